This design comes from an exercise in tuning for small area on the open sky130 flow, not from production work. At most, simulation tests tie the RTL to the original design; equivalence was not proved. Order is by start time. A run may have started before the one above it ended, and the first run may already hold edits. Not every run is shown, and edits may drop behaviour that the tests do not exercise. No functional check of the RTL was part of runs 2, 13 and 22.

[run.sh]
#!/bin/bash
# synth_recipe.tcl (not shown) runs the flow's synth.tcl, then flattens the netlist and writes it again
# the make line also repeats each setting of config.mk as NAME=value (left out here)
make -C /OpenROAD-flow-scripts/flow DESIGN_CONFIG=/design/flow/config.mk WORK_HOME=/design/flow/orfs CLKGATE_MAP_FILE= SYNTH_SCRIPT=/design/flow/synth_recipe.tcl finish
[config.mk]
export PLATFORM = sky130hd
export DESIGN_NAME = smv16b
export DESIGN_NICKNAME = smv16b
export VERILOG_FILES = /design/flow/design.v
export SDC_FILE = /design/flow/constraint.sdc
export NUM_CORES = 4
export LEC_CHECK = 0
export CAP_MARGIN = 20
export CORE_MARGIN = 2
export CORE_UTILIZATION = 40
export SLEW_MARGIN = 20
[constraint.sdc]
create_clock -name core_clock -period 10.0 [get_ports {clk}]
set_input_delay 2.0000 -clock core_clock [delete_from_list [all_inputs] [get_ports {clk}]]
set_output_delay 2.0000 -clock core_clock [all_outputs]
set_load 0.01 [all_outputs]
[design.v]
module full_adder(
	output	s,
	output	co,  
	input	a,
	input	b,
	input	ci	 
);
	wire x;
	wire y;
	wire z;
	assign x = a ^ b;
	assign s = x ^ ci;
	assign y = x & ci;
	assign z = a & b;
	assign co = y | z;
endmodule
module adder32b(
	output	[31:0]	s,
	output	co,  
	input	[31:0]	a,
	input	[31:0]	b,
	input	ci	 
);
	wire [31:0] carry;
	assign co = carry[31];
		full_adder g0(
			.a(a[0]),
			.b(b[0]),
			.s(s[0]),
			.ci(ci),
			.co(carry[0])
		);
		full_adder g1(
			.a(a[1]),
			.b(b[1]),
			.s(s[1]),
			.ci(carry[0]),
			.co(carry[1])
		);
		full_adder g2(
			.a(a[2]),
			.b(b[2]),
			.s(s[2]),
			.ci(carry[1]),
			.co(carry[2])
		);
		full_adder g3(
			.a(a[3]),
			.b(b[3]),
			.s(s[3]),
			.ci(carry[2]),
			.co(carry[3])
		);
		full_adder g4(
			.a(a[4]),
			.b(b[4]),
			.s(s[4]),
			.ci(carry[3]),
			.co(carry[4])
		);
		full_adder g5(
			.a(a[5]),
			.b(b[5]),
			.s(s[5]),
			.ci(carry[4]),
			.co(carry[5])
		);
		full_adder g6(
			.a(a[6]),
			.b(b[6]),
			.s(s[6]),
			.ci(carry[5]),
			.co(carry[6])
		);
		full_adder g7(
			.a(a[7]),
			.b(b[7]),
			.s(s[7]),
			.ci(carry[6]),
			.co(carry[7])
		);
		full_adder g8(
			.a(a[8]),
			.b(b[8]),
			.s(s[8]),
			.ci(carry[7]),
			.co(carry[8])
		);
		full_adder g9(
			.a(a[9]),
			.b(b[9]),
			.s(s[9]),
			.ci(carry[8]),
			.co(carry[9])
		);
		full_adder g10(
			.a(a[10]),
			.b(b[10]),
			.s(s[10]),
			.ci(carry[9]),
			.co(carry[10])
		);
		full_adder g11(
			.a(a[11]),
			.b(b[11]),
			.s(s[11]),
			.ci(carry[10]),
			.co(carry[11])
		);
		full_adder g12(
			.a(a[12]),
			.b(b[12]),
			.s(s[12]),
			.ci(carry[11]),
			.co(carry[12])
		);
		full_adder g13(
			.a(a[13]),
			.b(b[13]),
			.s(s[13]),
			.ci(carry[12]),
			.co(carry[13])
		);
		full_adder g14(
			.a(a[14]),
			.b(b[14]),
			.s(s[14]),
			.ci(carry[13]),
			.co(carry[14])
		);
		full_adder g15(
			.a(a[15]),
			.b(b[15]),
			.s(s[15]),
			.ci(carry[14]),
			.co(carry[15])
		);
		full_adder g16(
			.a(a[16]),
			.b(b[16]),
			.s(s[16]),
			.ci(carry[15]),
			.co(carry[16])
		);
		full_adder g17(
			.a(a[17]),
			.b(b[17]),
			.s(s[17]),
			.ci(carry[16]),
			.co(carry[17])
		);
		full_adder g18(
			.a(a[18]),
			.b(b[18]),
			.s(s[18]),
			.ci(carry[17]),
			.co(carry[18])
		);
		full_adder g19(
			.a(a[19]),
			.b(b[19]),
			.s(s[19]),
			.ci(carry[18]),
			.co(carry[19])
		);
		full_adder g20(
			.a(a[20]),
			.b(b[20]),
			.s(s[20]),
			.ci(carry[19]),
			.co(carry[20])
		);
		full_adder g21(
			.a(a[21]),
			.b(b[21]),
			.s(s[21]),
			.ci(carry[20]),
			.co(carry[21])
		);
		full_adder g22(
			.a(a[22]),
			.b(b[22]),
			.s(s[22]),
			.ci(carry[21]),
			.co(carry[22])
		);
		full_adder g23(
			.a(a[23]),
			.b(b[23]),
			.s(s[23]),
			.ci(carry[22]),
			.co(carry[23])
		);
		full_adder g24(
			.a(a[24]),
			.b(b[24]),
			.s(s[24]),
			.ci(carry[23]),
			.co(carry[24])
		);
		full_adder g25(
			.a(a[25]),
			.b(b[25]),
			.s(s[25]),
			.ci(carry[24]),
			.co(carry[25])
		);
		full_adder g26(
			.a(a[26]),
			.b(b[26]),
			.s(s[26]),
			.ci(carry[25]),
			.co(carry[26])
		);
		full_adder g27(
			.a(a[27]),
			.b(b[27]),
			.s(s[27]),
			.ci(carry[26]),
			.co(carry[27])
		);
		full_adder g28(
			.a(a[28]),
			.b(b[28]),
			.s(s[28]),
			.ci(carry[27]),
			.co(carry[28])
		);
		full_adder g29(
			.a(a[29]),
			.b(b[29]),
			.s(s[29]),
			.ci(carry[28]),
			.co(carry[29])
		);
		full_adder g30(
			.a(a[30]),
			.b(b[30]),
			.s(s[30]),
			.ci(carry[29]),
			.co(carry[30])
		);
		full_adder g31(
			.a(a[31]),
			.b(b[31]),
			.s(s[31]),
			.ci(carry[30]),
			.co(carry[31])
		);
endmodule
module smv16b(
	output	[15:0]	dout_inst,
	output	reg [15:0]	dout_avg,
	input 	[15:0]	din,
	input 	run,
	input	sysrst,		
	input	clk	
);
	reg[2:0] state;
	parameter s0	=3'b000;
	parameter s1	=3'b001;
	parameter s2	=3'b010;
	parameter s3	=3'b011;
	parameter s4	=3'b100;
	parameter s5	=3'b101;	
	reg [15:0] p,p0,p1,p2,p3,p4,p5,p6,p7,p8,p9,p10,p11,p12,p13,p14,p15;
	reg [3:0] cnt;
	reg [4:0] delay;
	reg  [31:0] r_sum_i, r_sum_r, r_sum_o;	
	wire [31:0] sum_i,sum_r, sum_o;
	wire [2:0] co;
	always@(posedge clk) begin
		if(~sysrst) begin
			state <=s0;
			cnt <=0;
			delay<=0;
		end else begin
			case (state) 
				s0 :	 
						begin
							cnt <=0;
							delay<=0;
							if(~sysrst) begin
								state <=s0;
							end else begin
								state <=s1;
							end
						end
				s1:		 
						begin
							if(run) begin
								state <=s2;  
							end else begin
								state <=s0;
							end						
						end
				s2:		 
						begin
							cnt <=0;
							state <= s3;
						end
				s3:		 
						begin
								state <= s4;
						end
				s4:		 
						begin
							if(cnt < 4'd15) begin
								cnt <= cnt +1;
								delay <=0;
								state <= s3;
							end else begin
								state <= s5;	
							end
						end
				s5:		 
						begin
								state <= s1;
						end
				default :	begin
							end
			endcase
		end
	end
	assign  dout_inst = p15;
	always@(posedge clk) begin
		if(~sysrst) begin
				p15	<=0;
				p14 <=0;
				p13 <=0;
				p12 <=0;
				p11 <=0;
				p10 <=0;
				p9 	<=0;
				p8 	<=0;
				p7 	<=0;
				p6 	<=0;
				p5  <=0;
				p4  <=0;
				p3  <=0;
				p2  <=0;
				p1  <=0;
				p0  <=0;	
				r_sum_i	<=0;	
				r_sum_r	<=0;	
				r_sum_o	<=0;				
		end else begin
			case (state) 
				s0:	begin
					end
				s1: begin
					end
				s2:	begin
						p0	<= din;
						p1	<=p0;
						p2	<=p1;			
						p3	<=p2;
						p4	<=p3;		
						p5	<=p4;
						p6	<=p5;		
						p7	<=p6;
						p8	<=p7;		
						p9	<=p8;
						p10	<=p9;		
						p11	<=p10;
						p12	<=p11;		
						p13	<=p12;
						p14	<=p13;		
						p15	<=p14;					
					end
				s3:	begin				
					end
				s4:	begin
						r_sum_i <= sum_i;
						r_sum_r <= sum_r;				
					end
				s5: begin
						r_sum_i <= 0;
						r_sum_r <= 0;
						dout_avg <= sum_o[15:0];
					end
				default:	begin
							end
			endcase
		end
	end
	always@(*) begin
		case (cnt)
			4'd0:	p =p0;
			4'd1:	p =p1;
			4'd2:	p =p2;
			4'd3:	p =p3;
			4'd4:	p =p4;
			4'd5:	p =p5;						
			4'd6:	p =p6;
			4'd7:	p =p7;
			4'd8:	p =p8;
			4'd9:	p =p9;
			4'd10:	p =p10;
			4'd11:	p =p11;
			4'd12:	p =p12;
			4'd13:	p =p13;
			4'd14:	p =p14;
			4'd15:	p =p15;		
		endcase
	end
	adder32b ADDER_I(
		.s(sum_i),
		.co(co[0]),
		.a( {20'b0000_0000_0000_0000_0000,p[15:4]} ),
		.b(r_sum_i),
		.ci(1'b0)
	);
	adder32b ADDER_R(
		.s(sum_r),
		.co(co[1]),
		.a( {28'b0000_0000_0000_0000_0000_0000_0000, p[3:0]} ),
		.b(r_sum_r),
		.ci(1'b0)						
	);	
	adder32b ADDER_O(
		.s(sum_o),
		.co(co[2]),
		.a(r_sum_i),
		.b( {4'b000,r_sum_r[31:4]} ),
		.ci(1'b0)						
	);		
endmodule
==> results of run 1 <==
-- synth_stat cells (3+ instances only) --
master	number
sky130_fd_sc_hd__nand2_1	544
sky130_fd_sc_hd__dfxtp_1	299
sky130_fd_sc_hd__a21boi_0	256
sky130_fd_sc_hd__clkbuf_1	70
sky130_fd_sc_hd__buf_2	60
sky130_fd_sc_hd__a21oi_1	57
sky130_fd_sc_hd__nor2b_1	39
sky130_fd_sc_hd__nor2_1	36
sky130_fd_sc_hd__nor3b_1	36
sky130_fd_sc_hd__a22oi_1	34
sky130_fd_sc_hd__fa_1	28
sky130_fd_sc_hd__ha_1	25
sky130_fd_sc_hd__nand3_1	25
sky130_fd_sc_hd__a222oi_1	23
sky130_fd_sc_hd__edfxtp_1	16
sky130_fd_sc_hd__a221oi_1	15
sky130_fd_sc_hd__a31oi_1	12
sky130_fd_sc_hd__o21ai_0	12
sky130_fd_sc_hd__a22o_1	9
sky130_fd_sc_hd__buf_1	9
sky130_fd_sc_hd__inv_1	8
sky130_fd_sc_hd__a221o_1	6
sky130_fd_sc_hd__o22ai_1	6
sky130_fd_sc_hd__a2111oi_0	5
sky130_fd_sc_hd__o211ai_1	5
sky130_fd_sc_hd__and2_1	4
sky130_fd_sc_hd__buf_4	4
sky130_fd_sc_hd__mux2i_1	4
sky130_fd_sc_hd__nand2b_1	4
sky130_fd_sc_hd__xnor2_1	4
sky130_fd_sc_hd__a211o_1	3
sky130_fd_sc_hd__a211oi_1	3
sky130_fd_sc_hd__a32oi_1	3
sky130_fd_sc_hd__buf_6	3
sky130_fd_sc_hd__nor3_1	3
-- kinds of logic (layout without fill, tap and decap cells) --
logic type / Yosys count / in the layout / share of synthesized area, %
AOI/OAI and AO/OA: 462 / 462 / 23.5
xor gates and xnor gates: 4 / 4 / 0.242
adders and majority gates: 53 / 53 / 6.03
buffers and inverters: 155 / 137 / 4.79
DFF: 315 / 315 / 44.6
muxes: 6 / 6 / 0.587
and+or+nand+nor: 697 / 697 / 20.2
-- metal layers --
layer,wire (um),track usage [%],vias to the layer above
met5,0,0,-
met4,840,5.30,0
met3,1710,2.65,48
met2,16600,30.8,257
met1,17300,26.9,5438
li1,-,-,5710
-- per-stage QoR --
step	util (%)	hold WS (ns)
after detailed placement	42.3	0.465
final	45.4	0.474
after floorplan	-	0.440
after global placement	42.3	0.462
after CTS	45.4	0.474
after global routing	45.4	0.498
-- tightest hold or removal path, cell delays in order, from the launching register on --
cell and delay [ns]:
sky130_fd_sc_hd__dfxtp_1 0.32, sky130_fd_sc_hd__nand2_1 0.06, sky130_fd_sc_hd__a21boi_1 0.05
-- worst max-delay path by stage --
| stage | startpoint | to | slack, ns |
|---|---|---|---|
| after global placement | cnt[0]$_SDFFE_PN0P_ | r_sum_i[14]$_SDFFE_PN0P_ | 2.09 |
| after detailed placement | cnt[0]$_SDFFE_PN0P_ | r_sum_i[14]$_SDFFE_PN0P_ | 2.06 |
| after global routing | cnt[0]$_SDFFE_PN0P_ | r_sum_i[14]$_SDFFE_PN0P_ | 1.60 |
| after CTS | cnt[0]$_SDFFE_PN0P_ | r_sum_i[14]$_SDFFE_PN0P_ | 2.03 |
| final | cnt[0]$_SDFFE_PN0P_ | r_sum_i[14]$_SDFFE_PN0P_ | 2.09 |
| after floorplan | cnt[0]$_SDFFE_PN0P_ | r_sum_i[14]$_SDFFE_PN0P_ | 2.61 |
-- cell type report --
cell class	count	area, um^2
clock buffer	53	1050
clock inverter	7	85.1
fill	3411	19500
inverter	9	33.8
multi-input combinational	1222	7350
sequential	315	6470
tap	461	577
timing repair buffer	68	637
==> metrics.md, run 1 <==
| Metric | Value |
|---|---|
| Result of the run | timing/DRC/antenna clean |
| Number of nets with antenna violations after routing | 0 |
| Vias in the first global route | 10,700 |
| Final setup fails | 0 |
| Max-cap violations | 0 |
| Level count of the clock H-tree | 2 |
| Library cell occupying the most area in the post-synthesis netlist | sky130_fd_sc_hd__dfxtp_1 |
| Worst slack at placement | 2.06 ns |
| Post-Synthesis Net Count | 1,764 |
| Count of non-filler cells in the finished layout | 2,135 |
| CTS buffer count | 35 |
| Arrival time worst endpoint | 8.31 ns |
| Final Cell Area | 16,200 um^2 |
| Core Region | 35,700 um^2 |
| Largest net degree at the start of global routing | 173 |
| Clock latency (worst-skew pair) | 0.51 ns |
| Number of flip-flops in the largest register | 20 |
| End point of the worst hold path | p13[15]$_SDFFE_PN0P_ |
| Distinct cell type count after synthesis | 50 |
| Number of synthesized flops with an enable pin | 16 |
| Worst max-slew margin expressed relative to the limit | 28.4% |
| Fin nets | 1,723 |
| Register with the highest flop count | r_sum_r |
| Top FF cell, synth | sky130_fd_sc_hd__dfxtp_1 |
| Number of buffers inserted by port buffering | 50 |
| Global-route wire length before repair | 59,100 um |
| Setup repair after global routing missed its margin | no |
| Commonest non-fill, non-tap cells in the layout | 543 x sky130_fd_sc_hd__nand2_1, 297 x sky130_fd_sc_hd__dfxtp_1, 256 x sky130_fd_sc_hd__a21boi_0 |
| Reg2reg end | r_sum_i[14]$_SDFFE_PN0P_ |
| Placed standard-cell area | 15,100 um^2 |
| Post-synth ARST share | 0% |
| Average detailed-routed wire length per instance | 17.1 um |
| Largest driver fanout on the critical path | 26 |
| Worst r2r src | cnt[0]$_SDFFE_PN0P_ |
| Slowest cell delay on critical path | 0.58 ns |
| Vias per cell | 5.36 |
| Max-slew violation count | 0 |
| Launching element type of the critical path | flop |
| Initial Utilization | 40.6% |
| Instance count on the critical path | 24 |
| Row Count | 69 |
| Average size of a mapped cell | 8.57 um^2 |
| Category of cells accounting for the largest share of critical-path delay | adder cells |
| Number of detailed-route iterations in the first pass | 23 |
| Type of the worst setup path | flop to flop |
| Post-detailed-route DRC marker count | 0 |
| Share of post-route cells with drive strength above 1 | 4.84% |
| CTS tree | built |
| Buffers inserted by post-CTS timing repair | 0 |
| Synthesized netlist cell count | 1,692 |
| Number of DRC markers in iteration 0 | 1,132 |
| Horizontal die dimension | 194 um |
| Post-synthesis sequential area ratio | 44.6% |
| Yosys warns | 1 |
| Area fraction of the dominant cell type after synthesis | 41.3% |
| Post-synthesis cell area | 14,500 um^2 |
| Maximum frequency from static timing analysis | 126 MHz |
| Period utilization | 79.1% |
| Worst reg2reg setup slack | 2.09 ns |
| Routability Congestion | 0.808 |
| Total of flip-flops plus latches after synthesis | 315 |
| Die Area | 37,800 um^2 |
| Beginning of the worst hold path | p13[15]$_SDFFE_PN0P_ |
| Most used cell along the critical path | sky130_fd_sc_hd__fa_1 |
| CTS clock-pin slew for the worst setup and hold paths | 0.06 ns |
| Diodes inserted | 0 |
| Antenna violations before repair | 1 |
| Overall Global Routing Usage | 19.1% |
| Cell chain of the critical path | inv_1 -> ha_2 -> nor3_1 -> and2_1 -> nor3_1 -> a31oi_1 -> ha_1 -> fa_1 -> fa_1 -> fa_1 -> fa_1 -> fa_1 -> fa_1 -> fa_1 -> fa_1 -> fa_1 -> fa_1 -> fa_1 -> ha_1 -> ha_1 -> ha_1 -> nor3b_1 -> a21oi_1 -> nor2b_1 |
| Cells taking the most area after synthesis | sky130_fd_sc_hd__dfxtp_1 41%, sky130_fd_sc_hd__nand2_1 14%, sky130_fd_sc_hd__a21boi_0 13%, sky130_fd_sc_hd__fa_1 3.9%, sky130_fd_sc_hd__edfxtp_1 3.3% |
| Final count of hold timing violations | 0 |
| # IOs | 51 |
| Most common cell after layout, fill and taps aside | sky130_fd_sc_hd__nand2_1 |
| Sum Neg Setup Slack | 0 ns |
| Cell at the slowest stage of the critical path | sky130_fd_sc_hd__ha_2 |
| Critical path capture point type | flop |
| CTS root buffer | sky130_fd_sc_hd__clkbuf_16 |
| Signed area change from the synthesized netlist to the final layout | 11.8% |
| Vertical extent of the die | 194 um |
| Post-detail-place hpwl | 23,000 um |
| Overflow left after global routing | 0 |
| Buf/Inv on CP | 1 |
| Worst Reg2Reg Path Length in Cells | 24 |
| Worst Setup Slack, final | 2.09 ns |
| Vias after detailed routing | 11,500 |
| Clock period minus worst slack | 7.91 ns |
| Hold Path Class | flop to flop |
| Maximum buffer depth of the clock tree | 3 |
| Worst-case clock skew | 0.00705 ns |
| Slew at the pin closest to its max-slew limit | 1.07 ns |
| DRT Wirelength | 36,500 um |
| Count of hold buffers inserted by post-cts repair | 0 |
| Required time reported for the critical path endpoint | 10.40 ns |
| CTS Sinks | 315 |
| Quantity of gates resized following cts | 0 |
| Instance count after placement with tap cells included | 2,075 |
| Number of cells traversed by the worst hold path | 2 |
Power of run 1 is not shown: the default activity estimate is doubtful for this run.
==> run 2, diff against run 1 <==
--- a/design.v
+++ b/design.v
@@ -253,176 +253,65 @@
 	output	reg [15:0]	dout_avg,
 	input 	[15:0]	din,
 	input 	run,
-	input	sysrst,		
-	input	clk	
+	input	sysrst,
+	input	clk
 );
-	reg[2:0] state;
-	parameter s0	=3'b000;
-	parameter s1	=3'b001;
-	parameter s2	=3'b010;
-	parameter s3	=3'b011;
-	parameter s4	=3'b100;
-	parameter s5	=3'b101;	
-	reg [15:0] p,p0,p1,p2,p3,p4,p5,p6,p7,p8,p9,p10,p11,p12,p13,p14,p15;
-	reg [3:0] cnt;
-	reg [4:0] delay;
-	reg  [31:0] r_sum_i, r_sum_r, r_sum_o;	
-	wire [31:0] sum_i,sum_r, sum_o;
-	wire [2:0] co;
-	always@(posedge clk) begin
-		if(~sysrst) begin
-			state <=s0;
-			cnt <=0;
-			delay<=0;
-		end else begin
-			case (state) 
-				s0 :	 
-						begin
-							cnt <=0;
-							delay<=0;
-							if(~sysrst) begin
-								state <=s0;
-							end else begin
-								state <=s1;
-							end
-						end
-				s1:		 
-						begin
-							if(run) begin
-								state <=s2;  
-							end else begin
-								state <=s0;
-							end						
-						end
-				s2:		 
-						begin
-							cnt <=0;
-							state <= s3;
-						end
-				s3:		 
-						begin
-								state <= s4;
-						end
-				s4:		 
-						begin
-							if(cnt < 4'd15) begin
-								cnt <= cnt +1;
-								delay <=0;
-								state <= s3;
-							end else begin
-								state <= s5;	
-							end
-						end
-				s5:		 
-						begin
-								state <= s1;
-						end
-				default :	begin
-							end
-			endcase
-		end
+	reg [5:0]  t;       
+	reg [3:0]  c;       
+	reg        clr;     
+	reg        pend;    
+	reg [15:0] ring [0:13];
+	reg [15:0] n, d;
+	reg [19:0] acc;
+	wire rst   = ~sysrst;
+	wire load  = (t == 6'd2);
+	wire swap  = pend & (c == 4'd0);
+	wire [15:0] tap = ring[13];
+	wire [19:0] sum = acc + {4'b0, tap};
+	assign dout_inst = d;
+	integer i;
+	always @(posedge clk) begin
+		for (i = 13; i > 0; i = i - 1)
+			ring[i] <= ring[i-1];
+		ring[0] <= swap ? n : (clr ? 16'd0 : tap);
 	end
-	assign  dout_inst = p15;
-	always@(posedge clk) begin
-		if(~sysrst) begin
-				p15	<=0;
-				p14 <=0;
-				p13 <=0;
-				p12 <=0;
-				p11 <=0;
-				p10 <=0;
-				p9 	<=0;
-				p8 	<=0;
-				p7 	<=0;
-				p6 	<=0;
-				p5  <=0;
-				p4  <=0;
-				p3  <=0;
-				p2  <=0;
-				p1  <=0;
-				p0  <=0;	
-				r_sum_i	<=0;	
-				r_sum_r	<=0;	
-				r_sum_o	<=0;				
+	always @(posedge clk) begin
+		if (rst) begin
+			t    <= 6'd0;
+			c    <= 4'd0;
+			clr  <= 1'b1;
+			pend <= 1'b0;
+			n    <= 16'd0;
+			d    <= 16'd0;
 		end else begin
-			case (state) 
-				s0:	begin
-					end
-				s1: begin
-					end
-				s2:	begin
-						p0	<= din;
-						p1	<=p0;
-						p2	<=p1;			
-						p3	<=p2;
-						p4	<=p3;		
-						p5	<=p4;
-						p6	<=p5;		
-						p7	<=p6;
-						p8	<=p7;		
-						p9	<=p8;
-						p10	<=p9;		
-						p11	<=p10;
-						p12	<=p11;		
-						p13	<=p12;
-						p14	<=p13;		
-						p15	<=p14;					
-					end
-				s3:	begin				
-					end
-				s4:	begin
-						r_sum_i <= sum_i;
-						r_sum_r <= sum_r;				
-					end
-				s5: begin
-						r_sum_i <= 0;
-						r_sum_r <= 0;
-						dout_avg <= sum_o[15:0];
-					end
-				default:	begin
-							end
-			endcase
+			if (t == 6'd35)
+				t <= 6'd1;
+			else if (t == 6'd1 && !run)
+				t <= 6'd0;
+			else
+				t <= t + 6'd1;
+			if (c == 4'd13 || swap)
+				c <= 4'd0;
+			else
+				c <= c + 4'd1;
+			if (c == 4'd13)
+				clr <= 1'b0;
+			if (load) begin
+				pend <= 1'b1;
+				n    <= din;
+				d    <= n;
+			end else if (swap) begin
+				pend <= 1'b0;
+				n    <= tap;
+			end
 		end
 	end
-	always@(*) begin
-		case (cnt)
-			4'd0:	p =p0;
-			4'd1:	p =p1;
-			4'd2:	p =p2;
-			4'd3:	p =p3;
-			4'd4:	p =p4;
-			4'd5:	p =p5;						
-			4'd6:	p =p6;
-			4'd7:	p =p7;
-			4'd8:	p =p8;
-			4'd9:	p =p9;
-			4'd10:	p =p10;
-			4'd11:	p =p11;
-			4'd12:	p =p12;
-			4'd13:	p =p13;
-			4'd14:	p =p14;
-			4'd15:	p =p15;		
-		endcase
+	always @(posedge clk) begin
+		if (t == 6'd21)
+			acc <= {4'b0, d} + {4'b0, n};
+		else
+			acc <= sum;
+		if (t == 6'd35 && sysrst)
+			dout_avg <= sum[19:4];
 	end
-	adder32b ADDER_I(
-		.s(sum_i),
-		.co(co[0]),
-		.a( {20'b0000_0000_0000_0000_0000,p[15:4]} ),
-		.b(r_sum_i),
-		.ci(1'b0)
-	);
-	adder32b ADDER_R(
-		.s(sum_r),
-		.co(co[1]),
-		.a( {28'b0000_0000_0000_0000_0000_0000_0000, p[3:0]} ),
-		.b(r_sum_r),
-		.ci(1'b0)						
-	);	
-	adder32b ADDER_O(
-		.s(sum_o),
-		.co(co[2]),
-		.a(r_sum_i),
-		.b( {4'b000,r_sum_r[31:4]} ),
-		.ci(1'b0)						
-	);		
 endmodule
==> metrics.md, run 2 <==
| Metric | Value |
|---|---|
| Antenna violations before repair | 0 (-1) |
| Slowest cell delay on critical path | 0.58 ns (about the same) |
| Vertical extent of the die | 157 um (-19%) |
| Vias in the first global route | 5,162 (-52%) |
| Core Region | 23,300 um^2 (-35%) |
| Fin nets | 904 (-48%) |
| Fill cell instance count of the final layout | 2,120 (-38%) |
| Critical path capture point type | output port |
| Result of the run | timing/DRC/antenna clean |
| Row Count | 56 (-19%) |
| Worst-case clock skew | 0.0328 ns (+0.0258 ns) |
| Number of nets with antenna violations after routing | 0 (unchanged) |
| Top FF cell, synth | sky130_fd_sc_hd__dfxtp_1 |
| Worst r2r src | d[0]$_SDFFE_PN0P_ |
| Maximum frequency from static timing analysis | 281 MHz (+120%) |
| Worst max-slew margin expressed relative to the limit | 43.9% (+16 points) |
| Synth cell count leaders | 288 x sky130_fd_sc_hd__dfxtp_1, 103 x sky130_fd_sc_hd__nand2_1, 38 x sky130_fd_sc_hd__ha_1 |
| Overflow left after global routing | 0 (unchanged) |
| Number of DRC markers in iteration 0 | 220 (-81%) |
| Final count of hold timing violations | 0 (unchanged) |
| Clock latency (worst-skew pair) | 0.56 ns (+0.05 ns) |
| Setup repair after global routing missed its margin | no |
| Sequential Area | 6250 um^2 (-3.4%) |
| Buf/Inv on CP | 1 (unchanged) |
| CTS tree | built |
| Routability Congestion | 0.791 (-2.1%) |
| Diodes inserted | 0 (unchanged) |
| Share of post-route cells with drive strength above 1 | 8.29% (+3.5 points) |
| Hold Path Class | flop to flop |
| Buffers inserted by post-CTS timing repair | 0 (unchanged) |
| Launching element type of the critical path | flop |
| Required time reported for the critical path endpoint | 8.00 ns (-2.40 ns) |
| Instance count on the critical path | 1 (-96%) |
| Overall Global Routing Usage | 13.2% (-5.9 points) |
| Maximum buffer depth of the clock tree | 3 (unchanged) |
| Worst setup path start | d[8]$_SDFFE_PN0P_ |
| Post-detailed-route DRC marker count | 0 (unchanged) |
| Type of the worst setup path | flop to output port |
| Synthesized netlist cell count | 789 (-53%) |
| Post-detail-place hpwl | 11,000 um (-52%) |
| Horizontal die dimension | 157 um (-19%) |
| Category of cells accounting for the largest share of critical-path delay | buffers and inverters |
| Final setup fails | 0 (unchanged) |
| Arrival time worst endpoint | 1.56 ns (-6.75 ns) |
| Post-Synthesis Net Count | 848 (-52%) |
| Number of detailed-route iterations in the first pass | 4 (-83%) |
| Quantity of gates resized following cts | 0 (unchanged) |
| Sum Neg Setup Slack | 0 ns (unchanged) |
| Signed area change from the synthesized netlist to the final layout | 19.9% |
| Total of flip-flops plus latches after synthesis | 304 (-3.5%) |
| Most common cell after layout, fill and taps aside | sky130_fd_sc_hd__dfxtp_1 |
| Register with the highest flop count | ring |
| Library cell occupying the most area in the post-synthesis netlist | sky130_fd_sc_hd__dfxtp_1 |
| Number of buffers inserted by port buffering | 50 (unchanged) |
| Post-synthesis cell area | 9410 um^2 (-35%) |
| Area fraction of the dominant cell type after synthesis | 61.2% (+20 points) |
| Number of synthesized flops with an enable pin | 16 (unchanged) |
| Largest driver fanout on the critical path | 3 (-88%) |
| Vias after detailed routing | 5,468 (-52%) |
| Cell chain of the critical path | clkdlybuf4s50_1 |
| Global-route wire length before repair | 25,900 um (-56%) |
| CTS Sinks | 304 (-3.5%) |
| Multi-input combinational cell area | 3040 um^2 (-59%) |
| DRT Wirelength | 16,000 um (-56%) |
| End of the critical path | dout_inst[8] |
| Worst Reg2Reg Path Length in Cells | 8 (-67%) |
| Number of flip-flops in the largest register | 224 (+1000%) |
| Period utilization | 35.6% (-43 points) |
| Vias per cell | 4.61 (-14%) |
| Die Area | 24,800 um^2 (-34%) |
| Count of hold buffers inserted by post-cts repair | 0 (unchanged) |
| Cells taking the most area after synthesis | sky130_fd_sc_hd__dfxtp_1 61%, sky130_fd_sc_hd__edfxtp_1 5.1%, sky130_fd_sc_hd__ha_1 5.1%, sky130_fd_sc_hd__nand2_1 4.1%, sky130_fd_sc_hd__mux2i_1 2.0% |
| Clock period minus worst slack | 3.56 ns (-4.35 ns) |
| # IOs | 51 (unchanged) |
| Reg2reg end | acc[16]$_DFF_P_ |
| CTS buffer count | 30 (-14%) |
| Slew at the pin closest to its max-slew limit | 0.821 ns (-0.254 ns) |
| Distinct cell type count after synthesis | 55 (+10%) |
| Dominant cell by count in the synthesized netlist | sky130_fd_sc_hd__dfxtp_1 |
| Largest net degree at the start of global routing | 51 (-71%) |
| Cell at the slowest stage of the critical path | sky130_fd_sc_hd__clkdlybuf4s50_1 |
| Average detailed-routed wire length per instance | 13.5 um (-21%) |
| Max-cap violations | 0 (unchanged) |
| Average size of a mapped cell | 11.9 um^2 (+39%) |
| Commonest non-fill, non-tap cells in the layout | 288 x sky130_fd_sc_hd__dfxtp_1, 103 x sky130_fd_sc_hd__nand2_1, 50 x sky130_fd_sc_hd__clkdlybuf4s50_1 |
| CTS clock-pin slew for the worst setup and hold paths | 0.06 ns (about the same) |
| Registers with the highest flip-flop counts | ring (224), acc (20) |
| Worst reg2reg setup slack | 7.04 ns (+4.95 ns) |
| Post-synth ARST share | 0% (unchanged) |
| Level count of the clock H-tree | 1 (-1) |
| Yosys warns | 2 (+1) |
| Max-slew violation count | 0 (unchanged) |
| Post-synthesis sequential area ratio | 66.3% (+22 points) |
| Initial Utilization | 40.5% (-0.18 points) |
| CTS root buffer | sky130_fd_sc_hd__clkbuf_16 |
[run 2: cell types whose count changed in the layout (fill, tap and decap cells not counted), moves of 23 or more]
cell,delta
sky130_fd_sc_hd__nor3b_1,-36
sky130_fd_sc_hd__a21boi_0,-239
sky130_fd_sc_hd__a22oi_1,-34
sky130_fd_sc_hd__a222oi_1,-23
sky130_fd_sc_hd__nor2b_1,-37
sky130_fd_sc_hd__a21oi_1,-25
sky130_fd_sc_hd__fa_1,-26
sky130_fd_sc_hd__nand2_1,-440
[run 2: worst min-delay path by stage]
stage / from / end / slack [ns] / cells past startpoint
floorplan: ring[9][0]$_DFF_P_ / ring[10][0]$_DFF_P_ / 0.31 / 0
global placement: ring[1][4]$_DFF_P_ / ring[2][4]$_DFF_P_ / 0.31 / 0
CTS: ring[5][2]$_DFF_P_ / ring[6][2]$_DFF_P_ / 0.32 / 0
finish: ring[5][2]$_DFF_P_ / ring[6][2]$_DFF_P_ / 0.32 / 0
detailed placement: ring[12][15]$_DFF_P_ / ring[13][15]$_DFF_P_ / 0.31 / 0
global route: ring[5][2]$_DFF_P_ / ring[6][2]$_DFF_P_ / 0.32 / 0
[run 2: kinds of logic after synthesis]
kind of cell / Yosys count / synth area share (%)
simple gates: 196 / 9.37
buf+inv: 39 / 1.58
xor+xnor: 32 / 2.98
flops: 304 / 66.3
compound gates: 152 / 11.4
mux: 26 / 2.86
fa+ha+maj: 40 / 5.48
[run 2: through the flow]
stage / utilization (%) / cells / hold slack (ns) / worst slack (ns) / instance area (um^2)
after floorplan: - / 789 / 0.310 / 7.10 / 9410
after global placement: 44.0 / 1132 / 0.310 / 6.08 / 10200
after CTS: 48.5 / 1187 / 0.321 / 6.41 / 11300
final: 48.5 / 1187 / 0.323 / 6.44 / 11300
after detailed placement: 44.0 / 1132 / 0.312 / 6.07 / 10200
after global routing: 48.5 / 1187 / 0.323 / 6.39 / 11300
[run 2: routing by layer]
layer	part of all wire [%]	GRT usage [%]	vias to the layer above
met1	52	19.2	2526
met4	2.7	4.24	0
met3	4.2	2.67	30
li1	-	-	2818
met5	0	0	-
met2	41	19.7	94
[run 2: final cells by class]
class | count | share of cell area, %
clock buffers | 43 | 7.98
flip-flops and latches | 304 | 55.3
repair buffers | 53 | 4.63
multi-input cells | 446 | 26.9
well taps | 319 | 3.54
inverters | 10 | 0.332
clock inverters | 12 | 1.32
[run 2: worst register-to-register path, cell delays in order (launching register included)]
cell and delay (ns):
sky130_fd_sc_hd__dfxtp_1 0.34, sky130_fd_sc_hd__ha_1 0.26, sky130_fd_sc_hd__fa_1 0.44, sky130_fd_sc_hd__a211oi_1 0.35
sky130_fd_sc_hd__o211ai_1 0.23, sky130_fd_sc_hd__nand2_1 0.17, sky130_fd_sc_hd__o31ai_1 0.13, sky130_fd_sc_hd__a2111oi_0 0.75
sky130_fd_sc_hd__nor3_1 0.13
Power of run 2 is not shown: the default activity estimate is doubtful for this run.
==> run 3, diff against run 2 <==
--- a/design.v
+++ b/design.v
@@ -267,7 +267,20 @@
 	wire load  = (t == 6'd2);
 	wire swap  = pend & (c == 4'd0);
 	wire [15:0] tap = ring[13];
-	wire [19:0] sum = acc + {4'b0, tap};
+	wire        init = (t == 6'd21);
+	wire [19:0] opa  = init ? {4'b0, d} : acc;
+	wire [15:0] opb  = init ? n : tap;
+	wire [19:0] sum;
+	wire [20:0] cy;
+	assign cy[0] = 1'b0;
+	genvar k;
+	generate
+		for (k = 0; k < 20; k = k + 1) begin : g_add
+			wire b = (k < 16) ? opb[k] : 1'b0;
+			assign sum[k]  = opa[k] ^ b ^ cy[k];
+			assign cy[k+1] = (opa[k] & b) | (opa[k] & cy[k]) | (b & cy[k]);
+		end
+	endgenerate
 	assign dout_inst = d;
 	integer i;
 	always @(posedge clk) begin
@@ -307,10 +320,7 @@
 		end
 	end
 	always @(posedge clk) begin
-		if (t == 6'd21)
-			acc <= {4'b0, d} + {4'b0, n};
-		else
-			acc <= sum;
+		acc <= sum;
 		if (t == 6'd35 && sysrst)
 			dout_avg <= sum[19:4];
 	end
--- a/config.mk
+++ b/config.mk
@@ -8,4 +8,7 @@
 export CAP_MARGIN = 20
 export CORE_MARGIN = 2
 export CORE_UTILIZATION = 40
+export CTS_BUF_LIST = sky130_fd_sc_hd__clkbuf_16
+export CTS_CLUSTER_DIAMETER = 100
+export CTS_CLUSTER_SIZE = 24
 export SLEW_MARGIN = 20
==> metrics.md, run 3 <==
| Metric | Value |
|---|---|
| Register with the highest flop count | ring |
| Cells taking the most area after synthesis | sky130_fd_sc_hd__dfxtp_1 68%, sky130_fd_sc_hd__edfxtp_1 5.7%, sky130_fd_sc_hd__fa_1 3.5%, sky130_fd_sc_hd__nand2_1 3.1%, sky130_fd_sc_hd__mux2_1 2.7% |
| Worst-case clock skew | 0.0165 ns (-0.0164 ns) |
| CTS root buffer | sky130_fd_sc_hd__clkbuf_16 |
| Average detailed-routed wire length per instance | 15.7 um (+16%) |
| Slew at the pin closest to its max-slew limit | 1.05 ns (+0.230 ns) |
| Max-cap violations | 0 (unchanged) |
| Clock period minus worst slack | 8.31 ns (+4.75 ns) |
| Post-synth ARST share | 0% (unchanged) |
| Synth cell count leaders | 288 x sky130_fd_sc_hd__dfxtp_1, 69 x sky130_fd_sc_hd__nand2_1, 22 x sky130_fd_sc_hd__nand3_1 |
| Critical path capture point type | flop |
| Max-slew violation count | 0 (unchanged) |
| Worst slack at placement | 1.73 ns (-4.34 ns) |
| Quantity of gates resized following cts | 0 (unchanged) |
| Post-synthesis cell area | 8460 um^2 (-10%) |
| Global-route wire length before repair | 23,600 um (-9.0%) |
| Post-Synthesis Net Count | 649 (-23%) |
| Result of the run | timing/DRC/antenna clean |
| Dominant cell by count in the synthesized netlist | sky130_fd_sc_hd__dfxtp_1 |
| Share of post-route cells with drive strength above 1 | 8.64% (+0.34 points) |
| Post-layout utilization of the core | 46.2% (-2.3 points) |
| Worst max-slew margin expressed relative to the limit | 29.9% (-14 points) |
| Type of the worst setup path | flop to flop |
| Core Region | 20,900 um^2 (-10%) |
| Number of DRC markers in iteration 0 | 274 (+25%) |
| Commonest non-fill, non-tap cells in the layout | 288 x sky130_fd_sc_hd__dfxtp_1, 69 x sky130_fd_sc_hd__nand2_1, 50 x sky130_fd_sc_hd__clkdlybuf4s50_1 |
| Period utilization | 83.1% (+47 points) |
| Routability Congestion | 0.796 (+0.72%) |
| Average size of a mapped cell | 14.0 um^2 (+17%) |
| Synthesized netlist cell count | 605 (-23%) |
| Sum Neg Setup Slack | 0 ns (unchanged) |
| Worst Setup Slack, final | 1.69 ns (-4.75 ns) |
| Fin nets | 696 (-23%) |
| Most common cell after layout, fill and taps aside | sky130_fd_sc_hd__dfxtp_1 |
| CTS tree | built |
| Post-detailed-route DRC marker count | 0 (unchanged) |
| Overflow left after global routing | 0 (unchanged) |
| Count of non-filler cells in the finished layout | 935 (-21%) |
| Post-synthesis sequential area ratio | 73.8% (+7.4 points) |
| Setup repair after global routing missed its margin | no |
| Largest net degree at the start of global routing | 41 (-20%) |
| Row Count | 53 (-5.4%) |
| Post-detail-place hpwl | 9190 um (-16%) |
| Number of nets with antenna violations after routing | 0 (unchanged) |
| Top FF cell, synth | sky130_fd_sc_hd__dfxtp_1 |
| Registers with the highest flip-flop counts | ring (224), acc (20) |
| Largest driver fanout on the critical path | 7 (+4) |
| Maximum frequency from static timing analysis | 120 MHz (-57%) |
| Final count of hold timing violations | 0 (unchanged) |
| Count of hold buffers inserted by post-cts repair | 0 (unchanged) |
| Yosys warns | 2 (unchanged) |
| Hold Path Class | flop to flop |
| Library cell occupying the most area in the post-synthesis netlist | sky130_fd_sc_hd__dfxtp_1 |
| Initial Utilization | 40.5% (+0.052 points) |
| Clock latency (worst-skew pair) | 0.49 ns (-0.07 ns) |
| Horizontal die dimension | 149 um (-5.0%) |
| Vias per cell | 4.62 (+0.25%) |
| Number of synthesized flops with an enable pin | 16 (unchanged) |
| CTS Sinks | 304 (unchanged) |
| Vias after detailed routing | 4,318 (-21%) |
| Area fraction of the dominant cell type after synthesis | 68.1% (+6.9 points) |
| Vias in the first global route | 4,390 (-15%) |
| Total of flip-flops plus latches after synthesis | 304 (unchanged) |
| Signed area change from the synthesized netlist to the final layout | 14.1% |
| Buffers inserted by post-CTS timing repair | 0 (unchanged) |
| Final setup fails | 0 (unchanged) |
| Number of buffers inserted by port buffering | 50 (unchanged) |
| CTS buffer count | 16 (-47%) |
| Maximum buffer depth of the clock tree | 3 (unchanged) |
| Required time reported for the critical path endpoint | 10.23 ns (+2.23 ns) |
| Diodes inserted | 0 (unchanged) |
| Launching element type of the critical path | flop |
| Number of detailed-route iterations in the first pass | 4 (unchanged) |
| Number of flip-flops in the largest register | 224 (unchanged) |
| DRT Wirelength | 14,700 um (-8.4%) |
| Antenna violations before repair | 0 (unchanged) |
| # IOs | 51 (unchanged) |
| Level count of the clock H-tree | 1 (unchanged) |
| Distinct cell type count after synthesis | 37 (-33%) |
| Arrival time worst endpoint | 8.54 ns (+6.98 ns) |
| Instance count after placement with tap cells included | 909 (-20%) |
| CTS clock-pin slew for the worst setup and hold paths | 0.10 ns (+0.04 ns) |
| Vertical extent of the die | 149 um (-5.0%) |
| Overall Global Routing Usage | 13.5% (+0.30 points) |
| Die Area | 22,300 um^2 (-9.8%) |
==> run 3: changes by cell type after synthesis, moves of 19 or more <==
cell,previous run,this run
sky130_fd_sc_hd__nand2b_1,20,1
sky130_fd_sc_hd__ha_1,38,10
sky130_fd_sc_hd__clkbuf_1,27,8
sky130_fd_sc_hd__mux2_1,0,20
sky130_fd_sc_hd__nor2_1,31,5
sky130_fd_sc_hd__o21ai_0,27,2
sky130_fd_sc_hd__nand2_1,103,69
==> run 3: worst paths after layout <==
check,start,to,slack (ns),cells after the start
worst min-delay path,ring[8][8]$_DFF_P_,ring[9][8]$_DFF_P_,0.31,0
worst max-delay path,t[0]$_SDFF_PN0_,dout_avg[15]$_DFFE_PP_,1.69,26
worst min register to register,ring[8][8]$_DFF_P_,ring[9][8]$_DFF_P_,0.31,0
worst max register to register,t[0]$_SDFF_PN0_,dout_avg[15]$_DFFE_PP_,1.69,26
==> run 3: layer usage <==
layer	up-vias	share of wire, %	GRT usage [%]	wire length (um)
li1	2110	-	-	-
met5	-	0	0	0
met4	0	1.8	3.71	264
met3	19	5.2	2.84	760
met1	2111	47	18.7	6840
met2	78	46	21.6	6830
==> run 3: critical path: stages, from the launching register on <==
cell                       delay, ns
sky130_fd_sc_hd__dfxtp_1        0.39
sky130_fd_sc_hd__ha_1           0.24
sky130_fd_sc_hd__nand4b_4       0.16
sky130_fd_sc_hd__nor2_8         0.18
sky130_fd_sc_hd__mux2_1         0.34
sky130_fd_sc_hd__ha_1           0.21
sky130_fd_sc_hd__fa_1           0.35
sky130_fd_sc_hd__inv_1          0.08
sky130_fd_sc_hd__fa_1           0.15
sky130_fd_sc_hd__inv_1          0.05
sky130_fd_sc_hd__fa_1           0.37
sky130_fd_sc_hd__fa_1           0.39
sky130_fd_sc_hd__fa_1           0.41
sky130_fd_sc_hd__fa_1           0.41
sky130_fd_sc_hd__fa_1           0.40
sky130_fd_sc_hd__fa_1           0.40
sky130_fd_sc_hd__fa_1           0.41
sky130_fd_sc_hd__fa_1           0.40
sky130_fd_sc_hd__fa_1           0.42
sky130_fd_sc_hd__fa_1           0.40
sky130_fd_sc_hd__fa_1           0.40
sky130_fd_sc_hd__fa_1           0.40
sky130_fd_sc_hd__fa_1           0.38
sky130_fd_sc_hd__ha_1           0.19
sky130_fd_sc_hd__ha_1           0.18
sky130_fd_sc_hd__ha_1           0.19
sky130_fd_sc_hd__xnor2_1        0.14
==> run 3: stage by stage <==
stage	area (um^2)	hold WS, ns
floorplan	8460	0.310
global placement	9200	0.310
detailed placement	9200	0.312
CTS	9660	0.316
global route	9660	0.323
finish	9660	0.312
==> run 3: area by class of cell <==
cell class | count | area, um^2
timing repair buffer | 57 | 553
inverter | 9 | 33.8
tap | 275 | 344
multi-input combinational | 264 | 2020
clock inverter | 9 | 38.8
fill | 1796 | 11200
clock buffer | 17 | 425
sequential | 304 | 6250
==> run 3: cells by family (layout without fill, tap and decap cells) <==
logic type	Yosys count	after routing	synth area share, %
compound gates	55	55	4.09
xor+xnor	6	6	0.621
fa+ha+maj	25	25	5.03
buf+inv	37	92	2.57
flops	304	304	73.8
mux	32	32	4.23
simple gates	146	146	9.67
Power of run 3 is not shown: the default activity estimate is doubtful for this run.
==> run 4, diff against run 3 <==
--- a/config.mk
+++ b/config.mk
@@ -8,7 +8,7 @@
 export CAP_MARGIN = 20
 export CORE_MARGIN = 2
 export CORE_UTILIZATION = 40
-export CTS_BUF_LIST = sky130_fd_sc_hd__clkbuf_16
-export CTS_CLUSTER_DIAMETER = 100
-export CTS_CLUSTER_SIZE = 24
+export CTS_BUF_LIST = sky130_fd_sc_hd__clkbuf_8
+export CTS_CLUSTER_DIAMETER = 60
+export CTS_CLUSTER_SIZE = 14
 export SLEW_MARGIN = 20
==> metrics.md, run 4 <==
| Metric | Value |
|---|---|
| Result of the run | timing/DRC/antenna clean |
| CTS buffer count | 25 (+9) |
| Initial Utilization | 40.5% (unchanged) |
| Met3 global-route usage | 2.90% (+0.061 points) |
| Vertical extent of the die | 149 um (unchanged) |
| Main combinational cell family by area after synthesis | simple AND/OR/NAND/NOR gates |
| Number of flip-flops in the largest register | 224 (unchanged) |
| Top FF cell, synth | sky130_fd_sc_hd__dfxtp_1 |
| Synthesized netlist cell count | 605 (unchanged) |
| Number of synthesized flops with an enable pin | 16 (unchanged) |
| Vias per cell | 4.57 (-0.94%) |
| Overall Global Routing Usage | 13.8% (+0.27 points) |
| # IOs | 51 (unchanged) |
| Number of DRC markers in iteration 0 | 275 (+0.36%) |
| Number of detailed-route iterations in the first pass | 4 (unchanged) |
| Commonest non-fill, non-tap cells in the layout | 288 x sky130_fd_sc_hd__dfxtp_1, 69 x sky130_fd_sc_hd__nand2_1, 50 x sky130_fd_sc_hd__clkdlybuf4s50_1 |
| Clock latency (worst-skew pair) | 0.55 ns (+0.06 ns) |
| Arrival time worst endpoint | 8.61 ns (+0.07 ns) |
| Largest driver fanout on the critical path | 7 (unchanged) |
| Registers with the highest flip-flop counts | ring (224), acc (20) |
| Antenna violations before repair | 0 (unchanged) |
| Diodes inserted | 0 (unchanged) |
| Register with the highest flop count | ring |
| Largest net degree at the start of global routing | 41 (unchanged) |
| Cells taking the most area after synthesis | sky130_fd_sc_hd__dfxtp_1 68%, sky130_fd_sc_hd__edfxtp_1 5.7%, sky130_fd_sc_hd__fa_1 3.5%, sky130_fd_sc_hd__nand2_1 3.1%, sky130_fd_sc_hd__mux2_1 2.7% |
| Setup repair after global routing missed its margin | no |
| Yosys warns | 2 (unchanged) |
| CTS tree | built |
| Library cell occupying the most area in the post-synthesis netlist | sky130_fd_sc_hd__dfxtp_1 |
| Post-Synth Adder-Cell Area | 5.03% (unchanged) |
| Post-synth ARST share | 0% (unchanged) |
| Area share of and/or/nand/nor cells after synthesis | 9.67% (unchanged) |
| Routing usage on met1 | 18.7% (+0.037 points) |
| Count of hold buffers inserted by post-cts repair | 0 (unchanged) |
| Share of post-route cells with drive strength above 1 | 9.85% (+1.2 points) |
| Period utilization | 83.1% (about the same) |
| Overflow left after global routing | 0 (unchanged) |
| Distinct cell type count after synthesis | 37 (unchanged) |
| Signed area change from the synthesized netlist to the final layout | 13.2% |
| Global-route wire length before repair | 24,000 um (+1.8%) |
| Hold Path Class | flop to flop |
| Max-slew violation count | 0 (unchanged) |
| Most common cell after layout, fill and taps aside | sky130_fd_sc_hd__dfxtp_1 |
| Global routing usage on met2 | 22.0% (+0.41 points) |
| DRT Wirelength | 14,800 um (+0.95%) |
| Post-synthesis sequential area ratio | 73.8% (unchanged) |
| CTS clock-pin slew for the worst setup and hold paths | 0.10 ns (about the same) |
| Synth cell count leaders | 288 x sky130_fd_sc_hd__dfxtp_1, 69 x sky130_fd_sc_hd__nand2_1, 22 x sky130_fd_sc_hd__nand3_1 |
| Vias after detailed routing | 4,323 (+0.12%) |
| Vias in the first global route | 4,473 (+1.9%) |
| Xor and xnor fraction of the mapped netlist area | 0.621% (unchanged) |
| Post-detail-place hpwl | 9190 um (unchanged) |
| CTS root buffer | sky130_fd_sc_hd__clkbuf_8 |
| Max-cap violations | 0 (unchanged) |
| Final count of hold timing violations | 0 (unchanged) |
| Fraction of synthesized area in multiplexers | 4.23% (unchanged) |
| Highest-utilization routing layer at the global route stage | met2 |
| Routability Congestion | 0.796 (unchanged) |
| Row Count | 53 (unchanged) |
| Sum Neg Setup Slack | 0 ns (unchanged) |
| Average detailed-routed wire length per instance | 15.7 um (-0.12%) |
| Average size of a mapped cell | 14.0 um^2 (unchanged) |
| Number of buffers inserted by port buffering | 50 (unchanged) |
| Dominant cell by count in the synthesized netlist | sky130_fd_sc_hd__dfxtp_1 |
| Die Area | 22,300 um^2 (unchanged) |
| Area fraction of the dominant cell type after synthesis | 68.1% (unchanged) |
| Horizontal die dimension | 149 um (unchanged) |
| Maximum frequency from static timing analysis | 120 MHz (about the same) |
| Worst Hold Slack | 0.319 ns (+0.00623 ns) |
| Worst max-slew margin expressed relative to the limit | 31.1% (+1.2 points) |
| Level count of the clock H-tree | 1 (unchanged) |
| Core Region | 20,900 um^2 (unchanged) |
| Fin nets | 705 (+1.3%) |
| Buffers inserted by post-CTS timing repair | 0 (unchanged) |
| Launching element type of the critical path | flop |
| Type of the worst setup path | flop to flop |
| Number of nets with antenna violations after routing | 0 (unchanged) |
| Clock period minus worst slack | 8.31 ns (+0.00256 ns) |
| Critical path capture point type | flop |
| CTS Sinks | 304 (unchanged) |
| Worst-case clock skew | 0.0183 ns (+0.00179 ns) |
| Area fraction in compound gates after synthesis | 4.09% (unchanged) |
| Post-Synthesis Net Count | 649 (unchanged) |
| Final setup fails | 0 (unchanged) |
| Slew at the pin closest to its max-slew limit | 1.03 ns (-0.0177 ns) |
| Post-synthesis cell area | 8460 um^2 (unchanged) |
| Post-detailed-route DRC marker count | 0 (unchanged) |
| Fill cell instance count of the final layout | 1,811 (+0.84%) |
| Maximum buffer depth of the clock tree | 3 (unchanged) |
| Quantity of gates resized following cts | 0 (unchanged) |
| Total of flip-flops plus latches after synthesis | 304 (unchanged) |
| Required time reported for the critical path endpoint | 10.29 ns (+0.06 ns) |
==> run 4: cell count changes in the layout (fill, tap and decap cells not counted), sizes merged <==
cell and change:
clkbuf +8, clkinv +1, clkinvlp +1
==> run 4: logic make-up (layout without fill, tap and decap cells) <==
logic type      Yosys count  in the layout
flops                   304            304
simple gates            146            146
compound gates           55             55
buf+inv                  37            102
mux                      32             32
fa+ha+maj                25             25
xor+xnor                  6              6
==> run 4: final timing paths <==
path / from / end / slack [ns] / depth (start not counted)
max: t[1]$_SDFF_PP0_ / dout_avg[15]$_DFFE_PP_ / 1.69 / 27
min: ring[10][5]$_DFF_P_ / ring[11][5]$_DFF_P_ / 0.32 / 0
max reg2reg: t[1]$_SDFF_PP0_ / dout_avg[15]$_DFFE_PP_ / 1.69 / 27
min reg2reg: ring[10][5]$_DFF_P_ / ring[11][5]$_DFF_P_ / 0.32 / 0
==> run 4: through the flow <==
| step | setup WS, ns | instances | utilization, % | area (um^2) |
|---|---|---|---|---|
| finish | 1.69 | 945 | 45.9 | 9590 |
| detailed placement | 1.73 | 909 | 44.0 | 9200 |
| CTS | 1.64 | 945 | 45.9 | 9590 |
| global route | 1.32 | 945 | 45.9 | 9590 |
| global placement | 1.79 | 909 | 44.0 | 9200 |
| floorplan | 2.03 | 605 | - | 8460 |
==> run 4: metal layers <==
| layer | vias up | routed length (um) | part of all wire (%) |
|---|---|---|---|
| li1 | 2122 | - | - |
| met1 | 2091 | 6870 | 46 |
| met2 | 87 | 6840 | 46 |
| met3 | 23 | 821 | 5.5 |
| met4 | 0 | 296 | 2.0 |
| met5 | - | 0 | 0 |
==> run 4: cell type report <==
class | count | area, um^2 | area share, %
flip-flops and latches | 304 | 6250 | 65.2
multi-input cells | 264 | 2020 | 21.1
repair buffers | 57 | 553 | 5.77
clock buffers | 25 | 344 | 3.59
well taps | 275 | 344 | 3.59
clock inverters | 11 | 46.3 | 0.483
inverters | 9 | 33.8 | 0.352
==> run 4: critical path: stages, from the launching register on <==
cell                       delay, ns
sky130_fd_sc_hd__dfxtp_1        0.36
sky130_fd_sc_hd__inv_1          0.07
sky130_fd_sc_hd__ha_1           0.21
sky130_fd_sc_hd__nand4b_4       0.16
sky130_fd_sc_hd__nor2_8         0.18
sky130_fd_sc_hd__mux2_1         0.34
sky130_fd_sc_hd__ha_1           0.21
sky130_fd_sc_hd__fa_1           0.35
sky130_fd_sc_hd__inv_1          0.08
sky130_fd_sc_hd__fa_1           0.15
sky130_fd_sc_hd__inv_1          0.05
sky130_fd_sc_hd__fa_1           0.37
sky130_fd_sc_hd__fa_1           0.39
sky130_fd_sc_hd__fa_1           0.41
sky130_fd_sc_hd__fa_1           0.41
sky130_fd_sc_hd__fa_1           0.39
sky130_fd_sc_hd__fa_1           0.39
sky130_fd_sc_hd__fa_1           0.41
sky130_fd_sc_hd__fa_1           0.40
sky130_fd_sc_hd__fa_1           0.42
sky130_fd_sc_hd__fa_1           0.40
sky130_fd_sc_hd__fa_1           0.40
sky130_fd_sc_hd__fa_1           0.40
sky130_fd_sc_hd__fa_1           0.38
sky130_fd_sc_hd__ha_1           0.19
sky130_fd_sc_hd__ha_1           0.18
sky130_fd_sc_hd__ha_1           0.19
sky130_fd_sc_hd__xnor2_1        0.14
Power of run 4 is not shown: the default activity estimate is doubtful for this run.
==> run 5, diff against run 4 <==
==> flow/run.sh (new file) <==
#!/bin/bash
# Standard ORFS layout (standard.sh), with the port buffers inserted
# by buffer_ports made from the smallest buffer cell instead of the default.
set -euo pipefail
export BUFFER_PORTS_ARGS="-buffer_cell sky130_fd_sc_hd__buf_1"
bash standard.sh > flow_orfs.log 2>&1
==> standard.sh (new file) <==
#!/bin/bash
# synth_recipe.tcl (not shown) runs the flow's synth.tcl, then flattens the netlist and writes it again
# the make line also repeats each setting of config.mk as NAME=value (left out here)
make -C /OpenROAD-flow-scripts/flow DESIGN_CONFIG=/design/flow/config.mk WORK_HOME=/design/flow/orfs CLKGATE_MAP_FILE= SYNTH_SCRIPT=/design/flow/synth_recipe.tcl "${@:-finish}"
removed: run.sh
==> metrics.md, run 5 <==
| Metric | Value |
|---|---|
| Result of the run | timing/DRC/antenna clean |
| Initial Utilization | 40.5% (unchanged) |
| Required time reported for the critical path endpoint | 10.29 ns (about the same) |
| DRT Wirelength | 15,000 um (+1.1%) |
| Horizontal die dimension | 149 um (unchanged) |
| # IOs | 51 (unchanged) |
| Number of detailed-route iterations in the first pass | 4 (unchanged) |
| Hold Path Class | flop to flop |
| Vias in the first global route | 4,568 (+2.1%) |
| Antenna violations before repair | 0 (unchanged) |
| Number of flip-flops in the largest register | 224 (unchanged) |
| Post-synthesis cell area | 8460 um^2 (unchanged) |
| Launching element type of the critical path | flop |
| CTS root buffer | sky130_fd_sc_hd__clkbuf_8 |
| Commonest non-fill, non-tap cells in the layout | 288 x sky130_fd_sc_hd__dfxtp_1, 69 x sky130_fd_sc_hd__nand2_1, 50 x sky130_fd_sc_hd__buf_1 |
| Registers with the highest flip-flop counts | ring (224), acc (20) |
| Diodes inserted | 0 (unchanged) |
| Yosys warns | 2 (unchanged) |
| Setup repair after global routing missed its margin | no |
| Share of post-route cells with drive strength above 1 | 9.76% (-0.091 points) |
| Row Count | 53 (unchanged) |
| Average detailed-routed wire length per instance | 15.9 um (+1.6%) |
| Dominant cell by count in the synthesized netlist | sky130_fd_sc_hd__dfxtp_1 |
| Quantity of gates resized following cts | 0 (unchanged) |
| Sum Neg Setup Slack | 0 ns (unchanged) |
| Core Region | 20,900 um^2 (unchanged) |
| Area fraction of the dominant cell type after synthesis | 68.1% (unchanged) |
| Arrival time worst endpoint | 8.57 ns (-0.04 ns) |
| Worst reg2reg setup slack | 1.72 ns (+0.03 ns) |
| Synthesized netlist cell count | 605 (unchanged) |
| CTS tree | built |
| Number of synthesized flops with an enable pin | 16 (unchanged) |
| Clock latency (worst-skew pair) | 0.54 ns (about the same) |
| Top FF cell, synth | sky130_fd_sc_hd__dfxtp_1 |
| Register with the highest flop count | ring |
| Number of buffers inserted by port buffering | 50 (unchanged) |
| Synth cell count leaders | 288 x sky130_fd_sc_hd__dfxtp_1, 69 x sky130_fd_sc_hd__nand2_1, 22 x sky130_fd_sc_hd__nand3_1 |
| Global-route wire length before repair | 24,000 um (about the same) |
| Post-detail-place hpwl | 9310 um (+1.4%) |
| Max-slew violation count | 0 (unchanged) |
| Largest net degree at the start of global routing | 41 (unchanged) |
| Type of the worst setup path | flop to flop |
| Die Area | 22,300 um^2 (unchanged) |
| Overall Global Routing Usage | 13.7% (-0.096 points) |
| Distinct cell type count after synthesis | 37 (unchanged) |
| Critical path capture point type | flop |
| Number of DRC markers in iteration 0 | 352 (+28%) |
| Post-detailed-route DRC marker count | 0 (unchanged) |
| Period utilization | 82.8% (-0.29 points) |
| Signed area change from the synthesized netlist to the final layout | 9.31% |
| Total of flip-flops plus latches after synthesis | 304 (unchanged) |
| CTS buffer count | 25 (unchanged) |
| Buffers inserted by post-CTS timing repair | 0 (unchanged) |
| Most common cell after layout, fill and taps aside | sky130_fd_sc_hd__dfxtp_1 |
| Average size of a mapped cell | 14.0 um^2 (unchanged) |
| Overflow left after global routing | 0 (unchanged) |
| Vias per cell | 4.62 (+0.91%) |
| CTS Sinks | 304 (unchanged) |
| Maximum frequency from static timing analysis | 121 MHz (+0.35%) |
| Largest driver fanout on the critical path | 5 (-2) |
| Final setup fails | 0 (unchanged) |
| Post-synth ARST share | 0% (unchanged) |
| Clock period minus worst slack | 8.28 ns (-0.0287 ns) |
| Routability Congestion | 0.739 (-7.2%) |
| Slew at the pin closest to its max-slew limit | 1.03 ns (-0.00143 ns) |
| Post-synthesis sequential area ratio | 73.8% (unchanged) |
| Vertical extent of the die | 149 um (unchanged) |
| Maximum buffer depth of the clock tree | 3 (unchanged) |
| Final count of hold timing violations | 0 (unchanged) |
| Number of nets with antenna violations after routing | 0 (unchanged) |
| Cells taking the most area after synthesis | sky130_fd_sc_hd__dfxtp_1 68%, sky130_fd_sc_hd__edfxtp_1 5.7%, sky130_fd_sc_hd__fa_1 3.5%, sky130_fd_sc_hd__nand2_1 3.1%, sky130_fd_sc_hd__mux2_1 2.7% |
| CTS clock-pin slew for the worst setup and hold paths | 0.10 ns (about the same) |
| Count of hold buffers inserted by post-cts repair | 0 (unchanged) |
| Worst max-slew margin expressed relative to the limit | 31.2% (+0.096 points) |
| Fin nets | 704 (-0.14%) |
| Vias after detailed routing | 4,344 (+0.49%) |
| Level count of the clock H-tree | 1 (unchanged) |
| Post-Synthesis Net Count | 649 (unchanged) |
| Worst-case clock skew | 0.0185 ns (+0.000232 ns) |
| Library cell occupying the most area in the post-synthesis netlist | sky130_fd_sc_hd__dfxtp_1 |
| Max-cap violations | 0 (unchanged) |
-- run 5: cell counts after synthesis --
Identical to the previous run, type by type.
-- run 5: layer usage --
| layer | global-route usage [%] | routed length (um) | share of wire, % |
|---|---|---|---|
| met1 | 17.3 | 6750 | 45 |
| met4 | 6.29 | 467 | 3.1 |
| met2 | 22.5 | 6980 | 47 |
| met5 | 0 | 0 | 0 |
| met3 | 2.96 | 801 | 5.3 |
-- run 5: kinds of logic (layout without fill, tap and decap cells) --
kind of cell	count (synthesis)	after routing	share of synthesized area (%)
flip-flops	304	304	73.8
adder cells (fa/ha/maj)	25	25	5.03
XOR/XNOR	6	6	0.621
AND/OR/NAND/NOR	146	146	9.67
multiplexers	32	32	4.23
AO/OA/AOI/OAI	55	55	4.09
buffers and inverters	37	98	2.57
-- run 5: critical path: stages, from the launching register on --
cell	delay, ns
sky130_fd_sc_hd__dfxtp_1	0.40
sky130_fd_sc_hd__ha_1	0.23
sky130_fd_sc_hd__nand4b_4	0.15
sky130_fd_sc_hd__nor2_8	0.15
sky130_fd_sc_hd__mux2_1	0.34
sky130_fd_sc_hd__ha_1	0.21
sky130_fd_sc_hd__fa_1	0.35
sky130_fd_sc_hd__inv_1	0.07
sky130_fd_sc_hd__fa_1	0.16
sky130_fd_sc_hd__inv_1	0.05
sky130_fd_sc_hd__fa_1	0.37
sky130_fd_sc_hd__fa_1	0.39
sky130_fd_sc_hd__fa_1	0.40
sky130_fd_sc_hd__fa_1	0.40
sky130_fd_sc_hd__fa_1	0.42
sky130_fd_sc_hd__fa_1	0.41
sky130_fd_sc_hd__fa_1	0.40
sky130_fd_sc_hd__fa_1	0.42
sky130_fd_sc_hd__fa_1	0.43
sky130_fd_sc_hd__fa_1	0.40
sky130_fd_sc_hd__fa_1	0.41
sky130_fd_sc_hd__fa_1	0.39
sky130_fd_sc_hd__fa_1	0.37
sky130_fd_sc_hd__ha_1	0.20
sky130_fd_sc_hd__ha_1	0.18
sky130_fd_sc_hd__ha_1	0.18
sky130_fd_sc_hd__xnor2_1	0.14
-- run 5: final timing paths --
kind / startpoint / to / depth (start not counted)
setup reg to reg: t[0]$_SDFF_PN0_ / dout_avg[15]$_DFFE_PP_ / 26
hold / removal: ring[7][10]$_DFF_P_ / ring[8][10]$_DFF_P_ / 0
setup / recovery: t[0]$_SDFF_PN0_ / dout_avg[15]$_DFFE_PP_ / 26
hold reg to reg: ring[7][10]$_DFF_P_ / ring[8][10]$_DFF_P_ / 0
-- run 5: through the flow --
| stage | area (um^2) | hold slack (ns) | setup slack [ns] | instances | util, % |
|---|---|---|---|---|---|
| after floorplan | 8460 | 0.310 | 2.03 | 605 | - |
| after global placement | 8880 | 0.310 | 1.78 | 908 | 42.5 |
| after detailed placement | 8880 | 0.312 | 1.73 | 908 | 42.5 |
| after CTS | 9250 | 0.320 | 1.68 | 941 | 44.3 |
| after global routing | 9250 | 0.326 | 1.36 | 941 | 44.3 |
| final | 9250 | 0.321 | 1.72 | 941 | 44.3 |
-- run 5: area by class of cell --
type | count | area [um^2]
fillers | 1883 | 11600
flip-flops and latches | 304 | 6250
multi-input cells | 264 | 2020
clock buffers | 25 | 344
well taps | 275 | 344
repair buffers | 56 | 233
inverters | 9 | 33.8
clock inverters | 8 | 31.3
Power of run 5 is not shown: the default activity estimate is doubtful for this run.
==> run 6, diff against run 5 <==
--- a/design.v
+++ b/design.v
@@ -256,29 +256,44 @@
 	input	sysrst,
 	input	clk
 );
-	reg [5:0]  t;       
-	reg [3:0]  c;       
+	localparam [5:0] S_IDLE = 6'd0;
+	localparam [5:0] S_POLL = 6'd1;
+	localparam [5:0] S_F1   = 6'd3;    
+	localparam [5:0] S_F20  = 6'd22;   
+	localparam [5:0] S_F34  = 6'd6;    
+	localparam [3:0] C_0    = 4'd0;
+	localparam [3:0] C_13   = 4'd4;
+	reg [5:0]  t;
+	reg [3:0]  c;
 	reg        clr;     
 	reg        pend;    
 	reg [15:0] ring [0:13];
 	reg [15:0] n, d;
 	reg [19:0] acc;
 	wire rst   = ~sysrst;
-	wire load  = (t == 6'd2);
-	wire swap  = pend & (c == 4'd0);
+	wire load  = (t == S_F1);
+	wire swap  = pend & (c == C_0);
+	wire cwrap = (c == C_13);
 	wire [15:0] tap = ring[13];
-	wire        init = (t == 6'd21);
-	wire [19:0] opa  = init ? {4'b0, d} : acc;
-	wire [15:0] opb  = init ? n : tap;
+	wire keep  = ~swap & ~clr;
+	wire n_din = sysrst & load;
+	wire n_tap = sysrst & swap;
+	wire n_hld = sysrst & ~load & ~swap;
+	wire d_new = sysrst & load;
+	wire d_hld = sysrst & ~load;
+	wire [5:0] t_lfsr = {t[4:0], ~(t[5] ^ t[4])};
+	wire [3:0] c_lfsr = {c[2:0], ~(c[3] ^ c[2])};
+	wire        init = (t == S_F20);
+	wire [19:0] opa  = ({20{init}} & {4'b0, d}) | ({20{~init}} & acc);
+	wire [19:0] opb  = {4'b0, ({16{init}} & n) | ({16{~init}} & tap)};
 	wire [19:0] sum;
 	wire [20:0] cy;
 	assign cy[0] = 1'b0;
 	genvar k;
 	generate
 		for (k = 0; k < 20; k = k + 1) begin : g_add
-			wire b = (k < 16) ? opb[k] : 1'b0;
-			assign sum[k]  = opa[k] ^ b ^ cy[k];
-			assign cy[k+1] = (opa[k] & b) | (opa[k] & cy[k]) | (b & cy[k]);
+			assign sum[k]  = opa[k] ^ opb[k] ^ cy[k];
+			assign cy[k+1] = (opa[k] & opb[k]) | (opa[k] & cy[k]) | (opb[k] & cy[k]);
 		end
 	endgenerate
 	assign dout_inst = d;
@@ -286,42 +301,40 @@
 	always @(posedge clk) begin
 		for (i = 13; i > 0; i = i - 1)
 			ring[i] <= ring[i-1];
-		ring[0] <= swap ? n : (clr ? 16'd0 : tap);
+		ring[0] <= ({16{swap}} & n) | ({16{keep}} & tap);
 	end
 	always @(posedge clk) begin
 		if (rst) begin
-			t    <= 6'd0;
-			c    <= 4'd0;
+			t    <= S_IDLE;
+			c    <= C_0;
 			clr  <= 1'b1;
 			pend <= 1'b0;
-			n    <= 16'd0;
-			d    <= 16'd0;
 		end else begin
-			if (t == 6'd35)
-				t <= 6'd1;
-			else if (t == 6'd1 && !run)
-				t <= 6'd0;
+			if (t == S_F34)
+				t <= S_POLL;
+			else if (t == S_POLL && !run)
+				t <= S_IDLE;
 			else
-				t <= t + 6'd1;
-			if (c == 4'd13 || swap)
-				c <= 4'd0;
+				t <= t_lfsr;
+			if (cwrap || swap)
+				c <= C_0;
 			else
-				c <= c + 4'd1;
-			if (c == 4'd13)
+				c <= c_lfsr;
+			if (cwrap)
 				clr <= 1'b0;
-			if (load) begin
+			if (load)
 				pend <= 1'b1;
-				n    <= din;
-				d    <= n;
-			end else if (swap) begin
+			else if (swap)
 				pend <= 1'b0;
-				n    <= tap;
-			end
 		end
 	end
 	always @(posedge clk) begin
+		n <= ({16{n_din}} & din) | ({16{n_tap}} & tap) | ({16{n_hld}} & n);
+		d <= ({16{d_new}} & n) | ({16{d_hld}} & d);
+	end
+	always @(posedge clk) begin
 		acc <= sum;
-		if (t == 6'd35 && sysrst)
+		if (t == S_F34 && sysrst)
 			dout_avg <= sum[19:4];
 	end
 endmodule
--- a/config.mk
+++ b/config.mk
@@ -7,8 +7,9 @@
 export LEC_CHECK = 0
 export CAP_MARGIN = 20
 export CORE_MARGIN = 2
-export CORE_UTILIZATION = 40
+export CORE_UTILIZATION = 70
 export CTS_BUF_LIST = sky130_fd_sc_hd__clkbuf_8
 export CTS_CLUSTER_DIAMETER = 60
-export CTS_CLUSTER_SIZE = 14
+export CTS_CLUSTER_SIZE = 16
+export PLACE_DENSITY = 0.8
 export SLEW_MARGIN = 20
==> metrics.md, run 6 <==
| Metric | Value |
|---|---|
| Result of the run | timing/DRC/antenna clean |
| CTS root buffer | sky130_fd_sc_hd__clkbuf_8 |
| Vias after detailed routing | 3,935 (-9.4%) |
| Vias in the first global route | 4,016 (-12%) |
| Antenna violations before repair | 0 (unchanged) |
| Arrival time worst endpoint | 9.59 ns (+1.02 ns) |
| Post-Synthesis Net Count | 578 (-11%) |
| Maximum frequency from static timing analysis | 107 MHz (-11%) |
| Largest net degree at the start of global routing | 34 (-17%) |
| Post-synth ARST share | 0% (unchanged) |
| Setup repair after global routing missed its margin | no |
| Worst-case clock skew | 0.0167 ns (-0.00176 ns) |
| Required time reported for the critical path endpoint | 10.26 ns (-0.03 ns) |
| Horizontal die dimension | 112 um (-25%) |
| Clock latency (worst-skew pair) | 0.52 ns (-0.02 ns) |
| Die Area | 12,500 um^2 (-44%) |
| Number of cells traversed by the worst hold path | 0 (unchanged) |
| Slowest cell delay on critical path | 0.49 ns (+0.06 ns) |
| Vias per cell | 5.27 (+14%) |
| CTS clock-pin slew for the worst setup and hold paths | 0.10 ns (about the same) |
| Clock period minus worst slack | 9.33 ns (+1.04 ns) |
| Launching element type of the critical path | flop |
| Overall Global Routing Usage | 21.3% (+7.6 points) |
| Global-route wire length before repair | 21,100 um (-12%) |
| Average size of a mapped cell | 15.1 um^2 (+8.3%) |
| Number of nets with antenna violations after routing | 0 (unchanged) |
| Core Region | 11,400 um^2 (-46%) |
| Vertical extent of the die | 112 um (-25%) |
| Top FF cell, synth | sky130_fd_sc_hd__dfxtp_1 |
| Level count of the clock H-tree | 1 (unchanged) |
| Count of non-filler cells in the finished layout | 747 (-21%) |
| Signed area change from the synthesized netlist to the final layout | 7.89% |
| Average detailed-routed wire length per instance | 17.2 um (+8.0%) |
| Share of post-route cells with drive strength above 1 | 7.62% (-2.1 points) |
| Post-detailed-route DRC marker count | 0 (unchanged) |
| Cell chain of the critical path | or3b_4 -> nor2_8 -> buf_4 -> mux2_4 -> fa_1 -> inv_1 -> fa_1 -> inv_1 -> fa_1 -> fa_1 -> fa_1 -> fa_1 -> fa_1 -> fa_1 -> fa_1 -> fa_1 -> fa_1 -> fa_1 -> fa_1 -> fa_1 -> fa_1 -> ha_1 -> ha_1 -> ha_1 |
| Hold Path Class | flop to flop |
| Buffers inserted by post-CTS timing repair | 0 (unchanged) |
| Registers with the highest flip-flop counts | ring (224), acc (20) |
| Most used cell along the critical path | sky130_fd_sc_hd__fa_1 |
| Total of flip-flops plus latches after synthesis | 304 (unchanged) |
| Number of DRC markers in iteration 0 | 253 (-28%) |
| Final setup fails | 0 (unchanged) |
| Library cell occupying the most area in the post-synthesis netlist | sky130_fd_sc_hd__dfxtp_1 |
| Sum Neg Setup Slack | 0 ns (unchanged) |
| CTS buffer count | 22 (-12%) |
| Worst Hold Slack | 0.321 ns (+0.000515 ns) |
| Cell at the slowest stage of the critical path | sky130_fd_sc_hd__fa_1 |
| Critical path capture point type | flop |
| Number of flip-flops in the largest register | 224 (unchanged) |
| # IOs | 51 (unchanged) |
| Worst slack at placement | 0.636 ns (-1.09 ns) |
| Post-synthesis sequential area ratio | 76.9% (+3.1 points) |
| Count of hold buffers inserted by post-cts repair | 0 (unchanged) |
| Instance count after placement with tap cells included | 714 (-21%) |
| Area fraction of the dominant cell type after synthesis | 71.0% (+2.9 points) |
| Number of detailed-route iterations in the first pass | 4 (unchanged) |
| Period utilization | 93.3% (+10 points) |
| Type of the worst setup path | flop to flop |
| DRT Wirelength | 12,900 um (-14%) |
| Diodes inserted | 0 (unchanged) |
| CTS tree | built |
| Post-synthesis cell area | 8120 um^2 (-4.1%) |
| Post-detail-place hpwl | 8060 um (-13%) |
| Initial Utilization | 71.4% (+31 points) |
| Number of synthesized flops with an enable pin | 16 (unchanged) |
| Most common cell after layout, fill and taps aside | sky130_fd_sc_hd__dfxtp_1 |
| Worst max-slew margin expressed relative to the limit | 36.0% (+4.8 points) |
| Dominant cell by count in the synthesized netlist | sky130_fd_sc_hd__dfxtp_1 |
| Worst Setup Slack, final | 0.673 ns (-1.04 ns) |
| Commonest non-fill, non-tap cells in the layout | 288 x sky130_fd_sc_hd__dfxtp_1, 50 x sky130_fd_sc_hd__buf_1, 23 x sky130_fd_sc_hd__clkbuf_8 |
| Sequential Area | 6250 um^2 (unchanged) |
| Yosys warns | 2 (unchanged) |
| Register with the highest flop count | ring |
| Worst Reg2Reg Path Length in Cells | 24 (-7.7%) |
| Routability Congestion | 0.785 (+6.2%) |
| Max-cap violations | 0 (unchanged) |
| Fin nets | 637 (-9.5%) |
| Cells taking the most area after synthesis | sky130_fd_sc_hd__dfxtp_1 71%, sky130_fd_sc_hd__edfxtp_1 5.9%, sky130_fd_sc_hd__fa_1 3.7%, sky130_fd_sc_hd__mux2_1 2.8%, sky130_fd_sc_hd__a221o_1 2.0% |
| Slew at the pin closest to its max-slew limit | 0.957 ns (-0.0740 ns) |
| Row Count | 39 (-26%) |
| Final count of hold timing violations | 0 (unchanged) |
| Number of buffers inserted by port buffering | 50 (unchanged) |
| CTS Sinks | 304 (unchanged) |
| Fill cell instance count of the final layout | 682 (-64%) |
| Overflow left after global routing | 0 (unchanged) |
| Max-slew violation count | 0 (unchanged) |
| Maximum buffer depth of the clock tree | 3 (unchanged) |
| Synthesized netlist cell count | 536 (-11%) |
| Quantity of gates resized following cts | 0 (unchanged) |
| Synth cell count leaders | 288 x sky130_fd_sc_hd__dfxtp_1, 22 x sky130_fd_sc_hd__nor2_1, 20 x sky130_fd_sc_hd__mux2_1 |
| Largest driver fanout on the critical path | 16 (+11) |
| Distinct cell type count after synthesis | 37 (unchanged) |
| Multi-input combinational cell area | 1720 um^2 (-15%) |
run 6: worst paths after layout:
path                                          endpoint               start  slack, ns
worst max-delay path            dout_avg[14]$_DFFE_PP_     t[2]$_SDFF_PP0_       0.67
worst min-delay path                ring[9][2]$_DFF_P_  ring[8][2]$_DFF_P_       0.32
worst max register to register  dout_avg[14]$_DFFE_PP_     t[2]$_SDFF_PP0_       0.67
worst min register to register      ring[9][2]$_DFF_P_  ring[8][2]$_DFF_P_       0.32
run 6: worst max-delay path, delay by kind of cell (launching register included):
| kind | cells | cell delay [ns] |
|---|---|---|
| buffers and inverters | 3 | 0.42 |
| AND/OR/NAND/NOR | 2 | 0.58 |
| flip-flops | 1 | 0.40 |
| adder cells (fa/ha/maj) | 18 | 7.34 |
| multiplexers | 1 | 0.33 |
run 6: kinds of logic after synthesis:
family                   share of synthesized area (%)
AO/OA/AOI/OAI                                     5.52
AND/OR/NAND/NOR                                   5.99
adder cells (fa/ha/maj)                           4.93
XOR/XNOR                                         0.108
flip-flops                                        76.9
multiplexers                                      4.64
buffers and inverters                             1.90
run 6: final cells by class:
| class | count | share of cell area [%] |
|---|---|---|
| sequential | 304 | 71.3 |
| multi-input combinational | 203 | 19.7 |
| clock buffer | 23 | 3.61 |
| timing repair buffer | 55 | 2.57 |
| tap | 143 | 2.04 |
| clock inverter | 10 | 0.428 |
| inverter | 9 | 0.386 |
run 6: per-stage QoR:
step	instance area, um^2	utilization (%)
floorplan	8120	-
global placement	8410	73.9
detailed placement	8410	73.9
CTS	8760	77.1
global route	8760	77.1
finish	8760	77.1
run 6: metal layers:
layer / up-vias / GRT usage [%] / routed length (um)
li1: 1910 / - / -
met1: 1920 / 30.4 / 5860
met2: 84 / 33.3 / 6170
met3: 21 / 4.74 / 623
met4: 0 / 6.17 / 204
met5: - / 0 / 0
Power of run 6 is not shown: the default activity estimate is doubtful for this run.
==> run 7, diff against run 6 <==
--- a/config.mk
+++ b/config.mk
@@ -7,9 +7,8 @@
 export LEC_CHECK = 0
 export CAP_MARGIN = 20
 export CORE_MARGIN = 2
-export CORE_UTILIZATION = 70
+export CORE_UTILIZATION = 40
 export CTS_BUF_LIST = sky130_fd_sc_hd__clkbuf_8
 export CTS_CLUSTER_DIAMETER = 60
-export CTS_CLUSTER_SIZE = 16
-export PLACE_DENSITY = 0.8
+export CTS_CLUSTER_SIZE = 14
 export SLEW_MARGIN = 20
==> metrics.md, run 7 <==
| Metric | Value |
|---|---|
| Worst setup path start | t[2]$_SDFF_PP0_ |
| Die Area | 21,500 um^2 (+72%) |
| Met1 Wirelength | 6450 um (+10%) |
| Category of cells accounting for the largest share of critical-path delay | adder cells |
| # IOs | 51 (unchanged) |
| Slowest cell delay on critical path | 0.50 ns (about the same) |
| Distinct cell type count after synthesis | 37 (unchanged) |
| Number of detailed-route iterations in the first pass | 4 (unchanged) |
| Worst max-slew margin expressed relative to the limit | 34.0% (-2.0 points) |
| Number of cells traversed by the worst hold path | 0 (unchanged) |
| End of the critical path | dout_avg[15]$_DFFE_PP_ |
| CTS tree | built |
| Cell at the slowest stage of the critical path | sky130_fd_sc_hd__fa_1 |
| Number of DRC markers in iteration 0 | 263 (+4.0%) |
| Global-route wire length before repair | 22,000 um (+4.4%) |
| Reg2reg end | dout_avg[15]$_DFFE_PP_ |
| Overflow left after global routing | 0 (unchanged) |
| Level count of the clock H-tree | 1 (unchanged) |
| Yosys warns | 2 (unchanged) |
| Fin nets | 639 (+0.31%) |
| CTS buffer count | 25 (+14%) |
| Post-detailed-route DRC marker count | 0 (unchanged) |
| DRT Wirelength | 13,500 um (+4.9%) |
| Setup repair after global routing missed its margin | no |
| Core Region | 20,100 um^2 (+77%) |
| Highest metal layer used by the detailed router | met4 |
| Register with the highest flop count | ring |
| Quantity of gates resized following cts | 0 (unchanged) |
| Total of flip-flops plus latches after synthesis | 304 (unchanged) |
| Post-Synthesis Net Count | 578 (unchanged) |
| Maximum frequency from static timing analysis | 107 MHz (-0.66%) |
| Required time reported for the critical path endpoint | 10.28 ns (+0.02 ns) |
| Vias per cell | 4.53 (-14%) |
| Largest net degree at the start of global routing | 34 (unchanged) |
| Max-slew violation count | 0 (unchanged) |
| Launching element type of the critical path | flop |
| Post-synthesis cell area | 8120 um^2 (unchanged) |
| Maximum buffer depth of the clock tree | 3 (unchanged) |
| Number of flip-flops in the largest register | 224 (unchanged) |
| Placed standard-cell area | 8560 um^2 (+1.8%) |
| Row Count | 52 (+33%) |
| Signed area change from the synthesized netlist to the final layout | 10.4% |
| Hold Path Class | flop to flop |
| Area fraction of the dominant cell type after synthesis | 71.0% (unchanged) |
| Type of the worst setup path | flop to flop |
| CTS root buffer | sky130_fd_sc_hd__clkbuf_8 |
| Top FF cell, synth | sky130_fd_sc_hd__dfxtp_1 |
| Number of nets with antenna violations after routing | 0 (unchanged) |
| Largest driver fanout on the critical path | 7 (-9) |
| Wire length on met2 | 5990 um (-2.9%) |
| Library cell occupying the most area in the post-synthesis netlist | sky130_fd_sc_hd__dfxtp_1 |
| Final count of hold timing violations | 0 (unchanged) |
| Worst r2r src | t[2]$_SDFF_PP0_ |
| CTS Sinks | 304 (unchanged) |
| Post-detail-place hpwl | 8400 um (+4.2%) |
| Slew at the pin closest to its max-slew limit | 0.986 ns (+0.0294 ns) |
| Diodes inserted | 0 (unchanged) |
| Clock period minus worst slack | 9.39 ns (+0.0615 ns) |
| Final Cell Area | 8960 um^2 (+2.3%) |
| Final setup fails | 0 (unchanged) |
| Result of the run | timing/DRC/antenna clean |
| Average detailed-routed wire length per instance | 15.4 um (-10%) |
| Synthesized netlist cell count | 536 (unchanged) |
| Count of hold buffers inserted by post-cts repair | 0 (unchanged) |
| Dominant cell by count in the synthesized netlist | sky130_fd_sc_hd__dfxtp_1 |
| Vertical extent of the die | 146 um (+31%) |
| Arrival time worst endpoint | 9.67 ns (+0.08 ns) |
| Critical path capture point type | flop |
| CTS clock-pin slew for the worst setup and hold paths | 0.10 ns (about the same) |
| Number of buffers inserted by port buffering | 50 (unchanged) |
| Average size of a mapped cell | 15.1 um^2 (unchanged) |
| Routability Congestion | 0.734 (-6.4%) |
| Met3 wire length | 536 um (-14%) |
| Registers with the highest flip-flop counts | ring (224), acc (20) |
| Most common cell after layout, fill and taps aside | sky130_fd_sc_hd__dfxtp_1 |
| Most used cell along the critical path | sky130_fd_sc_hd__fa_1 |
| Share of post-route cells with drive strength above 1 | 8.10% (+0.48 points) |
| Cells taking the most area after synthesis | sky130_fd_sc_hd__dfxtp_1 71%, sky130_fd_sc_hd__edfxtp_1 5.9%, sky130_fd_sc_hd__fa_1 3.7%, sky130_fd_sc_hd__mux2_1 2.8%, sky130_fd_sc_hd__a221o_1 2.0% |
| Max-cap violations | 0 (unchanged) |
| Synth cell count leaders | 288 x sky130_fd_sc_hd__dfxtp_1, 22 x sky130_fd_sc_hd__nor2_1, 20 x sky130_fd_sc_hd__mux2_1 |
| Initial Utilization | 40.4% (-31 points) |
| Worst Reg2Reg Path Length in Cells | 25 (+4.2%) |
| Instance count on the critical path | 25 (+4.2%) |
| Fill cell instance count of the final layout | 1,785 (+160%) |
| Buf/Inv on CP | 2 (-1) |
| Post-synthesis sequential area ratio | 76.9% (unchanged) |
| Period utilization | 93.9% (+0.62 points) |
| Clock latency (worst-skew pair) | 0.54 ns (+0.02 ns) |
| Antenna violations before repair | 0 (unchanged) |
| Sum Neg Setup Slack | 0 ns (unchanged) |
| Horizontal die dimension | 146 um (+31%) |
| Worst-case clock skew | 0.0246 ns (+0.00790 ns) |
| Buffers inserted by post-CTS timing repair | 0 (unchanged) |
| Number of synthesized flops with an enable pin | 16 (unchanged) |
| Overall Global Routing Usage | 12.9% (-8.3 points) |
| Post-synth ARST share | 0% (unchanged) |
| Vias in the first global route | 4,161 (+3.6%) |
| Worst reg2reg setup slack | 0.61 ns (-0.06 ns) |
| Vias after detailed routing | 3,960 (+0.64%) |
| Commonest non-fill, non-tap cells in the layout | 288 x sky130_fd_sc_hd__dfxtp_1, 50 x sky130_fd_sc_hd__buf_1, 27 x sky130_fd_sc_hd__clkbuf_8 |
run 7: cell counts after synthesis:
Identical to the previous run, type by type.
run 7: logic make-up after synthesis:
| group | synth area share (%) |
|---|---|
| flops | 76.9 |
| simple gates | 5.99 |
| compound gates | 5.52 |
| mux | 4.64 |
| buf+inv | 1.90 |
| fa+ha+maj | 4.93 |
| xor+xnor | 0.108 |
run 7: worst min-delay path by stage:
stage | endpoint | slack [ns] | from
after floorplan | ring[10][0]$_DFF_P_ | 0.31 | ring[9][0]$_DFF_P_
after global placement | ring[13][10]$_DFF_P_ | 0.31 | ring[12][10]$_DFF_P_
after CTS | ring[13][12]$_DFF_P_ | 0.32 | ring[12][12]$_DFF_P_
final | ring[13][9]$_DFF_P_ | 0.31 | ring[12][9]$_DFF_P_
after detailed placement | ring[1][10]$_DFF_P_ | 0.31 | ring[0][10]$_DFF_P_
after global routing | ring[13][12]$_DFF_P_ | 0.32 | ring[12][12]$_DFF_P_
run 7: worst register-to-register path: cells and delay by family, from the launching register on:
| family | cells | cell delay, ns |
|---|---|---|
| xor gates and xnor gates | 1 | 0.14 |
| adders and majority gates | 19 | 7.50 |
| buffers and inverters | 2 | 0.15 |
| DFF | 1 | 0.39 |
| muxes | 1 | 0.34 |
| and+or+nand+nor | 2 | 0.63 |
run 7: layer usage:
layer	up-vias	track usage [%]
met5	-	0
met2	79	20.2
met4	0	6.55
met3	49	2.50
li1	1908	-
met1	1924	17.3
run 7: per-stage QoR:
stage	hold slack [ns]	std cells	utilization (%)	worst slack, ns
after floorplan	0.310	536	-	0.852
after global placement	0.310	840	42.6	0.623
after detailed placement	0.312	840	42.6	0.589
after CTS	0.321	875	44.6	0.549
after global routing	0.324	875	44.6	0.277
final	0.308	875	44.6	0.611
run 7: area by class of cell:
type                       instances  area (um^2)  share of cell area (%)
multi-input combinational        203         1730                    19.3
tap                              270          338                    3.77
inverter                           9         33.8                   0.377
sequential                       304         6250                    69.7
clock buffer                      27          372                    4.15
timing repair buffer              54          218                    2.43
clock inverter                     8         30.0                   0.335
Power of run 7 is not shown: the default activity estimate is doubtful for this run.
==> run 8, diff against run 7 <==
--- a/config.mk
+++ b/config.mk
@@ -8,7 +8,7 @@
 export CAP_MARGIN = 20
 export CORE_MARGIN = 2
 export CORE_UTILIZATION = 40
-export CTS_BUF_LIST = sky130_fd_sc_hd__clkbuf_8
-export CTS_CLUSTER_DIAMETER = 60
-export CTS_CLUSTER_SIZE = 14
+export CTS_BUF_LIST = sky130_fd_sc_hd__clkbuf_4
+export CTS_CLUSTER_DIAMETER = 40
+export CTS_CLUSTER_SIZE = 8
 export SLEW_MARGIN = 20
==> metrics.md, run 8 <==
| Metric | Value |
|---|---|
| Overall Global Routing Usage | 13.4% (+0.44 points) |
| Arrival time worst endpoint | 9.75 ns (+0.08 ns) |
| Multi-input combinational cell area | 1730 um^2 (unchanged) |
| Synthesized netlist cell count | 536 (unchanged) |
| Placed standard-cell area | 8560 um^2 (unchanged) |
| Worst Setup Slack, final | 0.621 ns (+0.00908 ns) |
| Final count of hold timing violations | 0 (unchanged) |
| Vias after detailed routing | 4,043 (+2.1%) |
| Top FF cell, synth | sky130_fd_sc_hd__dfxtp_1 |
| Number of synthesized flops with an enable pin | 16 (unchanged) |
| Sum Neg Setup Slack | 0 ns (unchanged) |
| Launching element type of the critical path | flop |
| Dominant cell by count in the synthesized netlist | sky130_fd_sc_hd__dfxtp_1 |
| CTS root buffer | sky130_fd_sc_hd__clkbuf_4 |
| Vias per cell | 4.46 (-1.5%) |
| Worst max-slew margin expressed relative to the limit | 37.2% (+3.2 points) |
| Period utilization | 93.8% (about the same) |
| Slew at the pin closest to its max-slew limit | 0.938 ns (-0.0480 ns) |
| CTS tree | built |
| Post-synth ARST share | 0% (unchanged) |
| Vias in the first global route | 4,321 (+3.8%) |
| Max-slew violation count | 0 (unchanged) |
| Area fraction of the dominant cell type after synthesis | 71.0% (unchanged) |
| Row Count | 52 (unchanged) |
| Result of the run | timing/DRC/antenna clean |
| Commonest non-fill, non-tap cells in the layout | 288 x sky130_fd_sc_hd__dfxtp_1, 60 x sky130_fd_sc_hd__clkbuf_4, 50 x sky130_fd_sc_hd__buf_1 |
| Type of the worst setup path | flop to flop |
| Buf/Inv on CP | 2 (unchanged) |
| Setup repair after global routing missed its margin | no |
| Signed area change from the synthesized netlist to the final layout | 11.7% |
| Number of nets with antenna violations after routing | 0 (unchanged) |
| Global-route wire length before repair | 22,400 um (+2.0%) |
| Most common cell after layout, fill and taps aside | sky130_fd_sc_hd__dfxtp_1 |
| Clock latency (worst-skew pair) | 0.63 ns (+0.09 ns) |
| Slowest cell delay on critical path | 0.50 ns (about the same) |
| Worst slack at placement | 0.589 ns (unchanged) |
| Die Area | 21,500 um^2 (unchanged) |
| Number of DRC markers in iteration 0 | 213 (-19%) |
| Final Cell Area | 9070 um^2 (+1.2%) |
| Final setup fails | 0 (unchanged) |
| Average size of a mapped cell | 15.1 um^2 (unchanged) |
| CTS buffer count | 45 (+80%) |
| Critical path capture point type | flop |
| DRT Wirelength | 13,600 um (+0.87%) |
| Post-synthesis sequential area ratio | 76.9% (unchanged) |
| Post-synthesis cell area | 8120 um^2 (unchanged) |
| Most used cell along the critical path | sky130_fd_sc_hd__fa_1 |
| Registers with the highest flip-flop counts | ring (224), acc (20) |
| Cells taking the most area after synthesis | sky130_fd_sc_hd__dfxtp_1 71%, sky130_fd_sc_hd__edfxtp_1 5.9%, sky130_fd_sc_hd__fa_1 3.7%, sky130_fd_sc_hd__mux2_1 2.8%, sky130_fd_sc_hd__a221o_1 2.0% |
| Vertical extent of the die | 146 um (unchanged) |
| Antenna violations before repair | 1 (+1) |
| Routability Congestion | 0.734 (unchanged) |
| Average detailed-routed wire length per instance | 15.0 um (-2.7%) |
| Worst-case clock skew | 0.0334 ns (+0.00877 ns) |
| Largest net degree at the start of global routing | 34 (unchanged) |
| Library cell occupying the most area in the post-synthesis netlist | sky130_fd_sc_hd__dfxtp_1 |
| Fin nets | 659 (+3.1%) |
| Clock period minus worst slack | 9.38 ns (-0.00908 ns) |
| Sequential Area | 6250 um^2 (unchanged) |
| Max-cap violations | 0 (unchanged) |
| Number of buffers inserted by port buffering | 50 (unchanged) |
| Horizontal die dimension | 146 um (unchanged) |
| Required time reported for the critical path endpoint | 10.37 ns (+0.09 ns) |
| Synth cell count leaders | 288 x sky130_fd_sc_hd__dfxtp_1, 22 x sky130_fd_sc_hd__nor2_1, 20 x sky130_fd_sc_hd__mux2_1 |
| Yosys warns | 2 (unchanged) |
| Number of detailed-route iterations in the first pass | 4 (unchanged) |
| CTS Sinks | 304 (unchanged) |
| Instance count after placement with tap cells included | 840 (unchanged) |
| Maximum frequency from static timing analysis | 107 MHz (about the same) |
| Post-Synthesis Net Count | 578 (unchanged) |
| Hold Path Class | flop to flop |
| Total of flip-flops plus latches after synthesis | 304 (unchanged) |
| Buffers inserted by post-CTS timing repair | 0 (unchanged) |
| CTS clock-pin slew for the worst setup and hold paths | 0.10 ns (about the same) |
| Count of non-filler cells in the finished layout | 907 (+3.7%) |
| Post-detail-place hpwl | 8400 um (unchanged) |
| Count of hold buffers inserted by post-cts repair | 0 (unchanged) |
| # IOs | 51 (unchanged) |
| Category of cells accounting for the largest share of critical-path delay | adder cells |
| Number of flip-flops in the largest register | 224 (unchanged) |
| Core Region | 20,100 um^2 (unchanged) |
| Overflow left after global routing | 0 (unchanged) |
| Cell at the slowest stage of the critical path | sky130_fd_sc_hd__fa_1 |
| Post-detailed-route DRC marker count | 0 (unchanged) |
| Quantity of gates resized following cts | 0 (unchanged) |
| Distinct cell type count after synthesis | 37 (unchanged) |
| Register with the highest flop count | ring |
| Largest driver fanout on the critical path | 7 (unchanged) |
| Level count of the clock H-tree | 2 (+1) |
| Fill cell instance count of the final layout | 1,796 (+0.62%) |
| Initial Utilization | 40.4% (unchanged) |
| Share of post-route cells with drive strength above 1 | 13.7% (+5.6 points) |
| Maximum buffer depth of the clock tree | 3 (unchanged) |
## run 8: cell counts after synthesis
Identical to the previous run, type by type.
## run 8: layout make-up
type | count | area share (%)
antenna | 1 | 0.0276
clock buffer | 60 | 4.96
clock inverter | 6 | 0.621
inverter | 9 | 0.372
multi-input combinational | 203 | 19.0
sequential | 304 | 68.8
tap | 270 | 3.72
timing repair buffer | 54 | 2.40
## run 8: cell families after synthesis
group	count (synthesis)	synth area share [%]
flip-flops	304	76.9
multiplexers	32	4.64
adder cells (fa/ha/maj)	23	4.93
buffers and inverters	29	1.90
AO/OA/AOI/OAI	56	5.52
AND/OR/NAND/NOR	91	5.99
XOR/XNOR	1	0.108
## run 8: worst reg2reg max path, stage by stage (launching register included)
cell                      delay [ns]
sky130_fd_sc_hd__dfxtp_1        0.39
sky130_fd_sc_hd__or3b_4         0.44
sky130_fd_sc_hd__nor2_8         0.19
sky130_fd_sc_hd__mux2_1         0.34
sky130_fd_sc_hd__ha_1           0.22
sky130_fd_sc_hd__fa_1           0.43
sky130_fd_sc_hd__inv_1          0.09
sky130_fd_sc_hd__fa_1           0.17
sky130_fd_sc_hd__inv_1          0.06
sky130_fd_sc_hd__fa_1           0.46
sky130_fd_sc_hd__fa_1           0.46
sky130_fd_sc_hd__fa_1           0.46
sky130_fd_sc_hd__fa_1           0.46
sky130_fd_sc_hd__fa_1           0.46
sky130_fd_sc_hd__fa_1           0.48
sky130_fd_sc_hd__fa_1           0.50
sky130_fd_sc_hd__fa_1           0.48
sky130_fd_sc_hd__fa_1           0.47
sky130_fd_sc_hd__fa_1           0.47
sky130_fd_sc_hd__fa_1           0.46
sky130_fd_sc_hd__fa_1           0.46
sky130_fd_sc_hd__fa_1           0.43
sky130_fd_sc_hd__ha_1           0.22
sky130_fd_sc_hd__ha_1           0.21
sky130_fd_sc_hd__ha_1           0.21
sky130_fd_sc_hd__xnor2_1        0.14
## run 8: path summary, 6_finish.rpt
kind	startpoint	endpoint	slack, ns	cells after the start
setup reg to reg	t[2]$_SDFF_PP0_	dout_avg[15]$_DFFE_PP_	0.62	25
hold / removal	ring[9][0]$_DFF_P_	ring[10][0]$_DFF_P_	0.31	0
setup / recovery	t[2]$_SDFF_PP0_	dout_avg[15]$_DFFE_PP_	0.62	25
hold reg to reg	ring[9][0]$_DFF_P_	ring[10][0]$_DFF_P_	0.31	0
## run 8: per-layer routing
metal / vias to the layer above / wire length, um / global-route usage [%]
met4: 0 / 364 / 7.33
li1: 1976 / - / -
met2: 91 / 6170 / 20.2
met3: 30 / 659 / 3.69
met5: - / 0 / 0
met1: 1946 / 6410 / 17.5
## run 8: metrics by stage
| stage | util [%] | hold slack [ns] |
|---|---|---|
| 4_1_cts | 45.1 | 0.315 |
| 5_1_grt | 45.1 | 0.318 |
| 3_3_place_gp | 42.6 | 0.310 |
| 2_1_floorplan | - | 0.310 |
| 3_5_place_dp | 42.6 | 0.312 |
| 6_report | 45.1 | 0.310 |
Power of run 8 is not shown: the default activity estimate is doubtful for this run.
==> run 9, diff against run 8 <==
--- a/flow/run.sh
+++ b/flow/run.sh
@@ -3,4 +3,5 @@
 # by buffer_ports made from the smallest buffer cell instead of the default.
 set -euo pipefail
 export BUFFER_PORTS_ARGS="-buffer_cell sky130_fd_sc_hd__buf_1"
+export RECOVER_POWER=100
 bash standard.sh > flow_orfs.log 2>&1
==> config.mk (replaced) <==
export PLATFORM = sky130hd
export DESIGN_NAME = smv16b
export DESIGN_NICKNAME = smv16b
export VERILOG_FILES = /design/flow/design.v
export SDC_FILE = /design/flow/constraint.sdc
export NUM_CORES = 4
export LEC_CHECK = 0
export CAP_MARGIN = 20
export CORE_MARGIN = 2
export CORE_UTILIZATION = 70
export CTS_BUF_LIST = sky130_fd_sc_hd__clkbuf_8
export CTS_CLUSTER_DIAMETER = 60
export CTS_CLUSTER_SIZE = 16
export PLACE_DENSITY = 0.8
export SLEW_MARGIN = 20
==> metrics.md, run 9 <==
| Metric | Value |
|---|---|
| Result of the run | complete, but fails checks |
| Layout check failures | capacitance limit, slew limit |
| Highest-utilization routing layer at the global route stage | met2 |
| Clock latency (worst-skew pair) | 0.52 ns (-0.11 ns) |
| Routing usage on met1 | 30.4% (+13 points) |
| Diodes inserted | 0 (-1) |
| Post-detail-place hpwl | 8060 um (-4.1%) |
| Commonest non-fill, non-tap cells in the layout | 288 x sky130_fd_sc_hd__dfxtp_1, 50 x sky130_fd_sc_hd__buf_1, 23 x sky130_fd_sc_hd__clkbuf_8 |
| CTS root buffer | sky130_fd_sc_hd__clkbuf_8 |
| Average size of a mapped cell | 15.1 um^2 (unchanged) |
| # IOs | 51 (unchanged) |
| Cells taking the most area after synthesis | sky130_fd_sc_hd__dfxtp_1 71%, sky130_fd_sc_hd__edfxtp_1 5.9%, sky130_fd_sc_hd__fa_1 3.7%, sky130_fd_sc_hd__mux2_1 2.8%, sky130_fd_sc_hd__a221o_1 2.0% |
| Worst max-slew margin expressed relative to the limit | -79.3% (-120 points) |
| Register with the highest flop count | ring |
| Vias per cell | 5.23 (+17%) |
| Category of cells accounting for the largest share of critical-path delay | adder cells |
| Number of detailed-route iterations in the first pass | 4 (unchanged) |
| Area fraction of the dominant cell type after synthesis | 71.0% (unchanged) |
| Most common cell after layout, fill and taps aside | sky130_fd_sc_hd__dfxtp_1 |
| Launching element type of the critical path | flop |
| Slowest cell delay on critical path | 0.49 ns (about the same) |
| Cell at the slowest stage of the critical path | sky130_fd_sc_hd__fa_1 |
| Required time reported for the critical path endpoint | 10.26 ns (-0.11 ns) |
| Fin nets | 637 (-3.3%) |
| CTS tree | built |
| Arrival time worst endpoint | 9.67 ns (-0.08 ns) |
| Final setup fails | 0 (unchanged) |
| Number of buffers inserted by port buffering | 50 (unchanged) |
| Core Region | 11,400 um^2 (-43%) |
| Level count of the clock H-tree | 1 (-1) |
| Area fraction in compound gates after synthesis | 5.52% (unchanged) |
| Type of the worst setup path | flop to flop |
| Worst-case clock skew | 0.0188 ns (-0.0146 ns) |
| Dominant cell by count in the synthesized netlist | sky130_fd_sc_hd__dfxtp_1 |
| Max-slew violation count | 34 (+34) |
| Max-cap violations | 2 (+2) |
| Overall Global Routing Usage | 21.3% (+7.9 points) |
| Number of synthesized flops with an enable pin | 16 (unchanged) |
| Placed standard-cell area | 8410 um^2 (-1.8%) |
| Area share of and/or/nand/nor cells after synthesis | 5.99% (unchanged) |
| Registers with the highest flip-flop counts | ring (224), acc (20) |
| CTS buffer count | 22 (-51%) |
| Xor and xnor fraction of the mapped netlist area | 0.108% (unchanged) |
| Vertical extent of the die | 112 um (-24%) |
| CTS Sinks | 304 (unchanged) |
| Vias after detailed routing | 3,906 (-3.4%) |
| Post-Synthesis Net Count | 578 (unchanged) |
| Fraction of synthesized area in multiplexers | 4.64% (unchanged) |
| Vias in the first global route | 4,016 (-7.1%) |
| Total of flip-flops plus latches after synthesis | 304 (unchanged) |
| Count of non-filler cells in the finished layout | 747 (-18%) |
| Synthesized netlist cell count | 536 (unchanged) |
| Number of flip-flops in the largest register | 224 (unchanged) |
| Post-synth ARST share | 0% (unchanged) |
| Die Area | 12,500 um^2 (-42%) |
| Share of post-route cells with drive strength above 1 | 6.29% (-7.4 points) |
| Number of nets with antenna violations after routing | 0 (unchanged) |
| Synth cell count leaders | 288 x sky130_fd_sc_hd__dfxtp_1, 22 x sky130_fd_sc_hd__nor2_1, 20 x sky130_fd_sc_hd__mux2_1 |
| Average detailed-routed wire length per instance | 17.2 um (+15%) |
| Buffers inserted by post-CTS timing repair | 0 (unchanged) |
| Instance count after placement with tap cells included | 714 (-15%) |
| Row Count | 39 (-25%) |
| Global routing usage on met2 | 33.3% (+13 points) |
| Count of hold buffers inserted by post-cts repair | 0 (unchanged) |
| Most used cell along the critical path | sky130_fd_sc_hd__fa_1 |
| Final Cell Area | 8720 um^2 (-3.8%) |
| Largest driver fanout on the critical path | 16 (+9) |
| Signed area change from the synthesized netlist to the final layout | 7.44% |
| Main combinational cell family by area after synthesis | simple AND/OR/NAND/NOR gates |
| Setup repair after global routing missed its margin | no |
| Period utilization | 94.1% (+0.28 points) |
| Final count of hold timing violations | 0 (unchanged) |
| Initial Utilization | 71.4% (+31 points) |
| Horizontal die dimension | 112 um (-24%) |
| Library cell occupying the most area in the post-synthesis netlist | sky130_fd_sc_hd__dfxtp_1 |
| Post-layout utilization of the core | 76.7% (+32 points) |
| Antenna violations before repair | 0 (-1) |
| Met3 global-route usage | 4.74% (+1.0 points) |
| Routability Congestion | 0.785 (+6.9%) |
| Number of DRC markers in iteration 0 | 253 (+19%) |
| Post-synthesis sequential area ratio | 76.9% (unchanged) |
| Global-route wire length before repair | 21,100 um (-6.1%) |
| CTS clock-pin slew for the worst setup and hold paths | 0.10 ns (about the same) |
| Maximum buffer depth of the clock tree | 3 (unchanged) |
| Post-Synth Adder-Cell Area | 4.93% (unchanged) |
| Quantity of gates resized following cts | 0 (unchanged) |
| Critical path capture point type | flop |
| Slew at the pin closest to its max-slew limit | 2.67 ns (+1.73 ns) |
| DRT Wirelength | 12,800 um (-5.7%) |
| Largest net degree at the start of global routing | 34 (unchanged) |
| Yosys warns | 2 (unchanged) |
| Distinct cell type count after synthesis | 37 (unchanged) |
| Buf/Inv on CP | 3 (+1) |
| Post-detailed-route DRC marker count | 0 (unchanged) |
| Post-synthesis cell area | 8120 um^2 (unchanged) |
| Hold Path Class | flop to flop |
| Cell chain of the critical path | or3b_1 -> nor2_8 -> buf_4 -> mux2_1 -> fa_1 -> inv_1 -> fa_1 -> inv_1 -> fa_1 -> fa_1 -> fa_1 -> fa_1 -> fa_1 -> fa_1 -> fa_1 -> fa_1 -> fa_1 -> fa_1 -> fa_1 -> fa_1 -> fa_1 -> ha_1 -> ha_1 -> ha_1 |
| Clock period minus worst slack | 9.41 ns (+0.0282 ns) |
| Maximum frequency from static timing analysis | 106 MHz (-0.30%) |
| Sum Neg Setup Slack | 0 ns (unchanged) |
| Overflow left after global routing | 0 (unchanged) |
| Top FF cell, synth | sky130_fd_sc_hd__dfxtp_1 |
## run 9: cell counts after synthesis
Identical to the previous run, type by type.
## run 9: final cells by class
class / instances / area, um^2
tap: 143 / 179
timing repair buffer: 55 / 214
clock buffer: 23 / 317
clock inverter: 10 / 37.5
fill: 693 / 2650
inverter: 9 / 33.8
sequential: 304 / 6250
multi-input combinational: 203 / 1700
## run 9: path summary, 6_finish.rpt
path / slack, ns / to / cells after the start / startpoint
max: 0.59 / dout_avg[14]$_DFFE_PP_ / 24 / t[2]$_SDFF_PP0_
min: 0.32 / ring[3][2]$_DFF_P_ / 0 / ring[2][2]$_DFF_P_
max reg2reg: 0.59 / dout_avg[14]$_DFFE_PP_ / 24 / t[2]$_SDFF_PP0_
min reg2reg: 0.32 / ring[3][2]$_DFF_P_ / 0 / ring[2][2]$_DFF_P_
## run 9: cells by family (layout without fill, tap and decap cells)
family / count (synthesis) / count (layout)
muxes: 32 / 32
buffers and inverters: 29 / 97
xor gates and xnor gates: 1 / 1
DFF: 304 / 304
and+or+nand+nor: 91 / 91
AOI/OAI and AO/OA: 56 / 56
adders and majority gates: 23 / 23
## run 9: through the flow
stage	hold WS, ns	setup slack, ns
finish	0.322	0.592
global route	0.330	0.229
CTS	0.327	0.611
detailed placement	0.312	0.636
global placement	0.309	0.772
floorplan	0.310	0.852
## run 9: per-layer routing
| metal | up-vias | part of all wire, % | wire (um) |
|---|---|---|---|
| met3 | 26 | 5.0 | 642 |
| met2 | 82 | 47 | 5990 |
| met4 | 0 | 2.0 | 252 |
| met1 | 1887 | 46 | 5940 |
| met5 | - | 0 | 0 |
| li1 | 1911 | - | - |
## run 9: worst reg2reg max path: stages, from the launching register on
cell and delay, ns:
sky130_fd_sc_hd__dfxtp_1 0.39, sky130_fd_sc_hd__or3b_1 0.47, sky130_fd_sc_hd__nor2_8 0.17, sky130_fd_sc_hd__buf_4 0.27, sky130_fd_sc_hd__mux2_1 0.38, sky130_fd_sc_hd__fa_1 0.39
sky130_fd_sc_hd__inv_1 0.09, sky130_fd_sc_hd__fa_1 0.17, sky130_fd_sc_hd__inv_1 0.06, sky130_fd_sc_hd__fa_1 0.45, sky130_fd_sc_hd__fa_1 0.46, sky130_fd_sc_hd__fa_1 0.46
sky130_fd_sc_hd__fa_1 0.46, sky130_fd_sc_hd__fa_1 0.46, sky130_fd_sc_hd__fa_1 0.48, sky130_fd_sc_hd__fa_1 0.48, sky130_fd_sc_hd__fa_1 0.47, sky130_fd_sc_hd__fa_1 0.47
sky130_fd_sc_hd__fa_1 0.49, sky130_fd_sc_hd__fa_1 0.48, sky130_fd_sc_hd__fa_1 0.46, sky130_fd_sc_hd__fa_1 0.43, sky130_fd_sc_hd__ha_1 0.21, sky130_fd_sc_hd__ha_1 0.19
sky130_fd_sc_hd__ha_1 0.34
Power of run 9 is not shown: the default activity estimate is doubtful for this run.
==> run 10, diff against run 9 <==
==> flow/run.sh (replaced) <==
#!/bin/bash
# The standard ORFS layout (standard.sh) with two changes:
#  - synthesis maps the combinational logic with an area-oriented ABC script
#    (flow/abc_area.script) instead of ORFS's speed script; everything else
#    in synthesis (incl. -nofsm -noshare, flatten, rename) is unchanged, so the
#    registers are the standard synthesis's;
#  - the port buffers inserted by buffer_ports use the smallest buffer cell.
# Each tool's output goes to a log file in this folder.
set -euo pipefail
W=$(pwd)
# synthesis script: synth_recipe.tcl, sourcing a copy of ORFS's synth.tcl whose
# abc call uses our ABC script
sed 's#^  log_cmd abc {\*}\$abc_args#  set abc_args [lreplace $abc_args 1 1 '"$W"'/flow/abc_area.script]\n  log_cmd abc {*}$abc_args#' \
  "$FLOW_HOME/scripts/synth.tcl" > "$W/synth_area.tcl"
grep -q "flow/abc_area.script" "$W/synth_area.tcl"
sed "s#source \$::env(SCRIPTS_DIR)/synth.tcl#source $W/synth_area.tcl#" synth_recipe.tcl > "$W/synth_recipe_area.tcl"
grep -q "synth_area.tcl" "$W/synth_recipe_area.tcl"
sed "s#SYNTH_SCRIPT=[^ ]*#SYNTH_SCRIPT=$W/synth_recipe_area.tcl#" standard.sh > "$W/standard_area.sh"
grep -q "synth_recipe_area.tcl" "$W/standard_area.sh"
export BUFFER_PORTS_ARGS="-buffer_cell sky130_fd_sc_hd__buf_1"
bash "$W/standard_area.sh" > "$W/flow_orfs.log" 2>&1
==> flow/abc_area.script (new file) <==
strash
dch -f
amap
topo
dnsize
==> metrics.md, run 10 <==
| Metric | Value |
|---|---|
| Result of the run | timing/DRC/antenna clean |
| Antenna violations before repair | 0 (unchanged) |
| Distinct cell type count after synthesis | 19 (-49%) |
| Buffers inserted by post-CTS timing repair | 0 (unchanged) |
| Final setup fails | 0 (unchanged) |
| Final count of hold timing violations | 0 (unchanged) |
| Area fraction of the dominant cell type after synthesis | 74.6% (+3.6 points) |
| Cells taking the most area after synthesis | sky130_fd_sc_hd__dfxtp_1 75%, sky130_fd_sc_hd__edfxtp_1 6.2%, sky130_fd_sc_hd__clkinv_1 4.0%, sky130_fd_sc_hd__o22ai_1 4.0%, sky130_fd_sc_hd__fa_1 3.9% |
| Vias after detailed routing | 3,927 (+0.54%) |
| Horizontal die dimension | 109 um (-2.4%) |
| Signed area change from the synthesized netlist to the final layout | 9.81% |
| Arrival time worst endpoint | 9.55 ns (-0.12 ns) |
| Critical path capture point type | flop |
| Overflow left after global routing | 0 (unchanged) |
| Number of synthesized flops with an enable pin | 16 (unchanged) |
| Core Region | 10,800 um^2 (-5.1%) |
| Worst r2r src | t[1]$_SDFF_PP0_ |
| Worst Setup Slack, final | 0.707 ns (+0.114 ns) |
| Fin nets | 661 (+3.8%) |
| Post-synth ARST share | 0% (unchanged) |
| Row Count | 38 (-2.6%) |
| Synth cell count leaders | 288 x sky130_fd_sc_hd__dfxtp_1, 83 x sky130_fd_sc_hd__clkinv_1, 49 x sky130_fd_sc_hd__o22ai_1 |
| CTS Sinks | 304 (unchanged) |
| Yosys warns | 2 (unchanged) |
| Total of flip-flops plus latches after synthesis | 304 (unchanged) |
| Share of post-route cells with drive strength above 1 | 4.63% (-1.7 points) |
| Maximum frequency from static timing analysis | 108 MHz (+1.2%) |
| Average detailed-routed wire length per instance | 16.5 um (-3.9%) |
| Top FF cell, synth | sky130_fd_sc_hd__dfxtp_1 |
| Most common cell after layout, fill and taps aside | sky130_fd_sc_hd__dfxtp_1 |
| Post-layout utilization of the core | 78.6% (+1.9 points) |
| Largest net degree at the start of global routing | 49 (+44%) |
| Hold Path Class | flop to flop |
| Post-detail-place hpwl | 8190 um (+1.6%) |
| Clock latency (worst-skew pair) | 0.52 ns (about the same) |
| Register with the highest flop count | ring |
| Highest metal layer used by the detailed router | met4 |
| Required time reported for the critical path endpoint | 10.26 ns (about the same) |
| Met3 wire length | 763 um (+19%) |
| Commonest non-fill, non-tap cells in the layout | 288 x sky130_fd_sc_hd__dfxtp_1, 83 x sky130_fd_sc_hd__clkinv_1, 50 x sky130_fd_sc_hd__buf_1 |
| CTS tree | built |
| Type of the worst setup path | flop to flop |
| Routability Congestion | 0.827 (+5.4%) |
| Average size of a mapped cell | 14.3 um^2 (-5.5%) |
| Clock period minus worst slack | 9.29 ns (-0.114 ns) |
| Post-Synthesis Net Count | 582 (+0.69%) |
| Vias in the first global route | 4,133 (+2.9%) |
| Worst slack at placement | 0.716 ns (+0.0794 ns) |
| Slew at the pin closest to its max-slew limit | 1.04 ns (-1.64 ns) |
| Quantity of gates resized following cts | 0 (unchanged) |
| Worst Hold Slack | 0.319 ns (-0.00292 ns) |
| Count of hold buffers inserted by post-cts repair | 0 (unchanged) |
| Synthesized netlist cell count | 540 (+0.75%) |
| Launching element type of the critical path | flop |
| Die Area | 11,900 um^2 (-4.7%) |
| Global-route wire length before repair | 19,800 um (-6.0%) |
| Largest driver fanout on the critical path | 48 (+32) |
| Worst-case clock skew | 0.0230 ns (+0.00420 ns) |
| Vias per cell | 5.12 (-2.1%) |
| Number of nets with antenna violations after routing | 0 (unchanged) |
| CTS buffer count | 22 (unchanged) |
| Worst setup path start | t[1]$_SDFF_PP0_ |
| Beginning of the worst hold path | ring[4][7]$_DFF_P_ |
| Number of detailed-route iterations in the first pass | 5 (+1) |
| Worst Reg2Reg Path Length in Cells | 27 (+13%) |
| Maximum buffer depth of the clock tree | 3 (unchanged) |
| Overall Global Routing Usage | 21.9% (+0.61 points) |
| Registers with the highest flip-flop counts | ring (224), acc (20) |
| Dominant cell by count in the synthesized netlist | sky130_fd_sc_hd__dfxtp_1 |
| Diodes inserted | 0 (unchanged) |
| Initial Utilization | 71.6% (+0.19 points) |
| Worst max-slew margin expressed relative to the limit | 30.8% (+110 points) |
| Post-synthesis cell area | 7730 um^2 (-4.8%) |
| Period utilization | 92.9% (-1.1 points) |
| Number of buffers inserted by port buffering | 50 (unchanged) |
| CTS root buffer | sky130_fd_sc_hd__clkbuf_8 |
| Library cell occupying the most area in the post-synthesis netlist | sky130_fd_sc_hd__dfxtp_1 |
| Number of flip-flops in the largest register | 224 (unchanged) |
| CTS clock-pin slew for the worst setup and hold paths | 0.10 ns (about the same) |
| DRT Wirelength | 12,700 um (-1.3%) |
| Post-synthesis sequential area ratio | 80.8% (+3.9 points) |
| Number of cells traversed by the worst hold path | 0 (unchanged) |
| Wire length on met2 | 6080 um (+1.4%) |
| Sum Neg Setup Slack | 0 ns (unchanged) |
| Level count of the clock H-tree | 1 (unchanged) |
| # IOs | 51 (unchanged) |
| Met1 Wirelength | 5500 um (-7.5%) |
| Post-detailed-route DRC marker count | 0 (unchanged) |
| Setup repair after global routing missed its margin | no |
| Vertical extent of the die | 109 um (-2.4%) |
| Max-cap violations | 0 (-2) |
| Max-slew violation count | 0 (-100%) |
| Number of DRC markers in iteration 0 | 297 (+17%) |
[run 10: cell count changes after synthesis, moves of 10 or more]
cell	change
sky130_fd_sc_hd__nand2_1	-12
sky130_fd_sc_hd__a21oi_1	+14
sky130_fd_sc_hd__clkinv_1	+83
sky130_fd_sc_hd__o21ai_0	-10
sky130_fd_sc_hd__nand2b_1	-16
sky130_fd_sc_hd__a222oi_1	+16
sky130_fd_sc_hd__a221o_1	-16
sky130_fd_sc_hd__mux2_1	-20
sky130_fd_sc_hd__a22o_1	-16
sky130_fd_sc_hd__nand3_1	-17
sky130_fd_sc_hd__o22ai_1	+49
[run 10: final timing paths]
kind	end	slack [ns]
worst min-delay path	ring[5][7]$_DFF_P_	0.32
worst max-delay path	dout_avg[15]$_DFFE_PP_	0.71
worst max register to register	dout_avg[15]$_DFFE_PP_	0.71
worst min register to register	ring[5][7]$_DFF_P_	0.32
[run 10: layout make-up]
class / count / area (um^2)
Timing Repair Buffer: 55 / 225
Sequential cell: 304 / 6250
Clock inverter: 9 / 33.8
Fill cell: 625 / 2310
Tap cell: 140 / 175
Inverter: 83 / 312
Multi-Input combinational cell: 153 / 1180
Clock buffer: 23 / 317
[run 10: per-stage QoR]
stage,instance area (um^2),cells
6_report,8490,767
5_1_grt,8490,767
4_1_cts,8490,767
3_5_place_dp,8140,735
3_3_place_gp,8140,735
2_1_floorplan,7740,540
[run 10: cell families after synthesis]
family	synth area share, %
AO/OA/AOI/OAI	7.46
adder cells (fa/ha/maj)	5.18
buffers and inverters	4.03
flip-flops	80.8
AND/OR/NAND/NOR	2.51
[run 10: routing by layer]
layer / vias to the layer above / track usage (%)
li1: 1937 / -
met1: 1849 / 28.0
met2: 108 / 36.6
met3: 33 / 4.60
met4: 0 / 8.61
met5: - / 0
[run 10: worst max-delay path: stages, from the launching register on]
cell	delay, ns
sky130_fd_sc_hd__dfxtp_1	0.37
sky130_fd_sc_hd__nand4_1	0.19
sky130_fd_sc_hd__nor2b_4	0.17
sky130_fd_sc_hd__buf_4	0.40
sky130_fd_sc_hd__o22ai_1	0.13
sky130_fd_sc_hd__ha_1	0.24
sky130_fd_sc_hd__fa_1	0.42
sky130_fd_sc_hd__clkinv_1	0.08
sky130_fd_sc_hd__fa_1	0.18
sky130_fd_sc_hd__clkinv_1	0.09
sky130_fd_sc_hd__fa_1	0.45
sky130_fd_sc_hd__fa_1	0.47
sky130_fd_sc_hd__fa_1	0.46
sky130_fd_sc_hd__fa_1	0.45
sky130_fd_sc_hd__fa_1	0.46
sky130_fd_sc_hd__fa_1	0.46
sky130_fd_sc_hd__fa_1	0.46
sky130_fd_sc_hd__fa_1	0.46
sky130_fd_sc_hd__fa_1	0.48
sky130_fd_sc_hd__fa_1	0.46
sky130_fd_sc_hd__fa_1	0.46
sky130_fd_sc_hd__fa_1	0.46
sky130_fd_sc_hd__fa_1	0.43
sky130_fd_sc_hd__ha_1	0.21
sky130_fd_sc_hd__ha_1	0.20
sky130_fd_sc_hd__ha_1	0.20
sky130_fd_sc_hd__a21oi_1	0.11
sky130_fd_sc_hd__a31oi_1	0.07
Power of run 10 is not shown: the default activity estimate is doubtful for this run.
==> run 11, diff against run 10 <==
--- a/config.mk
+++ b/config.mk
@@ -8,8 +8,8 @@
 export CAP_MARGIN = 20
 export CORE_MARGIN = 2
 export CORE_UTILIZATION = 70
-export CTS_BUF_LIST = sky130_fd_sc_hd__clkbuf_8
-export CTS_CLUSTER_DIAMETER = 60
-export CTS_CLUSTER_SIZE = 16
+export CTS_BUF_LIST = sky130_fd_sc_hd__clkbuf_16
+export CTS_CLUSTER_DIAMETER = 100
+export CTS_CLUSTER_SIZE = 30
 export PLACE_DENSITY = 0.8
 export SLEW_MARGIN = 20
==> metrics.md, run 11 <==
| Metric | Value |
|---|---|
| Post-detail-place hpwl | 8190 um (unchanged) |
| Result of the run | timing/DRC/antenna clean |
| Slowest cell delay on critical path | 0.48 ns (about the same) |
| Clock period minus worst slack | 9.38 ns (+0.0841 ns) |
| Final setup fails | 0 (unchanged) |
| Most common cell after layout, fill and taps aside | sky130_fd_sc_hd__dfxtp_1 |
| DRT Wirelength | 13,400 um (+6.0%) |
| Post-synthesis sequential area ratio | 80.8% (unchanged) |
| Final count of hold timing violations | 0 (unchanged) |
| Commonest non-fill, non-tap cells in the layout | 288 x sky130_fd_sc_hd__dfxtp_1, 83 x sky130_fd_sc_hd__clkinv_1, 50 x sky130_fd_sc_hd__buf_1 |
| Beginning of the worst hold path | ring[5][9]$_DFF_P_ |
| Post-synthesis cell area | 7730 um^2 (unchanged) |
| Count of non-filler cells in the finished layout | 757 (-1.3%) |
| Global-route wire length before repair | 20,900 um (+5.5%) |
| Most used cell along the critical path | sky130_fd_sc_hd__fa_1 |
| Dominant cell by count in the synthesized netlist | sky130_fd_sc_hd__dfxtp_1 |
| Clock latency (worst-skew pair) | 0.48 ns (-0.04 ns) |
| Number of detailed-route iterations in the first pass | 7 (+2) |
| Largest driver fanout on the critical path | 14 (-71%) |
| Setup repair after global routing missed its margin | no |
| Row Count | 38 (unchanged) |
| CTS clock-pin slew for the worst setup and hold paths | 0.11 ns (about the same) |
| CTS Sinks | 304 (unchanged) |
| Antenna violations before repair | 0 (unchanged) |
| Routability Congestion | 0.827 (unchanged) |
| Arrival time worst endpoint | 9.62 ns (+0.07 ns) |
| Max-slew violation count | 0 (unchanged) |
| Post-detailed-route DRC marker count | 0 (unchanged) |
| Worst-case clock skew | 0.0394 ns (+0.0163 ns) |
| Vias after detailed routing | 4,039 (+2.9%) |
| Vias in the first global route | 4,122 (-0.27%) |
| Overall Global Routing Usage | 23.1% (+1.2 points) |
| Yosys warns | 2 (unchanged) |
| Period utilization | 93.8% (+0.84 points) |
| Diodes inserted | 0 (unchanged) |
| Maximum frequency from static timing analysis | 107 MHz (-0.90%) |
| Average size of a mapped cell | 14.3 um^2 (unchanged) |
| Type of the worst setup path | flop to flop |
| Number of flip-flops in the largest register | 224 (unchanged) |
| Slew at the pin closest to its max-slew limit | 1.05 ns (+0.0115 ns) |
| Instance count after placement with tap cells included | 735 (unchanged) |
| Library cell occupying the most area in the post-synthesis netlist | sky130_fd_sc_hd__dfxtp_1 |
| Number of synthesized flops with an enable pin | 16 (unchanged) |
| Post-layout utilization of the core | 79.4% (+0.72 points) |
| Vias per cell | 5.34 (+4.2%) |
| Count of hold buffers inserted by post-cts repair | 0 (unchanged) |
| Cell at the slowest stage of the critical path | sky130_fd_sc_hd__fa_1 |
| Fin nets | 653 (-1.2%) |
| Share of post-route cells with drive strength above 1 | 3.57% (-1.1 points) |
| # IOs | 51 (unchanged) |
| Sum Neg Setup Slack | 0 ns (unchanged) |
| Number of nets with antenna violations after routing | 0 (unchanged) |
| CTS root buffer | sky130_fd_sc_hd__clkbuf_16 |
| CTS tree | built |
| Average detailed-routed wire length per instance | 17.7 um (+7.4%) |
| Number of DRC markers in iteration 0 | 311 (+4.7%) |
| Number of buffers inserted by port buffering | 50 (unchanged) |
| Die Area | 11,900 um^2 (unchanged) |
| Worst setup path start | t[1]$_SDFF_PP0_ |
| Signed area change from the synthesized netlist to the final layout | 10.8% |
| Maximum buffer depth of the clock tree | 3 (unchanged) |
| Vertical extent of the die | 109 um (unchanged) |
| Max-cap violations | 0 (unchanged) |
| Total of flip-flops plus latches after synthesis | 304 (unchanged) |
| Buffers inserted by post-CTS timing repair | 0 (unchanged) |
| Overflow left after global routing | 0 (unchanged) |
| Quantity of gates resized following cts | 0 (unchanged) |
| Synth cell count leaders | 288 x sky130_fd_sc_hd__dfxtp_1, 83 x sky130_fd_sc_hd__clkinv_1, 49 x sky130_fd_sc_hd__o22ai_1 |
| Worst slack at placement | 0.716 ns (unchanged) |
| Cells taking the most area after synthesis | sky130_fd_sc_hd__dfxtp_1 75%, sky130_fd_sc_hd__edfxtp_1 6.2%, sky130_fd_sc_hd__clkinv_1 4.0%, sky130_fd_sc_hd__o22ai_1 4.0%, sky130_fd_sc_hd__fa_1 3.9% |
| Launching element type of the critical path | flop |
| Core Region | 10,800 um^2 (unchanged) |
| Area fraction of the dominant cell type after synthesis | 74.6% (unchanged) |
| Post-synth ARST share | 0% (unchanged) |
| Hold Path Class | flop to flop |
| Critical path capture point type | flop |
| Top FF cell, synth | sky130_fd_sc_hd__dfxtp_1 |
| Synthesized netlist cell count | 540 (unchanged) |
| Level count of the clock H-tree | 1 (unchanged) |
| Worst r2r src | t[1]$_SDFF_PP0_ |
| Horizontal die dimension | 109 um (unchanged) |
| Initial Utilization | 71.6% (unchanged) |
| CTS buffer count | 14 (-36%) |
| Worst Setup Slack, final | 0.623 ns (-0.0841 ns) |
| Post-Synthesis Net Count | 582 (unchanged) |
| Worst max-slew margin expressed relative to the limit | 30.0% (-0.77 points) |
| Distinct cell type count after synthesis | 19 (unchanged) |
| Register with the highest flop count | ring |
| Largest net degree at the start of global routing | 49 (unchanged) |
| Required time reported for the critical path endpoint | 10.24 ns (-0.02 ns) |
| Registers with the highest flip-flop counts | ring (224), acc (20) |
## run 11: cell counts after synthesis
No cell type changed its count.
## run 11: cells by family after synthesis
group / count (synthesis) / share of synthesized area [%]
AOI/OAI and AO/OA: 86 / 7.46
adders and majority gates: 23 / 5.18
buffers and inverters: 83 / 4.03
DFF: 304 / 80.8
and+or+nand+nor: 44 / 2.51
## run 11: layer usage
layer  wire length, um  GRT usage (%)
met4               441           8.79
met2              6660           39.4
met3               639           3.35
met1              5680           30.0
met5                 0              0
## run 11: final cells by class
| class | count | area (um^2) |
|---|---|---|
| clock inverters | 7 | 52.6 |
| multi-input cells | 153 | 1180 |
| repair buffers | 55 | 225 |
| inverters | 83 | 312 |
| fillers | 595 | 2230 |
| flip-flops and latches | 304 | 6250 |
| clock buffers | 15 | 375 |
| well taps | 140 | 175 |
## run 11: final timing paths
check / cells after the start / end / slack, ns
max: 28 / dout_avg[15]$_DFFE_PP_ / 0.62
min: 0 / ring[6][9]$_DFF_P_ / 0.31
max reg2reg: 28 / dout_avg[15]$_DFFE_PP_ / 0.62
min reg2reg: 0 / ring[6][9]$_DFF_P_ / 0.31
## run 11: metrics by stage
| step | instance area, um^2 | hold WS [ns] |
|---|---|---|
| after floorplan | 7740 | 0.310 |
| after global placement | 8140 | 0.309 |
| after detailed placement | 8140 | 0.312 |
| after CTS | 8560 | 0.310 |
| after global routing | 8560 | 0.300 |
| final | 8560 | 0.309 |
## run 11: worst max-delay path: cells and delay by family (launching register included)
family / cells / cell delay (ns)
buffers and inverters: 3 / 0.52
AND/OR/NAND/NOR: 3 / 0.52
flip-flops: 1 / 0.38
adder cells (fa/ha/maj): 19 / 7.45
AO/OA/AOI/OAI: 3 / 0.27
Power of run 11 is not shown: the default activity estimate is doubtful for this run.
==> run 12, diff against run 11 <==
--- a/config.mk
+++ b/config.mk
@@ -8,8 +8,8 @@
 export CAP_MARGIN = 20
 export CORE_MARGIN = 2
 export CORE_UTILIZATION = 70
-export CTS_BUF_LIST = sky130_fd_sc_hd__clkbuf_16
-export CTS_CLUSTER_DIAMETER = 100
-export CTS_CLUSTER_SIZE = 30
+export CTS_BUF_LIST = sky130_fd_sc_hd__clkbuf_8
+export CTS_CLUSTER_DIAMETER = 60
+export CTS_CLUSTER_SIZE = 19
 export PLACE_DENSITY = 0.8
 export SLEW_MARGIN = 20
==> metrics.md, run 12 <==
| Metric | Value |
|---|---|
| Arrival time worst endpoint | 9.53 ns (-0.09 ns) |
| Level count of the clock H-tree | 1 (unchanged) |
| Post-detail-place hpwl | 8190 um (unchanged) |
| Highest-utilization routing layer at the global route stage | met2 |
| Distinct cell type count after synthesis | 19 (unchanged) |
| Synth cell count leaders | 288 x sky130_fd_sc_hd__dfxtp_1, 83 x sky130_fd_sc_hd__clkinv_1, 49 x sky130_fd_sc_hd__o22ai_1 |
| DRT Wirelength | 12,500 um (-6.6%) |
| Slew at the pin closest to its max-slew limit | 1.05 ns (-0.000734 ns) |
| Die Area | 11,900 um^2 (unchanged) |
| Final count of hold timing violations | 0 (unchanged) |
| Max-cap violations | 0 (unchanged) |
| Post-synthesis cell area | 7730 um^2 (unchanged) |
| Worst max-slew margin expressed relative to the limit | 30.1% (+0.049 points) |
| Clock latency (worst-skew pair) | 0.51 ns (+0.03 ns) |
| Most used cell along the critical path | sky130_fd_sc_hd__fa_1 |
| Max-slew violation count | 0 (unchanged) |
| Vias per cell | 5.14 (-3.6%) |
| Worst slack at placement | 0.716 ns (unchanged) |
| Launching element type of the critical path | flop |
| Routability Congestion | 0.827 (unchanged) |
| Post-synthesis sequential area ratio | 80.8% (unchanged) |
| Largest net degree at the start of global routing | 49 (unchanged) |
| Clock period minus worst slack | 9.28 ns (-0.0924 ns) |
| Setup repair after global routing missed its margin | no |
| Synthesized netlist cell count | 540 (unchanged) |
| Average detailed-routed wire length per instance | 16.4 um (-7.4%) |
| Number of flip-flops in the largest register | 224 (unchanged) |
| Global-route wire length before repair | 19,800 um (-5.3%) |
| Commonest non-fill, non-tap cells in the layout | 288 x sky130_fd_sc_hd__dfxtp_1, 83 x sky130_fd_sc_hd__clkinv_1, 50 x sky130_fd_sc_hd__buf_1 |
| CTS buffer count | 19 (+5) |
| Vias after detailed routing | 3,928 (-2.7%) |
| CTS root buffer | sky130_fd_sc_hd__clkbuf_8 |
| Registers with the highest flip-flop counts | ring (224), acc (20) |
| Vias in the first global route | 4,067 (-1.3%) |
| CTS clock-pin slew for the worst setup and hold paths | 0.12 ns (about the same) |
| Core Region | 10,800 um^2 (unchanged) |
| Cells taking the most area after synthesis | sky130_fd_sc_hd__dfxtp_1 75%, sky130_fd_sc_hd__edfxtp_1 6.2%, sky130_fd_sc_hd__clkinv_1 4.0%, sky130_fd_sc_hd__o22ai_1 4.0%, sky130_fd_sc_hd__fa_1 3.9% |
| Yosys warns | 2 (unchanged) |
| CTS Sinks | 304 (unchanged) |
| Total of flip-flops plus latches after synthesis | 304 (unchanged) |
| Dominant cell by count in the synthesized netlist | sky130_fd_sc_hd__dfxtp_1 |
| Antenna violations before repair | 0 (unchanged) |
| Critical path capture point type | flop |
| Sequential Area | 6250 um^2 (unchanged) |
| Worst Setup Slack, final | 0.715 ns (+0.0924 ns) |
| Overflow left after global routing | 0 (unchanged) |
| Overall Global Routing Usage | 21.8% (-1.3 points) |
| Worst-case clock skew | 0.0275 ns (-0.0118 ns) |
| Result of the run | timing/DRC/antenna clean |
| CTS tree | built |
| Register with the highest flop count | ring |
| Share of post-route cells with drive strength above 1 | 4.01% (+0.44 points) |
| Hold Path Class | flop to flop |
| Post-detailed-route DRC marker count | 0 (unchanged) |
| Horizontal die dimension | 109 um (unchanged) |
| Library cell occupying the most area in the post-synthesis netlist | sky130_fd_sc_hd__dfxtp_1 |
| Met3 global-route usage | 3.53% (+0.18 points) |
| Slowest cell delay on critical path | 0.48 ns (about the same) |
| Quantity of gates resized following cts | 0 (unchanged) |
| Post-Synthesis Net Count | 582 (unchanged) |
| Beginning of the worst hold path | ring[4][7]$_DFF_P_ |
| Number of nets with antenna violations after routing | 0 (unchanged) |
| Maximum buffer depth of the clock tree | 3 (unchanged) |
| Cell at the slowest stage of the critical path | sky130_fd_sc_hd__fa_1 |
| # IOs | 51 (unchanged) |
| Signed area change from the synthesized netlist to the final layout | 9.15% |
| Routing usage on met1 | 28.7% (-1.4 points) |
| Diodes inserted | 0 (unchanged) |
| Largest driver fanout on the critical path | 14 (unchanged) |
| Final setup fails | 0 (unchanged) |
| Initial Utilization | 71.6% (unchanged) |
| Row Count | 38 (unchanged) |
| Maximum frequency from static timing analysis | 108 MHz (+0.99%) |
| Most common cell after layout, fill and taps aside | sky130_fd_sc_hd__dfxtp_1 |
| Global routing usage on met2 | 36.6% (-2.8 points) |
| Count of hold buffers inserted by post-cts repair | 0 (unchanged) |
| Buffers inserted by post-CTS timing repair | 0 (unchanged) |
| Fin nets | 658 (+0.77%) |
| Average size of a mapped cell | 14.3 um^2 (unchanged) |
| Number of detailed-route iterations in the first pass | 7 (unchanged) |
| Required time reported for the critical path endpoint | 10.25 ns (about the same) |
| Post-synth ARST share | 0% (unchanged) |
| Fill cell instance count of the final layout | 616 (+3.5%) |
| Placed standard-cell area | 8140 um^2 (unchanged) |
| Vertical extent of the die | 109 um (unchanged) |
| Number of buffers inserted by port buffering | 50 (unchanged) |
| Number of synthesized flops with an enable pin | 16 (unchanged) |
| Final Cell Area | 8440 um^2 (-1.5%) |
| Sum Neg Setup Slack | 0 ns (unchanged) |
| Area fraction of the dominant cell type after synthesis | 74.6% (unchanged) |
| Top FF cell, synth | sky130_fd_sc_hd__dfxtp_1 |
| Type of the worst setup path | flop to flop |
| Number of DRC markers in iteration 0 | 258 (-17%) |
| Multi-input combinational cell area | 1180 um^2 (unchanged) |
| Worst r2r src | t[1]$_SDFF_PP0_ |
| Period utilization | 92.8% (-0.92 points) |
| Worst setup path start | t[1]$_SDFF_PP0_ |
-- run 12: cell types whose count changed in the layout (fill, tap and decap cells not counted) --
cell                        change
sky130_fd_sc_hd__inv_1          +4
sky130_fd_sc_hd__clkinv_16      -1
sky130_fd_sc_hd__clkbuf_8      +19
sky130_fd_sc_hd__clkbuf_16     -15
-- run 12: worst max-delay path: cells and delay by family, from the launching register on --
kind                       cells  cell delay (ns)
adders and majority gates     19             7.38
DFF                            1             0.38
buffers and inverters          3             0.49
AOI/OAI and AO/OA              3             0.28
and+or+nand+nor                3             0.51
-- run 12: logic make-up (layout without fill, tap and decap cells) --
family / after synthesis / after routing / synth area share, %
compound gates: 86 / 86 / 7.46
buf+inv: 83 / 167 / 4.03
flops: 304 / 304 / 80.8
simple gates: 44 / 44 / 2.51
fa+ha+maj: 23 / 23 / 5.18
-- run 12: final timing paths --
kind | end | slack, ns | cells after the start
worst max-delay path | dout_avg[15]$_DFFE_PP_ | 0.72 | 28
worst min-delay path | ring[5][7]$_DFF_P_ | 0.32 | 0
worst max register to register | dout_avg[15]$_DFFE_PP_ | 0.72 | 28
worst min register to register | ring[5][7]$_DFF_P_ | 0.32 | 0
-- run 12: stage by stage --
| stage | cells | hold WS (ns) | utilization (%) |
|---|---|---|---|
| global placement | 735 | 0.309 | 75.4 |
| detailed placement | 735 | 0.312 | 75.4 |
| finish | 764 | 0.316 | 78.2 |
| global route | 764 | 0.332 | 78.2 |
| CTS | 764 | 0.321 | 78.2 |
| floorplan | 540 | 0.310 | - |
-- run 12: final cells by class --
| cell class | count | share of cell area [%] |
|---|---|---|
| clock buffer | 19 | 3.10 |
| clock inverter | 10 | 0.445 |
| inverter | 83 | 3.69 |
| multi-input combinational | 153 | 14.0 |
| sequential | 304 | 74.0 |
| tap | 140 | 2.08 |
| timing repair buffer | 55 | 2.67 |
-- run 12: per-layer routing --
metal / part of all wire, % / wire length [um] / vias up
met2: 49 / 6120 / 99
met3: 4.5 / 564 / 26
met1: 44 / 5480 / 1874
li1: - / - / 1929
met5: 0 / 0 / -
met4: 2.9 / 365 / 0
Power of run 12 is not shown: the default activity estimate is doubtful for this run.
==> run 13, diff against run 12 <==
--- a/design.v
+++ b/design.v
@@ -263,18 +263,23 @@
 	localparam [5:0] S_F34  = 6'd6;    
 	localparam [3:0] C_0    = 4'd0;
 	localparam [3:0] C_13   = 4'd4;
+	localparam [15:0] PR = {16{1'b0}};   
+	localparam [15:0] PN = {16{1'b1}};   
+	localparam [19:0] PA = {20{1'b0}};   
 	reg [5:0]  t;
 	reg [3:0]  c;
 	reg        clr;     
 	reg        pend;    
-	reg [15:0] ring [0:13];
-	reg [15:0] n, d;
-	reg [19:0] acc;
+	reg [15:0] ring_q [0:13];
+	reg [15:0] n_q, d;
+	reg [19:0] acc_q;
+	wire [15:0] tap = ring_q[13] ^ PR;
+	wire [15:0] n   = n_q ^ PN;
+	wire [19:0] acc = acc_q ^ PA;
 	wire rst   = ~sysrst;
 	wire load  = (t == S_F1);
 	wire swap  = pend & (c == C_0);
 	wire cwrap = (c == C_13);
-	wire [15:0] tap = ring[13];
 	wire keep  = ~swap & ~clr;
 	wire n_din = sysrst & load;
 	wire n_tap = sysrst & swap;
@@ -300,8 +305,8 @@
 	integer i;
 	always @(posedge clk) begin
 		for (i = 13; i > 0; i = i - 1)
-			ring[i] <= ring[i-1];
-		ring[0] <= ({16{swap}} & n) | ({16{keep}} & tap);
+			ring_q[i] <= ring_q[i-1];
+		ring_q[0] <= (({16{swap}} & n) | ({16{keep}} & tap)) ^ PR;
 	end
 	always @(posedge clk) begin
 		if (rst) begin
@@ -329,11 +334,11 @@
 		end
 	end
 	always @(posedge clk) begin
-		n <= ({16{n_din}} & din) | ({16{n_tap}} & tap) | ({16{n_hld}} & n);
-		d <= ({16{d_new}} & n) | ({16{d_hld}} & d);
+		n_q <= (({16{n_din}} & din) | ({16{n_tap}} & tap) | ({16{n_hld}} & n)) ^ PN;
+		d   <= ({16{d_new}} & n) | ({16{d_hld}} & d);
 	end
 	always @(posedge clk) begin
-		acc <= sum;
+		acc_q <= sum ^ PA;
 		if (t == S_F34 && sysrst)
 			dout_avg <= sum[19:4];
 	end
==> metrics.md, run 13 <==
| Metric | Value |
|---|---|
| Worst max-slew margin expressed relative to the limit | 28.2% (-1.9 points) |
| Die Area | 11,800 um^2 (-0.75%) |
| Routability Congestion | 0.837 (+1.2%) |
| Number of detailed-route iterations in the first pass | 5 (-2) |
| Worst r2r src | t[1]$_SDFF_PP0_ |
| Global-route wire length before repair | 20,100 um (+1.4%) |
| CTS tree | built |
| # IOs | 51 (unchanged) |
| Post-synth ARST share | 0% (unchanged) |
| Slew at the pin closest to its max-slew limit | 1.07 ns (+0.0286 ns) |
| Library cell occupying the most area in the post-synthesis netlist | sky130_fd_sc_hd__dfxtp_1 |
| Clock period minus worst slack | 9.46 ns (+0.172 ns) |
| Worst-case clock skew | 0.0131 ns (-0.0144 ns) |
| Clock latency (worst-skew pair) | 0.51 ns (about the same) |
| Cells taking the most area after synthesis | sky130_fd_sc_hd__dfxtp_1 75%, sky130_fd_sc_hd__edfxtp_1 6.3%, sky130_fd_sc_hd__o22ai_1 4.0%, sky130_fd_sc_hd__fa_1 3.9%, sky130_fd_sc_hd__clkinv_1 3.3% |
| Launching element type of the critical path | flop |
| Beginning of the worst hold path | ring_q[7][5]$_DFF_P_ |
| Worst Setup Slack, final | 0.543 ns (-0.172 ns) |
| Sum Neg Setup Slack | 0 ns (unchanged) |
| Placed standard-cell area | 8080 um^2 (-0.74%) |
| Result of the run | timing/DRC/antenna clean |
| Number of DRC markers in iteration 0 | 291 (+13%) |
| Max-slew violation count | 0 (unchanged) |
| Horizontal die dimension | 109 um (-0.38%) |
| Worst slack at placement | 0.534 ns (-0.182 ns) |
| Vias after detailed routing | 3,946 (+0.46%) |
| Post-detailed-route DRC marker count | 0 (unchanged) |
| Max-cap violations | 0 (unchanged) |
| Vias in the first global route | 4,145 (+1.9%) |
| Level count of the clock H-tree | 1 (unchanged) |
| Fin nets | 642 (-2.4%) |
| Average size of a mapped cell | 14.6 um^2 (+2.3%) |
| Quantity of gates resized following cts | 0 (unchanged) |
| CTS Sinks | 304 (unchanged) |
| Setup repair after global routing missed its margin | no |
| Yosys warns | 2 (unchanged) |
| Count of hold buffers inserted by post-cts repair | 0 (unchanged) |
| Arrival time worst endpoint | 9.71 ns (+0.18 ns) |
| Row Count | 38 (unchanged) |
| Most common cell after layout, fill and taps aside | sky130_fd_sc_hd__dfxtp_1 |
| Vertical extent of the die | 109 um (-0.38%) |
| Overall Global Routing Usage | 22.3% (+0.54 points) |
| Antenna violations before repair | 0 (unchanged) |
| Post-synthesis cell area | 7670 um^2 (-0.78%) |
| Worst Hold Slack | 0.326 ns (+0.00936 ns) |
| Share of post-route cells with drive strength above 1 | 4.13% (+0.12 points) |
| Diodes inserted | 0 (unchanged) |
| Total of flip-flops plus latches after synthesis | 304 (unchanged) |
| Type of the worst setup path | flop to flop |
| Hold Path Class | flop to flop |
| Average detailed-routed wire length per instance | 17.0 um (+3.9%) |
| Buffers inserted by post-CTS timing repair | 0 (unchanged) |
| Final setup fails | 0 (unchanged) |
| Fill cell instance count of the final layout | 616 (unchanged) |
| Period utilization | 94.6% (+1.7 points) |
| Dominant cell by count in the synthesized netlist | sky130_fd_sc_hd__dfxtp_1 |
| Synth cell count leaders | 288 x sky130_fd_sc_hd__dfxtp_1, 67 x sky130_fd_sc_hd__clkinv_1, 49 x sky130_fd_sc_hd__o22ai_1 |
| Core Region | 10,700 um^2 (-0.44%) |
| Signed area change from the synthesized netlist to the final layout | 9.12% (about the same) |
| Required time reported for the critical path endpoint | 10.25 ns (about the same) |
| Number of nets with antenna violations after routing | 0 (unchanged) |
| Commonest non-fill, non-tap cells in the layout | 288 x sky130_fd_sc_hd__dfxtp_1, 67 x sky130_fd_sc_hd__clkinv_1, 50 x sky130_fd_sc_hd__buf_1 |
| DRT Wirelength | 12,700 um (+1.5%) |
| Critical path capture point type | flop |
| CTS root buffer | sky130_fd_sc_hd__clkbuf_8 |
| Distinct cell type count after synthesis | 19 (unchanged) |
| Post-detail-place hpwl | 8380 um (+2.3%) |
| Maximum buffer depth of the clock tree | 3 (unchanged) |
| Number of flip-flops in the largest register | 224 (unchanged) |
| Overflow left after global routing | 0 (unchanged) |
| Maximum frequency from static timing analysis | 106 MHz (-1.8%) |
| CTS buffer count | 19 (unchanged) |
| Final count of hold timing violations | 0 (unchanged) |
| Largest driver fanout on the critical path | 48 (+34) |
| CTS clock-pin slew for the worst setup and hold paths | 0.11 ns (about the same) |
| Initial Utilization | 71.4% (-0.24 points) |
| Register with the highest flop count | ring_q |
| Registers with the highest flip-flop counts | ring_q (224), acc_q (20) |
| Area fraction of the dominant cell type after synthesis | 75.2% (+0.58 points) |
| Post-Synthesis Net Count | 566 (-2.7%) |
| Post-synthesis sequential area ratio | 81.4% (+0.63 points) |
| Final Cell Area | 8370 um^2 (-0.80%) |
| Vias per cell | 5.29 (+2.9%) |
| Worst setup path start | t[1]$_SDFF_PP0_ |
| Number of buffers inserted by port buffering | 50 (unchanged) |
| Number of synthesized flops with an enable pin | 16 (unchanged) |
| Worst reg2reg setup slack | 0.54 ns (-0.17 ns) |
| Top FF cell, synth | sky130_fd_sc_hd__dfxtp_1 |
| Synthesized netlist cell count | 524 (-3.0%) |
| Largest net degree at the start of global routing | 49 (unchanged) |
run 13: critical path, stage by stage, from the launching register on:
cell and delay [ns]:
sky130_fd_sc_hd__dfxtp_1 0.39, sky130_fd_sc_hd__nand4_1 0.20, sky130_fd_sc_hd__nor2b_4 0.17, sky130_fd_sc_hd__buf_4 0.41, sky130_fd_sc_hd__o22ai_1 0.16, sky130_fd_sc_hd__ha_1 0.24
sky130_fd_sc_hd__fa_1 0.43, sky130_fd_sc_hd__clkinv_1 0.07, sky130_fd_sc_hd__fa_1 0.17, sky130_fd_sc_hd__clkinv_1 0.08, sky130_fd_sc_hd__fa_1 0.45, sky130_fd_sc_hd__fa_1 0.46
sky130_fd_sc_hd__fa_1 0.46, sky130_fd_sc_hd__fa_1 0.46, sky130_fd_sc_hd__fa_1 0.46, sky130_fd_sc_hd__fa_1 0.46, sky130_fd_sc_hd__fa_1 0.46, sky130_fd_sc_hd__fa_1 0.46
sky130_fd_sc_hd__fa_1 0.50, sky130_fd_sc_hd__fa_1 0.47, sky130_fd_sc_hd__fa_1 0.48, sky130_fd_sc_hd__fa_1 0.48, sky130_fd_sc_hd__fa_1 0.44, sky130_fd_sc_hd__ha_1 0.21
sky130_fd_sc_hd__ha_1 0.20, sky130_fd_sc_hd__ha_1 0.22, sky130_fd_sc_hd__a21oi_1 0.14, sky130_fd_sc_hd__a31oi_1 0.08
run 13: kinds of logic after synthesis:
kind of cell    share of synthesized area (%)
compound gates                           7.52
fa+ha+maj                                5.22
buf+inv                                  3.28
flops                                    81.4
simple gates                             2.53
run 13: path summary, 6_finish.rpt:
kind         cells past startpoint                     end
max reg2reg                     27  dout_avg[15]$_DFFE_PP_
min                              0    ring_q[8][5]$_DFF_P_
min reg2reg                      0    ring_q[8][5]$_DFF_P_
max                             27  dout_avg[15]$_DFFE_PP_
run 13: metal layers:
metal / wire length, um / track usage [%]
met2: 6100 / 37.5
met4: 312 / 7.23
met5: 0 / 0
met3: 837 / 5.08
met1: 5470 / 29.1
run 13: layout make-up:
cell class,instances,area (um^2),area share (%)
clock buffers,19,262,3.13
clock inverters,8,30.0,0.359
inverters,67,251,3.01
multi-input cells,153,1180,14.1
flip-flops and latches,304,6250,74.6
well taps,140,175,2.09
repair buffers,55,225,2.69
run 13: stage by stage:
stage | util, % | instances
global placement | 75.2 | 719
CTS | 77.9 | 746
global route | 77.9 | 746
detailed placement | 75.2 | 719
floorplan | - | 524
finish | 77.9 | 746
Power of run 13 is not shown: the default activity estimate is doubtful for this run.
==> run 14, diff against run 13 <==
--- a/design.v
+++ b/design.v
@@ -263,19 +263,15 @@
 	localparam [5:0] S_F34  = 6'd6;    
 	localparam [3:0] C_0    = 4'd0;
 	localparam [3:0] C_13   = 4'd4;
-	localparam [15:0] PR = {16{1'b0}};   
-	localparam [15:0] PN = {16{1'b1}};   
-	localparam [19:0] PA = {20{1'b0}};   
 	reg [5:0]  t;
 	reg [3:0]  c;
 	reg        clr;     
 	reg        pend;    
-	reg [15:0] ring_q [0:13];
+	reg [15:0] ring [0:13];
 	reg [15:0] n_q, d;
-	reg [19:0] acc_q;
-	wire [15:0] tap = ring_q[13] ^ PR;
-	wire [15:0] n   = n_q ^ PN;
-	wire [19:0] acc = acc_q ^ PA;
+	reg [19:0] acc;
+	wire [15:0] tap = ring[13];
+	wire [15:0] n   = ~n_q;
 	wire rst   = ~sysrst;
 	wire load  = (t == S_F1);
 	wire swap  = pend & (c == C_0);
@@ -305,8 +301,8 @@
 	integer i;
 	always @(posedge clk) begin
 		for (i = 13; i > 0; i = i - 1)
-			ring_q[i] <= ring_q[i-1];
-		ring_q[0] <= (({16{swap}} & n) | ({16{keep}} & tap)) ^ PR;
+			ring[i] <= ring[i-1];
+		ring[0] <= ({16{swap}} & n) | ({16{keep}} & tap);
 	end
 	always @(posedge clk) begin
 		if (rst) begin
@@ -334,11 +330,11 @@
 		end
 	end
 	always @(posedge clk) begin
-		n_q <= (({16{n_din}} & din) | ({16{n_tap}} & tap) | ({16{n_hld}} & n)) ^ PN;
+		n_q <= ~(({16{n_din}} & din) | ({16{n_tap}} & tap) | ({16{n_hld}} & n));
 		d   <= ({16{d_new}} & n) | ({16{d_hld}} & d);
 	end
 	always @(posedge clk) begin
-		acc_q <= sum ^ PA;
+		acc <= sum;
 		if (t == S_F34 && sysrst)
 			dout_avg <= sum[19:4];
 	end
==> metrics.md, run 14 <==
| Metric | Value |
|---|---|
| Commonest non-fill, non-tap cells in the layout | 288 x sky130_fd_sc_hd__dfxtp_1, 67 x sky130_fd_sc_hd__clkinv_1, 50 x sky130_fd_sc_hd__buf_1 |
| Number of nets with antenna violations after routing | 0 (unchanged) |
| Hold Path Class | flop to flop |
| # IOs | 51 (unchanged) |
| Register with the highest flop count | ring |
| Diodes inserted | 0 (unchanged) |
| Arrival time worst endpoint | 9.63 ns (-0.08 ns) |
| Number of flip-flops in the largest register | 224 (unchanged) |
| Overflow left after global routing | 0 (unchanged) |
| Synthesized netlist cell count | 524 (unchanged) |
| Highest metal layer used by the detailed router | met4 |
| Worst max-slew margin expressed relative to the limit | 35.5% (+7.3 points) |
| Most common cell after layout, fill and taps aside | sky130_fd_sc_hd__dfxtp_1 |
| Die Area | 11,800 um^2 (unchanged) |
| Antenna violations before repair | 0 (unchanged) |
| Met1 Wirelength | 5480 um (+0.26%) |
| Total of flip-flops plus latches after synthesis | 304 (unchanged) |
| Number of detailed-route iterations in the first pass | 5 (unchanged) |
| Launching element type of the critical path | flop |
| Setup repair after global routing missed its margin | no |
| Max-slew violation count | 0 (unchanged) |
| Level count of the clock H-tree | 1 (unchanged) |
| Vertical extent of the die | 109 um (unchanged) |
| Registers with the highest flip-flop counts | ring (224), acc (20) |
| Result of the run | timing/DRC/antenna clean |
| Critical path capture point type | flop |
| Post-Synthesis Net Count | 566 (unchanged) |
| Post-synthesis cell area | 7670 um^2 (unchanged) |
| Post-synthesis sequential area ratio | 81.4% (unchanged) |
| Post-synth ARST share | 0% (unchanged) |
| Period utilization | 93.8% (-0.80 points) |
| CTS tree | built |
| Clock period minus worst slack | 9.38 ns (-0.0799 ns) |
| Vias per cell | 5.32 (+0.64%) |
| CTS buffer count | 19 (unchanged) |
| Final count of hold timing violations | 0 (unchanged) |
| Horizontal die dimension | 109 um (unchanged) |
| Maximum buffer depth of the clock tree | 3 (unchanged) |
| Share of post-route cells with drive strength above 1 | 4.13% (+0.0068 points) |
| Fill cell instance count of the final layout | 646 (+4.9%) |
| Buffers inserted by post-CTS timing repair | 0 (unchanged) |
| Average detailed-routed wire length per instance | 17.0 um (about the same) |
| Global-route wire length before repair | 19,700 um (-2.0%) |
| Routability Congestion | 0.822 (-1.8%) |
| Signed area change from the synthesized netlist to the final layout | 9.07% (about the same) |
| Largest driver fanout on the critical path | 48 (unchanged) |
| Yosys warns | 2 (unchanged) |
| Type of the worst setup path | flop to flop |
| Post-detail-place hpwl | 8400 um (+0.24%) |
| CTS root buffer | sky130_fd_sc_hd__clkbuf_8 |
| Library cell occupying the most area in the post-synthesis netlist | sky130_fd_sc_hd__dfxtp_1 |
| Distinct cell type count after synthesis | 19 (unchanged) |
| Sum Neg Setup Slack | 0 ns (unchanged) |
| Required time reported for the critical path endpoint | 10.25 ns (about the same) |
| Dominant cell by count in the synthesized netlist | sky130_fd_sc_hd__dfxtp_1 |
| Worst-case clock skew | 0.0161 ns (+0.00300 ns) |
| Initial Utilization | 71.4% (unchanged) |
| Row Count | 38 (unchanged) |
| Final setup fails | 0 (unchanged) |
| Fin nets | 642 (unchanged) |
| Clock latency (worst-skew pair) | 0.52 ns (about the same) |
| Number of buffers inserted by port buffering | 50 (unchanged) |
| Core Region | 10,700 um^2 (unchanged) |
| Maximum frequency from static timing analysis | 107 MHz (+0.85%) |
| Overall Global Routing Usage | 22.0% (-0.30 points) |
| Average size of a mapped cell | 14.6 um^2 (unchanged) |
| Post-detailed-route DRC marker count | 0 (unchanged) |
| Number of synthesized flops with an enable pin | 16 (unchanged) |
| Number of DRC markers in iteration 0 | 403 (+38%) |
| Count of hold buffers inserted by post-cts repair | 0 (unchanged) |
| Vias in the first global route | 4,013 (-3.2%) |
| Met3 wire length | 790 um (-5.6%) |
| Area fraction of the dominant cell type after synthesis | 75.2% (unchanged) |
| DRT Wirelength | 12,700 um (-0.20%) |
| Vias after detailed routing | 3,966 (+0.51%) |
| Max-cap violations | 0 (unchanged) |
| CTS clock-pin slew for the worst setup and hold paths | 0.11 ns (about the same) |
| Wire length on met2 | 6040 um (-0.92%) |
| Largest net degree at the start of global routing | 49 (unchanged) |
| Slew at the pin closest to its max-slew limit | 0.965 ns (-0.109 ns) |
| Top FF cell, synth | sky130_fd_sc_hd__dfxtp_1 |
| Synth cell count leaders | 288 x sky130_fd_sc_hd__dfxtp_1, 67 x sky130_fd_sc_hd__clkinv_1, 49 x sky130_fd_sc_hd__o22ai_1 |
| CTS Sinks | 304 (unchanged) |
| Cells taking the most area after synthesis | sky130_fd_sc_hd__dfxtp_1 75%, sky130_fd_sc_hd__edfxtp_1 6.3%, sky130_fd_sc_hd__o22ai_1 4.0%, sky130_fd_sc_hd__fa_1 3.9%, sky130_fd_sc_hd__clkinv_1 3.3% |
| Quantity of gates resized following cts | 0 (unchanged) |
-- run 14: changes by cell type in the layout (fill, tap and decap cells not counted) --
| cell | previous run | this run |
|---|---|---|
| sky130_fd_sc_hd__inv_1 | 8 | 7 |
-- run 14: final cells by class --
| class | count | area, um^2 | area share, % |
|---|---|---|---|
| Clock buffer | 19 | 262 | 3.13 |
| Clock inverter | 7 | 26.3 | 0.314 |
| Inverter | 67 | 251 | 3.01 |
| Multi-Input combinational cell | 153 | 1180 | 14.1 |
| Sequential cell | 304 | 6250 | 74.7 |
| Tap cell | 140 | 175 | 2.09 |
| Timing Repair Buffer | 55 | 225 | 2.69 |
-- run 14: worst max-delay path: stages, from the launching register on --
cell                       delay (ns)
sky130_fd_sc_hd__dfxtp_1         0.39
sky130_fd_sc_hd__nand4_1         0.19
sky130_fd_sc_hd__nor2b_4         0.18
sky130_fd_sc_hd__buf_4           0.41
sky130_fd_sc_hd__o22ai_1         0.14
sky130_fd_sc_hd__ha_1            0.24
sky130_fd_sc_hd__fa_1            0.43
sky130_fd_sc_hd__clkinv_1        0.07
sky130_fd_sc_hd__fa_1            0.17
sky130_fd_sc_hd__clkinv_1        0.09
sky130_fd_sc_hd__fa_1            0.46
sky130_fd_sc_hd__fa_1            0.46
sky130_fd_sc_hd__fa_1            0.46
sky130_fd_sc_hd__fa_1            0.46
sky130_fd_sc_hd__fa_1            0.46
sky130_fd_sc_hd__fa_1            0.46
sky130_fd_sc_hd__fa_1            0.46
sky130_fd_sc_hd__fa_1            0.46
sky130_fd_sc_hd__fa_1            0.47
sky130_fd_sc_hd__fa_1            0.47
sky130_fd_sc_hd__fa_1            0.49
sky130_fd_sc_hd__fa_1            0.48
sky130_fd_sc_hd__fa_1            0.43
sky130_fd_sc_hd__ha_1            0.20
sky130_fd_sc_hd__ha_1            0.20
sky130_fd_sc_hd__ha_1            0.21
sky130_fd_sc_hd__a21oi_1         0.11
sky130_fd_sc_hd__a31oi_1         0.07
-- run 14: cell families after synthesis --
group                    after synthesis  share of synthesized area [%]
adder cells (fa/ha/maj)               23                           5.22
AND/OR/NAND/NOR                       44                           2.53
buffers and inverters                 67                           3.28
flip-flops                           304                           81.4
AO/OA/AOI/OAI                         86                           7.52
-- run 14: path summary, 6_finish.rpt --
check                 startpoint                      to  cells past startpoint  slack (ns)
max              t[1]$_SDFF_PP0_  dout_avg[15]$_DFFE_PP_                     27        0.62
min          ring[8][13]$_DFF_P_     ring[9][13]$_DFF_P_                      0        0.32
max reg2reg      t[1]$_SDFF_PP0_  dout_avg[15]$_DFFE_PP_                     27        0.62
min reg2reg  ring[8][13]$_DFF_P_     ring[9][13]$_DFF_P_                      0        0.32
-- run 14: stage by stage --
step           hold slack (ns)  cell area [um^2]  utilization [%]  std cells  worst slack (ns)
4_1_cts                  0.329              8360             77.8        745             0.600
6_report                 0.325              8360             77.8        745             0.623
3_3_place_gp             0.311              8080             75.2        719             0.820
3_5_place_dp             0.312              8080             75.2        719             0.632
5_1_grt                  0.335              8360             77.8        745             0.179
2_1_floorplan            0.310              7680                -        524             0.277
-- run 14: layer usage --
metal / global-route usage [%] / vias up
met5: 0 / -
met4: 8.15 / 0
met3: 4.60 / 37
met2: 35.8 / 121
met1: 29.6 / 1918
li1: - / 1890
Power of run 14 is not shown: the default activity estimate is doubtful for this run.
==> run 15, diff against run 14 <==
--- a/flow/run.sh
+++ b/flow/run.sh
@@ -18,4 +18,5 @@
 sed "s#SYNTH_SCRIPT=[^ ]*#SYNTH_SCRIPT=$W/synth_recipe_area.tcl#" standard.sh > "$W/standard_area.sh"
 grep -q "synth_recipe_area.tcl" "$W/standard_area.sh"
 export BUFFER_PORTS_ARGS="-buffer_cell sky130_fd_sc_hd__buf_1"
+export CTS_ARGS="-sink_clustering_enable -repair_clock_nets -dont_use_dummy_load -buf_list sky130_fd_sc_hd__clkbuf_8 -sink_clustering_size 19 -sink_clustering_max_diameter 60"
 bash "$W/standard_area.sh" > "$W/flow_orfs.log" 2>&1
==> metrics.md, run 15 <==
| Metric | Value |
|---|---|
| Result of the run | timing/DRC/antenna clean |
| CTS tree | built |
| Fill cell instance count of the final layout | 648 (+0.31%) |
| Maximum buffer depth of the clock tree | 3 (unchanged) |
| Worst setup path start | t[1]$_SDFF_PP0_ |
| DRT Wirelength | 12,700 um (about the same) |
| Synth cell count leaders | 288 x sky130_fd_sc_hd__dfxtp_1, 67 x sky130_fd_sc_hd__clkinv_1, 49 x sky130_fd_sc_hd__o22ai_1 |
| Vias per cell | 5.36 (+0.72%) |
| Worst-case clock skew | 0.0229 ns (+0.00685 ns) |
| Post-synthesis sequential area ratio | 81.4% (unchanged) |
| Overflow left after global routing | 0 (unchanged) |
| CTS root buffer | sky130_fd_sc_hd__clkbuf_8 |
| Number of synthesized flops with an enable pin | 16 (unchanged) |
| Number of buffers inserted by port buffering | 50 (unchanged) |
| Final count of hold timing violations | 0 (unchanged) |
| Synthesized netlist cell count | 524 (unchanged) |
| Maximum frequency from static timing analysis | 106 MHz (-0.20%) |
| Most common cell after layout, fill and taps aside | sky130_fd_sc_hd__dfxtp_1 |
| Number of flip-flops in the largest register | 224 (unchanged) |
| Largest net degree at the start of global routing | 49 (unchanged) |
| Number of nets with antenna violations after routing | 0 (unchanged) |
| Yosys warns | 2 (unchanged) |
| Top FF cell, synth | sky130_fd_sc_hd__dfxtp_1 |
| Average detailed-routed wire length per instance | 17.2 um (+0.97%) |
| Die Area | 11,800 um^2 (unchanged) |
| Distinct cell type count after synthesis | 19 (unchanged) |
| Vias in the first global route | 4,003 (-0.25%) |
| Antenna violations before repair | 0 (unchanged) |
| Routability Congestion | 0.822 (unchanged) |
| Slowest cell delay on critical path | 0.49 ns (about the same) |
| Post-detailed-route DRC marker count | 0 (unchanged) |
| Clock period minus worst slack | 9.40 ns (+0.0185 ns) |
| Worst Hold Slack | 0.329 ns (+0.00463 ns) |
| Library cell occupying the most area in the post-synthesis netlist | sky130_fd_sc_hd__dfxtp_1 |
| Buffers inserted by post-CTS timing repair | 0 (unchanged) |
| Post-synthesis cell area | 7670 um^2 (unchanged) |
| Share of post-route cells with drive strength above 1 | 4.18% (+0.048 points) |
| Overall Global Routing Usage | 22.0% (-0.042 points) |
| Dominant cell by count in the synthesized netlist | sky130_fd_sc_hd__dfxtp_1 |
| Final Cell Area | 8340 um^2 (-0.31%) |
| Average size of a mapped cell | 14.6 um^2 (unchanged) |
| Quantity of gates resized following cts | 0 (unchanged) |
| Hold Path Class | flop to flop |
| Launching element type of the critical path | flop |
| Register with the highest flop count | ring |
| Registers with the highest flip-flop counts | ring (224), acc (20) |
| Cell at the slowest stage of the critical path | sky130_fd_sc_hd__fa_1 |
| Worst Reg2Reg Path Length in Cells | 27 (unchanged) |
| Fin nets | 642 (unchanged) |
| Vertical extent of the die | 109 um (unchanged) |
| Sum Neg Setup Slack | 0 ns (unchanged) |
| Most used cell along the critical path | sky130_fd_sc_hd__fa_1 |
| Clock latency (worst-skew pair) | 0.52 ns (about the same) |
| Period utilization | 94.0% (+0.18 points) |
| Type of the worst setup path | flop to flop |
| Commonest non-fill, non-tap cells in the layout | 288 x sky130_fd_sc_hd__dfxtp_1, 67 x sky130_fd_sc_hd__clkinv_1, 50 x sky130_fd_sc_hd__buf_1 |
| Diodes inserted | 0 (unchanged) |
| Final setup fails | 0 (unchanged) |
| Count of hold buffers inserted by post-cts repair | 0 (unchanged) |
| Total of flip-flops plus latches after synthesis | 304 (unchanged) |
| # IOs | 51 (unchanged) |
| Horizontal die dimension | 109 um (unchanged) |
| Post-Synthesis Net Count | 566 (unchanged) |
| Level count of the clock H-tree | 1 (unchanged) |
| Post-synth ARST share | 0% (unchanged) |
| Reg2reg end | dout_avg[15]$_DFFE_PP_ |
| Max-slew violation count | 0 (unchanged) |
| Largest driver fanout on the critical path | 48 (unchanged) |
| Row Count | 38 (unchanged) |
| Core Region | 10,700 um^2 (unchanged) |
| End of the critical path | dout_avg[15]$_DFFE_PP_ |
| CTS clock-pin slew for the worst setup and hold paths | 0.11 ns (about the same) |
| CTS buffer count | 19 (unchanged) |
| Post-detail-place hpwl | 8400 um (unchanged) |
| Setup repair after global routing missed its margin | no |
| Initial Utilization | 71.4% (unchanged) |
| Worst r2r src | t[1]$_SDFF_PP0_ |
| Critical path capture point type | flop |
| Max-cap violations | 0 (unchanged) |
| Signed area change from the synthesized netlist to the final layout | 8.73% |
| Number of detailed-route iterations in the first pass | 4 (-1) |
| Vias after detailed routing | 3,957 (-0.23%) |
| Worst reg2reg setup slack | 0.60 ns (-0.02 ns) |
| Worst max-slew margin expressed relative to the limit | 34.5% (-0.99 points) |
| Number of DRC markers in iteration 0 | 416 (+3.2%) |
| CTS Sinks | 304 (unchanged) |
| Global-route wire length before repair | 19,600 um (-0.14%) |
| Cells taking the most area after synthesis | sky130_fd_sc_hd__dfxtp_1 75%, sky130_fd_sc_hd__edfxtp_1 6.3%, sky130_fd_sc_hd__o22ai_1 4.0%, sky130_fd_sc_hd__fa_1 3.9%, sky130_fd_sc_hd__clkinv_1 3.3% |
| Area fraction of the dominant cell type after synthesis | 75.2% (unchanged) |
| Required time reported for the critical path endpoint | 10.25 ns (about the same) |
| Placed standard-cell area | 8080 um^2 (unchanged) |
| Slew at the pin closest to its max-slew limit | 0.980 ns (+0.0148 ns) |
| Arrival time worst endpoint | 9.64 ns (about the same) |
[run 15: cell count changes in the layout (fill, tap and decap cells not counted), sizes merged]
cell	previous run	this run
inv	7	0
[run 15: cell type report]
| type | instances | area [um^2] | share of cell area [%] |
|---|---|---|---|
| clock buffers | 19 | 262 | 3.14 |
| well taps | 140 | 175 | 2.10 |
| repair buffers | 55 | 225 | 2.70 |
| flip-flops and latches | 304 | 6250 | 74.9 |
| multi-input cells | 153 | 1180 | 14.1 |
| inverters | 67 | 251 | 3.02 |
[run 15: worst min path at each step]
stage / startpoint / end / slack (ns) / cells after the start
floorplan: ring[9][0]$_DFF_P_ / ring[10][0]$_DFF_P_ / 0.31 / 0
global placement: ring[7][13]$_DFF_P_ / ring[8][13]$_DFF_P_ / 0.31 / 0
detailed placement: ring[12][4]$_DFF_P_ / ring[13][4]$_DFF_P_ / 0.31 / 0
CTS: ring[8][13]$_DFF_P_ / ring[9][13]$_DFF_P_ / 0.33 / 0
global route: ring[3][2]$_DFF_P_ / ring[4][2]$_DFF_P_ / 0.34 / 0
finish: ring[7][6]$_DFF_P_ / ring[8][6]$_DFF_P_ / 0.33 / 0
[run 15: worst max-delay path, delay by kind of cell, from the launching register on]
family	cells	cell delay (ns)
flip-flops	1	0.39
AND/OR/NAND/NOR	2	0.37
AO/OA/AOI/OAI	3	0.33
buffers and inverters	3	0.57
adder cells (fa/ha/maj)	19	7.47
[run 15: per-stage QoR]
step | worst slack (ns) | cells | utilization (%)
2_1_floorplan | 0.277 | 524 | -
3_3_place_gp | 0.820 | 719 | 75.2
3_5_place_dp | 0.632 | 719 | 75.2
4_1_cts | 0.593 | 738 | 77.6
5_1_grt | 0.164 | 738 | 77.6
6_report | 0.604 | 738 | 77.6
[run 15: logic make-up after synthesis]
kind of cell	count (synthesis)	synth area share [%]
compound gates	86	7.52
buf+inv	67	3.28
fa+ha+maj	23	5.22
simple gates	44	2.53
flops	304	81.4
[run 15: routing by layer]
layer,wire length (um),share of wire (%),global-route usage [%]
met1,5510,43,29.6
met2,6060,48,36.1
met3,774,6.1,4.30
met4,356,2.8,7.88
met5,0,0,0
Power of run 15 is not shown: the default activity estimate is doubtful for this run.
==> run 16, diff against run 15 <==
--- a/config.mk
+++ b/config.mk
@@ -5,11 +5,11 @@
 export SDC_FILE = /design/flow/constraint.sdc
 export NUM_CORES = 4
 export LEC_CHECK = 0
-export CAP_MARGIN = 20
+export CAP_MARGIN = 5
 export CORE_MARGIN = 2
 export CORE_UTILIZATION = 70
 export CTS_BUF_LIST = sky130_fd_sc_hd__clkbuf_8
 export CTS_CLUSTER_DIAMETER = 60
 export CTS_CLUSTER_SIZE = 19
 export PLACE_DENSITY = 0.8
-export SLEW_MARGIN = 20
+export SLEW_MARGIN = 5
==> metrics.md, run 16 <==
| Metric | Value |
|---|---|
| Commonest non-fill, non-tap cells in the layout | 288 x sky130_fd_sc_hd__dfxtp_1, 67 x sky130_fd_sc_hd__clkinv_1, 50 x sky130_fd_sc_hd__buf_1 |
| CTS Sinks | 304 (unchanged) |
| Average size of a mapped cell | 14.6 um^2 (unchanged) |
| Vertical extent of the die | 109 um (unchanged) |
| Post-layout utilization of the core | 77.6% (unchanged) |
| Post-synthesis cell area | 7670 um^2 (unchanged) |
| Period utilization | 94.0% (unchanged) |
| Most common cell after layout, fill and taps aside | sky130_fd_sc_hd__dfxtp_1 |
| Result of the run | timing/DRC/antenna clean |
| Overflow left after global routing | 0 (unchanged) |
| Area fraction of the dominant cell type after synthesis | 75.2% (unchanged) |
| Met3 global-route usage | 4.30% (unchanged) |
| Dominant cell by count in the synthesized netlist | sky130_fd_sc_hd__dfxtp_1 |
| Post-Synth Adder-Cell Area | 5.22% (unchanged) |
| Number of detailed-route iterations in the first pass | 4 (unchanged) |
| Antenna violations before repair | 0 (unchanged) |
| CTS clock-pin slew for the worst setup and hold paths | 0.11 ns (about the same) |
| CTS buffer count | 19 (unchanged) |
| Setup repair after global routing missed its margin | no |
| Share of post-route cells with drive strength above 1 | 4.18% (unchanged) |
| Registers with the highest flip-flop counts | ring (224), acc (20) |
| Library cell occupying the most area in the post-synthesis netlist | sky130_fd_sc_hd__dfxtp_1 |
| Final count of hold timing violations | 0 (unchanged) |
| Synthesized netlist cell count | 524 (unchanged) |
| Global routing usage on met2 | 36.1% (unchanged) |
| Die Area | 11,800 um^2 (unchanged) |
| Required time reported for the critical path endpoint | 10.25 ns (about the same) |
| Clock latency (worst-skew pair) | 0.52 ns (about the same) |
| Maximum buffer depth of the clock tree | 3 (unchanged) |
| Max-slew violation count | 0 (unchanged) |
| Signed area change from the synthesized netlist to the final layout | 8.73% (unchanged) |
| Type of the worst setup path | flop to flop |
| Post-synthesis sequential area ratio | 81.4% (unchanged) |
| Global-route wire length before repair | 19,600 um (unchanged) |
| Number of DRC markers in iteration 0 | 416 (unchanged) |
| Area fraction in compound gates after synthesis | 7.52% (unchanged) |
| Row Count | 38 (unchanged) |
| Overall Global Routing Usage | 22.0% (unchanged) |
| Worst Hold Slack | 0.329 ns (unchanged) |
| Slew at the pin closest to its max-slew limit | 0.980 ns (unchanged) |
| Diodes inserted | 0 (unchanged) |
| Post-detailed-route DRC marker count | 0 (unchanged) |
| Top FF cell, synth | sky130_fd_sc_hd__dfxtp_1 |
| Post-detail-place hpwl | 8400 um (unchanged) |
| Area share of and/or/nand/nor cells after synthesis | 2.53% (unchanged) |
| Horizontal die dimension | 109 um (unchanged) |
| Register with the highest flop count | ring |
| Main combinational cell family by area after synthesis | compound AO/OA/AOI/OAI gates |
| Distinct cell type count after synthesis | 19 (unchanged) |
| Sum Neg Setup Slack | 0 ns (unchanged) |
| Xor and xnor fraction of the mapped netlist area | 0% (unchanged) |
| Hold Path Class | flop to flop |
| Routing usage on met1 | 29.6% (unchanged) |
| Total of flip-flops plus latches after synthesis | 304 (unchanged) |
| Fraction of synthesized area in multiplexers | 0% (unchanged) |
| Level count of the clock H-tree | 1 (unchanged) |
| Routability Congestion | 0.822 (unchanged) |
| Arrival time worst endpoint | 9.64 ns (about the same) |
| Vias in the first global route | 4,003 (unchanged) |
| Average detailed-routed wire length per instance | 17.2 um (unchanged) |
| Fin nets | 642 (unchanged) |
| Worst reg2reg setup slack | 0.60 ns (about the same) |
| Number of buffers inserted by port buffering | 50 (unchanged) |
| Buffers inserted by post-CTS timing repair | 0 (unchanged) |
| Post-Synthesis Net Count | 566 (unchanged) |
| Vias per cell | 5.36 (unchanged) |
| Fill cell instance count of the final layout | 648 (unchanged) |
| CTS root buffer | sky130_fd_sc_hd__clkbuf_8 |
| Count of hold buffers inserted by post-cts repair | 0 (unchanged) |
| Post-synth ARST share | 0% (unchanged) |
| Maximum frequency from static timing analysis | 106 MHz (unchanged) |
| Vias after detailed routing | 3,957 (unchanged) |
| Worst-case clock skew | 0.0229 ns (unchanged) |
| Placed standard-cell area | 8080 um^2 (unchanged) |
| Largest driver fanout on the critical path | 48 (unchanged) |
| Number of synthesized flops with an enable pin | 16 (unchanged) |
| CTS tree | built |
| # IOs | 51 (unchanged) |
| Largest net degree at the start of global routing | 49 (unchanged) |
| Quantity of gates resized following cts | 0 (unchanged) |
| Max-cap violations | 0 (unchanged) |
| Launching element type of the critical path | flop |
| DRT Wirelength | 12,700 um (unchanged) |
| Yosys warns | 2 (unchanged) |
| Core Region | 10,700 um^2 (unchanged) |
| Initial Utilization | 71.4% (unchanged) |
| Critical path capture point type | flop |
| Worst max-slew margin expressed relative to the limit | 34.5% (unchanged) |
| Highest-utilization routing layer at the global route stage | met2 |
| Synth cell count leaders | 288 x sky130_fd_sc_hd__dfxtp_1, 67 x sky130_fd_sc_hd__clkinv_1, 49 x sky130_fd_sc_hd__o22ai_1 |
| Final Cell Area | 8340 um^2 (unchanged) |
| Clock period minus worst slack | 9.40 ns (unchanged) |
| Number of flip-flops in the largest register | 224 (unchanged) |
| Final setup fails | 0 (unchanged) |
| Cells taking the most area after synthesis | sky130_fd_sc_hd__dfxtp_1 75%, sky130_fd_sc_hd__edfxtp_1 6.3%, sky130_fd_sc_hd__o22ai_1 4.0%, sky130_fd_sc_hd__fa_1 3.9%, sky130_fd_sc_hd__clkinv_1 3.3% |
| Number of nets with antenna violations after routing | 0 (unchanged) |
run 16: cell counts after synthesis:
No cell type changed its count.
run 16: kinds of logic after synthesis:
family / Yosys count
simple gates: 44
buf+inv: 67
fa+ha+maj: 23
flops: 304
compound gates: 86
run 16: final timing paths:
kind	startpoint	end	cells past startpoint
setup / recovery	t[1]$_SDFF_PP0_	dout_avg[15]$_DFFE_PP_	27
hold / removal	ring[7][6]$_DFF_P_	ring[8][6]$_DFF_P_	0
setup reg to reg	t[1]$_SDFF_PP0_	dout_avg[15]$_DFFE_PP_	27
hold reg to reg	ring[7][6]$_DFF_P_	ring[8][6]$_DFF_P_	0
run 16: layer usage:
layer | wire [um] | vias up
met5 | 0 | -
met4 | 356 | 0
met3 | 774 | 38
met2 | 6060 | 124
met1 | 5510 | 1905
li1 | - | 1890
run 16: per-stage QoR:
step | worst slack [ns] | std cells
detailed placement | 0.632 | 719
global route | 0.164 | 738
global placement | 0.820 | 719
floorplan | 0.277 | 524
CTS | 0.593 | 738
finish | 0.604 | 738
run 16: layout make-up:
cell class	instances	area, um^2	share of cell area [%]
sequential	304	6250	74.9
multi-input combinational	153	1180	14.1
clock buffer	19	262	3.14
inverter	67	251	3.02
timing repair buffer	55	225	2.70
tap	140	175	2.10
run 16: worst max-delay path: stages, from the launching register on:
cell and delay [ns]:
sky130_fd_sc_hd__dfxtp_1 0.39, sky130_fd_sc_hd__nand4_1 0.19, sky130_fd_sc_hd__nor2b_4 0.18, sky130_fd_sc_hd__buf_4 0.41, sky130_fd_sc_hd__o22ai_1 0.15, sky130_fd_sc_hd__ha_1 0.24, sky130_fd_sc_hd__fa_1 0.43, sky130_fd_sc_hd__clkinv_1 0.07
sky130_fd_sc_hd__fa_1 0.17, sky130_fd_sc_hd__clkinv_1 0.09, sky130_fd_sc_hd__fa_1 0.45, sky130_fd_sc_hd__fa_1 0.46, sky130_fd_sc_hd__fa_1 0.46, sky130_fd_sc_hd__fa_1 0.46, sky130_fd_sc_hd__fa_1 0.46, sky130_fd_sc_hd__fa_1 0.46
sky130_fd_sc_hd__fa_1 0.46, sky130_fd_sc_hd__fa_1 0.46, sky130_fd_sc_hd__fa_1 0.47, sky130_fd_sc_hd__fa_1 0.48, sky130_fd_sc_hd__fa_1 0.49, sky130_fd_sc_hd__fa_1 0.48, sky130_fd_sc_hd__fa_1 0.43, sky130_fd_sc_hd__ha_1 0.20
sky130_fd_sc_hd__ha_1 0.20, sky130_fd_sc_hd__ha_1 0.21, sky130_fd_sc_hd__a21oi_1 0.11, sky130_fd_sc_hd__a31oi_1 0.07
Power of run 16 is not shown: the default activity estimate is doubtful for this run.
==> run 17, diff against run 16 <==
--- a/flow/run.sh
+++ b/flow/run.sh
@@ -18,5 +18,5 @@
 sed "s#SYNTH_SCRIPT=[^ ]*#SYNTH_SCRIPT=$W/synth_recipe_area.tcl#" standard.sh > "$W/standard_area.sh"
 grep -q "synth_recipe_area.tcl" "$W/standard_area.sh"
 export BUFFER_PORTS_ARGS="-buffer_cell sky130_fd_sc_hd__buf_1"
-export CTS_ARGS="-sink_clustering_enable -repair_clock_nets -dont_use_dummy_load -buf_list sky130_fd_sc_hd__clkbuf_8 -sink_clustering_size 19 -sink_clustering_max_diameter 60"
+export CTS_ARGS="-sink_clustering_enable -repair_clock_nets -dont_use_dummy_load -buf_list {sky130_fd_sc_hd__clkbuf_4 sky130_fd_sc_hd__clkbuf_8} -sink_clustering_buffer sky130_fd_sc_hd__clkbuf_8 -root_buf sky130_fd_sc_hd__clkbuf_4 -sink_clustering_size 19 -sink_clustering_max_diameter 60"
 bash "$W/standard_area.sh" > "$W/flow_orfs.log" 2>&1
--- a/config.mk
+++ b/config.mk
@@ -5,11 +5,11 @@
 export SDC_FILE = /design/flow/constraint.sdc
 export NUM_CORES = 4
 export LEC_CHECK = 0
-export CAP_MARGIN = 5
+export CAP_MARGIN = 20
 export CORE_MARGIN = 2
 export CORE_UTILIZATION = 70
 export CTS_BUF_LIST = sky130_fd_sc_hd__clkbuf_8
 export CTS_CLUSTER_DIAMETER = 60
 export CTS_CLUSTER_SIZE = 19
 export PLACE_DENSITY = 0.8
-export SLEW_MARGIN = 5
+export SLEW_MARGIN = 20
==> metrics.md, run 17 <==
| Metric | Value |
|---|---|
| Vias after detailed routing | 3,912 (-1.1%) |
| Buf/Inv on CP | 3 (unchanged) |
| Final setup fails | 0 (unchanged) |
| Cell at the slowest stage of the critical path | sky130_fd_sc_hd__fa_1 |
| CTS buffer count | 19 (unchanged) |
| Met3 global-route usage | 3.83% (-0.48 points) |
| Worst Reg2Reg Path Length in Cells | 27 (unchanged) |
| DRT Wirelength | 12,600 um (-0.43%) |
| Highest-utilization routing layer at the global route stage | met2 |
| Most used cell along the critical path | sky130_fd_sc_hd__fa_1 |
| Global routing usage on met2 | 35.6% (-0.49 points) |
| Yosys warns | 2 (unchanged) |
| Antenna violations before repair | 0 (unchanged) |
| Vertical extent of the die | 109 um (unchanged) |
| Post-Synthesis Net Count | 566 (unchanged) |
| Number of flip-flops in the largest register | 224 (unchanged) |
| Fill cell instance count of the final layout | 651 (+0.46%) |
| Instance count on the critical path | 27 (unchanged) |
| Arrival time worst endpoint | 9.74 ns (+0.10 ns) |
| Beginning of the worst hold path | ring[3][11]$_DFF_P_ |
| Required time reported for the critical path endpoint | 10.34 ns (+0.09 ns) |
| Post-detail-place hpwl | 8400 um (unchanged) |
| Horizontal die dimension | 109 um (unchanged) |
| Worst reg2reg setup slack | 0.59 ns (about the same) |
| Synth cell count leaders | 288 x sky130_fd_sc_hd__dfxtp_1, 67 x sky130_fd_sc_hd__clkinv_1, 49 x sky130_fd_sc_hd__o22ai_1 |
| Quantity of gates resized following cts | 0 (unchanged) |
| Overall Global Routing Usage | 21.8% (-0.17 points) |
| Average detailed-routed wire length per instance | 17.1 um (-0.43%) |
| Cells taking the most area after synthesis | sky130_fd_sc_hd__dfxtp_1 75%, sky130_fd_sc_hd__edfxtp_1 6.3%, sky130_fd_sc_hd__o22ai_1 4.0%, sky130_fd_sc_hd__fa_1 3.9%, sky130_fd_sc_hd__clkinv_1 3.3% |
| Slew at the pin closest to its max-slew limit | 0.983 ns (+0.00285 ns) |
| Core Region | 10,700 um^2 (unchanged) |
| Slowest cell delay on critical path | 0.49 ns (about the same) |
| Worst-case clock skew | 0.0282 ns (+0.00525 ns) |
| Commonest non-fill, non-tap cells in the layout | 288 x sky130_fd_sc_hd__dfxtp_1, 67 x sky130_fd_sc_hd__clkinv_1, 50 x sky130_fd_sc_hd__buf_1 |
| Number of buffers inserted by port buffering | 50 (unchanged) |
| Largest driver fanout on the critical path | 48 (unchanged) |
| Vias per cell | 5.30 (-1.1%) |
| Reg2reg end | dout_avg[15]$_DFFE_PP_ |
| # IOs | 51 (unchanged) |
| Overflow left after global routing | 0 (unchanged) |
| Post-synth ARST share | 0% (unchanged) |
| Largest net degree at the start of global routing | 49 (unchanged) |
| Distinct cell type count after synthesis | 19 (unchanged) |
| Worst setup path start | t[1]$_SDFF_PP0_ |
| Sum Neg Setup Slack | 0 ns (unchanged) |
| Clock latency (worst-skew pair) | 0.61 ns (+0.09 ns) |
| Instance count after placement with tap cells included | 719 (unchanged) |
| Area fraction of the dominant cell type after synthesis | 75.2% (unchanged) |
| Routing usage on met1 | 30.1% (+0.53 points) |
| Most common cell after layout, fill and taps aside | sky130_fd_sc_hd__dfxtp_1 |
| Period utilization | 94.1% (+0.12 points) |
| Number of detailed-route iterations in the first pass | 7 (+3) |
| Buffers inserted by post-CTS timing repair | 0 (unchanged) |
| Result of the run | timing/DRC/antenna clean |
| Critical path capture point type | flop |
| Post-synthesis sequential area ratio | 81.4% (unchanged) |
| Library cell occupying the most area in the post-synthesis netlist | sky130_fd_sc_hd__dfxtp_1 |
| Clock period minus worst slack | 9.41 ns (+0.0121 ns) |
| CTS Sinks | 304 (unchanged) |
| Maximum frequency from static timing analysis | 106 MHz (-0.13%) |
| Launching element type of the critical path | flop |
| Routability Congestion | 0.822 (unchanged) |
| Type of the worst setup path | flop to flop |
| Die Area | 11,800 um^2 (unchanged) |
| Global-route wire length before repair | 19,600 um (-0.46%) |
| Average size of a mapped cell | 14.6 um^2 (unchanged) |
| Dominant cell by count in the synthesized netlist | sky130_fd_sc_hd__dfxtp_1 |
| Worst max-slew margin expressed relative to the limit | 34.3% (-0.19 points) |
| Fin nets | 642 (unchanged) |
| Vias in the first global route | 3,980 (-0.57%) |
| Share of post-route cells with drive strength above 1 | 4.18% (unchanged) |
| Diodes inserted | 0 (unchanged) |
| Max-cap violations | 0 (unchanged) |
| Post-synthesis cell area | 7670 um^2 (unchanged) |
| Worst r2r src | t[1]$_SDFF_PP0_ |
| Initial Utilization | 71.4% (unchanged) |
| End of the critical path | dout_avg[15]$_DFFE_PP_ |
| Maximum buffer depth of the clock tree | 3 (unchanged) |
| Post-detailed-route DRC marker count | 0 (unchanged) |
| Register with the highest flop count | ring |
| CTS clock-pin slew for the worst setup and hold paths | 0.11 ns (about the same) |
| Total of flip-flops plus latches after synthesis | 304 (unchanged) |
| Top FF cell, synth | sky130_fd_sc_hd__dfxtp_1 |
| Category of cells accounting for the largest share of critical-path delay | adder cells |
| Level count of the clock H-tree | 1 (unchanged) |
| Hold Path Class | flop to flop |
| Signed area change from the synthesized netlist to the final layout | 8.48% |
| Registers with the highest flip-flop counts | ring (224), acc (20) |
| CTS root buffer | sky130_fd_sc_hd__clkbuf_4 |
| Setup repair after global routing missed its margin | no |
| Count of hold buffers inserted by post-cts repair | 0 (unchanged) |
| Final count of hold timing violations | 0 (unchanged) |
| Row Count | 38 (unchanged) |
| Max-slew violation count | 0 (unchanged) |
| Count of non-filler cells in the finished layout | 738 (unchanged) |
| Number of DRC markers in iteration 0 | 315 (-24%) |
| Number of nets with antenna violations after routing | 0 (unchanged) |
| CTS tree | built |
| Synthesized netlist cell count | 524 (unchanged) |
| Number of synthesized flops with an enable pin | 16 (unchanged) |
run 17: how the worst min path moves through the flow:
| stage | to | cells after the start |
|---|---|---|
| 2_1_floorplan | ring[10][0]$_DFF_P_ | 0 |
| 3_3_place_gp | ring[8][13]$_DFF_P_ | 0 |
| 3_5_place_dp | ring[13][4]$_DFF_P_ | 0 |
| 4_1_cts | ring[11][5]$_DFF_P_ | 0 |
| 5_1_grt | ring[4][2]$_DFF_P_ | 0 |
| 6_report | ring[4][11]$_DFF_P_ | 0 |
run 17: layout make-up:
| cell class | instances | area, um^2 | area share (%) |
|---|---|---|---|
| Clock buffer | 19 | 243 | 2.92 |
| Inverter | 67 | 251 | 3.02 |
| Multi-Input combinational cell | 153 | 1180 | 14.2 |
| Sequential cell | 304 | 6250 | 75.1 |
| Tap cell | 140 | 175 | 2.11 |
| Timing Repair Buffer | 55 | 225 | 2.71 |
run 17: kinds of logic (layout without fill, tap and decap cells):
kind of cell             after synthesis  after routing  synth area share, %
AND/OR/NAND/NOR                       44             44                 2.53
AO/OA/AOI/OAI                         86             86                 7.52
buffers and inverters                 67            141                 3.28
adder cells (fa/ha/maj)               23             23                 5.22
flip-flops                           304            304                 81.4
run 17: routing by layer:
layer	routed length, um	vias to the layer above
met1	5580	1888
met2	6010	104
met5	0	-
met4	331	0
met3	720	30
li1	-	1890
run 17: metrics by stage:
step	hold WS [ns]	setup slack, ns	util (%)	instance area (um^2)
global placement	0.311	0.820	75.2	8080
finish	0.325	0.592	77.4	8320
floorplan	0.310	0.277	-	7680
global route	0.338	0.156	77.4	8320
detailed placement	0.312	0.632	75.2	8080
CTS	0.335	0.609	77.4	8320
Power of run 17 is not shown: the default activity estimate is doubtful for this run.
==> run 18, diff against run 17 <==
--- a/config.mk
+++ b/config.mk
@@ -11,5 +11,7 @@
 export CTS_BUF_LIST = sky130_fd_sc_hd__clkbuf_8
 export CTS_CLUSTER_DIAMETER = 60
 export CTS_CLUSTER_SIZE = 19
+export GPL_ROUTABILITY_DRIVEN = 0
+export GPL_TIMING_DRIVEN = 0
 export PLACE_DENSITY = 0.8
 export SLEW_MARGIN = 20
==> metrics.md, run 18 <==
| Metric | Value |
|---|---|
| Top FF cell, synth | sky130_fd_sc_hd__dfxtp_1 |
| Distinct cell type count after synthesis | 19 (unchanged) |
| Number of buffers inserted by port buffering | 50 (unchanged) |
| Post-detailed-route DRC marker count | 0 (unchanged) |
| Vias per cell | 5.43 (+2.4%) |
| Number of nets with antenna violations after routing | 0 (unchanged) |
| Initial Utilization | 71.4% (unchanged) |
| Slew at the pin closest to its max-slew limit | 0.889 ns (-0.0945 ns) |
| Final setup fails | 0 (unchanged) |
| Result of the run | timing/DRC/antenna clean |
| Area share of and/or/nand/nor cells after synthesis | 2.53% (unchanged) |
| Dominant cell by count in the synthesized netlist | sky130_fd_sc_hd__dfxtp_1 |
| Largest net degree at the start of global routing | 25 (-49%) |
| Sum Neg Setup Slack | 0 ns (unchanged) |
| Library cell occupying the most area in the post-synthesis netlist | sky130_fd_sc_hd__dfxtp_1 |
| Slowest cell delay on critical path | 0.51 ns (+0.02 ns) |
| Post-synthesis cell area | 7670 um^2 (unchanged) |
| Category of cells accounting for the largest share of critical-path delay | adder cells |
| Average detailed-routed wire length per instance | 17.3 um (+0.84%) |
| Vertical extent of the die | 109 um (unchanged) |
| Synth cell count leaders | 288 x sky130_fd_sc_hd__dfxtp_1, 67 x sky130_fd_sc_hd__clkinv_1, 49 x sky130_fd_sc_hd__o22ai_1 |
| Diodes inserted | 0 (unchanged) |
| CTS tree | built |
| Level count of the clock H-tree | 1 (unchanged) |
| Worst slack at placement | -1.17 ns (-1.81 ns) |
| Post-Synthesis Net Count | 566 (unchanged) |
| CTS clock-pin slew for the worst setup and hold paths | 0.11 ns (about the same) |
| Global routing usage on met2 | 35.6% (+0.045 points) |
| Cell at the slowest stage of the critical path | sky130_fd_sc_hd__fa_1 |
| Maximum frequency from static timing analysis | 104 MHz (-2.3%) |
| Maximum buffer depth of the clock tree | 3 (unchanged) |
| CTS root buffer | sky130_fd_sc_hd__clkbuf_4 |
| Worst Setup Slack, final | 0.371 ns (-0.221 ns) |
| Launching element type of the critical path | flop |
| Hold Path Class | flop to flop |
| Number of synthesized flops with an enable pin | 16 (unchanged) |
| Area fraction of the dominant cell type after synthesis | 75.2% (unchanged) |
| Clock latency (worst-skew pair) | 0.62 ns (about the same) |
| Max-slew violation count | 0 (unchanged) |
| Registers with the highest flip-flop counts | ring (224), acc (20) |
| Most common cell after layout, fill and taps aside | sky130_fd_sc_hd__dfxtp_1 |
| Global-route wire length before repair | 19,600 um (+0.32%) |
| Xor and xnor fraction of the mapped netlist area | 0% (unchanged) |
| Commonest non-fill, non-tap cells in the layout | 288 x sky130_fd_sc_hd__dfxtp_1, 66 x sky130_fd_sc_hd__clkinv_1, 50 x sky130_fd_sc_hd__buf_1 |
| Fraction of synthesized area in multiplexers | 0% (unchanged) |
| Yosys warns | 2 (unchanged) |
| Type of the worst setup path | flop to flop |
| Area fraction in compound gates after synthesis | 7.52% (unchanged) |
| Fin nets | 643 (+0.16%) |
| Cells taking the most area after synthesis | sky130_fd_sc_hd__dfxtp_1 75%, sky130_fd_sc_hd__edfxtp_1 6.3%, sky130_fd_sc_hd__o22ai_1 4.0%, sky130_fd_sc_hd__fa_1 3.9%, sky130_fd_sc_hd__clkinv_1 3.3% |
| Buf/Inv on CP | 4 (+1) |
| # IOs | 51 (unchanged) |
| Max-cap violations | 0 (unchanged) |
| Post-Synth Adder-Cell Area | 5.22% (unchanged) |
| Die Area | 11,800 um^2 (unchanged) |
| Worst max-slew margin expressed relative to the limit | 40.7% (+6.4 points) |
| Vias in the first global route | 4,054 (+1.9%) |
| Post-synthesis sequential area ratio | 81.4% (unchanged) |
| Arrival time worst endpoint | 9.98 ns (+0.24 ns) |
| Final Cell Area | 8360 um^2 (+0.48%) |
| Antenna violations before repair | 0 (unchanged) |
| CTS Sinks | 304 (unchanged) |
| Register with the highest flop count | ring |
| Critical path capture point type | flop |
| Post-detail-place hpwl | 7920 um (-5.7%) |
| Worst reg2reg setup slack | 0.37 ns (-0.22 ns) |
| Post-synth ARST share | 0% (unchanged) |
| DRT Wirelength | 12,800 um (+0.98%) |
| Total of flip-flops plus latches after synthesis | 304 (unchanged) |
| Share of post-route cells with drive strength above 1 | 5.01% (+0.83 points) |
| Number of flip-flops in the largest register | 224 (unchanged) |
| Core Region | 10,700 um^2 (unchanged) |
| Overflow left after global routing | 0 (unchanged) |
| Synthesized netlist cell count | 524 (unchanged) |
| Average size of a mapped cell | 14.6 um^2 (unchanged) |
| Overall Global Routing Usage | 22.0% (+0.16 points) |
| Routing usage on met1 | 29.2% (-0.85 points) |
| Horizontal die dimension | 109 um (unchanged) |
| Most used cell along the critical path | sky130_fd_sc_hd__fa_1 |
| Largest driver fanout on the critical path | 12 (-75%) |
| CTS buffer count | 19 (unchanged) |
| Signed area change from the synthesized netlist to the final layout | 9.01% |
| Final count of hold timing violations | 0 (unchanged) |
| Highest-utilization routing layer at the global route stage | met2 |
| Main combinational cell family by area after synthesis | compound AO/OA/AOI/OAI gates |
| Number of detailed-route iterations in the first pass | 5 (-2) |
| Clock period minus worst slack | 9.63 ns (+0.221 ns) |
| Row Count | 38 (unchanged) |
| Worst-case clock skew | 0.0286 ns (+0.000418 ns) |
| Placed standard-cell area | 8050 um^2 (-0.37%) |
| Count of hold buffers inserted by post-cts repair | 0 (unchanged) |
| Met3 global-route usage | 4.48% (+0.66 points) |
| Setup repair after global routing missed its margin | no |
| Required time reported for the critical path endpoint | 10.35 ns (about the same) |
| Period utilization | 96.3% (+2.2 points) |
| Vias after detailed routing | 4,011 (+2.5%) |
| Number of DRC markers in iteration 0 | 385 (+22%) |
## run 18: cell type report
class	instances	area (um^2)
Multi-Input combinational cell	155	1200
Inverter	67	259
Fill cell	680	2390
Clock buffer	19	243
Timing Repair Buffer	54	233
Tap cell	140	175
Sequential cell	304	6250
## run 18: what timing repair did
item | CTS | global route
hold endpoints to repair | 0 | 0
buffers inserted | 1 | 1
resized for setup | 2 | 1
pin swaps | 0 | 1
gates cloned | 2 | 0
setup endpoints to repair | 10 | 3
## run 18: through the flow
step | utilization (%) | instances | hold WS, ns
6_report | 77.8 | 739 | 0.315
5_1_grt | 77.8 | 739 | 0.321
4_1_cts | 77.4 | 736 | 0.295
3_5_place_dp | 74.9 | 714 | 0.312
3_3_place_gp | 74.8 | 714 | 0.310
2_1_floorplan | - | 524 | 0.310
## run 18: per-layer routing
| metal | vias to the layer above | share of wire [%] |
|---|---|---|
| li1 | 1902 | - |
| met1 | 1918 | 43 |
| met2 | 157 | 48 |
| met3 | 34 | 6.0 |
| met4 | 0 | 3.0 |
| met5 | - | 0 |
## run 18: worst paths after layout
check | start | to | cells after the start
min reg2reg | ring[10][5]$_DFF_P_ | ring[11][5]$_DFF_P_ | 0
min | ring[10][5]$_DFF_P_ | ring[11][5]$_DFF_P_ | 0
max reg2reg | t[3]$_SDFF_PP0_ | dout_avg[15]$_DFFE_PP_ | 28
max | t[3]$_SDFF_PP0_ | dout_avg[15]$_DFFE_PP_ | 28
## run 18: cells by family after synthesis
family                     after synthesis
adders and majority gates               23
DFF                                    304
AOI/OAI and AO/OA                       86
buffers and inverters                   67
and+or+nand+nor                         44
Power of run 18 is not shown: the default activity estimate is doubtful for this run.
==> run 19, diff against run 18 <==
--- a/config.mk
+++ b/config.mk
@@ -11,7 +11,6 @@
 export CTS_BUF_LIST = sky130_fd_sc_hd__clkbuf_8
 export CTS_CLUSTER_DIAMETER = 60
 export CTS_CLUSTER_SIZE = 19
-export GPL_ROUTABILITY_DRIVEN = 0
-export GPL_TIMING_DRIVEN = 0
 export PLACE_DENSITY = 0.8
+export SETUP_SLACK_MARGIN = -0.3
 export SLEW_MARGIN = 20
==> metrics.md, run 19 <==
| Metric | Value |
|---|---|
| Buffers inserted by post-CTS timing repair | 0 (-1) |
| Commonest non-fill, non-tap cells in the layout | 288 x sky130_fd_sc_hd__dfxtp_1, 67 x sky130_fd_sc_hd__clkinv_1, 50 x sky130_fd_sc_hd__buf_1 |
| Area fraction of the dominant cell type after synthesis | 75.2% (unchanged) |
| Sum Neg Setup Slack | 0 ns (unchanged) |
| Required time reported for the critical path endpoint | 10.35 ns (about the same) |
| Post-synthesis sequential area ratio | 81.4% (unchanged) |
| Synthesized netlist cell count | 524 (unchanged) |
| Dominant cell by count in the synthesized netlist | sky130_fd_sc_hd__dfxtp_1 |
| Average size of a mapped cell | 14.6 um^2 (unchanged) |
| Total of flip-flops plus latches after synthesis | 304 (unchanged) |
| Critical path capture point type | flop |
| Final count of hold timing violations | 0 (unchanged) |
| CTS tree | built |
| Worst-case clock skew | 0.0256 ns (-0.00304 ns) |
| DRT Wirelength | 13,100 um (+2.9%) |
| Initial Utilization | 71.4% (unchanged) |
| Maximum buffer depth of the clock tree | 3 (unchanged) |
| Number of nets with antenna violations after routing | 0 (unchanged) |
| Overall Global Routing Usage | 23.0% (+1.0 points) |
| Vias in the first global route | 4,088 (+0.84%) |
| Post-synth ARST share | 0% (unchanged) |
| Maximum frequency from static timing analysis | 105 MHz (+0.91%) |
| CTS clock-pin slew for the worst setup and hold paths | 0.12 ns (about the same) |
| Cells taking the most area after synthesis | sky130_fd_sc_hd__dfxtp_1 75%, sky130_fd_sc_hd__edfxtp_1 6.3%, sky130_fd_sc_hd__o22ai_1 4.0%, sky130_fd_sc_hd__fa_1 3.9%, sky130_fd_sc_hd__clkinv_1 3.3% |
| Registers with the highest flip-flop counts | ring (224), acc (20) |
| Slowest cell delay on critical path | 0.48 ns (-0.03 ns) |
| Number of detailed-route iterations in the first pass | 9 (+4) |
| CTS buffer count | 19 (unchanged) |
| Number of synthesized flops with an enable pin | 16 (unchanged) |
| Horizontal die dimension | 109 um (unchanged) |
| Max-cap violations | 0 (unchanged) |
| Max-slew violation count | 0 (unchanged) |
| Post-synthesis cell area | 7670 um^2 (unchanged) |
| Clock period minus worst slack | 9.54 ns (-0.0866 ns) |
| Average detailed-routed wire length per instance | 17.8 um (+3.0%) |
| Vias after detailed routing | 4,016 (+0.12%) |
| Result of the run | timing/DRC/antenna clean |
| CTS root buffer | sky130_fd_sc_hd__clkbuf_4 |
| Vertical extent of the die | 109 um (unchanged) |
| Number of flip-flops in the largest register | 224 (unchanged) |
| Row Count | 38 (unchanged) |
| Top FF cell, synth | sky130_fd_sc_hd__dfxtp_1 |
| Worst max-slew margin expressed relative to the limit | 30.2% (-11 points) |
| Most common cell after layout, fill and taps aside | sky130_fd_sc_hd__dfxtp_1 |
| Quantity of gates resized following cts | 0 (-2) |
| Count of hold buffers inserted by post-cts repair | 0 (unchanged) |
| Global-route wire length before repair | 20,500 um (+4.3%) |
| Register with the highest flop count | ring |
| Post-detail-place hpwl | 8410 um (+6.3%) |
| Slew at the pin closest to its max-slew limit | 1.04 ns (+0.156 ns) |
| Post-detailed-route DRC marker count | 0 (unchanged) |
| Worst reg2reg setup slack | 0.46 ns (+0.09 ns) |
| Setup repair after global routing missed its margin | no |
| Largest driver fanout on the critical path | 13 (+1) |
| Distinct cell type count after synthesis | 19 (unchanged) |
| Overflow left after global routing | 0 (unchanged) |
| Library cell occupying the most area in the post-synthesis netlist | sky130_fd_sc_hd__dfxtp_1 |
| CTS Sinks | 304 (unchanged) |
| Post-Synthesis Net Count | 566 (unchanged) |
| Type of the worst setup path | flop to flop |
| Synth cell count leaders | 288 x sky130_fd_sc_hd__dfxtp_1, 67 x sky130_fd_sc_hd__clkinv_1, 49 x sky130_fd_sc_hd__o22ai_1 |
| Period utilization | 95.4% (-0.87 points) |
| Vias per cell | 5.44 (+0.26%) |
| Die Area | 11,800 um^2 (unchanged) |
| Number of buffers inserted by port buffering | 50 (unchanged) |
| Antenna violations before repair | 1 (+1) |
| Level count of the clock H-tree | 1 (unchanged) |
| Largest net degree at the start of global routing | 49 (+96%) |
| Number of DRC markers in iteration 0 | 251 (-35%) |
| Launching element type of the critical path | flop |
| Final setup fails | 0 (unchanged) |
| Clock latency (worst-skew pair) | 0.62 ns (about the same) |
| # IOs | 51 (unchanged) |
| Most used cell along the critical path | sky130_fd_sc_hd__fa_1 |
| Signed area change from the synthesized netlist to the final layout | 8.48% |
| Cell at the slowest stage of the critical path | sky130_fd_sc_hd__fa_1 |
| Arrival time worst endpoint | 9.89 ns (-0.09 ns) |
| Share of post-route cells with drive strength above 1 | 4.18% (-0.83 points) |
| Core Region | 10,700 um^2 (unchanged) |
| Diodes inserted | 0 (unchanged) |
| Fill cell instance count of the final layout | 670 (-1.5%) |
| Routability Congestion | 0.812 |
| Yosys warns | 2 (unchanged) |
| Fin nets | 642 (-0.16%) |
| Hold Path Class | flop to flop |
==> run 19: cell counts after synthesis <==
Identical to the previous run, type by type.
==> run 19: worst paths after layout <==
kind                             to  cells past startpoint               start
max          dout_avg[15]$_DFFE_PP_                     28     t[1]$_SDFF_PP0_
min              ring[3][1]$_DFF_P_                      0  ring[2][1]$_DFF_P_
max reg2reg  dout_avg[15]$_DFFE_PP_                     28     t[1]$_SDFF_PP0_
min reg2reg      ring[3][1]$_DFF_P_                      0  ring[2][1]$_DFF_P_
==> run 19: metal layers <==
layer	up-vias	GRT usage [%]	routed length [um]
met5	-	0	0
met2	148	38.7	6580
met4	0	8.88	362
met1	1953	29.9	5340
met3	30	4.36	843
li1	1885	-	-
==> run 19: kinds of logic (layout without fill, tap and decap cells) <==
logic type / after synthesis / in the layout / share of synthesized area (%)
adder cells (fa/ha/maj): 23 / 23 / 5.22
buffers and inverters: 67 / 141 / 3.28
AO/OA/AOI/OAI: 86 / 86 / 7.52
AND/OR/NAND/NOR: 44 / 44 / 2.53
flip-flops: 304 / 304 / 81.4
==> run 19: through the flow <==
step	utilization (%)	hold WS (ns)	area (um^2)	instances	worst slack, ns
floorplan	-	0.310	7670	524	-0.237
global placement	75.2	0.311	8080	719	0.794
detailed placement	75.2	0.312	8080	719	0.462
CTS	77.4	0.316	8320	738	0.421
global route	77.4	0.325	8320	738	0.0312
finish	77.4	0.326	8320	738	0.458
==> run 19: final cells by class <==
type                            count  area [um^2]  share of cell area, %
Tap cell                          140          175                   2.11
Inverter                           67          251                   3.02
Sequential cell                   304         6250                   75.1
Timing Repair Buffer               55          225                   2.71
Clock buffer                       19          243                   2.92
Multi-Input combinational cell    153         1180                   14.2
==> run 19: worst max-delay path, delay by kind of cell (launching register included) <==
kind                     cells  cell delay, ns
flip-flops                   1            0.39
AO/OA/AOI/OAI                3            0.32
AND/OR/NAND/NOR              3            0.55
adder cells (fa/ha/maj)     19            7.51
buffers and inverters        3            0.50
Power of run 19 is not shown: the default activity estimate is doubtful for this run.
==> run 20, diff against run 19 <==
--- a/flow/run.sh
+++ b/flow/run.sh
@@ -18,5 +18,5 @@
 sed "s#SYNTH_SCRIPT=[^ ]*#SYNTH_SCRIPT=$W/synth_recipe_area.tcl#" standard.sh > "$W/standard_area.sh"
 grep -q "synth_recipe_area.tcl" "$W/standard_area.sh"
 export BUFFER_PORTS_ARGS="-buffer_cell sky130_fd_sc_hd__buf_1"
-export CTS_ARGS="-sink_clustering_enable -repair_clock_nets -dont_use_dummy_load -buf_list {sky130_fd_sc_hd__clkbuf_4 sky130_fd_sc_hd__clkbuf_8} -sink_clustering_buffer sky130_fd_sc_hd__clkbuf_8 -root_buf sky130_fd_sc_hd__clkbuf_4 -sink_clustering_size 19 -sink_clustering_max_diameter 60"
+export CTS_ARGS="-sink_clustering_enable -repair_clock_nets -dont_use_dummy_load -buf_list {sky130_fd_sc_hd__clkbuf_4 sky130_fd_sc_hd__clkbuf_8} -sink_clustering_buffer sky130_fd_sc_hd__clkbuf_8 -root_buf sky130_fd_sc_hd__clkbuf_4 -sink_clustering_size 20 -sink_clustering_max_diameter 50"
 bash "$W/standard_area.sh" > "$W/flow_orfs.log" 2>&1
--- a/config.mk
+++ b/config.mk
@@ -12,5 +12,4 @@
 export CTS_CLUSTER_DIAMETER = 60
 export CTS_CLUSTER_SIZE = 19
 export PLACE_DENSITY = 0.8
-export SETUP_SLACK_MARGIN = -0.3
 export SLEW_MARGIN = 20
==> metrics.md, run 20 <==
| Metric | Value |
|---|---|
| Post-layout utilization of the core | 77.4% (unchanged) |
| CTS root buffer | sky130_fd_sc_hd__clkbuf_4 |
| Row Count | 38 (unchanged) |
| Number of synthesized flops with an enable pin | 16 (unchanged) |
| Routability Congestion | 0.822 (+1.3%) |
| Setup repair after global routing missed its margin | no |
| Number of DRC markers in iteration 0 | 389 (+55%) |
| CTS Sinks | 304 (unchanged) |
| Critical path capture point type | flop |
| Distinct cell type count after synthesis | 19 (unchanged) |
| Overall Global Routing Usage | 22.1% (-0.89 points) |
| Type of the worst setup path | flop to flop |
| Library cell occupying the most area in the post-synthesis netlist | sky130_fd_sc_hd__dfxtp_1 |
| Number of buffers inserted by port buffering | 50 (unchanged) |
| Post-synthesis sequential area ratio | 81.4% (unchanged) |
| Category of cells accounting for the largest share of critical-path delay | adder cells |
| Vias in the first global route | 3,986 (-2.5%) |
| Number of flip-flops in the largest register | 224 (unchanged) |
| Share of post-route cells with drive strength above 1 | 4.18% (unchanged) |
| Post-Synthesis Net Count | 566 (unchanged) |
| Clock latency (worst-skew pair) | 0.59 ns (-0.03 ns) |
| Final count of hold timing violations | 0 (unchanged) |
| Yosys warns | 2 (unchanged) |
| Register with the highest flop count | ring |
| Post-detailed-route DRC marker count | 0 (unchanged) |
| Worst r2r src | t[0]$_SDFF_PN0_ |
| Die Area | 11,800 um^2 (unchanged) |
| Vias after detailed routing | 3,928 (-2.2%) |
| Average size of a mapped cell | 14.6 um^2 (unchanged) |
| Slowest cell delay on critical path | 0.49 ns (about the same) |
| Clock period minus worst slack | 9.36 ns (-0.181 ns) |
| Commonest non-fill, non-tap cells in the layout | 288 x sky130_fd_sc_hd__dfxtp_1, 67 x sky130_fd_sc_hd__clkinv_1, 50 x sky130_fd_sc_hd__buf_1 |
| Worst reg2reg setup slack | 0.64 ns (+0.18 ns) |
| Post-synth ARST share | 0% (unchanged) |
| Cell at the slowest stage of the critical path | sky130_fd_sc_hd__fa_1 |
| Diodes inserted | 0 (unchanged) |
| Hold Path Class | flop to flop |
| Overflow left after global routing | 0 (unchanged) |
| Most used cell along the critical path | sky130_fd_sc_hd__fa_1 |
| Instance count after placement with tap cells included | 719 (unchanged) |
| Synth cell count leaders | 288 x sky130_fd_sc_hd__dfxtp_1, 67 x sky130_fd_sc_hd__clkinv_1, 49 x sky130_fd_sc_hd__o22ai_1 |
| Vertical extent of the die | 109 um (unchanged) |
| Initial Utilization | 71.4% (unchanged) |
| Vias per cell | 5.32 (-2.2%) |
| Buf/Inv on CP | 4 (+1) |
| Final setup fails | 0 (unchanged) |
| Max-slew violation count | 0 (unchanged) |
| Slew at the pin closest to its max-slew limit | 0.964 ns (-0.0802 ns) |
| Number of nets with antenna violations after routing | 0 (unchanged) |
| Antenna violations before repair | 0 (-1) |
| Horizontal die dimension | 109 um (unchanged) |
| Level count of the clock H-tree | 1 (unchanged) |
| Dominant cell by count in the synthesized netlist | sky130_fd_sc_hd__dfxtp_1 |
| Worst setup path start | t[0]$_SDFF_PN0_ |
| Period utilization | 93.6% (-1.8 points) |
| Global-route wire length before repair | 19,900 um (-2.8%) |
| Maximum frequency from static timing analysis | 107 MHz (+1.9%) |
| DRT Wirelength | 12,600 um (-4.0%) |
| CTS tree | built |
| Synthesized netlist cell count | 524 (unchanged) |
| Quantity of gates resized following cts | 0 (unchanged) |
| Average detailed-routed wire length per instance | 17.1 um (-4.0%) |
| Area fraction of the dominant cell type after synthesis | 75.2% (unchanged) |
| Worst-case clock skew | 0.0294 ns (+0.00383 ns) |
| Arrival time worst endpoint | 9.69 ns (-0.20 ns) |
| Most common cell after layout, fill and taps aside | sky130_fd_sc_hd__dfxtp_1 |
| Worst max-slew margin expressed relative to the limit | 35.5% (+5.4 points) |
| Cells taking the most area after synthesis | sky130_fd_sc_hd__dfxtp_1 75%, sky130_fd_sc_hd__edfxtp_1 6.3%, sky130_fd_sc_hd__o22ai_1 4.0%, sky130_fd_sc_hd__fa_1 3.9%, sky130_fd_sc_hd__clkinv_1 3.3% |
| Largest driver fanout on the critical path | 48 (+35) |
| Count of hold buffers inserted by post-cts repair | 0 (unchanged) |
| Registers with the highest flip-flop counts | ring (224), acc (20) |
| CTS clock-pin slew for the worst setup and hold paths | 0.11 ns (about the same) |
| Required time reported for the critical path endpoint | 10.33 ns (-0.02 ns) |
| Maximum buffer depth of the clock tree | 3 (unchanged) |
| Largest net degree at the start of global routing | 49 (unchanged) |
| Launching element type of the critical path | flop |
| Core Region | 10,700 um^2 (unchanged) |
| Post-synthesis cell area | 7670 um^2 (unchanged) |
| Result of the run | timing/DRC/antenna clean |
| Total of flip-flops plus latches after synthesis | 304 (unchanged) |
| Max-cap violations | 0 (unchanged) |
| Top FF cell, synth | sky130_fd_sc_hd__dfxtp_1 |
| CTS buffer count | 19 (unchanged) |
| # IOs | 51 (unchanged) |
| Sum Neg Setup Slack | 0 ns (unchanged) |
| Beginning of the worst hold path | ring[11][3]$_DFF_P_ |
| Buffers inserted by post-CTS timing repair | 0 (unchanged) |
| Number of detailed-route iterations in the first pass | 5 (-4) |
| Fin nets | 642 (unchanged) |
| Post-detail-place hpwl | 8400 um (-0.17%) |
| Count of non-filler cells in the finished layout | 738 (unchanged) |
| Signed area change from the synthesized netlist to the final layout | 8.48% (unchanged) |
[run 20: metrics by stage]
stage | area, um^2 | worst slack (ns) | hold slack, ns
3_5_place_dp | 8080 | 0.632 | 0.312
6_report | 8320 | 0.639 | 0.330
5_1_grt | 8320 | 0.228 | 0.318
2_1_floorplan | 7680 | 0.277 | 0.310
3_3_place_gp | 8080 | 0.820 | 0.311
4_1_cts | 8320 | 0.641 | 0.326
[run 20: area by class of cell]
| class | count | area [um^2] |
|---|---|---|
| tap | 140 | 175 |
| clock buffer | 19 | 243 |
| inverter | 67 | 251 |
| multi-input combinational | 153 | 1180 |
| sequential | 304 | 6250 |
| timing repair buffer | 55 | 225 |
| fill | 654 | 2430 |
[run 20: final timing paths]
path	to	cells after the start
hold reg to reg	ring[12][3]$_DFF_P_	0
setup / recovery	dout_avg[15]$_DFFE_PP_	28
setup reg to reg	dout_avg[15]$_DFFE_PP_	28
hold / removal	ring[12][3]$_DFF_P_	0
[run 20: kinds of logic (layout without fill, tap and decap cells)]
kind of cell	Yosys count	count (layout)	share of synthesized area (%)
compound gates	86	86	7.52
fa+ha+maj	23	23	5.22
buf+inv	67	141	3.28
flops	304	304	81.4
simple gates	44	44	2.53
[run 20: routing by layer]
metal / up-vias / share of wire, % / track usage (%)
li1: 1889 / - / -
met1: 1913 / 44 / 30.3
met2: 105 / 49 / 36.3
met3: 21 / 5.7 / 4.06
met4: 0 / 1.9 / 7.05
met5: - / 0 / 0
Power of run 20 is not shown: the default activity estimate is doubtful for this run.
==> run 21, diff against run 20 <==
--- a/flow/run.sh
+++ b/flow/run.sh
@@ -18,5 +18,5 @@
 sed "s#SYNTH_SCRIPT=[^ ]*#SYNTH_SCRIPT=$W/synth_recipe_area.tcl#" standard.sh > "$W/standard_area.sh"
 grep -q "synth_recipe_area.tcl" "$W/standard_area.sh"
 export BUFFER_PORTS_ARGS="-buffer_cell sky130_fd_sc_hd__buf_1"
-export CTS_ARGS="-sink_clustering_enable -repair_clock_nets -dont_use_dummy_load -buf_list {sky130_fd_sc_hd__clkbuf_4 sky130_fd_sc_hd__clkbuf_8} -sink_clustering_buffer sky130_fd_sc_hd__clkbuf_8 -root_buf sky130_fd_sc_hd__clkbuf_4 -sink_clustering_size 20 -sink_clustering_max_diameter 50"
+export CTS_ARGS="-sink_clustering_enable -repair_clock_nets -dont_use_dummy_load -buf_list {sky130_fd_sc_hd__clkbuf_4 sky130_fd_sc_hd__clkbuf_8} -sink_clustering_buffer sky130_fd_sc_hd__clkbuf_8 -root_buf sky130_fd_sc_hd__clkbuf_4 -sink_clustering_size 21 -sink_clustering_max_diameter 40"
 bash "$W/standard_area.sh" > "$W/flow_orfs.log" 2>&1
==> metrics.md, run 21 <==
| Metric | Value |
|---|---|
| Buf/Inv on CP | 3 (-1) |
| Hold Path Class | flop to flop |
| Number of DRC markers in iteration 0 | 288 (-26%) |
| Library cell occupying the most area in the post-synthesis netlist | sky130_fd_sc_hd__dfxtp_1 |
| Number of flip-flops in the largest register | 224 (unchanged) |
| Overflow left after global routing | 0 (unchanged) |
| Critical path capture point type | flop |
| Period utilization | 94.2% (+0.61 points) |
| Number of nets with antenna violations after routing | 0 (unchanged) |
| Required time reported for the critical path endpoint | 10.38 ns (+0.05 ns) |
| Count of hold buffers inserted by post-cts repair | 0 (unchanged) |
| Slowest cell delay on critical path | 0.49 ns (about the same) |
| Fin nets | 646 (+0.62%) |
| Number of synthesized flops with an enable pin | 16 (unchanged) |
| Post-detailed-route DRC marker count | 0 (unchanged) |
| # IOs | 51 (unchanged) |
| Worst r2r src | t[1]$_SDFF_PP0_ |
| Clock latency (worst-skew pair) | 0.63 ns (+0.04 ns) |
| Row Count | 38 (unchanged) |
| Post-synthesis sequential area ratio | 81.4% (unchanged) |
| Register with the highest flop count | ring |
| Cells taking the most area after synthesis | sky130_fd_sc_hd__dfxtp_1 75%, sky130_fd_sc_hd__edfxtp_1 6.3%, sky130_fd_sc_hd__o22ai_1 4.0%, sky130_fd_sc_hd__fa_1 3.9%, sky130_fd_sc_hd__clkinv_1 3.3% |
| Max-slew violation count | 0 (unchanged) |
| Max-cap violations | 0 (unchanged) |
| Initial Utilization | 71.4% (unchanged) |
| Post-synthesis cell area | 7670 um^2 (unchanged) |
| CTS Sinks | 304 (unchanged) |
| Slew at the pin closest to its max-slew limit | 0.978 ns (+0.0137 ns) |
| Arrival time worst endpoint | 9.80 ns (+0.11 ns) |
| Cell at the slowest stage of the critical path | sky130_fd_sc_hd__fa_1 |
| Post-detail-place hpwl | 8400 um (unchanged) |
| Number of buffers inserted by port buffering | 50 (unchanged) |
| CTS clock-pin slew for the worst setup and hold paths | 0.11 ns (about the same) |
| Sum Neg Setup Slack | 0 ns (unchanged) |
| Worst max-slew margin expressed relative to the limit | 34.6% (-0.92 points) |
| Placed standard-cell area | 8080 um^2 (unchanged) |
| Worst slack at placement | 0.632 ns (unchanged) |
| Maximum frequency from static timing analysis | 106 MHz (-0.65%) |
| Level count of the clock H-tree | 1 (unchanged) |
| CTS root buffer | sky130_fd_sc_hd__clkbuf_4 |
| Worst Setup Slack, final | 0.578 ns (-0.0614 ns) |
| Setup repair after global routing missed its margin | no |
| Post-Synthesis Net Count | 566 (unchanged) |
| Core Region | 10,700 um^2 (unchanged) |
| Synth cell count leaders | 288 x sky130_fd_sc_hd__dfxtp_1, 67 x sky130_fd_sc_hd__clkinv_1, 49 x sky130_fd_sc_hd__o22ai_1 |
| DRT Wirelength | 12,600 um (+0.13%) |
| Overall Global Routing Usage | 22.0% (-0.14 points) |
| Final setup fails | 0 (unchanged) |
| Maximum buffer depth of the clock tree | 3 (unchanged) |
| Clock period minus worst slack | 9.42 ns (+0.0614 ns) |
| Vias in the first global route | 4,006 (+0.50%) |
| CTS tree | built |
| Yosys warns | 2 (unchanged) |
| Post-synth ARST share | 0% (unchanged) |
| Result of the run | timing/DRC/antenna clean |
| Global-route wire length before repair | 19,700 um (-0.87%) |
| Distinct cell type count after synthesis | 19 (unchanged) |
| Synthesized netlist cell count | 524 (unchanged) |
| Routability Congestion | 0.822 (unchanged) |
| Average detailed-routed wire length per instance | 17.0 um (-0.41%) |
| Total of flip-flops plus latches after synthesis | 304 (unchanged) |
| Final Cell Area | 8370 um^2 (+0.66%) |
| Launching element type of the critical path | flop |
| Most common cell after layout, fill and taps aside | sky130_fd_sc_hd__dfxtp_1 |
| Quantity of gates resized following cts | 0 (unchanged) |
| Top FF cell, synth | sky130_fd_sc_hd__dfxtp_1 |
| Type of the worst setup path | flop to flop |
| Horizontal die dimension | 109 um (unchanged) |
| Worst-case clock skew | 0.0555 ns (+0.0261 ns) |
| Buffers inserted by post-CTS timing repair | 0 (unchanged) |
| Diodes inserted | 0 (unchanged) |
| Largest driver fanout on the critical path | 48 (unchanged) |
| Category of cells accounting for the largest share of critical-path delay | adder cells |
| Most used cell along the critical path | sky130_fd_sc_hd__fa_1 |
| Registers with the highest flip-flop counts | ring (224), acc (20) |
| Area fraction of the dominant cell type after synthesis | 75.2% (unchanged) |
| Commonest non-fill, non-tap cells in the layout | 288 x sky130_fd_sc_hd__dfxtp_1, 67 x sky130_fd_sc_hd__clkinv_1, 50 x sky130_fd_sc_hd__buf_1 |
| Post-layout utilization of the core | 77.9% (+0.51 points) |
| Average size of a mapped cell | 14.6 um^2 (unchanged) |
| Vias after detailed routing | 3,947 (+0.48%) |
| Dominant cell by count in the synthesized netlist | sky130_fd_sc_hd__dfxtp_1 |
| Final count of hold timing violations | 0 (unchanged) |
| Vias per cell | 5.32 (about the same) |
| Fill cell instance count of the final layout | 647 (-1.1%) |
| CTS buffer count | 23 (+4) |
| Beginning of the worst hold path | ring[9][5]$_DFF_P_ |
| Signed area change from the synthesized netlist to the final layout | 9.20% |
| Vertical extent of the die | 109 um (unchanged) |
| Number of detailed-route iterations in the first pass | 4 (-1) |
| Worst setup path start | t[1]$_SDFF_PP0_ |
| Largest net degree at the start of global routing | 49 (unchanged) |
| Die Area | 11,800 um^2 (unchanged) |
| Share of post-route cells with drive strength above 1 | 4.82% (+0.64 points) |
| Antenna violations before repair | 1 (+1) |
[run 21: cell counts after synthesis]
Identical to the previous run, type by type.
[run 21: metrics by stage]
step                hold slack [ns]  cells
global route                  0.279    742
floorplan                     0.310    524
detailed placement            0.312    719
finish                        0.283    742
global placement              0.311    719
CTS                           0.285    742
[run 21: cell families (layout without fill, tap and decap cells)]
family                     count (synthesis)  in the layout  synth area share [%]
buffers and inverters                     67            145                  3.28
and+or+nand+nor                           44             44                  2.53
adders and majority gates                 23             23                  5.22
AOI/OAI and AO/OA                         86             86                  7.52
DFF                                      304            304                  81.4
[run 21: worst paths after layout]
| kind | to | slack (ns) | cells past startpoint |
|---|---|---|---|
| worst min register to register | ring[10][5]$_DFF_P_ | 0.28 | 0 |
| worst max register to register | dout_avg[15]$_DFFE_PP_ | 0.58 | 27 |
| worst min-delay path | ring[10][5]$_DFF_P_ | 0.28 | 0 |
| worst max-delay path | dout_avg[15]$_DFFE_PP_ | 0.58 | 27 |
[run 21: final cells by class]
type | count | area [um^2] | share of cell area [%]
timing repair buffer | 55 | 225 | 2.69
inverter | 67 | 251 | 3.00
clock buffer | 23 | 298 | 3.56
sequential | 304 | 6250 | 74.6
multi-input combinational | 153 | 1180 | 14.1
tap | 140 | 175 | 2.09
[run 21: metal layers]
metal | vias up | routed length [um] | track usage (%)
met5 | - | 0 | 0
met4 | 0 | 296 | 6.68
met3 | 27 | 810 | 4.72
met2 | 112 | 6130 | 36.3
met1 | 1913 | 5380 | 29.6
li1 | 1895 | - | -
[run 21: worst reg2reg max path, delay by kind of cell, from the launching register on]
family	cells	cell delay, ns
AO/OA/AOI/OAI	3	0.36
flip-flops	1	0.39
buffers and inverters	3	0.57
AND/OR/NAND/NOR	2	0.37
adder cells (fa/ha/maj)	19	7.51
Power of run 21 is not shown: the default activity estimate is doubtful for this run.
==> run 22, diff against run 21 <==
--- a/design.v
+++ b/design.v
@@ -256,14 +256,15 @@
 	input	sysrst,
 	input	clk
 );
-	localparam [5:0] S_IDLE = 6'd0;
-	localparam [5:0] S_POLL = 6'd1;
-	localparam [5:0] S_F1   = 6'd3;    
-	localparam [5:0] S_F20  = 6'd22;   
-	localparam [5:0] S_F34  = 6'd6;    
-	localparam [3:0] C_0    = 4'd0;
-	localparam [3:0] C_13   = 4'd4;
+	localparam [5:0] S_IDLE = 6'd28;
+	localparam [5:0] S_POLL = 6'd56;
+	localparam [3:0] C_0    = 4'd1;
+	localparam [3:0] C_13   = 4'd8;
 	reg [5:0]  t;
+	wire st_poll = t[5] & t[4] & t[3];               
+	wire st_f1   = t[5] & t[4] & t[0];               
+	wire st_f20  = ~t[4] & t[3] & t[2] & ~t[0];      
+	wire st_f34  = t[2] & t[1] & t[0];               
 	reg [3:0]  c;
 	reg        clr;     
 	reg        pend;    
@@ -273,9 +274,9 @@
 	wire [15:0] tap = ring[13];
 	wire [15:0] n   = ~n_q;
 	wire rst   = ~sysrst;
-	wire load  = (t == S_F1);
-	wire swap  = pend & (c == C_0);
-	wire cwrap = (c == C_13);
+	wire load  = st_f1;
+	wire swap  = pend & ~c[3] & ~c[2] & ~c[1];       
+	wire cwrap = ~c[2] & ~c[1] & ~c[0];       
 	wire keep  = ~swap & ~clr;
 	wire n_din = sysrst & load;
 	wire n_tap = sysrst & swap;
@@ -284,7 +285,7 @@
 	wire d_hld = sysrst & ~load;
 	wire [5:0] t_lfsr = {t[4:0], ~(t[5] ^ t[4])};
 	wire [3:0] c_lfsr = {c[2:0], ~(c[3] ^ c[2])};
-	wire        init = (t == S_F20);
+	wire        init = st_f20;
 	wire [19:0] opa  = ({20{init}} & {4'b0, d}) | ({20{~init}} & acc);
 	wire [19:0] opb  = {4'b0, ({16{init}} & n) | ({16{~init}} & tap)};
 	wire [19:0] sum;
@@ -311,9 +312,9 @@
 			clr  <= 1'b1;
 			pend <= 1'b0;
 		end else begin
-			if (t == S_F34)
+			if (st_f34)
 				t <= S_POLL;
-			else if (t == S_POLL && !run)
+			else if (st_poll && !run)
 				t <= S_IDLE;
 			else
 				t <= t_lfsr;
@@ -335,7 +336,7 @@
 	end
 	always @(posedge clk) begin
 		acc <= sum;
-		if (t == S_F34 && sysrst)
+		if (st_f34 && sysrst)
 			dout_avg <= sum[19:4];
 	end
 endmodule
--- a/flow/run.sh
+++ b/flow/run.sh
@@ -18,5 +18,5 @@
 sed "s#SYNTH_SCRIPT=[^ ]*#SYNTH_SCRIPT=$W/synth_recipe_area.tcl#" standard.sh > "$W/standard_area.sh"
 grep -q "synth_recipe_area.tcl" "$W/standard_area.sh"
 export BUFFER_PORTS_ARGS="-buffer_cell sky130_fd_sc_hd__buf_1"
-export CTS_ARGS="-sink_clustering_enable -repair_clock_nets -dont_use_dummy_load -buf_list {sky130_fd_sc_hd__clkbuf_4 sky130_fd_sc_hd__clkbuf_8} -sink_clustering_buffer sky130_fd_sc_hd__clkbuf_8 -root_buf sky130_fd_sc_hd__clkbuf_4 -sink_clustering_size 21 -sink_clustering_max_diameter 40"
+export CTS_ARGS="-sink_clustering_enable -repair_clock_nets -dont_use_dummy_load -buf_list {sky130_fd_sc_hd__clkbuf_4 sky130_fd_sc_hd__clkbuf_8} -sink_clustering_buffer sky130_fd_sc_hd__clkbuf_8 -root_buf sky130_fd_sc_hd__clkbuf_4 -sink_clustering_size 19 -sink_clustering_max_diameter 60"
 bash "$W/standard_area.sh" > "$W/flow_orfs.log" 2>&1
==> metrics.md, run 22 <==
| Metric | Value |
|---|---|
| Count of non-filler cells in the finished layout | 727 (-2.0%) |
| Final count of hold timing violations | 0 (unchanged) |
| Antenna violations before repair | 0 (-1) |
| Max-slew violation count | 0 (unchanged) |
| Worst Reg2Reg Path Length in Cells | 27 (unchanged) |
| Number of flip-flops in the largest register | 224 (unchanged) |
| Share of post-route cells with drive strength above 1 | 4.26% (-0.56 points) |
| Largest net degree at the start of global routing | 30 (-39%) |
| Buffers inserted by post-CTS timing repair | 0 (unchanged) |
| Hold Path Class | flop to flop |
| Cells taking the most area after synthesis | sky130_fd_sc_hd__dfxtp_1 76%, sky130_fd_sc_hd__edfxtp_1 6.3%, sky130_fd_sc_hd__o22ai_1 4.1%, sky130_fd_sc_hd__fa_1 3.9%, sky130_fd_sc_hd__clkinv_1 2.9% |
| Maximum buffer depth of the clock tree | 3 (unchanged) |
| Launching element type of the critical path | flop |
| Xor and xnor fraction of the mapped netlist area | 0% (unchanged) |
| Final setup fails | 0 (unchanged) |
| Post-synthesis cell area | 7610 um^2 (-0.82%) |
| Cell at the slowest stage of the critical path | sky130_fd_sc_hd__fa_1 |
| Most common cell after layout, fill and taps aside | sky130_fd_sc_hd__dfxtp_1 |
| Main combinational cell family by area after synthesis | compound AO/OA/AOI/OAI gates |
| Registers with the highest flip-flop counts | ring (224), acc (20) |
| CTS root buffer | sky130_fd_sc_hd__clkbuf_4 |
| Synth cell count leaders | 288 x sky130_fd_sc_hd__dfxtp_1, 59 x sky130_fd_sc_hd__clkinv_1, 50 x sky130_fd_sc_hd__o22ai_1 |
| Clock period minus worst slack | 9.13 ns (-0.289 ns) |
| Die Area | 11,700 um^2 (-0.78%) |
| CTS clock-pin slew for the worst setup and hold paths | 0.11 ns (about the same) |
| Number of synthesized flops with an enable pin | 16 (unchanged) |
| Post-synth ARST share | 0% (unchanged) |
| Initial Utilization | 71.1% (-0.27 points) |
| Clock latency (worst-skew pair) | 0.59 ns (-0.04 ns) |
| Reg2reg end | dout_avg[15]$_DFFE_PP_ |
| Area fraction in compound gates after synthesis | 7.70% (+0.18 points) |
| CTS tree | built |
| Required time reported for the critical path endpoint | 10.33 ns (-0.05 ns) |
| Slowest cell delay on critical path | 0.48 ns (about the same) |
| Average size of a mapped cell | 14.9 um^2 (+1.5%) |
| # IOs | 51 (unchanged) |
| Core Region | 10,700 um^2 (-0.44%) |
| Vias after detailed routing | 3,873 (-1.9%) |
| Library cell occupying the most area in the post-synthesis netlist | sky130_fd_sc_hd__dfxtp_1 |
| Count of hold buffers inserted by post-cts repair | 0 (unchanged) |
| Routability Congestion | 0.816 (-0.81%) |
| Average detailed-routed wire length per instance | 16.5 um (-3.1%) |
| Fin nets | 628 (-2.8%) |
| CTS buffer count | 19 (-17%) |
| Dominant cell by count in the synthesized netlist | sky130_fd_sc_hd__dfxtp_1 |
| Quantity of gates resized following cts | 0 (unchanged) |
| Number of nets with antenna violations after routing | 0 (unchanged) |
| Maximum frequency from static timing analysis | 109 MHz (+3.2%) |
| Vertical extent of the die | 108 um (-0.39%) |
| Number of DRC markers in iteration 0 | 367 (+27%) |
| Total of flip-flops plus latches after synthesis | 304 (unchanged) |
| Overall Global Routing Usage | 21.5% (-0.52 points) |
| Number of cells traversed by the worst hold path | 0 (unchanged) |
| Most used cell along the critical path | sky130_fd_sc_hd__fa_1 |
| Vias in the first global route | 3,948 (-1.4%) |
| Diodes inserted | 0 (unchanged) |
| Yosys warns | 2 (unchanged) |
| Synthesized netlist cell count | 512 (-2.3%) |
| Row Count | 38 (unchanged) |
| CTS Sinks | 304 (unchanged) |
| Overflow left after global routing | 0 (unchanged) |
| Max-cap violations | 0 (unchanged) |
| Setup repair after global routing missed its margin | no |
| Result of the run | timing/DRC/antenna clean |
| Critical path capture point type | flop |
| End point of the worst hold path | ring[9][10]$_DFF_P_ |
| Worst r2r src | t[0]$_SDFF_PP0_ |
| Distinct cell type count after synthesis | 23 (+4) |
| Signed area change from the synthesized netlist to the final layout | 8.55% |
| Period utilization | 91.3% (-2.9 points) |
| Type of the worst setup path | flop to flop |
| Instance count after placement with tap cells included | 708 (-1.5%) |
| Worst max-slew margin expressed relative to the limit | 52.1% (+17 points) |
| Level count of the clock H-tree | 1 (unchanged) |
| Post-synthesis sequential area ratio | 82.1% (+0.67 points) |
| Worst-case clock skew | 0.0148 ns (-0.0407 ns) |
| Post-detailed-route DRC marker count | 0 (unchanged) |
| Worst reg2reg setup slack | 0.87 ns (+0.29 ns) |
| Area share of and/or/nand/nor cells after synthesis | 2.50% (-0.029 points) |
| Horizontal die dimension | 108 um (-0.39%) |
| Post-Synth Adder-Cell Area | 4.77% (-0.45 points) |
| Sum Neg Setup Slack | 0 ns (unchanged) |
| Number of detailed-route iterations in the first pass | 5 (+1) |
| Fraction of synthesized area in multiplexers | 0% (unchanged) |
| Post-detail-place hpwl | 7920 um (-5.7%) |
| Arrival time worst endpoint | 9.46 ns (-0.34 ns) |
| Post-Synthesis Net Count | 551 (-2.7%) |
| Commonest non-fill, non-tap cells in the layout | 288 x sky130_fd_sc_hd__dfxtp_1, 59 x sky130_fd_sc_hd__clkinv_1, 50 x sky130_fd_sc_hd__o22ai_1, 50 x sky130_fd_sc_hd__buf_1, 23 x sky130_fd_sc_hd__nor2_1 |
| Slew at the pin closest to its max-slew limit | 0.717 ns (-0.261 ns) |
| Global-route wire length before repair | 19,300 um (-2.1%) |
| Area fraction of the dominant cell type after synthesis | 75.8% (+0.62 points) |
| Vias per cell | 5.33 (+0.15%) |
| DRT Wirelength | 12,000 um (-5.1%) |
| Number of buffers inserted by port buffering | 50 (unchanged) |
| Register with the highest flop count | ring |
| Largest driver fanout on the critical path | 20 (-58%) |
| Top FF cell, synth | sky130_fd_sc_hd__dfxtp_1 |
| Beginning of the worst hold path | ring[8][10]$_DFF_P_ |
[run 22: critical path: cells and delay by family (launching register included)]
family          cells  cell delay [ns]
fa+ha+maj          18             7.20
flops               1             0.38
compound gates      3             0.25
simple gates        2             0.35
buf+inv             4             0.67
[run 22: layout make-up]
class,instances,area (um^2)
multi-input cells,149,1140
flip-flops and latches,304,6250
repair buffers,56,233
well taps,140,175
clock buffers,19,243
inverters,59,221
fillers,665,2440
[run 22: routing by layer]
| layer | vias to the layer above | share of wire [%] | track usage (%) |
|---|---|---|---|
| met1 | 1841 | 43 | 29.3 |
| met3 | 28 | 6.9 | 3.74 |
| met5 | - | 0 | 0 |
| met4 | 0 | 2.4 | 8.33 |
| li1 | 1863 | - | - |
| met2 | 141 | 48 | 34.7 |
[run 22: kinds of logic after synthesis]
group,Yosys count
buffers and inverters,59
AOI/OAI and AO/OA,87
and+or+nand+nor,42
DFF,304
adders and majority gates,20
[run 22: worst max-delay path by stage]
stage                          from                      to  slack [ns]
floorplan           t[0]$_SDFF_PP0_  dout_avg[15]$_DFFE_PP_        0.40
global placement    t[0]$_SDFF_PP0_  dout_avg[15]$_DFFE_PP_        1.06
detailed placement  t[0]$_SDFF_PP0_  dout_avg[15]$_DFFE_PP_        0.86
CTS                 t[0]$_SDFF_PP0_  dout_avg[15]$_DFFE_PP_        0.80
global route        t[0]$_SDFF_PP0_  dout_avg[15]$_DFFE_PP_        0.38
finish              t[0]$_SDFF_PP0_  dout_avg[15]$_DFFE_PP_        0.87
[run 22: metrics by stage]
step / cell area [um^2] / hold slack, ns / utilization [%] / worst slack, ns
floorplan: 7610 / 0.310 / - / 0.398
CTS: 8260 / 0.324 / 77.2 / 0.801
finish: 8260 / 0.331 / 77.2 / 0.867
detailed placement: 8010 / 0.312 / 74.9 / 0.859
global placement: 8010 / 0.310 / 74.9 / 1.06
global route: 8260 / 0.332 / 77.2 / 0.376
Power of run 22 is not shown: the default activity estimate is doubtful for this run.
==> run 23, diff against run 22 <==
--- a/design.v
+++ b/design.v
@@ -261,10 +261,6 @@
 	localparam [3:0] C_0    = 4'd1;
 	localparam [3:0] C_13   = 4'd8;
 	reg [5:0]  t;
-	wire st_poll = t[5] & t[4] & t[3];               
-	wire st_f1   = t[5] & t[4] & t[0];               
-	wire st_f20  = ~t[4] & t[3] & t[2] & ~t[0];      
-	wire st_f34  = t[2] & t[1] & t[0];               
 	reg [3:0]  c;
 	reg        clr;     
 	reg        pend;    
@@ -273,10 +269,16 @@
 	reg [19:0] acc;
 	wire [15:0] tap = ring[13];
 	wire [15:0] n   = ~n_q;
+	wire st_poll = t[5] & t[4] & t[3];               
+	wire st_f1   = t[5] & t[4] & t[0];               
+	wire st_f20  = ~t[4] & t[3] & t[2] & ~t[0];      
+	wire st_f34  = t[2] & t[1] & t[0];               
+	wire c_is_0  = ~c[3] & ~c[2] & ~c[1];            
+	wire c_is_13 = ~c[2] & ~c[1] & ~c[0];            
 	wire rst   = ~sysrst;
 	wire load  = st_f1;
-	wire swap  = pend & ~c[3] & ~c[2] & ~c[1];       
-	wire cwrap = ~c[2] & ~c[1] & ~c[0];       
+	wire swap  = pend & c_is_0;
+	wire cwrap = c_is_13;
 	wire keep  = ~swap & ~clr;
 	wire n_din = sysrst & load;
 	wire n_tap = sysrst & swap;
==> metrics.md, run 23 <==
| Metric | Value |
|---|---|
| Result of the run | timing/DRC/antenna clean |
| DRT Wirelength | 12,600 um (+5.2%) |
| Number of flip-flops in the largest register | 224 (unchanged) |
| Antenna violations before repair | 0 (unchanged) |
| Level count of the clock H-tree | 1 (unchanged) |
| Fin nets | 633 (+0.80%) |
| Maximum buffer depth of the clock tree | 3 (unchanged) |
| Vertical extent of the die | 108 um (about the same) |
| Type of the worst setup path | flop to flop |
| Buffers inserted by post-CTS timing repair | 0 (unchanged) |
| Most common cell after layout, fill and taps aside | sky130_fd_sc_hd__dfxtp_1 |
| Largest driver fanout on the critical path | 33 (+65%) |
| Post-synthesis sequential area ratio | 82.0% (-0.11 points) |
| Number of detailed-route iterations in the first pass | 5 (unchanged) |
| Launching element type of the critical path | flop |
| Synthesized netlist cell count | 515 (+0.59%) |
| Count of non-filler cells in the finished layout | 731 (+0.55%) |
| CTS tree | built |
| Highest metal layer used by the detailed router | met4 |
| Global-route wire length before repair | 20,100 um (+4.1%) |
| Met1 Wirelength | 5230 um (+2.2%) |
| Number of buffers inserted by port buffering | 50 (unchanged) |
| Vias per cell | 5.37 (+0.89%) |
| Cell at the slowest stage of the critical path | sky130_fd_sc_hd__fa_1 |
| Arrival time worst endpoint | 9.40 ns (-0.06 ns) |
| Clock period minus worst slack | 9.08 ns (-0.0509 ns) |
| CTS root buffer | sky130_fd_sc_hd__clkbuf_4 |
| CTS clock-pin slew for the worst setup and hold paths | 0.11 ns (about the same) |
| Diodes inserted | 0 (unchanged) |
| Maximum frequency from static timing analysis | 110 MHz (+0.56%) |
| Yosys warns | 2 (unchanged) |
| Post-synthesis cell area | 7620 um^2 (+0.13%) |
| Final count of hold timing violations | 0 (unchanged) |
| Clock latency (worst-skew pair) | 0.62 ns (+0.03 ns) |
| Area fraction of the dominant cell type after synthesis | 75.7% (-0.10 points) |
| Worst r2r src | t[0]$_SDFF_PP0_ |
| Die Area | 11,700 um^2 (+0.12%) |
| Worst max-slew margin expressed relative to the limit | 34.6% (-17 points) |
| Post-Synthesis Net Count | 555 (+0.73%) |
| CTS buffer count | 19 (unchanged) |
| Wire length on met2 | 6250 um (+8.9%) |
| Most used cell along the critical path | sky130_fd_sc_hd__fa_1 |
| Instance count after placement with tap cells included | 712 (+0.56%) |
| Routability Congestion | 0.901 (+10%) |
| Top FF cell, synth | sky130_fd_sc_hd__dfxtp_1 |
| Cells taking the most area after synthesis | sky130_fd_sc_hd__dfxtp_1 76%, sky130_fd_sc_hd__edfxtp_1 6.3%, sky130_fd_sc_hd__o22ai_1 4.1%, sky130_fd_sc_hd__fa_1 3.9%, sky130_fd_sc_hd__clkinv_1 3.0% |
| Max-cap violations | 0 (unchanged) |
| Worst Setup Slack, final | 0.918 ns (+0.0509 ns) |
| Initial Utilization | 70.9% (-0.22 points) |
| Slowest cell delay on critical path | 0.48 ns (about the same) |
| Average size of a mapped cell | 14.8 um^2 (-0.45%) |
| Number of nets with antenna violations after routing | 0 (unchanged) |
| Dominant cell by count in the synthesized netlist | sky130_fd_sc_hd__dfxtp_1 |
| Setup repair after global routing missed its margin | no |
| Count of hold buffers inserted by post-cts repair | 0 (unchanged) |
| Row Count | 38 (unchanged) |
| Max-slew violation count | 0 (unchanged) |
| Number of synthesized flops with an enable pin | 16 (unchanged) |
| Worst setup path start | t[0]$_SDFF_PP0_ |
| Overflow left after global routing | 0 (unchanged) |
| Beginning of the worst hold path | ring[12][7]$_DFF_P_ |
| Worst Hold Slack | 0.309 ns (-0.0216 ns) |
| Largest net degree at the start of global routing | 34 (+13%) |
| Hold Path Class | flop to flop |
| Average detailed-routed wire length per instance | 17.2 um (+4.6%) |
| Worst slack at placement | 0.915 ns (+0.0554 ns) |
| Vias in the first global route | 4,057 (+2.8%) |
| Number of DRC markers in iteration 0 | 387 (+5.4%) |
| Critical path capture point type | flop |
| Post-detailed-route DRC marker count | 0 (unchanged) |
| Registers with the highest flip-flop counts | ring (224), acc (20) |
| Signed area change from the synthesized netlist to the final layout | 8.64% (about the same) |
| CTS Sinks | 304 (unchanged) |
| Core Region | 10,700 um^2 (+0.44%) |
| # IOs | 51 (unchanged) |
| Synth cell count leaders | 288 x sky130_fd_sc_hd__dfxtp_1, 61 x sky130_fd_sc_hd__clkinv_1, 50 x sky130_fd_sc_hd__o22ai_1 |
| Horizontal die dimension | 108 um (about the same) |
| Met3 wire length | 732 um (-11%) |
| Worst-case clock skew | 0.0600 ns (+0.0453 ns) |
| Sum Neg Setup Slack | 0 ns (unchanged) |
| Library cell occupying the most area in the post-synthesis netlist | sky130_fd_sc_hd__dfxtp_1 |
| Commonest non-fill, non-tap cells in the layout | 288 x sky130_fd_sc_hd__dfxtp_1, 61 x sky130_fd_sc_hd__clkinv_1, 50 x sky130_fd_sc_hd__o22ai_1, 50 x sky130_fd_sc_hd__buf_1, 24 x sky130_fd_sc_hd__nor2_1 |
| Required time reported for the critical path endpoint | 10.32 ns (about the same) |
| Total of flip-flops plus latches after synthesis | 304 (unchanged) |
| Distinct cell type count after synthesis | 19 (-17%) |
| Vias after detailed routing | 3,929 (+1.4%) |
| Slew at the pin closest to its max-slew limit | 0.977 ns (+0.260 ns) |
| Period utilization | 90.8% (-0.51 points) |
| Quantity of gates resized following cts | 0 (unchanged) |
| Final setup fails | 0 (unchanged) |
| Overall Global Routing Usage | 22.5% (+1.0 points) |
| Post-synth ARST share | 0% (unchanged) |
| Share of post-route cells with drive strength above 1 | 4.40% (+0.14 points) |
| Register with the highest flop count | ring |
| Post-detail-place hpwl | 8310 um (+5.0%) |
[run 23: kinds of logic after synthesis]
logic type | Yosys count | share of synthesized area, %
fa+ha+maj | 21 | 4.93
flops | 304 | 82.0
buf+inv | 61 | 3.01
compound gates | 86 | 7.54
simple gates | 43 | 2.51
[run 23: critical path: cells and delay by family (launching register included)]
kind	cells	cell delay (ns)
fa+ha+maj	19	7.44
compound gates	3	0.30
flops	1	0.35
simple gates	1	0.13
buf+inv	5	0.60
[run 23: routing by layer]
metal | up-vias | GRT usage [%]
li1 | 1866 | -
met2 | 132 | 38.1
met4 | 0 | 9.16
met1 | 1891 | 28.4
met3 | 40 | 4.70
met5 | - | 0
[run 23: path summary, 6_finish.rpt]
| kind | slack (ns) | cells past startpoint | to |
|---|---|---|---|
| min | 0.31 | 0 | ring[13][7]$_DFF_P_ |
| max reg2reg | 0.92 | 28 | dout_avg[15]$_DFFE_PP_ |
| min reg2reg | 0.31 | 0 | ring[13][7]$_DFF_P_ |
| max | 0.92 | 28 | dout_avg[15]$_DFFE_PP_ |
[run 23: layout make-up]
type / count / area (um^2)
Multi-Input combinational cell: 150 / 1140
Clock buffer: 19 / 243
Fill cell: 642 / 2470
Timing Repair Buffer: 57 / 240
Sequential cell: 304 / 6250
Inverter: 61 / 229
Tap cell: 140 / 175
[run 23: through the flow]
stage,instance area [um^2],utilization (%)
2_1_floorplan,7620,-
5_1_grt,8270,77.0
3_3_place_gp,8030,74.7
3_5_place_dp,8030,74.7
6_report,8270,77.0
4_1_cts,8270,77.0
Power of run 23 is not shown: the default activity estimate is doubtful for this run.
==> run 24, diff against run 23 <==
--- a/config.mk
+++ b/config.mk
@@ -7,9 +7,9 @@
 export LEC_CHECK = 0
 export CAP_MARGIN = 20
 export CORE_MARGIN = 2
-export CORE_UTILIZATION = 70
+export CORE_UTILIZATION = 75
 export CTS_BUF_LIST = sky130_fd_sc_hd__clkbuf_8
 export CTS_CLUSTER_DIAMETER = 60
 export CTS_CLUSTER_SIZE = 19
-export PLACE_DENSITY = 0.8
+export PLACE_DENSITY = 0.85
 export SLEW_MARGIN = 20
==> metrics.md, run 24 <==
| Metric | Value |
|---|---|
| Top FF cell, synth | sky130_fd_sc_hd__dfxtp_1 |
| Total of flip-flops plus latches after synthesis | 304 (unchanged) |
| Max-cap violations | 0 (unchanged) |
| Largest net degree at the start of global routing | 28 (-18%) |
| DRT Wirelength | 14,800 um (+17%) |
| Cells taking the most area after synthesis | sky130_fd_sc_hd__dfxtp_1 76%, sky130_fd_sc_hd__edfxtp_1 6.3%, sky130_fd_sc_hd__o22ai_1 4.1%, sky130_fd_sc_hd__fa_1 3.9%, sky130_fd_sc_hd__clkinv_1 3.0% |
| Worst slack at placement | 0.794 ns (-0.120 ns) |
| Global-route wire length before repair | 23,000 um (+15%) |
| Type of the worst setup path | flop to flop |
| Overflow left after global routing | 0 (unchanged) |
| Post-Synthesis Net Count | 555 (unchanged) |
| Share of post-route cells with drive strength above 1 | 4.40% (unchanged) |
| CTS buffer count | 19 (unchanged) |
| Slowest cell delay on critical path | 0.51 ns (+0.03 ns) |
| Buffers inserted by post-CTS timing repair | 0 (unchanged) |
| CTS root buffer | sky130_fd_sc_hd__clkbuf_4 |
| Final setup fails | 0 (unchanged) |
| Level count of the clock H-tree | 1 (unchanged) |
| # IOs | 51 (unchanged) |
| Registers with the highest flip-flop counts | ring (224), acc (20) |
| Post-detailed-route DRC marker count | 0 (unchanged) |
| CTS clock-pin slew for the worst setup and hold paths | 0.12 ns (about the same) |
| Category of cells accounting for the largest share of critical-path delay | adder cells |
| Die Area | 11,000 um^2 (-6.4%) |
| Number of flip-flops in the largest register | 224 (unchanged) |
| Horizontal die dimension | 105 um (-3.3%) |
| Fin nets | 633 (unchanged) |
| Synth cell count leaders | 288 x sky130_fd_sc_hd__dfxtp_1, 61 x sky130_fd_sc_hd__clkinv_1, 50 x sky130_fd_sc_hd__o22ai_1 |
| Worst-case clock skew | 0.0715 ns (+0.0114 ns) |
| Signed area change from the synthesized netlist to the final layout | 8.56% (about the same) |
| Number of buffers inserted by port buffering | 50 (unchanged) |
| Worst max-slew margin expressed relative to the limit | 34.8% (+0.16 points) |
| Register with the highest flop count | ring |
| Antenna violations before repair | 1 (+1) |
| Sum Neg Setup Slack | 0 ns (unchanged) |
| Synthesized netlist cell count | 515 (unchanged) |
| Post-synth ARST share | 0% (unchanged) |
| Result of the run | timing/DRC/antenna clean |
| Cell at the slowest stage of the critical path | sky130_fd_sc_hd__fa_1 |
| Launching element type of the critical path | flop |
| Maximum frequency from static timing analysis | 108 MHz (-2.2%) |
| Area fraction of the dominant cell type after synthesis | 75.7% (unchanged) |
| Post-detail-place hpwl | 9270 um (+12%) |
| Maximum buffer depth of the clock tree | 3 (unchanged) |
| Routability Congestion | 0.868 (-3.6%) |
| Fill cell instance count of the final layout | 484 (-25%) |
| Dominant cell by count in the synthesized netlist | sky130_fd_sc_hd__dfxtp_1 |
| Buf/Inv on CP | 4 (-1) |
| Number of synthesized flops with an enable pin | 16 (unchanged) |
| Yosys warns | 2 (unchanged) |
| Count of hold buffers inserted by post-cts repair | 0 (unchanged) |
| Most used cell along the critical path | sky130_fd_sc_hd__fa_1 |
| Overall Global Routing Usage | 27.6% (+5.1 points) |
| Row Count | 36 (-5.3%) |
| Average detailed-routed wire length per instance | 20.4 um (+18%) |
| Clock period minus worst slack | 9.29 ns (+0.204 ns) |
| Library cell occupying the most area in the post-synthesis netlist | sky130_fd_sc_hd__dfxtp_1 |
| Worst Hold Slack | 0.307 ns (-0.00261 ns) |
| Required time reported for the critical path endpoint | 10.34 ns (+0.02 ns) |
| Slew at the pin closest to its max-slew limit | 0.975 ns (-0.00155 ns) |
| Clock latency (worst-skew pair) | 0.66 ns (+0.04 ns) |
| Instance count after placement with tap cells included | 705 (-0.98%) |
| Vertical extent of the die | 105 um (-3.3%) |
| Worst Setup Slack, final | 0.714 ns (-0.204 ns) |
| Distinct cell type count after synthesis | 19 (unchanged) |
| Count of non-filler cells in the finished layout | 725 (-0.82%) |
| Post-synthesis sequential area ratio | 82.0% (unchanged) |
| Critical path capture point type | flop |
| Hold Path Class | flop to flop |
| Initial Utilization | 77.6% (+6.7 points) |
| Commonest non-fill, non-tap cells in the layout | 288 x sky130_fd_sc_hd__dfxtp_1, 61 x sky130_fd_sc_hd__clkinv_1, 50 x sky130_fd_sc_hd__o22ai_1, 50 x sky130_fd_sc_hd__buf_1, 24 x sky130_fd_sc_hd__nor2_1 |
| Setup repair after global routing missed its margin | no |
| Number of nets with antenna violations after routing | 0 (unchanged) |
| Post-synthesis cell area | 7620 um^2 (unchanged) |
| Vias in the first global route | 4,292 (+5.8%) |
| Arrival time worst endpoint | 9.62 ns (+0.22 ns) |
| Number of detailed-route iterations in the first pass | 7 (+2) |
| Core Region | 9820 um^2 (-8.6%) |
| Period utilization | 92.9% (+2.0 points) |
| Average size of a mapped cell | 14.8 um^2 (unchanged) |
| Max-slew violation count | 0 (unchanged) |
| CTS tree | built |
| Number of DRC markers in iteration 0 | 519 (+34%) |
| Final count of hold timing violations | 0 (unchanged) |
| Largest driver fanout on the critical path | 21 (-36%) |
| Quantity of gates resized following cts | 0 (unchanged) |
| Vias after detailed routing | 4,015 (+2.2%) |
| Most common cell after layout, fill and taps aside | sky130_fd_sc_hd__dfxtp_1 |
| Vias per cell | 5.54 (+3.0%) |
| CTS Sinks | 304 (unchanged) |
==> run 24: cell counts after synthesis <==
Identical to the previous run, type by type.
==> run 24: area by class of cell <==
class	instances	area, um^2	area share (%)
sequential	304	6250	75.5
multi-input combinational	150	1140	13.8
clock buffer	19	243	2.94
timing repair buffer	57	240	2.91
inverter	61	229	2.77
tap	133	166	2.01
antenna	1	2.50	0.0303
==> run 24: worst paths after layout <==
check | startpoint | to | slack (ns) | cells past startpoint
worst max register to register | t[0]$_SDFF_PP0_ | dout_avg[15]$_DFFE_PP_ | 0.71 | 27
worst max-delay path | t[0]$_SDFF_PP0_ | dout_avg[15]$_DFFE_PP_ | 0.71 | 27
worst min register to register | ring[6][8]$_DFF_P_ | ring[7][8]$_DFF_P_ | 0.31 | 0
worst min-delay path | ring[6][8]$_DFF_P_ | ring[7][8]$_DFF_P_ | 0.31 | 0
==> run 24: cell families after synthesis <==
group	Yosys count	synth area share [%]
and+or+nand+nor	43	2.51
DFF	304	82.0
AOI/OAI and AO/OA	86	7.54
buffers and inverters	61	3.01
adders and majority gates	21	4.93
==> run 24: stage by stage <==
step / util (%) / area (um^2)
6_report: 84.2 / 8270
5_1_grt: 84.2 / 8270
4_1_cts: 84.2 / 8270
3_5_place_dp: 81.7 / 8020
3_3_place_gp: 81.7 / 8020
2_1_floorplan: - / 7620
==> run 24: metal layers <==
metal  vias to the layer above  wire length (um)  GRT usage [%]
met5                         -                 0              0
met2                       174              7320           47.4
met4                         0               538           9.14
li1                       1871                 -              -
met3                        50               886           4.55
met1                      1920              6020           36.1
Power of run 24 is not shown: the default activity estimate is doubtful for this run.
==> run 25, diff against run 24 <==
--- a/config.mk
+++ b/config.mk
@@ -7,9 +7,9 @@
 export LEC_CHECK = 0
 export CAP_MARGIN = 20
 export CORE_MARGIN = 2
-export CORE_UTILIZATION = 75
+export CORE_UTILIZATION = 60
 export CTS_BUF_LIST = sky130_fd_sc_hd__clkbuf_8
 export CTS_CLUSTER_DIAMETER = 60
 export CTS_CLUSTER_SIZE = 19
-export PLACE_DENSITY = 0.85
+export PLACE_DENSITY = 0.7
 export SLEW_MARGIN = 20
==> metrics.md, run 25 <==
| Metric | Value |
|---|---|
| Result of the run | timing/DRC/antenna clean |
| Routability Congestion | 0.787 (-9.3%) |
| Xor and xnor fraction of the mapped netlist area | 0% (unchanged) |
| Fill cell instance count of the final layout | 963 (+99%) |
| Final Cell Area | 8310 um^2 (+0.56%) |
| Post-Synthesis Net Count | 555 (unchanged) |
| Library cell occupying the most area in the post-synthesis netlist | sky130_fd_sc_hd__dfxtp_1 |
| Worst-case clock skew | 0.0433 ns (-0.0282 ns) |
| Worst max-slew margin expressed relative to the limit | 37.6% (+2.8 points) |
| Cell at the slowest stage of the critical path | sky130_fd_sc_hd__fa_1 |
| Post-synthesis sequential area ratio | 82.0% (unchanged) |
| CTS tree | built |
| Max-cap violations | 0 (unchanged) |
| CTS clock-pin slew for the worst setup and hold paths | 0.12 ns (about the same) |
| Area fraction in compound gates after synthesis | 7.54% (unchanged) |
| Diodes inserted | 0 (-1) |
| Vias per cell | 4.98 (-10%) |
| Synthesized netlist cell count | 515 (unchanged) |
| Maximum buffer depth of the clock tree | 3 (unchanged) |
| Placed standard-cell area | 8070 um^2 (+0.61%) |
| Sum Neg Setup Slack | 0 ns (unchanged) |
| Post-detailed-route DRC marker count | 0 (unchanged) |
| CTS root buffer | sky130_fd_sc_hd__clkbuf_4 |
| Routing usage on met1 | 23.8% (-12 points) |
| # IOs | 51 (unchanged) |
| Fin nets | 633 (unchanged) |
| Average detailed-routed wire length per instance | 15.9 um (-22%) |
| Number of flip-flops in the largest register | 224 (unchanged) |
| Commonest non-fill, non-tap cells in the layout | 288 x sky130_fd_sc_hd__dfxtp_1, 61 x sky130_fd_sc_hd__clkinv_1, 50 x sky130_fd_sc_hd__o22ai_1, 50 x sky130_fd_sc_hd__buf_1, 24 x sky130_fd_sc_hd__nor2_1 |
| Core Region | 12,500 um^2 (+27%) |
| Largest net degree at the start of global routing | 26 (-7.1%) |
| Area fraction of the dominant cell type after synthesis | 75.7% (unchanged) |
| Final setup fails | 0 (unchanged) |
| Main combinational cell family by area after synthesis | compound AO/OA/AOI/OAI gates |
| Vias in the first global route | 3,881 (-9.6%) |
| Final count of hold timing violations | 0 (unchanged) |
| Distinct cell type count after synthesis | 19 (unchanged) |
| Antenna violations before repair | 1 (unchanged) |
| Cells taking the most area after synthesis | sky130_fd_sc_hd__dfxtp_1 76%, sky130_fd_sc_hd__edfxtp_1 6.3%, sky130_fd_sc_hd__o22ai_1 4.1%, sky130_fd_sc_hd__fa_1 3.9%, sky130_fd_sc_hd__clkinv_1 3.0% |
| Worst Hold Slack | 0.328 ns (+0.0210 ns) |
| Global routing usage on met2 | 31.2% (-16 points) |
| Clock period minus worst slack | 9.08 ns (-0.202 ns) |
| Number of detailed-route iterations in the first pass | 5 (-2) |
| DRT Wirelength | 12,200 um (-18%) |
| Post-synth ARST share | 0% (unchanged) |
| Hold Path Class | flop to flop |
| Horizontal die dimension | 117 um (+11%) |
| Clock latency (worst-skew pair) | 0.62 ns (-0.04 ns) |
| Number of DRC markers in iteration 0 | 303 (-42%) |
| Required time reported for the critical path endpoint | 10.33 ns (about the same) |
| Quantity of gates resized following cts | 0 (unchanged) |
| Overflow left after global routing | 0 (unchanged) |
| Synth cell count leaders | 288 x sky130_fd_sc_hd__dfxtp_1, 61 x sky130_fd_sc_hd__clkinv_1, 50 x sky130_fd_sc_hd__o22ai_1 |
| Number of synthesized flops with an enable pin | 16 (unchanged) |
| Registers with the highest flip-flop counts | ring (224), acc (20) |
| Slew at the pin closest to its max-slew limit | 0.934 ns (-0.0417 ns) |
| Most common cell after layout, fill and taps aside | sky130_fd_sc_hd__dfxtp_1 |
| Die Area | 13,600 um^2 (+24%) |
| Launching element type of the critical path | flop |
| Post-detail-place hpwl | 7960 um (-14%) |
| Signed area change from the synthesized netlist to the final layout | 9.17% |
| Largest driver fanout on the critical path | 21 (unchanged) |
| Yosys warns | 2 (unchanged) |
| Top FF cell, synth | sky130_fd_sc_hd__dfxtp_1 |
| Number of buffers inserted by port buffering | 50 (unchanged) |
| Share of post-route cells with drive strength above 1 | 4.40% (unchanged) |
| Level count of the clock H-tree | 1 (unchanged) |
| Maximum frequency from static timing analysis | 110 MHz (+2.2%) |
| Critical path capture point type | flop |
| Vertical extent of the die | 117 um (+11%) |
| Met3 global-route usage | 4.31% (-0.25 points) |
| Slowest cell delay on critical path | 0.48 ns (-0.03 ns) |
| Post-Synth Adder-Cell Area | 4.93% (unchanged) |
| Fraction of synthesized area in multiplexers | 0% (unchanged) |
| Area share of and/or/nand/nor cells after synthesis | 2.51% (unchanged) |
| Overall Global Routing Usage | 18.6% (-9.0 points) |
| CTS buffer count | 19 (unchanged) |
| Average size of a mapped cell | 14.8 um^2 (unchanged) |
| Type of the worst setup path | flop to flop |
| Period utilization | 90.8% (-2.0 points) |
| Arrival time worst endpoint | 9.41 ns (-0.21 ns) |
| Total of flip-flops plus latches after synthesis | 304 (unchanged) |
| Max-slew violation count | 0 (unchanged) |
| Count of hold buffers inserted by post-cts repair | 0 (unchanged) |
| Initial Utilization | 60.8% (-17 points) |
| Row Count | 41 (+14%) |
| Post-synthesis cell area | 7620 um^2 (unchanged) |
| Buffers inserted by post-CTS timing repair | 0 (unchanged) |
| Dominant cell by count in the synthesized netlist | sky130_fd_sc_hd__dfxtp_1 |
| Most used cell along the critical path | sky130_fd_sc_hd__fa_1 |
| Register with the highest flop count | ring |
| CTS Sinks | 304 (unchanged) |
| Global-route wire length before repair | 19,300 um (-16%) |
| Setup repair after global routing missed its margin | no |
| Number of nets with antenna violations after routing | 0 (unchanged) |
| Highest-utilization routing layer at the global route stage | met2 |
| Vias after detailed routing | 3,796 (-5.5%) |
run 25: critical path, delay by kind of cell, from the launching register on:
kind	cells	cell delay [ns]
compound gates	3	0.31
fa+ha+maj	19	7.44
simple gates	1	0.14
flops	1	0.40
buf+inv	4	0.56
run 25: kinds of logic after synthesis:
kind of cell	after synthesis
DFF	304
AOI/OAI and AO/OA	86
adders and majority gates	21
buffers and inverters	61
and+or+nand+nor	43
run 25: final timing paths:
path	cells after the start	from	end	slack, ns
max	27	t[0]$_SDFF_PP0_	dout_avg[15]$_DFFE_PP_	0.92
min	0	ring[0][5]$_DFF_P_	ring[1][5]$_DFF_P_	0.33
max reg2reg	27	t[0]$_SDFF_PP0_	dout_avg[15]$_DFFE_PP_	0.92
min reg2reg	0	ring[0][5]$_DFF_P_	ring[1][5]$_DFF_P_	0.33
run 25: area by class of cell:
cell class	count	area, um^2	share of cell area [%]
clock buffers	19	243	2.92
inverters	61	229	2.75
multi-input cells	150	1140	13.7
flip-flops and latches	304	6250	75.1
well taps	172	215	2.59
repair buffers	57	240	2.89
run 25: per-stage QoR:
stage | instances | utilization [%] | worst slack [ns]
final | 763 | 66.4 | 0.916
after detailed placement | 744 | 64.5 | 0.933
after global placement | 744 | 64.5 | 1.07
after floorplan | 515 | - | 0.398
after CTS | 763 | 66.4 | 0.876
after global routing | 763 | 66.4 | 0.485
run 25: routing by layer:
| layer | part of all wire [%] | up-vias |
|---|---|---|
| met1 | 43 | 1810 |
| met2 | 49 | 87 |
| met5 | 0 | - |
| met3 | 5.3 | 26 |
| li1 | - | 1873 |
| met4 | 3.0 | 0 |
Power of run 25 is not shown: the default activity estimate is doubtful for this run.
==> run 26, diff against run 25 <==
--- a/config.mk
+++ b/config.mk
@@ -7,9 +7,10 @@
 export LEC_CHECK = 0
 export CAP_MARGIN = 20
 export CORE_MARGIN = 2
-export CORE_UTILIZATION = 60
+export CORE_UTILIZATION = 70
 export CTS_BUF_LIST = sky130_fd_sc_hd__clkbuf_8
 export CTS_CLUSTER_DIAMETER = 60
 export CTS_CLUSTER_SIZE = 19
-export PLACE_DENSITY = 0.7
+export GPL_TIMING_DRIVEN = 0
+export PLACE_DENSITY = 0.8
 export SLEW_MARGIN = 20
==> metrics.md, run 26 <==
| Metric | Value |
|---|---|
| Result of the run | timing/DRC/antenna clean |
| Library cell occupying the most area in the post-synthesis netlist | sky130_fd_sc_hd__dfxtp_1 |
| Registers with the highest flip-flop counts | ring (224), acc (20) |
| Type of the worst setup path | flop to flop |
| Multi-input combinational cell area | 1150 um^2 (+0.88%) |
| Routing usage on met1 | 28.6% (+4.8 points) |
| Diodes inserted | 0 (unchanged) |
| Sequential Area | 6250 um^2 (unchanged) |
| Register with the highest flop count | ring |
| Number of DRC markers in iteration 0 | 250 (-17%) |
| DRT Wirelength | 12,600 um (+3.3%) |
| Number of buffers inserted by port buffering | 50 (unchanged) |
| Fill cell instance count of the final layout | 670 (-30%) |
| Most common cell after layout, fill and taps aside | sky130_fd_sc_hd__dfxtp_1 |
| Horizontal die dimension | 108 um (-7.2%) |
| Total of flip-flops plus latches after synthesis | 304 (unchanged) |
| Number of flip-flops in the largest register | 224 (unchanged) |
| Top FF cell, synth | sky130_fd_sc_hd__dfxtp_1 |
| Maximum frequency from static timing analysis | 104 MHz (-5.1%) |
| Synthesized netlist cell count | 515 (unchanged) |
| Number of detailed-route iterations in the first pass | 5 (unchanged) |
| Worst slack at placement | -0.253 ns (-1.19 ns) |
| Level count of the clock H-tree | 1 (unchanged) |
| Worst max-slew margin expressed relative to the limit | 34.0% (-3.5 points) |
| Critical path capture point type | flop |
| Launching element type of the critical path | flop |
| # IOs | 51 (unchanged) |
| Worst Hold Slack | 0.326 ns (-0.00126 ns) |
| Post-detailed-route DRC marker count | 0 (unchanged) |
| CTS Sinks | 304 (unchanged) |
| Fin nets | 629 (-0.63%) |
| Count of hold buffers inserted by post-cts repair | 0 (unchanged) |
| Post-detail-place hpwl | 8130 um (+2.2%) |
| Vertical extent of the die | 108 um (-7.2%) |
| Yosys warns | 2 (unchanged) |
| Post-Synthesis Net Count | 555 (unchanged) |
| Slew at the pin closest to its max-slew limit | 0.987 ns (+0.0530 ns) |
| Clock period minus worst slack | 9.58 ns (+0.493 ns) |
| Distinct cell type count after synthesis | 19 (unchanged) |
| Final setup fails | 0 (unchanged) |
| Max-cap violations | 0 (unchanged) |
| Slowest cell delay on critical path | 0.50 ns (+0.02 ns) |
| Maximum buffer depth of the clock tree | 3 (unchanged) |
| Post-synth ARST share | 0% (unchanged) |
| Setup repair after global routing missed its margin | no |
| Average detailed-routed wire length per instance | 17.3 um (+8.5%) |
| CTS clock-pin slew for the worst setup and hold paths | 0.11 ns (about the same) |
| Period utilization | 95.8% (+4.9 points) |
| Cells taking the most area after synthesis | sky130_fd_sc_hd__dfxtp_1 76%, sky130_fd_sc_hd__edfxtp_1 6.3%, sky130_fd_sc_hd__o22ai_1 4.1%, sky130_fd_sc_hd__fa_1 3.9%, sky130_fd_sc_hd__clkinv_1 3.0% |
| Arrival time worst endpoint | 9.93 ns (+0.52 ns) |
| Initial Utilization | 70.9% (+10 points) |
| Worst-case clock skew | 0.0185 ns (-0.0248 ns) |
| Final count of hold timing violations | 0 (unchanged) |
| Overall Global Routing Usage | 22.0% (+3.4 points) |
| Number of nets with antenna violations after routing | 0 (unchanged) |
| Worst Setup Slack, final | 0.424 ns (-0.493 ns) |
| Required time reported for the critical path endpoint | 10.35 ns (+0.02 ns) |
| Largest driver fanout on the critical path | 48 (+130%) |
| Average size of a mapped cell | 14.8 um^2 (unchanged) |
| Row Count | 38 (-7.3%) |
| Synth cell count leaders | 288 x sky130_fd_sc_hd__dfxtp_1, 61 x sky130_fd_sc_hd__clkinv_1, 50 x sky130_fd_sc_hd__o22ai_1 |
| Number of synthesized flops with an enable pin | 16 (unchanged) |
| Post-synthesis sequential area ratio | 82.0% (unchanged) |
| Post-synthesis cell area | 7620 um^2 (unchanged) |
| Dominant cell by count in the synthesized netlist | sky130_fd_sc_hd__dfxtp_1 |
| Met3 global-route usage | 4.04% (-0.27 points) |
| Global-route wire length before repair | 19,500 um (+0.89%) |
| Max-slew violation count | 0 (unchanged) |
| Signed area change from the synthesized netlist to the final layout | 8.56% |
| Clock latency (worst-skew pair) | 0.60 ns (-0.02 ns) |
| Most used cell along the critical path | sky130_fd_sc_hd__fa_1 |
| Category of cells accounting for the largest share of critical-path delay | adder cells |
| Global routing usage on met2 | 37.5% (+6.3 points) |
| Vias per cell | 5.30 (+6.5%) |
| Antenna violations before repair | 0 (-1) |
| Sum Neg Setup Slack | 0 ns (unchanged) |
| Largest net degree at the start of global routing | 49 (+88%) |
| CTS buffer count | 19 (unchanged) |
| Highest-utilization routing layer at the global route stage | met2 |
| Routability Congestion | 0.766 (-2.7%) |
| Area fraction of the dominant cell type after synthesis | 75.7% (unchanged) |
| Die Area | 11,700 um^2 (-14%) |
| Hold Path Class | flop to flop |
| Cell at the slowest stage of the critical path | sky130_fd_sc_hd__fa_1 |
| Commonest non-fill, non-tap cells in the layout | 288 x sky130_fd_sc_hd__dfxtp_1, 60 x sky130_fd_sc_hd__clkinv_1, 50 x sky130_fd_sc_hd__o22ai_1, 50 x sky130_fd_sc_hd__buf_1, 20 x sky130_fd_sc_hd__nor2_1 |
| CTS root buffer | sky130_fd_sc_hd__clkbuf_4 |
| Vias after detailed routing | 3,852 (+1.5%) |
| Share of post-route cells with drive strength above 1 | 4.60% (+0.20 points) |
| Overflow left after global routing | 0 (unchanged) |
| Buf/Inv on CP | 5 (+1) |
| CTS tree | built |
| Core Region | 10,700 um^2 (-14%) |
| Vias in the first global route | 3,899 (+0.46%) |
run 26: kinds of logic (layout without fill, tap and decap cells):
group	after synthesis	after routing	synth area share [%]
adder cells (fa/ha/maj)	21	21	4.93
flip-flops	304	304	82.0
buffers and inverters	61	133	3.01
AND/OR/NAND/NOR	43	43	2.51
AO/OA/AOI/OAI	86	86	7.54
run 26: worst reg2reg max path: cells and delay by family, from the launching register on:
kind            cells  cell delay (ns)
buf+inv             5             0.80
compound gates      3             0.34
flops               1             0.34
fa+ha+maj          19             7.64
simple gates        1             0.17
run 26: layout make-up:
cell class,count,share of cell area [%]
Timing Repair Buffer,53,2.68
Tap cell,140,2.12
Inverter,61,2.80
Clock buffer,19,2.94
Sequential cell,304,75.5
Multi-Input combinational cell,150,13.9
run 26: what timing repair did:
| item | in CTS | in global routing |
|---|---|---|
| buffers inserted | 1 | 0 |
| pin swaps | 1 | 0 |
| setup endpoints to repair | 4 | 1 |
| resized for setup | 0 | 1 |
run 26: metrics by stage:
step,std cells,utilization [%],instance area [um^2]
after detailed placement,707,74.6,8020
after floorplan,515,-,7620
final,727,76.9,8270
after global routing,727,76.9,8270
after global placement,705,74.3,7980
after CTS,727,76.9,8270
run 26: worst paths after layout:
path	from	end	slack, ns	cells past startpoint
worst max-delay path	t[4]$_SDFF_PP1_	dout_avg[15]$_DFFE_PP_	0.42	28
worst min-delay path	ring[12][11]$_DFF_P_	ring[13][11]$_DFF_P_	0.33	0
worst max register to register	t[4]$_SDFF_PP1_	dout_avg[15]$_DFFE_PP_	0.42	28
worst min register to register	ring[12][11]$_DFF_P_	ring[13][11]$_DFF_P_	0.33	0
run 26: layer usage:
| layer | vias up | wire [um] |
|---|---|---|
| li1 | 1864 | - |
| met1 | 1867 | 5350 |
| met2 | 100 | 6280 |
| met3 | 21 | 648 |
| met4 | 0 | 282 |
| met5 | - | 0 |
Power of run 26 is not shown: the default activity estimate is doubtful for this run.

[what the ideal ports hide]
In the flow no input, the clock included, has a driving cell. The finished layouts below were timed again as built, in two steps.
Step 1 (the two cells are an assumption about what drives the block):
set clk [get_ports {clk}]
set_driving_cell -lib_cell sky130_fd_sc_hd__clkbuf_16 $clk
set_driving_cell -lib_cell sky130_fd_sc_hd__buf_2 [delete_from_list [all_inputs] $clk]
Step 2 times the ports against the registers' clock, not the clock port: input delays grow and output delays shrink by t, the midpoint of the rising clock arrivals with the driver on.
Three values: no drivers, after step 1, after step 2; two values: the first two.
| run | shift t [ns] | setup WS [ns] | worst hold slack (ns) | worst register clock-pin slew, ns |
|---|---|---|---|---|
| run 1 | 0.558 | 2.089 / 2.089 / 2.089 | 0.474 / 0.474 / 0.474 | 0.06 / 0.06 |
| run 2 | 0.589 | 6.436 / 6.392 / 6.068 | 0.323 / 0.323 / 0.323 | 0.06 / 0.06 |
| run 3 | 0.529 | 1.690 / 1.690 / 1.690 | 0.312 / 0.312 / 0.312 | 0.10 / 0.10 |
| run 4 | 0.583 | 1.688 / 1.688 / 1.688 | 0.319 / 0.319 / 0.319 | 0.10 / 0.10 |
| run 5 | 0.575 | 1.717 / 1.717 / 1.717 | 0.321 / 0.321 / 0.321 | 0.10 / 0.10 |
| run 6 | 0.550 | 0.673 / 0.673 / 0.673 | 0.321 / 0.321 / 0.321 | 0.10 / 0.10 |
| run 7 | 0.566 | 0.611 / 0.611 / 0.611 | 0.308 / 0.308 / 0.308 | 0.10 / 0.10 |
| run 8 | 0.654 | 0.621 / 0.621 / 0.621 | 0.310 / 0.310 / 0.310 | 0.10 / 0.10 |
| run 9 | 0.550 | 0.592 / 0.592 / 0.592 | 0.322 / 0.322 / 0.322 | 0.10 / 0.10 |
| run 10 | 0.545 | 0.707 / 0.707 / 0.707 | 0.319 / 0.319 / 0.319 | 0.10 / 0.10 |
| run 11 | 0.501 | 0.623 / 0.623 / 0.623 | 0.309 / 0.309 / 0.309 | 0.11 / 0.11 |
| run 12 | 0.526 | 0.715 / 0.715 / 0.715 | 0.316 / 0.316 / 0.316 | 0.12 / 0.12 |
| run 13 | 0.540 | 0.543 / 0.543 / 0.543 | 0.326 / 0.326 / 0.326 | 0.11 / 0.11 |
| run 14 | 0.540 | 0.623 / 0.623 / 0.623 | 0.325 / 0.325 / 0.325 | 0.11 / 0.11 |
| run 15 | 0.542 | 0.604 / 0.604 / 0.604 | 0.329 / 0.329 / 0.329 | 0.12 / 0.12 |
| run 16 | 0.542 | 0.604 / 0.604 / 0.604 | 0.329 / 0.329 / 0.329 | 0.12 / 0.12 |
| run 17 | 0.627 | 0.592 / 0.592 / 0.592 | 0.325 / 0.325 / 0.325 | 0.11 / 0.11 |
| run 18 | 0.635 | 0.371 / 0.371 / 0.371 | 0.315 / 0.315 / 0.315 | 0.11 / 0.11 |
| run 19 | 0.637 | 0.458 / 0.458 / 0.458 | 0.326 / 0.326 / 0.326 | 0.12 / 0.12 |
| run 20 | 0.607 | 0.639 / 0.639 / 0.639 | 0.330 / 0.330 / 0.330 | 0.11 / 0.11 |
| run 21 | 0.639 | 0.578 / 0.578 / 0.578 | 0.283 / 0.283 / 0.283 | 0.11 / 0.11 |
| run 22 | 0.613 | 0.867 / 0.867 / 0.867 | 0.331 / 0.331 / 0.331 | 0.11 / 0.11 |
| run 23 | 0.621 | 0.918 / 0.918 / 0.918 | 0.309 / 0.309 / 0.309 | 0.11 / 0.11 |
| run 24 | 0.653 | 0.714 / 0.714 / 0.714 | 0.307 / 0.307 / 0.307 | 0.12 / 0.12 |
| run 25 | 0.629 | 0.916 / 0.916 / 0.916 | 0.328 / 0.328 / 0.328 | 0.12 / 0.12 |
| run 26 | 0.626 | 0.424 / 0.424 / 0.424 | 0.326 / 0.326 / 0.326 | 0.11 / 0.11 |
For run 2, which loses most, drivers alone change the setup slack by -0.044 ns; drivers and shift together by -0.368 ns.
